This design comes from an exercise in tuning for small area on the open sky130 flow, not from production work. At most, simulation tests tie the RTL to the original design; equivalence was not proved. The runs stand in the order in which they began. Some may have run side by side, so a run need not build on the results above it, and the first need not be the original design. Some runs may be left out. An edit can pass the tests and still lose a function that they never use. The RTL of run 14 was laid out without a check of its function. The clock cells of runs 9 and 11 to 17 come from the design's own scripts or RTL, not from TritonCTS. The clock port is modelled as an ideal driver, which makes a skipped or thinned clock tree look cheaper than it is; a real chip needs a root buffer or a tree. No activity file was given, so power comes from the tool's default toggle rates.

==> design/flow/design.v <==
`timescale 1 ns / 1 ps
module ame_sobel_filter #(
    parameter LINE_DATA_BITS = 7,
    parameter COMP_DATA_BITS = 8
) (
    input logic clk_i,
    input logic rst_n_i,
    input  logic comp_init_i,
    output logic comp_done_o,
    input logic [5:0] [LINE_DATA_BITS-1:0] line_data_i,
    output logic [3:0] [3:0] [COMP_DATA_BITS-1:0] comp_data_o
);
typedef enum logic [2:0] {
    IDLE   = 3'b000,
    COMP_1 = 3'b001,
    COMP_2 = 3'b010,
    COMP_3 = 3'b011,
    COMP_4 = 3'b100,
    COMP_5 = 3'b101,
    COMP_6 = 3'b110
} state_t;
state_t ctl_sta;
logic [5:0] [1:0] [COMP_DATA_BITS-1:0] line_data;
logic [3:0] [3:0] [COMP_DATA_BITS-1:0] comp_data;
typedef enum logic {
    DATA_1 = 1'b0,
    DATA_2 = 1'b1
} comp_data_t;
generate
    for (genvar i = 0; i < 6; i++) begin: comp_block
        assign line_data[i][DATA_1] = line_data_i[i];
        assign line_data[i][DATA_2] = line_data_i[i] << 1;
    end
endgenerate
logic comp_done;
assign comp_done_o = comp_done;
assign comp_data_o = comp_data;
always_ff @(posedge clk_i or negedge rst_n_i)
begin
    if (!rst_n_i) begin
        ctl_sta <= IDLE;
        comp_done <= 'b0;
        comp_data <= 'b0;
    end else begin
        case (ctl_sta)
            IDLE:
                ctl_sta <= comp_init_i ? COMP_1 : ctl_sta;
            COMP_1:
                ctl_sta <= COMP_2;
            COMP_2:
                ctl_sta <= COMP_3;
            COMP_3:
                ctl_sta <= COMP_4;
            COMP_4:
                ctl_sta <= COMP_5;
            COMP_5:
                ctl_sta <= COMP_6;
            COMP_6:
                ctl_sta <= comp_init_i ? COMP_1 : IDLE;
            default:
                ctl_sta <= IDLE;
        endcase
        comp_done <= (ctl_sta == COMP_6);
        case (ctl_sta)
            IDLE:
                comp_data <= 'b0;
            COMP_1: begin
                comp_data[0][0] <= - line_data[0][DATA_1] - line_data[1][DATA_2] - line_data[2][DATA_1];
                comp_data[1][0] <= - line_data[1][DATA_1] - line_data[2][DATA_2] - line_data[3][DATA_1];
                comp_data[2][0] <= - line_data[2][DATA_1] - line_data[3][DATA_2] - line_data[4][DATA_1];
                comp_data[3][0] <= - line_data[3][DATA_1] - line_data[4][DATA_2] - line_data[5][DATA_1];
            end
            COMP_2: begin
                comp_data[0][1] <= - line_data[0][DATA_1] - line_data[1][DATA_2] - line_data[2][DATA_1];
                comp_data[1][1] <= - line_data[1][DATA_1] - line_data[2][DATA_2] - line_data[3][DATA_1];
                comp_data[2][1] <= - line_data[2][DATA_1] - line_data[3][DATA_2] - line_data[4][DATA_1];
                comp_data[3][1] <= - line_data[3][DATA_1] - line_data[4][DATA_2] - line_data[5][DATA_1];
            end
            COMP_3: begin
                comp_data[0][0] <= comp_data[0][0] + line_data[0][DATA_1] + line_data[1][DATA_2] + line_data[2][DATA_1];
                comp_data[1][0] <= comp_data[1][0] + line_data[1][DATA_1] + line_data[2][DATA_2] + line_data[3][DATA_1];
                comp_data[2][0] <= comp_data[2][0] + line_data[2][DATA_1] + line_data[3][DATA_2] + line_data[4][DATA_1];
                comp_data[3][0] <= comp_data[3][0] + line_data[3][DATA_1] + line_data[4][DATA_2] + line_data[5][DATA_1];
                comp_data[0][2] <= - line_data[0][DATA_1] - line_data[1][DATA_2] - line_data[2][DATA_1];
                comp_data[1][2] <= - line_data[1][DATA_1] - line_data[2][DATA_2] - line_data[3][DATA_1];
                comp_data[2][2] <= - line_data[2][DATA_1] - line_data[3][DATA_2] - line_data[4][DATA_1];
                comp_data[3][2] <= - line_data[3][DATA_1] - line_data[4][DATA_2] - line_data[5][DATA_1];
            end
            COMP_4: begin
                comp_data[0][1] <= comp_data[0][1] + line_data[0][DATA_1] + line_data[1][DATA_2] + line_data[2][DATA_1];
                comp_data[1][1] <= comp_data[1][1] + line_data[1][DATA_1] + line_data[2][DATA_2] + line_data[3][DATA_1];
                comp_data[2][1] <= comp_data[2][1] + line_data[2][DATA_1] + line_data[3][DATA_2] + line_data[4][DATA_1];
                comp_data[3][1] <= comp_data[3][1] + line_data[3][DATA_1] + line_data[4][DATA_2] + line_data[5][DATA_1];
                comp_data[0][3] <= - line_data[0][DATA_1] - line_data[1][DATA_2] - line_data[2][DATA_1];
                comp_data[1][3] <= - line_data[1][DATA_1] - line_data[2][DATA_2] - line_data[3][DATA_1];
                comp_data[2][3] <= - line_data[2][DATA_1] - line_data[3][DATA_2] - line_data[4][DATA_1];
                comp_data[3][3] <= - line_data[3][DATA_1] - line_data[4][DATA_2] - line_data[5][DATA_1];
            end
            COMP_5: begin
                comp_data[0][2] <= comp_data[0][2] + line_data[0][DATA_1] + line_data[1][DATA_2] + line_data[2][DATA_1];
                comp_data[1][2] <= comp_data[1][2] + line_data[1][DATA_1] + line_data[2][DATA_2] + line_data[3][DATA_1];
                comp_data[2][2] <= comp_data[2][2] + line_data[2][DATA_1] + line_data[3][DATA_2] + line_data[4][DATA_1];
                comp_data[3][2] <= comp_data[3][2] + line_data[3][DATA_1] + line_data[4][DATA_2] + line_data[5][DATA_1];
            end
            COMP_6: begin
                comp_data[0][3] <= comp_data[0][3] + line_data[0][DATA_1] + line_data[1][DATA_2] + line_data[2][DATA_1];
                comp_data[1][3] <= comp_data[1][3] + line_data[1][DATA_1] + line_data[2][DATA_2] + line_data[3][DATA_1];
                comp_data[2][3] <= comp_data[2][3] + line_data[2][DATA_1] + line_data[3][DATA_2] + line_data[4][DATA_1];
                comp_data[3][3] <= comp_data[3][3] + line_data[3][DATA_1] + line_data[4][DATA_2] + line_data[5][DATA_1];
            end
            default:
                comp_data <= 'b0;
        endcase
    end
end
endmodule
==> design/flow/run.sh <==
#!/bin/bash
# synth_recipe.tcl (not shown) runs the flow's synth.tcl, then flattens the netlist and writes it again
# the make line also repeats each setting of config.mk as NAME=value (left out here)
make -C /OpenROAD-flow-scripts/flow DESIGN_CONFIG=/design/flow/config.mk WORK_HOME=/design/flow/orfs CLKGATE_MAP_FILE= SYNTH_SCRIPT=/design/flow/synth_recipe.tcl finish
==> design/flow/config.mk <==
export PLATFORM = sky130hd
export DESIGN_NAME = ame_sobel_filter
export DESIGN_NICKNAME = ame_sobel_filter
export VERILOG_FILES = /design/flow/design.v
export SDC_FILE = /design/flow/constraint.sdc
export NUM_CORES = 4
export LEC_CHECK = 0
export CAP_MARGIN = 20
export CORE_MARGIN = 2
export CORE_UTILIZATION = 40
export SLEW_MARGIN = 20
==> design/flow/constraint.sdc <==
create_clock -name core_clock -period 5.0 [get_ports {clk_i}]
set_input_delay 1.0000 -clock core_clock [delete_from_list [all_inputs] [get_ports {clk_i}]]
set_output_delay 1.0000 -clock core_clock [all_outputs]
set_load 0.01 [all_outputs]
==> impl_metrics.env, run 1 <==
export IMPL_status="complete, no violations"
export IMPL_diodes=0
export IMPL_rsz0062_at_grt="no"
export IMPL_start_util_pct=40.63
export IMPL_hold_path_class="flip-flop to flip-flop"
export IMPL_skew_ns=0.01482
export IMPL_r2r_end="comp_data[127]"
export IMPL_gp_congestion=0.8867
export IMPL_hold_violations=0
export IMPL_cap_viol_max_count=0
export IMPL_final_common_cell="inv_1"
export IMPL_cts_resized_gates=0
export IMPL_worst_slew_pin_slew_ns=1.022
export IMPL_critical_path_max_stage_delay_ns=0.59
export IMPL_synthFlopType="dfrtp_1"
export IMPL_num_rows=68
export IMPL_wl_per_cell_um=21.63
export IMPL_dieWidth_um=191.6
export IMPL_routed_via_density=5.399
export IMPL_wirelength_mm=45.06
export IMPL_synth_nets=1787
export IMPL_synth_edf_count=0
export IMPL_avgSynthCellArea_sq_um=9.718
export IMPL_crit_chain="clkdlybuf4s50_1, inv_1, fa_1, inv_1, fa_1, ha_1, fa_1, a21o_1, a21oi_1, xor2_1, nor2_1, a221o_1"
export IMPL_nets=1954
export IMPL_period_minus_slack_ns=4.267
export IMPL_post_route_util_pct=49.25
export IMPL_syn_inst=1448
export IMPL_crit_fanout=4
export IMPL_required_ns=5.33
export IMPL_crit_path_top_delay_cell="fa_1"
export IMPL_ir_worst_vdd_v=0.0002869
export IMPL_postLayoutCellArea_sq_um=17060
export IMPL_drtIter0Drc=946
export IMPL_min_to="comp_data[3]"
export IMPL_cts_buffers=17
export IMPL_synth_cell_types=44
export IMPL_cts_tree="done"
export IMPL_fp_dieH_um=191.6
export IMPL_areaGrowthSynthToFinish_pct=21.21
export IMPL_critPathLaunchType="primary input"
export IMPL_drive_gt1_share_pct=4.853
export IMPL_timing_hold_ws_ns=0.5105
export IMPL_dieArea_sq_um=36690
export IMPL_place_hpwl_mm=34.17
export IMPL_final_cell_mix="inv_1, clkdlybuf4s50_1, fa_1"
export IMPL_powerDensity_nw_per_um2=633.4
export IMPL_grt_max_degree=60
export IMPL_p_leak_nw=8.097
export IMPL_syn_area_sq_um=14070
export IMPL_vias=11246
export IMPL_slew_headroom_pct=31.62
export IMPL_fin_tns_setup_ns=0
export IMPL_clockBufferDepth=2
export IMPL_first_global_vias=11249
export IMPL_synth_seq_area_share_pct=23.48
export IMPL_endpoint_kind="flip-flop"
export IMPL_final_antenna_net_count=0
export IMPL_route_detailed_drc=0
export IMPL_ioPinCount=174
export IMPL_postPlaceCellArea_sq_um=16370
export IMPL_clkSlewWorstSetupHoldPaths_ns=0.07
export IMPL_io_buffers=173
export IMPL_fmax_mhz=234.4
export IMPL_dr_pass1_iters=5
export IMPL_clk_latency_ns=0.44
export IMPL_ys_seq_elements=132
export IMPL_crit_type="primary input to flip-flop"
export IMPL_r2r_start="ctl_sta[2]"
export IMPL_period_share_pct=85.34
export IMPL_ff2ff_path_depth=3
export IMPL_h_tree_depth=4
export IMPL_grt_overflow_total=0
export IMPL_holdBufCountCts=0
export IMPL_hold_start="comp_data[3]"
export IMPL_rrSetupSlack_ns=1.92
export IMPL_root_buffer="clkbuf_16"
export IMPL_arrival_ns=4.59
export IMPL_post_cts_buffers=0
export IMPL_grt_antenna_before_repair=0
export IMPL_async_reset_ff_share_pct=100.0
export IMPL_hold_depth=2
export IMPL_cpMostUsedCell="fa_1"
export IMPL_grt_pass1_wl_mm=69.05
export IMPL_finalSetupViolations=0
export IMPL_coreArea_sq_um=34630
export IMPL_maxSlewViolCount=0
export IMPL_track_usage_pct=25.55
export IMPL_yosysWarningCount=1
export IMPL_clock_sinks=132
-- layer usage --
metal | wire (um) | track usage, % | vias to the layer above
li1 | - | - | 5225
met5 | 0 | 0 | -
met3 | 3050 | 3.855 | 56
met2 | 19390 | 37.21 | 431
met1 | 21450 | 38.85 | 5534
met4 | 1166 | 7.751 | 0
-- state kept, by name (all words and copies together), names as in the netlist --
register / cells
comp_data: 128
ctl_sta: 3
comp_done: 1
-- worst max-delay path by stage --
stage,start,endpoint,slack [ns],depth (start not counted)
3_5_place_dp,line_data_i[28],comp_data[102],0.31,12
2_1_floorplan,line_data_i[21],comp_data[78],1.14,11
4_1_cts,line_data_i[28],comp_data[102],0.75,12
6_report,line_data_i[15],comp_data[70],0.73,12
5_1_grt,line_data_i[28],comp_data[102],0.57,12
3_3_place_gp,line_data_i[28],comp_data[102],0.33,12
-- cell families (layout without fill, tap and decap cells) --
logic type | after synthesis | after routing | synth area share (%)
simple gates | 144 | 144 | 4.348
flops | 132 | 132 | 23.48
fa+ha+maj | 294 | 294 | 34.57
xor+xnor | 103 | 103 | 6.865
buf+inv | 317 | 497 | 8.581
mux | 10 | 10 | 0.7203
compound gates | 448 | 448 | 21.44
-- power breakdown --
group	switching, W	internal, W	total, W
clock	0.000563	0.000991	0.00155
sequential	0.000490	0.00146	0.00195
combinational	0.00420	0.00310	0.00730
total	0.00525	0.00555	0.0108
-- Yosys cell counts (16+ instances only) --
cell type,n,share of area (%)
inv_1,272,7.3
a2111o_1,16,1.3
clkbuf_1,28,0.75
dfrtp_1,132,23
a211oi_1,28,1.5
fa_1,158,22
a21oi_1,110,3.9
a22oi_1,17,0.91
a22o_1,46,2.9
o21ai_0,106,3.8
xor2_1,36,2.2
ha_1,136,12
nor2_1,25,0.67
xnor2_1,63,3.9
o21bai_1,24,1.3
a21o_1,44,2.3
nand2_1,90,2.4
-- worst max-delay path, delay by kind of cell --
family	cells	cell delay, ns
AOI/OAI and AO/OA	3	0.76
xor gates and xnor gates	1	0.19
adders and majority gates	4	1.69
buffers and inverters	3	0.89
and+or+nand+nor	1	0.06
-- cell type report --
cell class / instances / area (sq um)
clock buffers: 20 / 436.7
inverters: 273 / 1025
clock inverters: 12 / 252.7
fillers: 3185 / 17570
repair buffers: 192 / 1876
flip-flops and latches: 132 / 3306
well taps: 455 / 569.3
multi-input cells: 999 / 9590
-- per-stage QoR --
step / cells / setup slack, ns / total power, W
finish: 2083 / 0.7329 / 0.01080
detailed placement: 2051 / 0.3055 / 0.009112
global placement: 2051 / 0.3255 / 0.008992
global route: 2083 / 0.5685 / 0.01171
CTS: 2083 / 0.7501 / 0.01074
floorplan: 1448 / 1.137 / 0.006613
==> run 2, diff against run 1 <==
==> design/flow/design.v (replaced) <==
`timescale 1 ns / 1 ps
module ame_sobel_filter #(
    parameter LINE_DATA_BITS = 7,
    parameter COMP_DATA_BITS = 8
) (
    input logic clk_i,
    input logic rst_n_i,
    input  logic comp_init_i,
    output logic comp_done_o,
    input logic [5:0] [LINE_DATA_BITS-1:0] line_data_i,
    output logic [3:0] [3:0] [COMP_DATA_BITS-1:0] comp_data_o
);
logic [2:0] ctl_sta;
logic       comp_done;
logic [3:0] [COMP_DATA_BITS-1:0] col_sum;
logic [3:0] [COMP_DATA_BITS-1:0] sum_d1;
logic [3:0] [COMP_DATA_BITS-1:0] sum_d2;
logic [3:0] [3:0] [COMP_DATA_BITS-1:0] comp_data;
logic [3:0] [COMP_DATA_BITS-1:0] comp_diff;
generate
    for (genvar r = 0; r < 4; r++) begin: row_block
        logic [6:0] a, b, c;
        logic [7:0] cs_s, cs_c, rp_c, sb_c, nd;
        assign a = line_data_i[r];
        assign b = line_data_i[r+1];
        assign c = line_data_i[r+2];
        assign cs_s[0] = a[0] ^ c[0];
        assign cs_c[0] = a[0] & c[0];
        for (genvar i = 1; i < 7; i++) begin: csa
            assign cs_s[i] = a[i] ^ c[i] ^ b[i-1];
            assign cs_c[i] = (a[i] & c[i]) | (a[i] & b[i-1]) | (c[i] & b[i-1]);
        end
        assign cs_s[7] = b[6];
        assign cs_c[7] = 1'b0;
        assign col_sum[r][0] = cs_s[0];
        assign col_sum[r][1] = cs_s[1] ^ cs_c[0];
        assign rp_c[1]       = cs_s[1] & cs_c[0];
        for (genvar i = 2; i < 7; i++) begin: rpa
            assign col_sum[r][i] = cs_s[i] ^ cs_c[i-1] ^ rp_c[i-1];
            assign rp_c[i]       = (cs_s[i] & cs_c[i-1]) | (cs_s[i] & rp_c[i-1]) | (cs_c[i-1] & rp_c[i-1]);
        end
        assign col_sum[r][7] = cs_s[7] ^ cs_c[6] ^ rp_c[6];
        assign nd = ~sum_d2[r];
        assign comp_diff[r][0] = col_sum[r][0] ^ nd[0] ^ 1'b1;
        assign sb_c[0]         = col_sum[r][0] | nd[0];
        for (genvar i = 1; i < 7; i++) begin: sub
            assign comp_diff[r][i] = col_sum[r][i] ^ nd[i] ^ sb_c[i-1];
            assign sb_c[i]         = (col_sum[r][i] & nd[i]) | (col_sum[r][i] & sb_c[i-1]) | (nd[i] & sb_c[i-1]);
        end
        assign comp_diff[r][7] = col_sum[r][7] ^ nd[7] ^ sb_c[6];
    end
endgenerate
assign comp_done_o = comp_done;
assign comp_data_o = comp_data;
always_ff @(posedge clk_i or negedge rst_n_i)
begin
    if (!rst_n_i) begin
        ctl_sta   <= 3'd0;
        comp_done <= 1'b0;
    end else begin
        if (ctl_sta == 3'd0)
            ctl_sta <= comp_init_i ? 3'd1 : 3'd0;
        else if (ctl_sta == 3'd6)
            ctl_sta <= comp_init_i ? 3'd1 : 3'd0;
        else
            ctl_sta <= ctl_sta + 3'd1;
        comp_done <= (ctl_sta == 3'd6);
    end
end
generate
    for (genvar r = 0; r < 4; r++) begin: shift_block
        always_ff @(posedge clk_i)
        begin
            sum_d1[r] <= col_sum[r];
            sum_d2[r] <= sum_d1[r];
            comp_data[r][3] <= comp_diff[r];
            comp_data[r][2] <= comp_data[r][3];
            comp_data[r][1] <= comp_data[r][2];
            comp_data[r][0] <= comp_data[r][1];
        end
    end
endgenerate
endmodule
==> impl_metrics.env, run 2 <==
export IMPL_grt_antenna_before_repair=0
export IMPL_track_usage_pct=13.87
export IMPL_setup_ws_ns=0.1718
export IMPL_final_cell_mix="dfxtp_1, clkdlybuf4s50_1, inv_1"
export IMPL_grt_pass1_wl_mm=17.40
export IMPL_endpoint_kind="flip-flop"
export IMPL_synthMuxAreaShare_pct=0.3431
export IMPL_syn_area_sq_um=6200
export IMPL_num_rows=45
export IMPL_period_minus_slack_ns=4.828
export IMPL_wl_per_cell_um=12.38
export IMPL_drtIter0Drc=96
export IMPL_clk_latency_ns=0.42
export IMPL_grt_overflow_total=0
export IMPL_clockBufferDepth=2
export IMPL_comb_power_share_pct=35.0
export IMPL_avgSynthCellArea_sq_um=14.35
export IMPL_ir_worst_vdd_v=0.0003992
export IMPL_hold_violations=0
export IMPL_wirelength_mm=10.43
export IMPL_synth_top_area_share_pct=62.00
export IMPL_rrSetupSlack_ns=2.12
export IMPL_vias=3377
export IMPL_final_antenna_net_count=0
export IMPL_routed_via_density=4.011
export IMPL_h_tree_depth=4
export IMPL_crit_fanout=3
export IMPL_nets=771
export IMPL_synth_top_family_by_area="adder cells"
export IMPL_crit_type="primary input to flip-flop"
export IMPL_final_cells=842
export IMPL_ys_top_cells_by_area="dfxtp_1, fa_1, inv_1"
export IMPL_yosysTopAreaCell="dfxtp_1"
export IMPL_swShare_pct=28.49
export IMPL_dp_slack_ns=-0.6712
export IMPL_route_detailed_drc=0
export IMPL_intPower_w=0.004253
export IMPL_worst_slew_pin_slew_ns=0.2947
export IMPL_largestRegisters="comp_data (128), sum_d1 (32), sum_d2 (32)"
export IMPL_gp_congestion=0.8011
export IMPL_dieWidth_um=128.5
export IMPL_drive_gt1_share_pct=12.39
export IMPL_root_buffer="clkbuf_16"
export IMPL_required_ns=5.31
export IMPL_io_buffers=173
export IMPL_largest_reg_flops=128
export IMPL_fp_dieH_um=128.5
export IMPL_cts_tree="done"
export IMPL_place_hpwl_mm=8.253
export IMPL_cts_buffers=17
export IMPL_p_sw_w=0.001694
export IMPL_dieArea_sq_um=16510
export IMPL_synth_compound_area_share_pct=0.9687
export IMPL_hold_path_class="flip-flop to flip-flop"
export IMPL_async_reset_ff_share_pct=2.041
export IMPL_synthXorXnorAreaFrac_pct=3.532
export IMPL_clkSlewWorstSetupHoldPaths_ns=0.07
export IMPL_synth_simple_gate_area_share_pct=1.029
export IMPL_synth_cell_types=15
export IMPL_first_global_vias=3697
export IMPL_pwr_share_seq_pct=42.9
export IMPL_slew_headroom_pct=80.21
export IMPL_synth_most_common_cell="dfxtp_1"
export IMPL_top_register="comp_data"
export IMPL_critPathLaunchType="primary input"
export IMPL_areaGrowthSynthToFinish_pct=44.52
export IMPL_fmax_mhz=207.1
export IMPL_diodes=0
export IMPL_finalSetupViolations=0
export IMPL_pwr_share_clk_pct=22.1
export IMPL_timing_hold_ws_ns=0.3261
export IMPL_postPlaceCellArea_sq_um=8302
export IMPL_skew_ns=0.009127
export IMPL_power_total_w=0.005947
export IMPL_post_cts_buffers=0
export IMPL_ys_seq_elements=196
export IMPL_synth_edf_count=0
export IMPL_final_common_cell="dfxtp_1"
export IMPL_start_util_pct=40.93
export IMPL_synthFlopType="dfxtp_1"
export IMPL_cap_viol_max_count=0
export IMPL_syn_inst=432
export IMPL_maxSlewViolCount=0
export IMPL_period_share_pct=96.56
export IMPL_coreArea_sq_um=15150
export IMPL_postLayoutCellArea_sq_um=8960
export IMPL_arrival_ns=5.14
export IMPL_synth_common_cells="dfxtp_1, inv_1, fa_1"
export IMPL_clock_sinks=196
export IMPL_powerDensity_nw_per_um2=663.7
export IMPL_place_inst=811
export IMPL_synthAdderAreaFrac_pct=24.22
export IMPL_synth_seq_area_share_pct=63.61
export IMPL_yosysWarningCount=1
export IMPL_grt_max_degree=18
export IMPL_synth_nets=561
export IMPL_ioPinCount=174
export IMPL_dr_pass1_iters=4
export IMPL_status="complete, no violations"
export IMPL_p_leak_nw=4.015
export IMPL_rsz0062_at_grt="no"
-- run 2: final timing paths --
kind	from	to	cells past startpoint
max in group asynchronous	rst_n_i	comp_done	1
max reg2reg	sum_d2[25]	comp_data[127]	10
min in group asynchronous	rst_n_i	ctl_sta[2]	1
min	sum_d1[8]	sum_d2[8]	0
min reg2reg	sum_d1[8]	sum_d2[8]	0
max	line_data_i[22]	comp_data[127]	16
-- run 2: cell type report --
| class | instances | area, sq um |
|---|---|---|
| Clock buffer | 20 | 466.7 |
| Clock inverter | 11 | 116.4 |
| Fill cell | 1198 | 6186 |
| Inverter | 104 | 390.4 |
| Multi-Input combinational cell | 132 | 1938 |
| Sequential cell | 196 | 3944 |
| Tap cell | 188 | 235.2 |
| Timing Repair Buffer | 191 | 1869 |
-- run 2: critical path, cell delays in order --
cell             delay (ns)
clkdlybuf4s50_1        0.47
inv_2                  0.07
fa_1                   0.49
inv_1                  0.09
ha_1                   0.14
inv_1                  0.06
fa_2                   0.57
inv_1                  0.06
ha_1                   0.17
a21o_1                 0.17
fa_2                   0.37
fa_2                   0.38
fa_1                   0.41
fa_1                   0.38
xor2_1                 0.18
xnor2_1                0.12
-- run 2: repair_timing --
item,4_1_cts,5_1_grt
resized for setup,20,12
hold buffers,0,0
endpoints found under the setup margin,4,4
endpoints found under the hold margin,0,0
pin swaps,1,7
-- run 2: power by group through the flow --
| stage | clock, W | sequential, W | combinational [W] |
|---|---|---|---|
| 2_1_floorplan | 0 | 0.00281 | 0.000558 |
| 3_3_place_gp | 0 | 0.00257 | 0.00206 |
| 3_5_place_dp | 0 | 0.00259 | 0.00206 |
| 4_1_cts | 0.00136 | 0.00257 | 0.00212 |
| 5_1_grt | 0.00143 | 0.00263 | 0.00229 |
| 6_report | 0.00132 | 0.00255 | 0.00208 |
-- run 2: cell families after synthesis --
kind of cell,after synthesis
flops,196
buf+inv,104
fa+ha+maj,84
xor+xnor,25
simple gates,13
compound gates,8
mux,2
-- run 2: routing by layer --
layer | track usage (%) | vias up | share of wire, %
met5 | 0 | - | 0
met4 | 6.138 | 0 | 1.5
met3 | 5.780 | 14 | 8.1
met2 | 21.96 | 107 | 47
met1 | 16.68 | 1589 | 43
li1 | - | 1667 | -
-- run 2: through the flow --
step	util (%)	setup TNS [ns]
global route	59.16	0
global placement	54.81	-4.393
detailed placement	54.81	-4.551
CTS	58.96	0
floorplan	-	0
finish	59.16	0
==> run 3, diff against run 2 <==
==> design/flow/flow/run.sh (new file) <==
#!/bin/bash
# Standard layout, with the smallest buffer on the ports and a clock tree of
# small buffers without dummy loads.
export BUFFER_PORTS_ARGS="-buffer_cell sky130_fd_sc_hd__buf_1"
export CTS_ARGS="-sink_clustering_enable -repair_clock_nets -dont_use_dummy_load -buf_list {sky130_fd_sc_hd__clkbuf_4 sky130_fd_sc_hd__clkbuf_8}"
bash standard.sh > standard.log 2>&1
==> design/flow/standard.sh (new file) <==
#!/bin/bash
# synth_recipe.tcl (not shown) runs the flow's synth.tcl, then flattens the netlist and writes it again
# the make line also repeats each setting of config.mk as NAME=value (left out here)
make -C /OpenROAD-flow-scripts/flow DESIGN_CONFIG=/design/flow/config.mk WORK_HOME=/design/flow/orfs CLKGATE_MAP_FILE= SYNTH_SCRIPT=/design/flow/synth_recipe.tcl "${@:-finish}"
--- a/design/flow/config.mk
+++ b/design/flow/config.mk
@@ -9,3 +9,3 @@
 export CORE_MARGIN = 2
-export CORE_UTILIZATION = 40
+export CORE_UTILIZATION = 70
 export SLEW_MARGIN = 20
removed: design/flow/run.sh
==> impl_metrics.env, run 3 <==
export IMPL_syn_inst=432
export IMPL_syn_area_sq_um=6200
export IMPL_grt_antenna_before_repair=0
export IMPL_clockBufferDepth=2
export IMPL_synthFlopType="dfxtp_1"
export IMPL_yosysWarningCount=1
export IMPL_clk_latency_ns=0.44
export IMPL_holdBufCountCts=0
export IMPL_synth_most_common_cell="dfxtp_1"
export IMPL_track_usage_pct=24.06
export IMPL_hold_path_class="flip-flop to flip-flop"
export IMPL_drive_gt1_share_pct=5.354
export IMPL_ys_seq_elements=196
export IMPL_timing_hold_ws_ns=0.3203
export IMPL_clkSlewWorstSetupHoldPaths_ns=0.10
export IMPL_endpoint_kind="flip-flop"
export IMPL_cpLargestDelayFamily="adder cells"
export IMPL_powerDensity_nw_per_um2=645.4
export IMPL_root_buffer="clkbuf_8"
export IMPL_finalSetupViolations=0
export IMPL_post_cts_buffers=0
export IMPL_status="complete, no violations"
export IMPL_grt_overflow_total=0
export IMPL_fin_tns_setup_ns=0
export IMPL_async_reset_ff_share_pct=2.041
export IMPL_cts_buffers=17
export IMPL_ioPinCount=174
export IMPL_place_inst=726
export IMPL_routed_via_density=4.606
export IMPL_final_antenna_net_count=0
export IMPL_multi_input_area_sq_um=1876
export IMPL_period_share_pct=96.78
export IMPL_critical_path_max_stage_delay_ns=0.57
export IMPL_num_rows=34
export IMPL_gp_congestion=0.7745
export IMPL_cap_viol_max_count=0
export IMPL_critPathLaunchType="primary input"
export IMPL_start_util_pct=71.79
export IMPL_largest_reg_flops=128
export IMPL_cp_num_buf_inv=5
export IMPL_avgSynthCellArea_sq_um=14.35
export IMPL_final_cell_mix="dfxtp_1, buf_1, inv_1"
export IMPL_post_route_util_pct=84.83
export IMPL_grt_max_degree=20
export IMPL_crit_type="primary input to flip-flop"
export IMPL_synth_top_area_share_pct=62.00
export IMPL_dieArea_sq_um=9626
export IMPL_period_minus_slack_ns=4.839
export IMPL_hold_violations=0
export IMPL_clock_sinks=196
export IMPL_place_hpwl_mm=8.340
export IMPL_areaGrowthSynthToFinish_pct=18.16
export IMPL_slew_headroom_pct=78.31
export IMPL_synth_nets=561
export IMPL_postPlaceCellArea_sq_um=7082
export IMPL_worst_slew_pin_slew_ns=0.3254
export IMPL_route_detailed_drc=0
export IMPL_synth_cell_types=15
export IMPL_fillers=458
export IMPL_synth_common_cells="dfxtp_1, inv_1, fa_1"
export IMPL_vias=3422
export IMPL_first_global_vias=3764
export IMPL_final_cells=743
export IMPL_crit_path_top_delay_cell="fa_2"
export IMPL_fp_dieH_um=98.11
export IMPL_fmax_mhz=206.7
export IMPL_p_leak_nw=3.372
export IMPL_arrival_ns=5.17
export IMPL_io_buffers=173
export IMPL_yosysTopAreaCell="dfxtp_1"
export IMPL_crit_fanout=2
export IMPL_final_common_cell="dfxtp_1"
export IMPL_ys_top_cells_by_area="dfxtp_1, fa_1, inv_1"
export IMPL_synth_seq_area_share_pct=63.61
export IMPL_cpMostUsedCell="fa_1"
export IMPL_synth_edf_count=0
export IMPL_coreArea_sq_um=8636
export IMPL_dr_pass1_iters=6
export IMPL_dieWidth_um=98.11
export IMPL_wl_per_cell_um=14.21
export IMPL_crit_chain="buf_1, inv_1, fa_1, inv_1, ha_1, inv_1, fa_1, fa_1, fa_2, inv_1, fa_1, fa_1, fa_1, xor2_2, xnor2_1"
export IMPL_seq_area_sq_um=3944
export IMPL_wirelength_mm=10.56
export IMPL_postLayoutCellArea_sq_um=7326
export IMPL_top_register="comp_data"
export IMPL_diodes=0
export IMPL_drtIter0Drc=57
export IMPL_h_tree_depth=4
export IMPL_cts_tree="done"
export IMPL_maxSlewViolCount=0
export IMPL_ir_worst_vdd_v=0.0004503
export IMPL_skew_ns=0.02800
export IMPL_grt_pass1_wl_mm=17.57
export IMPL_nets=766
export IMPL_largestRegisters="comp_data (128), sum_d1 (32), sum_d2 (32)"
export IMPL_required_ns=5.33
run 3: cell counts after synthesis:
Identical to the previous run, type by type.
run 3: final cells by class:
cell class,count,share of cell area [%]
sequential,196,53.83
multi-input combinational,132,25.60
timing repair buffer,186,10.20
inverter,104,5.329
clock buffer,17,3.194
tap,108,1.845
run 3: report_power, final:
group / switching [W] / leakage (nW) / internal, W
Combinational: 0.000870 / 1.58 / 0.000558
Sequential: 0.000272 / 1.67 / 0.00229
Clock: 0.000438 / 0.122 / 0.000302
run 3: logic make-up after synthesis:
kind of cell | share of synthesized area [%]
buffers and inverters | 6.297
muxes | 0.3431
DFF | 63.61
AOI/OAI and AO/OA | 0.9688
adders and majority gates | 24.22
xor gates and xnor gates | 3.532
and+or+nand+nor | 1.029
run 3: through the flow:
stage          total power, W  worst slack, ns
5_1_grt              0.005041        -0.005066
3_3_place_gp         0.003903          -0.1474
3_5_place_dp         0.004023          -0.2835
6_report             0.004728           0.1611
4_1_cts              0.004775          0.04275
2_1_floorplan        0.003368          0.04855
run 3: layer usage:
layer	up-vias	share of wire (%)	track usage [%]
li1	1637	-	-
met1	1645	37	26.52
met2	121	56	44.47
met3	19	5.7	7.731
met4	0	1.7	6.838
met5	-	0	0
run 3: final timing paths:
| path | startpoint | end | slack [ns] | cells after the start |
|---|---|---|---|---|
| hold / removal | sum_d1[24] | sum_d2[24] | 0.32 | 0 |
| min in group asynchronous | rst_n_i | comp_done | 0.36 | 1 |
| setup / recovery | line_data_i[8] | comp_data[63] | 0.16 | 15 |
| hold reg to reg | sum_d1[24] | sum_d2[24] | 0.32 | 0 |
| max in group asynchronous | rst_n_i | ctl_sta[1] | 4.46 | 1 |
| setup reg to reg | sum_d2[9] | comp_data[63] | 1.84 | 10 |
run 3: worst register-to-register path, stage by stage, from the launching register on:
cell and delay (ns):
dfxtp_1 0.32, inv_1 0.04, ha_1 0.17, o21bai_1 0.18, a21o_1 0.19, fa_1 0.41
fa_1 0.44, fa_1 0.44, fa_1 0.45, xor2_2 0.21, xnor2_1 0.21
run 3: what timing repair did:
| action | in CTS | in global routing |
|---|---|---|
| resized for setup | 0 | 3 |
| endpoints found under the hold margin | 0 | 0 |
| setup endpoints to repair | 0 | 2 |
==> run 4, diff against run 3 <==
==> design/flow/design.v (replaced) <==
`timescale 1 ns / 1 ps
module ame_sobel_filter #(
    parameter LINE_DATA_BITS = 7,
    parameter COMP_DATA_BITS = 8
) (
    input logic clk_i,
    input logic rst_n_i,
    input  logic comp_init_i,
    output logic comp_done_o,
    input logic [5:0] [LINE_DATA_BITS-1:0] line_data_i,
    output logic [3:0] [3:0] [COMP_DATA_BITS-1:0] comp_data_o
);
localparam logic [2:0] IDLE  = 3'b000;
localparam logic [2:0] COL_0 = 3'b001;
localparam logic [2:0] COL_1 = 3'b010;
localparam logic [2:0] COL_2 = 3'b100;
localparam logic [2:0] COL_3 = 3'b101;
localparam logic [2:0] COL_4 = 3'b110;
localparam logic [2:0] COL_5 = 3'b111;
logic [2:0] ctl_sta;
logic       comp_done;
logic sub_2;
logic sub_0;
logic [41:0] line_bits;
logic [3:0] [COMP_DATA_BITS-1:0] comp_new;
logic [3:0] [3:0] [COMP_DATA_BITS-1:0] comp_data;
assign line_bits = line_data_i;
assign sub_2 = ctl_sta[2];
assign sub_0 = ctl_sta[2] & ctl_sta[1];
assign comp_done_o = comp_done;
assign comp_data_o = comp_data;
always_ff @(posedge clk_i or negedge rst_n_i)
begin
    if (!rst_n_i) begin
        ctl_sta   <= IDLE;
        comp_done <= 1'b0;
    end else begin
        case (ctl_sta)
            IDLE:    ctl_sta <= comp_init_i ? COL_0 : IDLE;
            COL_0:   ctl_sta <= COL_1;
            COL_1:   ctl_sta <= COL_2;
            COL_2:   ctl_sta <= COL_3;
            COL_3:   ctl_sta <= COL_4;
            COL_4:   ctl_sta <= COL_5;
            COL_5:   ctl_sta <= comp_init_i ? COL_0 : IDLE;
            default: ctl_sta <= IDLE;
        endcase
        comp_done <= (ctl_sta == COL_5);
    end
end
generate
    if (1) begin: row_0
        logic [7:0] na, nb;
        logic s0, s1, s2, s3, s4, s5, s6, s7, s8, s9, s10, s11, s12, s13, s14, s15, s16, s17, s18, s19, s20, s21, s22, s23, s24, s25, s26, s27, s28;
        logic c0, c1, c2, c3, c4, c5, c6, c7, c8, c9, c10, c11, c12, c13, c14, c15, c16, c17, c18, c19, c20, c21, c22, c23, c24, c25, c26, c27, c28;
        assign na = ~({8{sub_2}} & comp_data[0][2]);
        assign nb = ~({8{sub_0}} & comp_data[0][0]);
        assign s0 = na[0] ^ nb[0] ^ line_bits[0];
        assign c0 = (na[0] & nb[0]) | (na[0] & line_bits[0]) | (nb[0] & line_bits[0]);
        assign s1 = line_bits[14] ^ s0;
        assign c1 = line_bits[14] & s0;
        assign s2 = na[1] ^ nb[1] ^ 1'b1;
        assign c2 = (na[1] & nb[1]) | (na[1] & 1'b1) | (nb[1] & 1'b1);
        assign s3 = line_bits[7] ^ line_bits[1] ^ line_bits[15];
        assign c3 = (line_bits[7] & line_bits[1]) | (line_bits[7] & line_bits[15]) | (line_bits[1] & line_bits[15]);
        assign s4 = s2 ^ c0 ^ s3;
        assign c4 = (s2 & c0) | (s2 & s3) | (c0 & s3);
        assign s5 = c1 ^ s4;
        assign c5 = c1 & s4;
        assign s6 = na[2] ^ nb[2] ^ line_bits[8];
        assign c6 = (na[2] & nb[2]) | (na[2] & line_bits[8]) | (nb[2] & line_bits[8]);
        assign s7 = line_bits[2] ^ line_bits[16] ^ c2;
        assign c7 = (line_bits[2] & line_bits[16]) | (line_bits[2] & c2) | (line_bits[16] & c2);
        assign s8 = c3 ^ s6 ^ s7;
        assign c8 = (c3 & s6) | (c3 & s7) | (s6 & s7);
        assign s9 = c4 ^ s8 ^ c5;
        assign c9 = (c4 & s8) | (c4 & c5) | (s8 & c5);
        assign s10 = na[3] ^ nb[3] ^ line_bits[9];
        assign c10 = (na[3] & nb[3]) | (na[3] & line_bits[9]) | (nb[3] & line_bits[9]);
        assign s11 = line_bits[3] ^ line_bits[17] ^ c6;
        assign c11 = (line_bits[3] & line_bits[17]) | (line_bits[3] & c6) | (line_bits[17] & c6);
        assign s12 = c7 ^ s10 ^ c8;
        assign c12 = (c7 & s10) | (c7 & c8) | (s10 & c8);
        assign s13 = s11 ^ s12 ^ c9;
        assign c13 = (s11 & s12) | (s11 & c9) | (s12 & c9);
        assign s14 = na[4] ^ nb[4] ^ line_bits[10];
        assign c14 = (na[4] & nb[4]) | (na[4] & line_bits[10]) | (nb[4] & line_bits[10]);
        assign s15 = line_bits[4] ^ line_bits[18] ^ c10;
        assign c15 = (line_bits[4] & line_bits[18]) | (line_bits[4] & c10) | (line_bits[18] & c10);
        assign s16 = s14 ^ c11 ^ s15;
        assign c16 = (s14 & c11) | (s14 & s15) | (c11 & s15);
        assign s17 = c12 ^ s16 ^ c13;
        assign c17 = (c12 & s16) | (c12 & c13) | (s16 & c13);
        assign s18 = na[5] ^ nb[5] ^ line_bits[11];
        assign c18 = (na[5] & nb[5]) | (na[5] & line_bits[11]) | (nb[5] & line_bits[11]);
        assign s19 = line_bits[5] ^ line_bits[19] ^ c14;
        assign c19 = (line_bits[5] & line_bits[19]) | (line_bits[5] & c14) | (line_bits[19] & c14);
        assign s20 = s18 ^ c15 ^ s19;
        assign c20 = (s18 & c15) | (s18 & s19) | (c15 & s19);
        assign s21 = c16 ^ s20 ^ c17;
        assign c21 = (c16 & s20) | (c16 & c17) | (s20 & c17);
        assign s22 = na[6] ^ nb[6] ^ line_bits[12];
        assign c22 = (na[6] & nb[6]) | (na[6] & line_bits[12]) | (nb[6] & line_bits[12]);
        assign s23 = line_bits[6] ^ line_bits[20] ^ c18;
        assign c23 = (line_bits[6] & line_bits[20]) | (line_bits[6] & c18) | (line_bits[20] & c18);
        assign s24 = s22 ^ c19 ^ s23;
        assign c24 = (s22 & c19) | (s22 & s23) | (c19 & s23);
        assign s25 = c20 ^ s24 ^ c21;
        assign c25 = (c20 & s24) | (c20 & c21) | (s24 & c21);
        assign s26 = na[7] ^ nb[7] ^ line_bits[13];
        assign s27 = c22 ^ s26 ^ c23;
        assign s28 = c24 ^ s27 ^ c25;
        assign comp_new[0][0] = s1;
        assign comp_new[0][1] = s5;
        assign comp_new[0][2] = s9;
        assign comp_new[0][3] = s13;
        assign comp_new[0][4] = s17;
        assign comp_new[0][5] = s21;
        assign comp_new[0][6] = s25;
        assign comp_new[0][7] = s28;
    end
    if (1) begin: row_1
        logic [7:0] na, nb;
        logic s0, s1, s2, s3, s4, s5, s6, s7, s8, s9, s10, s11, s12, s13, s14, s15, s16, s17, s18, s19, s20, s21, s22, s23, s24, s25, s26, s27, s28;
        logic c0, c1, c2, c3, c4, c5, c6, c7, c8, c9, c10, c11, c12, c13, c14, c15, c16, c17, c18, c19, c20, c21, c22, c23, c24, c25, c26, c27, c28;
        assign na = ~({8{sub_2}} & comp_data[1][2]);
        assign nb = ~({8{sub_0}} & comp_data[1][0]);
        assign s0 = na[0] ^ nb[0] ^ line_bits[7];
        assign c0 = (na[0] & nb[0]) | (na[0] & line_bits[7]) | (nb[0] & line_bits[7]);
        assign s1 = line_bits[21] ^ s0;
        assign c1 = line_bits[21] & s0;
        assign s2 = na[1] ^ nb[1] ^ 1'b1;
        assign c2 = (na[1] & nb[1]) | (na[1] & 1'b1) | (nb[1] & 1'b1);
        assign s3 = line_bits[14] ^ line_bits[8] ^ line_bits[22];
        assign c3 = (line_bits[14] & line_bits[8]) | (line_bits[14] & line_bits[22]) | (line_bits[8] & line_bits[22]);
        assign s4 = s2 ^ c0 ^ s3;
        assign c4 = (s2 & c0) | (s2 & s3) | (c0 & s3);
        assign s5 = c1 ^ s4;
        assign c5 = c1 & s4;
        assign s6 = na[2] ^ nb[2] ^ line_bits[15];
        assign c6 = (na[2] & nb[2]) | (na[2] & line_bits[15]) | (nb[2] & line_bits[15]);
        assign s7 = line_bits[9] ^ line_bits[23] ^ c2;
        assign c7 = (line_bits[9] & line_bits[23]) | (line_bits[9] & c2) | (line_bits[23] & c2);
        assign s8 = c3 ^ s6 ^ s7;
        assign c8 = (c3 & s6) | (c3 & s7) | (s6 & s7);
        assign s9 = c4 ^ s8 ^ c5;
        assign c9 = (c4 & s8) | (c4 & c5) | (s8 & c5);
        assign s10 = na[3] ^ nb[3] ^ line_bits[16];
        assign c10 = (na[3] & nb[3]) | (na[3] & line_bits[16]) | (nb[3] & line_bits[16]);
        assign s11 = line_bits[10] ^ line_bits[24] ^ c6;
        assign c11 = (line_bits[10] & line_bits[24]) | (line_bits[10] & c6) | (line_bits[24] & c6);
        assign s12 = c7 ^ s10 ^ c8;
        assign c12 = (c7 & s10) | (c7 & c8) | (s10 & c8);
        assign s13 = s11 ^ s12 ^ c9;
        assign c13 = (s11 & s12) | (s11 & c9) | (s12 & c9);
        assign s14 = na[4] ^ nb[4] ^ line_bits[17];
        assign c14 = (na[4] & nb[4]) | (na[4] & line_bits[17]) | (nb[4] & line_bits[17]);
        assign s15 = line_bits[11] ^ line_bits[25] ^ c10;
        assign c15 = (line_bits[11] & line_bits[25]) | (line_bits[11] & c10) | (line_bits[25] & c10);
        assign s16 = s14 ^ c11 ^ s15;
        assign c16 = (s14 & c11) | (s14 & s15) | (c11 & s15);
        assign s17 = c12 ^ s16 ^ c13;
        assign c17 = (c12 & s16) | (c12 & c13) | (s16 & c13);
        assign s18 = na[5] ^ nb[5] ^ line_bits[18];
        assign c18 = (na[5] & nb[5]) | (na[5] & line_bits[18]) | (nb[5] & line_bits[18]);
        assign s19 = line_bits[12] ^ line_bits[26] ^ c14;
        assign c19 = (line_bits[12] & line_bits[26]) | (line_bits[12] & c14) | (line_bits[26] & c14);
        assign s20 = s18 ^ c15 ^ s19;
        assign c20 = (s18 & c15) | (s18 & s19) | (c15 & s19);
        assign s21 = c16 ^ s20 ^ c17;
        assign c21 = (c16 & s20) | (c16 & c17) | (s20 & c17);
        assign s22 = na[6] ^ nb[6] ^ line_bits[19];
        assign c22 = (na[6] & nb[6]) | (na[6] & line_bits[19]) | (nb[6] & line_bits[19]);
        assign s23 = line_bits[13] ^ line_bits[27] ^ c18;
        assign c23 = (line_bits[13] & line_bits[27]) | (line_bits[13] & c18) | (line_bits[27] & c18);
        assign s24 = s22 ^ c19 ^ s23;
        assign c24 = (s22 & c19) | (s22 & s23) | (c19 & s23);
        assign s25 = c20 ^ s24 ^ c21;
        assign c25 = (c20 & s24) | (c20 & c21) | (s24 & c21);
        assign s26 = na[7] ^ nb[7] ^ line_bits[20];
        assign s27 = c22 ^ s26 ^ c23;
        assign s28 = c24 ^ s27 ^ c25;
        assign comp_new[1][0] = s1;
        assign comp_new[1][1] = s5;
        assign comp_new[1][2] = s9;
        assign comp_new[1][3] = s13;
        assign comp_new[1][4] = s17;
        assign comp_new[1][5] = s21;
        assign comp_new[1][6] = s25;
        assign comp_new[1][7] = s28;
    end
    if (1) begin: row_2
        logic [7:0] na, nb;
        logic s0, s1, s2, s3, s4, s5, s6, s7, s8, s9, s10, s11, s12, s13, s14, s15, s16, s17, s18, s19, s20, s21, s22, s23, s24, s25, s26, s27, s28;
        logic c0, c1, c2, c3, c4, c5, c6, c7, c8, c9, c10, c11, c12, c13, c14, c15, c16, c17, c18, c19, c20, c21, c22, c23, c24, c25, c26, c27, c28;
        assign na = ~({8{sub_2}} & comp_data[2][2]);
        assign nb = ~({8{sub_0}} & comp_data[2][0]);
        assign s0 = na[0] ^ nb[0] ^ line_bits[14];
        assign c0 = (na[0] & nb[0]) | (na[0] & line_bits[14]) | (nb[0] & line_bits[14]);
        assign s1 = line_bits[28] ^ s0;
        assign c1 = line_bits[28] & s0;
        assign s2 = na[1] ^ nb[1] ^ 1'b1;
        assign c2 = (na[1] & nb[1]) | (na[1] & 1'b1) | (nb[1] & 1'b1);
        assign s3 = line_bits[21] ^ line_bits[15] ^ line_bits[29];
        assign c3 = (line_bits[21] & line_bits[15]) | (line_bits[21] & line_bits[29]) | (line_bits[15] & line_bits[29]);
        assign s4 = s2 ^ c0 ^ s3;
        assign c4 = (s2 & c0) | (s2 & s3) | (c0 & s3);
        assign s5 = c1 ^ s4;
        assign c5 = c1 & s4;
        assign s6 = na[2] ^ nb[2] ^ line_bits[22];
        assign c6 = (na[2] & nb[2]) | (na[2] & line_bits[22]) | (nb[2] & line_bits[22]);
        assign s7 = line_bits[16] ^ line_bits[30] ^ c2;
        assign c7 = (line_bits[16] & line_bits[30]) | (line_bits[16] & c2) | (line_bits[30] & c2);
        assign s8 = c3 ^ s6 ^ s7;
        assign c8 = (c3 & s6) | (c3 & s7) | (s6 & s7);
        assign s9 = c4 ^ s8 ^ c5;
        assign c9 = (c4 & s8) | (c4 & c5) | (s8 & c5);
        assign s10 = na[3] ^ nb[3] ^ line_bits[23];
        assign c10 = (na[3] & nb[3]) | (na[3] & line_bits[23]) | (nb[3] & line_bits[23]);
        assign s11 = line_bits[17] ^ line_bits[31] ^ c6;
        assign c11 = (line_bits[17] & line_bits[31]) | (line_bits[17] & c6) | (line_bits[31] & c6);
        assign s12 = c7 ^ s10 ^ c8;
        assign c12 = (c7 & s10) | (c7 & c8) | (s10 & c8);
        assign s13 = s11 ^ s12 ^ c9;
        assign c13 = (s11 & s12) | (s11 & c9) | (s12 & c9);
        assign s14 = na[4] ^ nb[4] ^ line_bits[24];
        assign c14 = (na[4] & nb[4]) | (na[4] & line_bits[24]) | (nb[4] & line_bits[24]);
        assign s15 = line_bits[18] ^ line_bits[32] ^ c10;
        assign c15 = (line_bits[18] & line_bits[32]) | (line_bits[18] & c10) | (line_bits[32] & c10);
        assign s16 = s14 ^ c11 ^ s15;
        assign c16 = (s14 & c11) | (s14 & s15) | (c11 & s15);
        assign s17 = c12 ^ s16 ^ c13;
        assign c17 = (c12 & s16) | (c12 & c13) | (s16 & c13);
        assign s18 = na[5] ^ nb[5] ^ line_bits[25];
        assign c18 = (na[5] & nb[5]) | (na[5] & line_bits[25]) | (nb[5] & line_bits[25]);
        assign s19 = line_bits[19] ^ line_bits[33] ^ c14;
        assign c19 = (line_bits[19] & line_bits[33]) | (line_bits[19] & c14) | (line_bits[33] & c14);
        assign s20 = s18 ^ c15 ^ s19;
        assign c20 = (s18 & c15) | (s18 & s19) | (c15 & s19);
        assign s21 = c16 ^ s20 ^ c17;
        assign c21 = (c16 & s20) | (c16 & c17) | (s20 & c17);
        assign s22 = na[6] ^ nb[6] ^ line_bits[26];
        assign c22 = (na[6] & nb[6]) | (na[6] & line_bits[26]) | (nb[6] & line_bits[26]);
        assign s23 = line_bits[20] ^ line_bits[34] ^ c18;
        assign c23 = (line_bits[20] & line_bits[34]) | (line_bits[20] & c18) | (line_bits[34] & c18);
        assign s24 = s22 ^ c19 ^ s23;
        assign c24 = (s22 & c19) | (s22 & s23) | (c19 & s23);
        assign s25 = c20 ^ s24 ^ c21;
        assign c25 = (c20 & s24) | (c20 & c21) | (s24 & c21);
        assign s26 = na[7] ^ nb[7] ^ line_bits[27];
        assign s27 = c22 ^ s26 ^ c23;
        assign s28 = c24 ^ s27 ^ c25;
        assign comp_new[2][0] = s1;
        assign comp_new[2][1] = s5;
        assign comp_new[2][2] = s9;
        assign comp_new[2][3] = s13;
        assign comp_new[2][4] = s17;
        assign comp_new[2][5] = s21;
        assign comp_new[2][6] = s25;
        assign comp_new[2][7] = s28;
    end
    if (1) begin: row_3
        logic [7:0] na, nb;
        logic s0, s1, s2, s3, s4, s5, s6, s7, s8, s9, s10, s11, s12, s13, s14, s15, s16, s17, s18, s19, s20, s21, s22, s23, s24, s25, s26, s27, s28;
        logic c0, c1, c2, c3, c4, c5, c6, c7, c8, c9, c10, c11, c12, c13, c14, c15, c16, c17, c18, c19, c20, c21, c22, c23, c24, c25, c26, c27, c28;
        assign na = ~({8{sub_2}} & comp_data[3][2]);
        assign nb = ~({8{sub_0}} & comp_data[3][0]);
        assign s0 = na[0] ^ nb[0] ^ line_bits[21];
        assign c0 = (na[0] & nb[0]) | (na[0] & line_bits[21]) | (nb[0] & line_bits[21]);
        assign s1 = line_bits[35] ^ s0;
        assign c1 = line_bits[35] & s0;
        assign s2 = na[1] ^ nb[1] ^ 1'b1;
        assign c2 = (na[1] & nb[1]) | (na[1] & 1'b1) | (nb[1] & 1'b1);
        assign s3 = line_bits[28] ^ line_bits[22] ^ line_bits[36];
        assign c3 = (line_bits[28] & line_bits[22]) | (line_bits[28] & line_bits[36]) | (line_bits[22] & line_bits[36]);
        assign s4 = s2 ^ c0 ^ s3;
        assign c4 = (s2 & c0) | (s2 & s3) | (c0 & s3);
        assign s5 = c1 ^ s4;
        assign c5 = c1 & s4;
        assign s6 = na[2] ^ nb[2] ^ line_bits[29];
        assign c6 = (na[2] & nb[2]) | (na[2] & line_bits[29]) | (nb[2] & line_bits[29]);
        assign s7 = line_bits[23] ^ line_bits[37] ^ c2;
        assign c7 = (line_bits[23] & line_bits[37]) | (line_bits[23] & c2) | (line_bits[37] & c2);
        assign s8 = c3 ^ s6 ^ s7;
        assign c8 = (c3 & s6) | (c3 & s7) | (s6 & s7);
        assign s9 = c4 ^ s8 ^ c5;
        assign c9 = (c4 & s8) | (c4 & c5) | (s8 & c5);
        assign s10 = na[3] ^ nb[3] ^ line_bits[30];
        assign c10 = (na[3] & nb[3]) | (na[3] & line_bits[30]) | (nb[3] & line_bits[30]);
        assign s11 = line_bits[24] ^ line_bits[38] ^ c6;
        assign c11 = (line_bits[24] & line_bits[38]) | (line_bits[24] & c6) | (line_bits[38] & c6);
        assign s12 = c7 ^ s10 ^ c8;
        assign c12 = (c7 & s10) | (c7 & c8) | (s10 & c8);
        assign s13 = s11 ^ s12 ^ c9;
        assign c13 = (s11 & s12) | (s11 & c9) | (s12 & c9);
        assign s14 = na[4] ^ nb[4] ^ line_bits[31];
        assign c14 = (na[4] & nb[4]) | (na[4] & line_bits[31]) | (nb[4] & line_bits[31]);
        assign s15 = line_bits[25] ^ line_bits[39] ^ c10;
        assign c15 = (line_bits[25] & line_bits[39]) | (line_bits[25] & c10) | (line_bits[39] & c10);
        assign s16 = s14 ^ c11 ^ s15;
        assign c16 = (s14 & c11) | (s14 & s15) | (c11 & s15);
        assign s17 = c12 ^ s16 ^ c13;
        assign c17 = (c12 & s16) | (c12 & c13) | (s16 & c13);
        assign s18 = na[5] ^ nb[5] ^ line_bits[32];
        assign c18 = (na[5] & nb[5]) | (na[5] & line_bits[32]) | (nb[5] & line_bits[32]);
        assign s19 = line_bits[26] ^ line_bits[40] ^ c14;
        assign c19 = (line_bits[26] & line_bits[40]) | (line_bits[26] & c14) | (line_bits[40] & c14);
        assign s20 = s18 ^ c15 ^ s19;
        assign c20 = (s18 & c15) | (s18 & s19) | (c15 & s19);
        assign s21 = c16 ^ s20 ^ c17;
        assign c21 = (c16 & s20) | (c16 & c17) | (s20 & c17);
        assign s22 = na[6] ^ nb[6] ^ line_bits[33];
        assign c22 = (na[6] & nb[6]) | (na[6] & line_bits[33]) | (nb[6] & line_bits[33]);
        assign s23 = line_bits[27] ^ line_bits[41] ^ c18;
        assign c23 = (line_bits[27] & line_bits[41]) | (line_bits[27] & c18) | (line_bits[41] & c18);
        assign s24 = s22 ^ c19 ^ s23;
        assign c24 = (s22 & c19) | (s22 & s23) | (c19 & s23);
        assign s25 = c20 ^ s24 ^ c21;
        assign c25 = (c20 & s24) | (c20 & c21) | (s24 & c21);
        assign s26 = na[7] ^ nb[7] ^ line_bits[34];
        assign s27 = c22 ^ s26 ^ c23;
        assign s28 = c24 ^ s27 ^ c25;
        assign comp_new[3][0] = s1;
        assign comp_new[3][1] = s5;
        assign comp_new[3][2] = s9;
        assign comp_new[3][3] = s13;
        assign comp_new[3][4] = s17;
        assign comp_new[3][5] = s21;
        assign comp_new[3][6] = s25;
        assign comp_new[3][7] = s28;
    end
    for (genvar r = 0; r < 4; r++) begin: shift_block
        always_ff @(posedge clk_i)
        begin
            comp_data[r][3] <= comp_new[r];
            comp_data[r][2] <= comp_data[r][3];
            comp_data[r][1] <= comp_data[r][2];
            comp_data[r][0] <= comp_data[r][1];
        end
    end
endgenerate
endmodule
==> impl_metrics.env, run 4 <==
export IMPL_clockBufferDepth=2
export IMPL_skew_ns=0.02595
export IMPL_syn_area_sq_um=5816
export IMPL_grt_overflow_total=0
export IMPL_crit_fanout=5
export IMPL_synthFlopType="dfxtp_1"
export IMPL_drive_gt1_share_pct=6.042
export IMPL_period_minus_slack_ns=4.779
export IMPL_largest_reg_flops=128
export IMPL_first_global_vias=3913
export IMPL_syn_inst=467
export IMPL_period_share_pct=95.57
export IMPL_maxSlewViolCount=0
export IMPL_cap_viol_max_count=0
export IMPL_nets=813
export IMPL_arrival_ns=5.10
export IMPL_wl_per_cell_um=15.35
export IMPL_cts_tree="done"
export IMPL_gp_congestion=0.8409
export IMPL_cts_buffers=17
export IMPL_routed_via_density=4.857
export IMPL_dieArea_sq_um=9054
export IMPL_coreArea_sq_um=8134
export IMPL_hold_path_class="flip-flop to flip-flop"
export IMPL_ys_seq_elements=132
export IMPL_avgSynthCellArea_sq_um=12.45
export IMPL_status="complete, no violations"
export IMPL_synth_top_area_share_pct=44.06
export IMPL_clock_sinks=132
export IMPL_endpoint_kind="flip-flop"
export IMPL_synth_edf_count=0
export IMPL_final_antenna_net_count=0
export IMPL_final_common_cell="buf_1"
export IMPL_rsz0062_at_grt="no"
export IMPL_synth_cell_types=20
export IMPL_clk_latency_ns=0.43
export IMPL_place_hpwl_mm=9.202
export IMPL_dieWidth_um=95.15
export IMPL_route_detailed_drc=0
export IMPL_final_cell_mix="buf_1, dfxtp_1, inv_1"
export IMPL_synth_seq_area_share_pct=45.78
export IMPL_async_reset_ff_share_pct=3.030
export IMPL_finalSetupViolations=0
export IMPL_io_buffers=173
export IMPL_yosysWarningCount=1
export IMPL_synth_common_cells="dfxtp_1, inv_1, fa_1"
export IMPL_diodes=0
export IMPL_grt_max_degree=28
export IMPL_fin_tns_setup_ns=0
export IMPL_critPathLaunchType="flip-flop"
export IMPL_top_register="comp_data"
export IMPL_grt_antenna_before_repair=0
export IMPL_dr_pass1_iters=4
export IMPL_drtIter0Drc=82
export IMPL_h_tree_depth=4
export IMPL_worst_slew_pin_slew_ns=0.2818
export IMPL_start_util_pct=71.50
export IMPL_required_ns=5.32
export IMPL_areaGrowthSynthToFinish_pct=19.26
export IMPL_holdBufCountCts=0
export IMPL_synth_most_common_cell="dfxtp_1"
export IMPL_synth_nets=616
export IMPL_wirelength_mm=11.77
export IMPL_slew_headroom_pct=81.21
export IMPL_ys_top_cells_by_area="dfxtp_1, fa_1, inv_1"
export IMPL_clkSlewWorstSetupHoldPaths_ns=0.08
export IMPL_root_buffer="clkbuf_8"
export IMPL_track_usage_pct=28.27
export IMPL_largestRegisters="comp_data (128), ctl_sta (2), comp_done (1)"
export IMPL_yosysTopAreaCell="dfxtp_1"
export IMPL_vias=3725
export IMPL_fp_dieH_um=95.15
export IMPL_hold_violations=0
export IMPL_grt_pass1_wl_mm=18.58
export IMPL_ioPinCount=174
export IMPL_num_rows=33
export IMPL_fmax_mhz=209.3
export IMPL_crit_type="flip-flop to flip-flop"
==> run 4: stage by stage <==
| stage | instances | worst slack (ns) | hold slack (ns) | instance area, sq um | util (%) |
|---|---|---|---|---|---|
| floorplan | 467 | 0.1625 | 0.3817 | 5816 | - |
| global placement | 746 | -0.06455 | 0.3313 | 6648 | 81.73 |
| detailed placement | 746 | -0.1522 | 0.3354 | 6648 | 81.73 |
| CTS | 763 | 0.001081 | 0.3396 | 6883 | 84.62 |
| global route | 767 | 0.03827 | 0.3446 | 6935 | 85.26 |
| finish | 767 | 0.2215 | 0.3387 | 6935 | 85.26 |
==> run 4: critical path, cell delays in order, from the launching register on <==
cell,delay (ns)
dfrtp_2,0.41
buf_4,0.16
and3_1,0.16
ha_1,0.16
inv_1,0.06
fa_1,0.47
inv_1,0.06
fa_2,0.40
fa_1,0.54
inv_1,0.05
fa_1,0.38
inv_1,0.09
fa_1,0.20
inv_1,0.07
fa_1,0.38
fa_1,0.38
xnor3_1,0.41
xnor2_2,0.16
xnor2_1,0.13
==> run 4: timing repair <==
action / CTS / global route
gates resized for setup: 1 / 7
buffers inserted: 0 / 4
endpoints found under the setup margin: 1 / 4
pin swaps: 0 / 1
==> run 4: per-layer routing <==
metal  wire length [um]  vias to the layer above  global-route usage (%)
li1                   -                     1713                       -
met1               4656                     1833                   36.36
met2               6155                      156                   47.36
met3                777                       23                   5.929
met4                182                        0                   11.23
met5                  0                        -                       0
==> run 4: worst paths after layout <==
kind / start / to / slack (ns) / cells after the start
min in group asynchronous: rst_n_i / ctl_sta[0] / 0.38 / 1
min reg2reg: comp_data[12] / comp_data[4] / 0.34 / 0
max: flip-flop / comp_data[127] / 0.22 / 18
max in group asynchronous: rst_n_i / ctl_sta[1] / 4.43 / 1
max reg2reg: flip-flop / comp_data[127] / 0.22 / 18
min: comp_data[12] / comp_data[4] / 0.34 / 0
==> run 4: logic make-up (layout without fill, tap and decap cells) <==
| group | count (synthesis) | after routing | synth area share [%] |
|---|---|---|---|
| adders and majority gates | 104 | 104 | 34.25 |
| xor gates and xnor gates | 16 | 16 | 3.356 |
| and+or+nand+nor | 67 | 67 | 6.390 |
| AOI/OAI and AO/OA | 10 | 10 | 1.097 |
| muxes | 1 | 1 | 0.1721 |
| buffers and inverters | 137 | 332 | 8.950 |
| DFF | 132 | 132 | 45.78 |
==> run 4: area by class of cell <==
cell class / count / area, sq um
fill: 453 / 1199
inverter: 127 / 476.7
clock buffer: 17 / 234.0
multi-input combinational: 198 / 2656
timing repair buffer: 188 / 772.0
sequential: 132 / 2665
tap: 105 / 131.4
Power of run 4 is not shown: the default activity estimate is doubtful for this run.
==> run 5, diff against run 4 <==
==> design/flow/flow/run.sh (replaced) <==
#!/bin/bash
# The standard layout, with three changes:
#  - after the standard synthesis, flow/pol2.py re-picks the polarity of the
#    full adders and gates to drop inverters (registers untouched); Yosys
#    proves the new netlist equivalent to the standard one, and the standard
#    netlist is kept if that proof fails;
#  - the port buffers are the smallest buffer;
#  - the clock tree uses small buffers and no dummy loads.
set -u
export BUFFER_PORTS_ARGS="-buffer_cell sky130_fd_sc_hd__buf_1"
export CTS_ARGS="-sink_clustering_enable -repair_clock_nets -dont_use_dummy_load -buf_list {sky130_fd_sc_hd__clkbuf_4 sky130_fd_sc_hd__clkbuf_8}"
LIB=$FLOW_HOME/platforms/sky130hd/lib/sky130_fd_sc_hd__tt_025C_1v80.lib
R=orfs/results/sky130hd/ame_sobel_filter/base

bash standard.sh synth > synth.log 2>&1 || exit 1

cp $R/1_2_yosys.v std_netlist.v
if python3 flow/pol2.py $LIB std_netlist.v pol_netlist.v > pol.log 2>&1; then
    yosys -p "read_liberty -ignore_miss_func $LIB; read_verilog std_netlist.v; rename $FLOW_TOP gold; read_verilog pol_netlist.v; rename $FLOW_TOP gate; flatten; rename -hide gate/w:_* gate/w:*.*; async2sync; opt_clean; equiv_make gold gate eq; hierarchy -top eq; equiv_simple -undef; equiv_induct -undef; equiv_status -assert" > equiv.log 2>&1
    if [ $? -eq 0 ]; then
        echo "using the re-polarised netlist" >> pol.log
        cp pol_netlist.v $R/1_2_yosys.v
        touch $R/1_2_yosys.v
    else
        echo "equivalence failed: keeping the standard netlist" >> pol.log
    fi
fi

bash standard.sh > standard.log 2>&1
==> design/flow/flow/pol2.py (new file) <==
#!/usr/bin/env python3
"""Re-pick the polarity of cells in a flat, mapped netlist to drop inverters.

A full adder is self-dual: inverting all three inputs inverts both outputs.
A simple gate has a twin in the library with the inverted output (and2/nand2,
a21o/a21oi, xor2/xnor2, ...). Synthesis leaves inverters around fa cells and
between gates that flipping some of them removes. This script drops the
netlist's inverters, then picks for each fa cell whether to flip it and for
each gate which twin to use, so that the area of the gates plus the inverters
still needed is smallest (a local search), and writes the netlist back with
one inverter per net that still needs an inverted copy. xor3/xnor3 cells
become fa cells (smaller) with the carry left open. Registers are not touched.

usage: pol2.py LIB IN.v OUT.v
"""
import re, sys, random, itertools

LIBF, INF, OUTF = sys.argv[1:4]
P = 'sky130_fd_sc_hd__'

# ---- library: area, pins and functions of simple one-output cells
lib = open(LIBF).read()
area, func, inpins, outpin = {}, {}, {}, {}
for cm in re.finditer(r'\n\s*cell\s*\(\s*"?(\w+)"?\s*\)\s*\{', lib):
    name = cm.group(1)
    end = lib.find('\n    cell (', cm.end())
    end = len(lib) if end < 0 else end
    blk = lib[cm.end():end]
    am = re.search(r'\barea\s*:\s*([\d.]+)', blk)
    if am:
        area[name] = float(am.group(1))
    if 'ff (' in blk or 'latch (' in blk or 'statetable' in blk:
        continue
    ins, outs = [], []
    for pm in re.finditer(r'\n\s*pin\s*\(\s*"?(\w+)"?\s*\)\s*\{(.*?)\n\s{8}\}', blk, re.S):
        pb = pm.group(2)
        d = re.search(r'direction\s*:\s*"?(\w+)', pb)
        if not d:
            continue
        if d.group(1) == 'input':
            ins.append(pm.group(1))
        elif d.group(1) == 'output':
            f = re.search(r'function\s*:\s*"([^"]*)"', pb)
            outs.append((pm.group(1), f.group(1) if f else None))
    if len(outs) == 1 and outs[0][1] and 1 <= len(ins) <= 5:
        inpins[name] = sorted(ins)
        outpin[name] = outs[0][0]
        func[name] = outs[0][1]

def to_py(e):
    toks = re.findall(r"[A-Za-z_]\w*|[!&|+^()']|\S", e)
    out = []
    prev = None   # previous token kind: 'v' for a value end, 'o' for an operator
    for t in toks:
        if re.fullmatch(r"[A-Za-z_]\w*", t) or t == '(' or t == '!':
            if prev == 'v':
                out.append(' and ')
            out.append({'!': ' not ', '(': '('}.get(t, t))
            prev = 'o' if t in '!(' else 'v'
        elif t == ')':
            out.append(')'); prev = 'v'
        elif t == "'":
            out.insert(len(out) - 1, ' not ') if False else out.append('')
            raise ValueError('postfix not')
        else:
            out.append({'&': ' and ', '|': ' or ', '+': ' or ', '^': ' != '}[t]); prev = 'o'
    return ''.join(out)

def truth(name):
    e = to_py(func[name])
    ins = inpins[name]
    tt = 0
    for k, vals in enumerate(itertools.product([0, 1], repeat=len(ins))):
        env = dict(zip(ins, [bool(v) for v in vals]))
        if eval(e, {}, env):
            tt |= 1 << k
    return tt

def usable(n):
    return n.startswith(P) and 'lpflow' not in n and 'probe' not in n and re.search(r'_[01]$', n)

twin = {}
sig = {}
for n in func:
    if not usable(n):
        continue
    try:
        sig[n] = (tuple(inpins[n]), truth(n))
    except Exception:
        pass
bysig = {}
for n, s in sig.items():
    bysig.setdefault(s, []).append(n)
for n, (pins, tt) in sig.items():
    full = (1 << (1 << len(pins))) - 1
    cands = bysig.get((pins, tt ^ full), [])
    if cands:
        twin[n] = min(cands, key=lambda c: (area[c], c))

# ---- netlist
src = open(INF).read()
m = re.search(r'^\s*sky130_fd_sc_hd__\w+\s', src, re.M)
head, body_end = src[:m.start()], src.rindex('endmodule')
body = src[m.start():body_end]
cell_re = re.compile(r'\s*(sky130_fd_sc_hd__\w+)\s+(\S+)\s*\((.*?)\);', re.S)
pin_re = re.compile(r'\.(\w+)\(\s*((?:\\\S+\s)|[^()\s]*)\s*\)')
cells = []
pos = 0
for cm in cell_re.finditer(body):
    assert body[pos:cm.start()].strip() == '', body[pos:cm.start()]
    pos = cm.end()
    pins = [(p, n.strip()) for p, n in pin_re.findall(cm.group(3))]
    cells.append([cm.group(1), cm.group(2), pins])
assert body[pos:].strip() == ''
assert 'assign' not in head

OUTS = {'X', 'Y', 'Q', 'Q_N', 'SUM', 'COUT', 'HI', 'LO'}
ports = set()
for pm in re.finditer(r'^\s*output\s+(\[(\d+):(\d+)\]\s+)?(\S+);', head, re.M):
    if pm.group(1):
        hi, lo = int(pm.group(2)), int(pm.group(3))
        for i in range(min(hi, lo), max(hi, lo) + 1):
            ports.add(f'{pm.group(4)}[{i}]')
    else:
        ports.add(pm.group(4))

def short(t):
    return t[len(P):]
isinv = lambda t: re.fullmatch(r'inv_\d+', short(t)) is not None
isfa = lambda t: re.fullmatch(r'fa_\d+', short(t)) is not None

# xor3/xnor3 -> fa with open carry; xnor3 needs its output inverted
base_pol = {}
for i, c in enumerate(cells):
    s = short(c[0])
    if re.fullmatch(r'x(n?)or3_1', s) and not any(n in ports for p, n in c[2]):
        d = dict(c[2])
        neg = s.startswith('xnor')
        c[0] = P + 'fa_1'
        c[2] = [('A', d['A']), ('B', d['B']), ('CIN', d['C']), ('COUT', ''), ('SUM', d['X'])]
        base_pol[i] = 1 if neg else 0

inv_of = {}
for c in cells:
    if isinv(c[0]):
        d = dict(c[2])
        if d['Y'] not in ports:
            inv_of[d['Y']] = d['A']

def resolve(n):
    p = 0
    while n in inv_of:
        n = inv_of[n]; p ^= 1
    return n, p

driver = {}
for i, c in enumerate(cells):
    for p, n in c[2]:
        if p in OUTS and n:
            driver[n] = i

live = [i for i, c in enumerate(cells) if not (isinv(c[0]) and dict(c[2])['Y'] in inv_of)]
def drives_port(c):
    return any(p in OUTS and n in ports for p, n in c[2])
FA = [i for i in live if isfa(cells[i][0]) and not drives_port(cells[i])]
GATE = [i for i in live if cells[i][0] in twin and not drives_port(cells[i]) and not isinv(cells[i][0])]
FAset, GATEset = set(FA), set(GATE)

loads = []  # (cell, pin index, root, pol)
for i in live:
    for k, (p, n) in enumerate(cells[i][2]):
        if p in OUTS:
            continue
        r, pol = resolve(n)
        loads.append((i, k, r, pol))
byroot = {}
for L in loads:
    byroot.setdefault(L[2], []).append(L)

const = lambda r: re.fullmatch(r"1'h[01]", r) is not None
INV_A = area[P + 'inv_1']

def srcflip(f, r):
    s = driver.get(r)
    return f.get(s, 0) ^ base_pol.get(s, 0) if s is not None else 0

def need(f, L):
    i, k, r, pol = L
    return pol ^ srcflip(f, r) ^ (f[i] if i in FAset else 0)

def gate_area(f, i):
    return area[twin[cells[i][0]]] if f[i] else area[cells[i][0]]

def total(f):
    a = 0.0
    needs = set()
    for L in loads:
        if need(f, L) and not const(L[2]):
            needs.add(L[2])
    a += INV_A * len(needs)
    for i in GATE:
        a += gate_area(f, i)
    return a

f = {i: 0 for i in FA + GATE}
start = total(f)
best, bestf = start, dict(f)
rng = random.Random(1)
var = FA + GATE
for restart in range(12):
    if restart:
        f = dict(bestf)
        for i in var:
            if rng.random() < 0.3:
                f[i] ^= 1
    cur = total(f)
    improved = True
    while improved:
        improved = False
        for i in var:
            f[i] ^= 1
            c2 = total(f)
            if c2 < cur - 1e-9:
                cur = c2; improved = True
            else:
                f[i] ^= 1
    if cur < best - 1e-9:
        best, bestf = cur, dict(f)
f = bestf

# ---- rewrite
newinv = {}
def inverted(r):
    if const(r):
        return "1'h1" if r.endswith('0') else "1'h0"
    if r not in newinv:
        newinv[r] = f'_polinv_{len(newinv)}_'
    return newinv[r]

for L in loads:
    i, k, r, pol = L
    p = cells[i][2][k][0]
    cells[i][2][k] = (p, inverted(r) if need(f, L) else r)
for i in GATE:
    if f[i]:
        old, new = cells[i][0], twin[cells[i][0]]
        op, np_ = outpin[old], outpin[new]
        cells[i][0] = new
        cells[i][2] = [(np_ if p == op else p, n) for p, n in cells[i][2]]

ninv_before = sum(1 for c in cells if isinv(c[0]))
sys.stderr.write(f'pol2.py: area of gates and removable inverters {start:.1f} -> {best:.1f}; '
                 f'{len(FA)} fa, {len(GATE)} gates; {len(inv_of)} inverters -> {len(newinv)}\n')

def fmt(n):
    return n + ' ' if n.startswith('\\') else n
out = [head]
for w in newinv.values():
    out.append(f'  wire {w};\n')
for i in live:
    c = cells[i]
    pins = ',\n'.join(f'    .{p}({fmt(n)})' for p, n in c[2])
    out.append(f'  {c[0]} {c[1]} (\n{pins}\n  );\n')
for r, w in newinv.items():
    out.append(f'  {P}inv_1 _polinv_cell_{w[8:-1]}_ (\n    .A({fmt(r)}),\n    .Y({w})\n  );\n')
out.append(src[body_end:])
open(OUTF, 'w').write(''.join(out))
==> impl_metrics.env, run 5 <==
export IMPL_hold_path_class="flip-flop to flip-flop"
export IMPL_gp_congestion=0.8682
export IMPL_coreArea_sq_um=7292
export IMPL_slew_headroom_pct=75.28
export IMPL_fp_dieH_um=91.22
export IMPL_largestRegisters="comp_data (128), ctl_sta (2), comp_done (1)"
export IMPL_critical_path_max_stage_delay_ns=0.50
export IMPL_first_global_vias=3850
export IMPL_dieArea_sq_um=8321
export IMPL_timing_hold_ws_ns=0.3344
export IMPL_routed_via_density=5.358
export IMPL_areaGrowthSynthToFinish_pct=23.43
export IMPL_drtIter0Drc=139
export IMPL_crit_type="primary input to flip-flop"
export IMPL_route_detailed_drc=0
export IMPL_cap_viol_max_count=0
export IMPL_finalSetupViolations=0
export IMPL_period_minus_slack_ns=4.951
export IMPL_fmax_mhz=202.0
export IMPL_cpLargestDelayFamily="adder cells"
export IMPL_track_usage_pct=32.33
export IMPL_final_common_cell="buf_1"
export IMPL_final_cell_mix="buf_1, dfxtp_1, fa_1"
export IMPL_crit_fanout=3
export IMPL_drive_gt1_share_pct=11.83
export IMPL_hold_violations=0
export IMPL_cp_num_buf_inv=2
export IMPL_status="complete, no violations"
export IMPL_synth_nets=503
export IMPL_arrival_ns=5.28
export IMPL_num_rows=31
export IMPL_start_util_pct=73.03
export IMPL_crit_path_top_delay_cell="fa_1"
export IMPL_endpoint_kind="flip-flop"
export IMPL_place_hpwl_mm=9.596
export IMPL_wl_per_cell_um=20.44
export IMPL_largest_reg_flops=128
export IMPL_dieWidth_um=91.22
export IMPL_grt_overflow_total=0
export IMPL_period_share_pct=99.02
export IMPL_rrSetupSlack_ns=0.05
export IMPL_crit_chain="clkbuf_2, buf_4, fa_1, fa_1, ha_1, fa_2, fa_2, fa_1, fa_2, fa_1, xnor2_2, xnor2_2, xnor2_1"
export IMPL_clockBufferDepth=2
export IMPL_dr_pass1_iters=4
export IMPL_cts_buffers=17
export IMPL_fin_tns_setup_ns=0
export IMPL_wirelength_mm=13.43
export IMPL_cpMostUsedCell="fa_1"
export IMPL_avgSynthCellArea_sq_um=15.04
export IMPL_ioPinCount=174
export IMPL_io_buffers=173
export IMPL_clkSlewWorstSetupHoldPaths_ns=0.07
export IMPL_final_antenna_net_count=0
export IMPL_clk_latency_ns=0.42
export IMPL_yosysWarningCount=1
export IMPL_postPlaceCellArea_sq_um=6223
export IMPL_required_ns=5.33
export IMPL_root_buffer="clkbuf_8"
export IMPL_hold_depth=0
export IMPL_cts_tree="done"
export IMPL_syn_inst=354
export IMPL_grt_antenna_before_repair=0
export IMPL_h_tree_depth=4
export IMPL_ff2ff_path_depth=14
export IMPL_postLayoutCellArea_sq_um=6573
export IMPL_nets=709
export IMPL_timing_critical_path_depth=13
export IMPL_maxSlewViolCount=0
export IMPL_diodes=0
export IMPL_vias=3520
export IMPL_grt_max_degree=27
export IMPL_skew_ns=0.02447
export IMPL_worst_slew_pin_slew_ns=0.3708
export IMPL_critPathLaunchType="primary input"
export IMPL_top_register="comp_data"
export IMPL_clock_sinks=132
export IMPL_grt_pass1_wl_mm=19.64
export IMPL_syn_area_sq_um=5325
[run 5: final cells by class]
cell class	instances	area (sq um)
repair buffers	197	855.8
inverters	14	52.55
flip-flops and latches	132	2665
well taps	99	123.9
clock buffers	17	234.0
multi-input cells	198	2641
fillers	295	719.4
[run 5: what timing repair did]
item,4_1_cts,5_1_grt
setup endpoints to repair,4,4
buffers inserted,2,2
resized for setup,8,15
pin swaps,1,9
hold buffers,0,0
[run 5: per-layer routing]
| layer | share of wire (%) | track usage (%) |
|---|---|---|
| met1 | 34 | 38.74 |
| met2 | 55 | 55.68 |
| met3 | 7.8 | 7.801 |
| met4 | 2.7 | 14.77 |
| met5 | 0 | 0 |
[run 5: path summary, 6_finish.rpt]
check                                start       endpoint
max                        line_data_i[14]  comp_data[95]
min                          comp_data[79]  comp_data[71]
max reg2reg                     ctl_sta[1]  comp_data[95]
min reg2reg                  comp_data[79]  comp_data[71]
max in group asynchronous          rst_n_i      async pin
min in group asynchronous          rst_n_i     ctl_sta[0]
[run 5: through the flow]
| stage | utilization, % | std cells | setup slack (ns) |
|---|---|---|---|
| floorplan | - | 354 | 0.01131 |
| global placement | 85.35 | 636 | -0.2356 |
| detailed placement | 85.35 | 636 | -0.4530 |
| CTS | 89.28 | 655 | 0.01616 |
| global route | 90.13 | 657 | -0.07003 |
| finish | 90.13 | 657 | 0.04881 |
Power of run 5 is not shown: the default activity estimate is doubtful for this run.
==> run 6, diff against run 5 <==
--- a/design/flow/flow/run.sh
+++ b/design/flow/flow/run.sh
@@ -10,3 +10,3 @@
 export BUFFER_PORTS_ARGS="-buffer_cell sky130_fd_sc_hd__buf_1"
-export CTS_ARGS="-sink_clustering_enable -repair_clock_nets -dont_use_dummy_load -buf_list {sky130_fd_sc_hd__clkbuf_4 sky130_fd_sc_hd__clkbuf_8}"
+export CTS_ARGS="-sink_clustering_enable -repair_clock_nets -dont_use_dummy_load -buf_list {sky130_fd_sc_hd__clkbuf_4 sky130_fd_sc_hd__clkbuf_8} -sink_clustering_size 20 -sink_clustering_max_diameter 80"
 LIB=$FLOW_HOME/platforms/sky130hd/lib/sky130_fd_sc_hd__tt_025C_1v80.lib
--- a/design/flow/config.mk
+++ b/design/flow/config.mk
@@ -9,3 +9,3 @@
 export CORE_MARGIN = 2
-export CORE_UTILIZATION = 70
+export CORE_UTILIZATION = 60
 export SLEW_MARGIN = 20
==> impl_metrics.env, run 6 <==
export IMPL_largest_reg_flops=128
export IMPL_grt_pass1_wl_mm=17.32
export IMPL_track_usage_pct=23.87
export IMPL_fillers=636
export IMPL_syn_inst=354
export IMPL_start_util_pct=61.36
export IMPL_final_cell_mix="buf_1, dfxtp_1, fa_1"
export IMPL_grt_overflow_total=0
export IMPL_drive_gt1_share_pct=10.25
export IMPL_status="complete, no violations"
export IMPL_fmax_mhz=207.9
export IMPL_diodes=0
export IMPL_final_antenna_net_count=0
export IMPL_r2r_end="comp_data[31]"
export IMPL_fp_dieH_um=98.21
export IMPL_grt_max_degree=27
export IMPL_rrSetupSlack_ns=0.19
export IMPL_period_minus_slack_ns=4.809
export IMPL_clk_latency_ns=0.42
export IMPL_h_tree_depth=4
export IMPL_cts_tree="done"
export IMPL_route_detailed_drc=0
export IMPL_synth_nets=503
export IMPL_nets=707
export IMPL_wl_per_cell_um=15.96
export IMPL_crit_chain="clkbuf_2, fa_1, fa_1, ha_2, fa_2, fa_2, fa_1, fa_1, fa_1, inv_1, fa_1, xnor2_2, xnor2_1"
export IMPL_gp_congestion=0.7979
export IMPL_maxSlewViolCount=0
export IMPL_required_ns=5.31
export IMPL_dr_pass1_iters=5
export IMPL_skew_ns=0.02420
export IMPL_dieArea_sq_um=9645
export IMPL_avgSynthCellArea_sq_um=15.04
export IMPL_yosysWarningCount=1
export IMPL_hold_path_class="flip-flop to flip-flop"
export IMPL_hold_violations=0
export IMPL_crit_path_top_delay_cell="fa_1"
export IMPL_cap_viol_max_count=0
export IMPL_arrival_ns=5.12
export IMPL_cpMostUsedCell="fa_1"
export IMPL_top_register="comp_data"
export IMPL_finalSetupViolations=0
export IMPL_place_hpwl_mm=8.682
export IMPL_dieWidth_um=98.21
export IMPL_period_share_pct=96.19
export IMPL_min_to="comp_data[118]"
export IMPL_final_common_cell="buf_1"
export IMPL_routed_via_density=4.886
export IMPL_ff2ff_path_depth=14
export IMPL_cts_buffers=17
export IMPL_fin_tns_setup_ns=0
export IMPL_num_rows=34
export IMPL_drtIter0Drc=54
export IMPL_crit_type="primary input to flip-flop"
export IMPL_worst_slew_pin_slew_ns=0.3601
export IMPL_io_buffers=173
export IMPL_clkSlewWorstSetupHoldPaths_ns=0.07
export IMPL_hold_start="comp_data[126]"
export IMPL_hold_depth=0
export IMPL_clock_sinks=132
export IMPL_first_global_vias=3500
export IMPL_rsz0062_at_grt="yes"
export IMPL_coreArea_sq_um=8678
export IMPL_critical_path_max_stage_delay_ns=0.49
export IMPL_areaGrowthSynthToFinish_pct=22.56
export IMPL_critPathLaunchType="primary input"
export IMPL_syn_area_sq_um=5325
export IMPL_endpoint_kind="flip-flop"
export IMPL_largestRegisters="comp_data (128), ctl_sta (2), comp_done (1)"
export IMPL_wirelength_mm=10.60
export IMPL_slew_headroom_pct=75.99
export IMPL_holdBufCountCts=0
export IMPL_vias=3244
export IMPL_grt_antenna_before_repair=0
export IMPL_r2r_start="ctl_sta[1]"
export IMPL_root_buffer="clkbuf_8"
export IMPL_crit_fanout=3
export IMPL_ioPinCount=174
export IMPL_clockBufferDepth=2
-- run 6: cell count changes in the layout (fill, tap and decap cells not counted), sizes merged --
cell,delta
clkbuf,-1
buf,-1
-- run 6: worst max path at each step --
stage	slack (ns)	to	from
2_1_floorplan	0.01	comp_data[127]	line_data_i[22]
3_3_place_gp	-0.26	comp_data[95]	line_data_i[14]
3_5_place_dp	-0.40	comp_data[31]	line_data_i[15]
4_1_cts	0.04	comp_data[95]	line_data_i[14]
5_1_grt	-0.02	comp_data[127]	flip-flop
6_report	0.19	comp_data[127]	line_data_i[22]
-- run 6: final cells by class --
type / instances / area [sq um] / area share [%]
well taps: 108 / 135.1 / 2.071
repair buffers: 195 / 817.0 / 12.52
clock buffers: 17 / 234.0 / 3.585
inverters: 14 / 52.55 / 0.8052
multi-input cells: 198 / 2624 / 40.20
flip-flops and latches: 132 / 2664 / 40.82
-- run 6: per-stage QoR --
stage	cell area (sq um)	hold slack [ns]	instances	utilization (%)	setup WS (ns)
2_1_floorplan	5330	0.3817	354	-	0.01131
3_3_place_gp	6230	0.3309	646	71.78	-0.2595
3_5_place_dp	6230	0.3340	646	71.78	-0.3990
4_1_cts	6464	0.3369	663	74.48	0.03880
5_1_grt	6526	0.3445	664	75.20	-0.01621
6_report	6526	0.3406	664	75.20	0.1907
-- run 6: metal layers --
metal	GRT usage (%)	vias to the layer above	wire, um
li1	-	1500	-
met4	8.008	0	148
met5	0	-	0
met2	38.62	123	5355
met3	7.301	13	651
met1	31.27	1608	4443
-- run 6: repair_timing --
action,in CTS,in global routing
setup endpoints to repair,0,4
buffers inserted,0,1
resized for setup,0,15
-- run 6: critical path: cells and delay by family --
family / cells / cell delay, ns
xor gates and xnor gates: 2 / 0.29
adders and majority gates: 9 / 3.62
buffers and inverters: 2 / 0.20
Power of run 6 is not shown: the default activity estimate is doubtful for this run.
==> run 7, diff against run 6 <==
--- a/design/flow/flow/run.sh
+++ b/design/flow/flow/run.sh
@@ -10,3 +10,3 @@
 export BUFFER_PORTS_ARGS="-buffer_cell sky130_fd_sc_hd__buf_1"
-export CTS_ARGS="-sink_clustering_enable -repair_clock_nets -dont_use_dummy_load -buf_list {sky130_fd_sc_hd__clkbuf_4 sky130_fd_sc_hd__clkbuf_8} -sink_clustering_size 20 -sink_clustering_max_diameter 80"
+export CTS_ARGS="-sink_clustering_enable -repair_clock_nets -dont_use_dummy_load -buf_list {sky130_fd_sc_hd__clkbuf_8} -sink_clustering_size 30 -sink_clustering_max_diameter 100"
 LIB=$FLOW_HOME/platforms/sky130hd/lib/sky130_fd_sc_hd__tt_025C_1v80.lib
==> impl_metrics.env, run 7 <==
export IMPL_status="complete, no violations"
export IMPL_endpoint_kind="flip-flop"
export IMPL_vias=3244
export IMPL_coreArea_sq_um=8678
export IMPL_critPathLaunchType="primary input"
export IMPL_syn_inst=354
export IMPL_grt_antenna_before_repair=0
export IMPL_top_register="comp_data"
export IMPL_ioPinCount=174
export IMPL_largestRegisters="comp_data (128), ctl_sta (2), comp_done (1)"
export IMPL_clockBufferDepth=2
export IMPL_first_global_vias=3500
export IMPL_largest_reg_flops=128
export IMPL_num_rows=34
export IMPL_worst_slew_pin_slew_ns=0.3601
export IMPL_final_cell_mix="buf_1, dfxtp_1, fa_1"
export IMPL_synth_nets=503
export IMPL_place_hpwl_mm=8.682
export IMPL_areaGrowthSynthToFinish_pct=22.56
export IMPL_m1WireLength_mm=4.443
export IMPL_dieWidth_um=98.21
export IMPL_hold_violations=0
export IMPL_drive_gt1_share_pct=10.25
export IMPL_period_minus_slack_ns=4.809
export IMPL_h_tree_depth=4
export IMPL_clk_latency_ns=0.42
export IMPL_routed_wl_met3_um=651
export IMPL_route_detailed_drc=0
export IMPL_routed_via_density=4.886
export IMPL_fp_dieH_um=98.21
export IMPL_grt_pass1_wl_mm=17.32
export IMPL_diodes=0
export IMPL_required_ns=5.31
export IMPL_crit_type="primary input to flip-flop"
export IMPL_dr_pass1_iters=5
export IMPL_min_to="comp_data[118]"
export IMPL_clkSlewWorstSetupHoldPaths_ns=0.07
export IMPL_nets=707
export IMPL_avgSynthCellArea_sq_um=15.04
export IMPL_period_share_pct=96.19
export IMPL_seq_area_sq_um=2664
export IMPL_grt_max_degree=27
export IMPL_wl_per_cell_um=15.96
export IMPL_gp_congestion=0.7979
export IMPL_multi_input_area_sq_um=2624
export IMPL_finalSetupViolations=0
export IMPL_crit_fanout=3
export IMPL_hold_depth=0
export IMPL_start_util_pct=61.36
export IMPL_yosysWarningCount=1
export IMPL_arrival_ns=5.12
export IMPL_drtIter0Drc=54
export IMPL_rrSetupSlack_ns=0.19
export IMPL_cts_buffers=17
export IMPL_rsz0062_at_grt="yes"
export IMPL_ff2ff_path_depth=14
export IMPL_slew_headroom_pct=75.99
export IMPL_final_antenna_net_count=0
export IMPL_hold_path_class="flip-flop to flip-flop"
export IMPL_cap_viol_max_count=0
export IMPL_syn_area_sq_um=5325
export IMPL_hold_start="comp_data[126]"
export IMPL_skew_ns=0.02420
export IMPL_fillers=636
export IMPL_root_buffer="clkbuf_8"
export IMPL_holdBufCountCts=0
export IMPL_maxSlewViolCount=0
export IMPL_cts_tree="done"
export IMPL_io_buffers=173
export IMPL_fmax_mhz=207.9
export IMPL_top_layer_used="met4"
export IMPL_grt_overflow_total=0
export IMPL_r2r_end="comp_data[31]"
export IMPL_wirelength_mm=10.60
export IMPL_clock_sinks=132
export IMPL_final_common_cell="buf_1"
export IMPL_postPlaceCellArea_sq_um=6230
export IMPL_postLayoutCellArea_sq_um=6526
export IMPL_r2r_start="ctl_sta[1]"
export IMPL_dr_wl_met2_mm=5.355
export IMPL_track_usage_pct=23.87
export IMPL_dieArea_sq_um=9645
[run 7: layout make-up]
| type | instances | area share [%] |
|---|---|---|
| multi-input cells | 198 | 40.20 |
| repair buffers | 195 | 12.52 |
| well taps | 108 | 2.071 |
| inverters | 14 | 0.8052 |
| clock buffers | 17 | 3.585 |
| flip-flops and latches | 132 | 40.82 |
[run 7: worst max-delay path: stages]
cell      delay [ns]
clkbuf_2        0.13
fa_1            0.47
fa_1            0.49
ha_2            0.21
fa_2            0.42
fa_2            0.41
fa_1            0.42
fa_1            0.39
fa_1            0.37
inv_1           0.07
fa_1            0.44
xnor2_2         0.16
xnor2_1         0.13
[run 7: worst max path at each step]
stage                     end       startpoint
6_report       comp_data[127]  line_data_i[22]
5_1_grt        comp_data[127]        flip-flop
4_1_cts         comp_data[95]  line_data_i[14]
3_5_place_dp    comp_data[31]  line_data_i[15]
3_3_place_gp    comp_data[95]  line_data_i[14]
2_1_floorplan  comp_data[127]  line_data_i[22]
[run 7: timing repair]
| item | CTS | global route |
|---|---|---|
| endpoints found under the setup margin | 0 | 4 |
| buffers inserted | 0 | 1 |
| gates resized for setup | 0 | 15 |
[run 7: metrics by stage]
| stage | setup slack [ns] | std cells | utilization [%] | hold WS [ns] | setup TNS [ns] |
|---|---|---|---|---|---|
| global route | -0.01621 | 664 | 75.20 | 0.3445 | -0.01621 |
| CTS | 0.03880 | 663 | 74.48 | 0.3369 | 0 |
| finish | 0.1907 | 664 | 75.20 | 0.3406 | 0 |
| detailed placement | -0.3990 | 646 | 71.78 | 0.3340 | -1.515 |
| floorplan | 0.01131 | 354 | - | 0.3817 | 0 |
| global placement | -0.2595 | 646 | 71.78 | 0.3309 | -0.9794 |
[run 7: per-layer routing]
layer / track usage, % / vias up
li1: - / 1500
met1: 31.27 / 1608
met2: 38.62 / 123
met3: 7.301 / 13
met4: 8.008 / 0
met5: 0 / -
Power of run 7 is not shown: the default activity estimate is doubtful for this run.
==> run 8, diff against run 7 <==
--- a/design/flow/config.mk
+++ b/design/flow/config.mk
@@ -7,5 +7,5 @@
 export LEC_CHECK = 0
-export CAP_MARGIN = 20
+export CAP_MARGIN = 0
 export CORE_MARGIN = 2
 export CORE_UTILIZATION = 60
-export SLEW_MARGIN = 20
+export SLEW_MARGIN = 0
==> impl_metrics.env, run 8 <==
export IMPL_areaGrowthSynthToFinish_pct=22.56
export IMPL_grt_max_degree=27
export IMPL_postPlaceCellArea_sq_um=6230
export IMPL_cpLargestDelayFamily="adder cells"
export IMPL_cts_buffers=17
export IMPL_dieArea_sq_um=9645
export IMPL_holdBufCountCts=0
export IMPL_drtIter0Drc=54
export IMPL_final_antenna_net_count=0
export IMPL_ioPinCount=174
export IMPL_wl_per_cell_um=15.96
export IMPL_nets=707
export IMPL_cap_viol_max_count=0
export IMPL_syn_area_sq_um=5325
export IMPL_cp_num_buf_inv=2
export IMPL_worst_slew_pin_slew_ns=0.3601
export IMPL_grt_pass1_wl_mm=17.32
export IMPL_num_rows=34
export IMPL_r2r_end="comp_data[31]"
export IMPL_top_register="comp_data"
export IMPL_endpoint_kind="flip-flop"
export IMPL_clockBufferDepth=2
export IMPL_hold_depth=0
export IMPL_slew_headroom_pct=75.99
export IMPL_critPathLaunchType="primary input"
export IMPL_root_buffer="clkbuf_8"
export IMPL_period_minus_slack_ns=4.809
export IMPL_crit_chain="clkbuf_2, fa_1, fa_1, ha_2, fa_2, fa_2, fa_1, fa_1, fa_1, inv_1, fa_1, xnor2_2, xnor2_1"
export IMPL_crit_fanout=3
export IMPL_track_usage_pct=23.87
export IMPL_coreArea_sq_um=8678
export IMPL_routed_via_density=4.886
export IMPL_wirelength_mm=10.60
export IMPL_final_common_cell="buf_1"
export IMPL_grtUsageMet2_pct=38.62
export IMPL_place_inst=646
export IMPL_finalSetupViolations=0
export IMPL_grt_use_met3_pct=7.301
export IMPL_largest_reg_flops=128
export IMPL_diodes=0
export IMPL_required_ns=5.31
export IMPL_fmax_mhz=207.9
export IMPL_gr_max_usage_layer="met2"
export IMPL_rsz0062_at_grt="yes"
export IMPL_cts_tree="done"
export IMPL_hold_start="comp_data[126]"
export IMPL_grt_overflow_total=0
export IMPL_hold_path_class="flip-flop to flip-flop"
export IMPL_clkSlewWorstSetupHoldPaths_ns=0.07
export IMPL_fp_dieH_um=98.21
export IMPL_grt_met1_usage_pct=31.27
export IMPL_largestRegisters="comp_data (128), ctl_sta (2), comp_done (1)"
export IMPL_status="complete, no violations"
export IMPL_synth_nets=503
export IMPL_crit_type="primary input to flip-flop"
export IMPL_ff2ff_path_depth=14
export IMPL_postLayoutCellArea_sq_um=6526
export IMPL_skew_ns=0.02420
export IMPL_crit_path_top_delay_cell="fa_1"
export IMPL_maxSlewViolCount=0
export IMPL_syn_inst=354
export IMPL_min_to="comp_data[118]"
export IMPL_yosysWarningCount=1
export IMPL_rrSetupSlack_ns=0.19
export IMPL_route_detailed_drc=0
export IMPL_final_cell_mix="buf_1, dfxtp_1, fa_1"
export IMPL_final_cells=664
export IMPL_drive_gt1_share_pct=10.25
export IMPL_setup_ws_ns=0.1907
export IMPL_start_util_pct=61.36
export IMPL_clk_latency_ns=0.42
export IMPL_r2r_start="ctl_sta[1]"
export IMPL_grt_antenna_before_repair=0
export IMPL_dp_slack_ns=-0.3990
export IMPL_gp_congestion=0.7979
export IMPL_period_share_pct=96.19
export IMPL_io_buffers=173
export IMPL_dr_pass1_iters=5
export IMPL_h_tree_depth=4
export IMPL_hold_violations=0
export IMPL_dieWidth_um=98.21
export IMPL_place_hpwl_mm=8.682
export IMPL_avgSynthCellArea_sq_um=15.04
export IMPL_arrival_ns=5.12
export IMPL_cpMostUsedCell="fa_1"
export IMPL_critical_path_max_stage_delay_ns=0.49
export IMPL_first_global_vias=3500
export IMPL_clock_sinks=132
export IMPL_vias=3244
==> run 8: cell counts in the layout (fill, tap and decap cells not counted) <==
No cell type changed its count.
==> run 8: cell type report <==
type	instances	area, sq um
flip-flops and latches	132	2664
fillers	636	2152
repair buffers	195	817.0
clock buffers	17	234.0
inverters	14	52.55
multi-input cells	198	2624
well taps	108	135.1
==> run 8: how the worst max path moves through the flow <==
stage / startpoint / endpoint / cells after the start
6_report: line_data_i[22] / comp_data[127] / 13
3_3_place_gp: line_data_i[14] / comp_data[95] / 13
5_1_grt: flip-flop / comp_data[127] / 13
4_1_cts: line_data_i[14] / comp_data[95] / 13
3_5_place_dp: line_data_i[15] / comp_data[31] / 12
2_1_floorplan: line_data_i[22] / comp_data[127] / 12
==> run 8: metal layers <==
metal	vias up	routed length (um)
met5	-	0
met4	0	148
met3	13	651
met2	123	5355
met1	1608	4443
li1	1500	-
==> run 8: repair_timing <==
action / CTS / global route
endpoints found under the setup margin: 0 / 4
resized for setup: 0 / 15
buffers inserted: 0 / 1
==> run 8: per-stage QoR <==
stage                     setup TNS [ns]  hold slack, ns  util [%]
after detailed placement          -1.515          0.3340     71.78
after floorplan                        0          0.3817         -
after global placement           -0.9794          0.3309     71.78
final                                  0          0.3406     75.20
after global routing            -0.01621          0.3445     75.20
after CTS                              0          0.3369     74.48
Power of run 8 is not shown: the default activity estimate is doubtful for this run.
==> run 9, diff against run 8 <==
--- a/design/flow/flow/run.sh
+++ b/design/flow/flow/run.sh
@@ -7,6 +7,7 @@
 #  - the port buffers are the smallest buffer;
-#  - the clock tree uses small buffers and no dummy loads.
+#  - the clock tree is two levels of buffers built by flow/mycts.tcl: a root
+#    buffer on the clock port and one leaf buffer per cluster of registers.
 set -u
 export BUFFER_PORTS_ARGS="-buffer_cell sky130_fd_sc_hd__buf_1"
-export CTS_ARGS="-sink_clustering_enable -repair_clock_nets -dont_use_dummy_load -buf_list {sky130_fd_sc_hd__clkbuf_8} -sink_clustering_size 30 -sink_clustering_max_diameter 100"
+export PRE_CTS_TCL="$(pwd)/flow/mycts.tcl"
 LIB=$FLOW_HOME/platforms/sky130hd/lib/sky130_fd_sc_hd__tt_025C_1v80.lib
==> design/flow/flow/mycts.tcl (new file) <==
# Replaces clock_tree_synthesis with a two-level clock tree: one root buffer
# on the clock port driving one leaf buffer per cluster of registers, the
# clusters found by k-means on the register positions. Sourced as PRE_CTS_TCL.
rename clock_tree_synthesis orfs_clock_tree_synthesis
proc clock_tree_synthesis { args } {
  set leaf_cell [expr { [info exists ::env(MYCTS_LEAF)] ? $::env(MYCTS_LEAF) : "sky130_fd_sc_hd__clkbuf_8" }]
  set root_cell [expr { [info exists ::env(MYCTS_ROOT)] ? $::env(MYCTS_ROOT) : "sky130_fd_sc_hd__clkbuf_8" }]
  set per_leaf  [expr { [info exists ::env(MYCTS_PER_LEAF)] ? $::env(MYCTS_PER_LEAF) : 15 }]
  set db [ord::get_db]
  set block [ord::get_db_block]
  set clk_name [get_name [lindex [get_property [lindex [all_clocks] 0] sources] 0]]
  set clk_net [$block findNet $clk_name]
  # sinks: every instance pin on the clock net
  set sinks {}
  foreach it [$clk_net getITerms] {
    set bb [[$it getInst] getBBox]
    lappend sinks [list $it [expr { ([$bb xMin] + [$bb xMax]) / 2.0 }] [expr { ([$bb yMin] + [$bb yMax]) / 2.0 }]]
  }
  set n [llength $sinks]
  set k [expr { max(1, int(ceil(double($n) / $per_leaf))) }]
  # k-means, seeded along the sorted x positions
  set sorted [lsort -real -index 1 $sinks]
  set cx {}; set cy {}
  for { set i 0 } { $i < $k } { incr i } {
    set s [lindex $sorted [expr { int(($i + 0.5) * $n / $k) }]]
    lappend cx [lindex $s 1]; lappend cy [lindex $s 2]
  }
  for { set iter 0 } { $iter < 30 } { incr iter } {
    set sx [lrepeat $k 0.0]; set sy [lrepeat $k 0.0]; set sn [lrepeat $k 0]
    # balanced assignment: nearest free cluster, closest pairs first
    set cap [expr { int(ceil(double($n) / $k)) }]
    set pairs {}
    set j 0
    foreach s $sinks {
      for { set i 0 } { $i < $k } { incr i } {
        lappend pairs [list $j $i [expr { abs([lindex $s 1] - [lindex $cx $i]) + abs([lindex $s 2] - [lindex $cy $i]) }]]
      }
      incr j
    }
    set assign [lrepeat $n -1]
    foreach pr [lsort -real -index 2 $pairs] {
      lassign $pr j i d
      if { [lindex $assign $j] >= 0 || [lindex $sn $i] >= $cap } { continue }
      lset assign $j $i
      set s [lindex $sinks $j]
      lset sx $i [expr { [lindex $sx $i] + [lindex $s 1] }]
      lset sy $i [expr { [lindex $sy $i] + [lindex $s 2] }]
      lset sn $i [expr { [lindex $sn $i] + 1 }]
    }
    for { set i 0 } { $i < $k } { incr i } {
      if { [lindex $sn $i] > 0 } {
        lset cx $i [expr { [lindex $sx $i] / [lindex $sn $i] }]
        lset cy $i [expr { [lindex $sy $i] / [lindex $sn $i] }]
      }
    }
  }
  # root buffer at the centre of the leaves
  set rx 0.0; set ry 0.0
  for { set i 0 } { $i < $k } { incr i } { set rx [expr { $rx + [lindex $cx $i] / $k }]; set ry [expr { $ry + [lindex $cy $i] / $k }] }
  set root [odb::dbInst_create $block [$db findMaster $root_cell] clkbuf_root_$clk_name]
  $root setLocation [expr { int($rx) }] [expr { int($ry) }]
  $root setPlacementStatus PLACED
  set root_net [odb::dbNet_create $block clknet_root_$clk_name]
  $root_net setSigType CLOCK
  [$root findITerm A] connect $clk_net
  [$root findITerm X] connect $root_net
  set leaf_nets {}
  for { set i 0 } { $i < $k } { incr i } {
    set leaf [odb::dbInst_create $block [$db findMaster $leaf_cell] clkbuf_leaf_${i}_$clk_name]
    $leaf setLocation [expr { int([lindex $cx $i]) }] [expr { int([lindex $cy $i]) }]
    $leaf setPlacementStatus PLACED
    set net [odb::dbNet_create $block clknet_leaf_${i}_$clk_name]
    $net setSigType CLOCK
    [$leaf findITerm A] connect $root_net
    [$leaf findITerm X] connect $net
    lappend leaf_nets $net
  }
  foreach s $sinks a $assign {
    set it [lindex $s 0]
    $it disconnect
    $it connect [lindex $leaf_nets $a]
  }
  puts "mycts: $n sinks, $k leaf buffers ($leaf_cell), root $root_cell"
  set_propagated_clock [all_clocks]
}
--- a/design/flow/config.mk
+++ b/design/flow/config.mk
@@ -7,5 +7,5 @@
 export LEC_CHECK = 0
-export CAP_MARGIN = 0
+export CAP_MARGIN = 20
 export CORE_MARGIN = 2
 export CORE_UTILIZATION = 60
-export SLEW_MARGIN = 0
+export SLEW_MARGIN = 20
==> impl_metrics.env, run 9 <==
export IMPL_status="complete, no violations"
export IMPL_routed_via_density=4.879
export IMPL_yosysWarningCount=1
export IMPL_endpoint_kind="flip-flop"
export IMPL_dieWidth_um=98.21
export IMPL_slew_headroom_pct=76.53
export IMPL_top_register="comp_data"
export IMPL_first_global_vias=3448
export IMPL_avgSynthCellArea_sq_um=15.04
export IMPL_synth_nets=503
export IMPL_required_ns=5.28
export IMPL_maxSlewViolCount=0
export IMPL_start_util_pct=61.36
export IMPL_min_to="comp_data[71]"
export IMPL_syn_inst=354
export IMPL_skew_ns=0.01254
export IMPL_arrival_ns=5.13
export IMPL_rsz0062_at_grt="yes"
export IMPL_route_detailed_drc=0
export IMPL_period_minus_slack_ns=4.846
export IMPL_track_usage_pct=22.17
export IMPL_grt_max_degree=27
export IMPL_nets=702
export IMPL_coreArea_sq_um=8678
export IMPL_wirelength_mm=10.52
export IMPL_num_rows=34
export IMPL_crit_type="primary input to flip-flop"
export IMPL_cap_viol_max_count=0
export IMPL_setup_ws_ns=0.1542
export IMPL_place_inst=646
export IMPL_place_hpwl_mm=8.682
export IMPL_drtIter0Drc=56
export IMPL_areaGrowthSynthToFinish_pct=21.03
export IMPL_final_antenna_net_count=0
export IMPL_gp_congestion=0.7979
export IMPL_clkSlewWorstSetupHoldPaths_ns=0.08
export IMPL_ioPinCount=174
export IMPL_ff2ff_path_depth=15
export IMPL_largestRegisters="comp_data (128), ctl_sta (2), comp_done (1)"
export IMPL_final_common_cell="buf_1"
export IMPL_final_cell_mix="buf_1, dfxtp_1, fa_1"
export IMPL_dieArea_sq_um=9645
export IMPL_hold_depth=0
export IMPL_finalSetupViolations=0
export IMPL_grt_overflow_total=0
export IMPL_hold_start="comp_data[79]"
export IMPL_grt_antenna_before_repair=0
export IMPL_r2r_end="comp_data[127]"
export IMPL_io_buffers=173
export IMPL_dp_slack_ns=-0.3990
export IMPL_dr_pass1_iters=5
export IMPL_post_route_util_pct=74.26
export IMPL_critPathLaunchType="primary input"
export IMPL_grt_pass1_wl_mm=17.22
export IMPL_period_share_pct=96.92
export IMPL_vias=3215
export IMPL_clk_latency_ns=0.40
export IMPL_diodes=0
export IMPL_holdBufCountCts=0
export IMPL_fp_dieH_um=98.21
export IMPL_rrSetupSlack_ns=0.17
export IMPL_syn_area_sq_um=5325
export IMPL_wl_per_cell_um=15.96
export IMPL_hold_path_class="flip-flop to flip-flop"
export IMPL_largest_reg_flops=128
export IMPL_crit_fanout=1
export IMPL_drive_gt1_share_pct=9.437
export IMPL_hold_violations=0
export IMPL_worst_slew_pin_slew_ns=0.3521
export IMPL_final_cells=659
export IMPL_fmax_mhz=206.4
export IMPL_r2r_start="ctl_sta[1]"
==> run 9: worst max path at each step <==
stage / to / depth (start not counted) / from / slack, ns
CTS: comp_data[31] / 14 / ctl_sta[1] / 0.04
global placement: comp_data[95] / 13 / line_data_i[14] / -0.26
detailed placement: comp_data[31] / 12 / line_data_i[15] / -0.40
global route: comp_data[127] / 15 / ctl_sta[1] / -0.03
finish: comp_data[127] / 13 / line_data_i[36] / 0.15
floorplan: comp_data[127] / 12 / line_data_i[22] / 0.01
==> run 9: worst max-delay path: stages <==
cell     delay (ns)
buf_1          0.10
fa_1           0.51
fa_1           0.49
ha_2           0.21
fa_2           0.41
fa_2           0.41
fa_1           0.42
fa_1           0.39
fa_1           0.37
inv_1          0.07
fa_1           0.45
xnor2_2        0.16
xnor2_1        0.13
==> run 9: layer usage <==
layer / GRT usage [%] / wire [um] / vias to the layer above
met5: 0 / 0 / -
met4: 3.161 / 183 / 0
met3: 3.150 / 683 / 16
met2: 38.51 / 5286 / 123
met1: 31.09 / 4360 / 1590
li1: - / - / 1486
==> run 9: timing repair <==
item                                    in CTS  in global routing
resized for setup                            0                 15
buffers inserted                             0                  3
endpoints found under the setup margin       0                  4
==> run 9: layout make-up <==
| type | instances | area [sq um] |
|---|---|---|
| repair buffers | 197 | 832.0 |
| well taps | 108 | 135.1 |
| fillers | 639 | 2233 |
| flip-flops and latches | 132 | 2664 |
| plain buffers | 10 | 137.6 |
| multi-input cells | 198 | 2624 |
| inverters | 14 | 52.55 |
==> run 9: through the flow <==
step / area, sq um / hold slack, ns / TNS (ns)
2_1_floorplan: 5330 / 0.3817 / 0
3_5_place_dp: 6230 / 0.3340 / -1.515
5_1_grt: 6445 / 0.3565 / -0.04285
4_1_cts: 6367 / 0.3517 / 0
3_3_place_gp: 6230 / 0.3309 / -0.9794
6_report: 6445 / 0.3510 / 0
Power of run 9 is not shown: the default activity estimate is doubtful for this run.
==> run 10, diff against run 9 <==
--- a/design/flow/flow/run.sh
+++ b/design/flow/flow/run.sh
@@ -7,7 +7,6 @@
 #  - the port buffers are the smallest buffer;
-#  - the clock tree is two levels of buffers built by flow/mycts.tcl: a root
-#    buffer on the clock port and one leaf buffer per cluster of registers.
+#  - the clock tree uses small buffers and no dummy loads.
 set -u
 export BUFFER_PORTS_ARGS="-buffer_cell sky130_fd_sc_hd__buf_1"
-export PRE_CTS_TCL="$(pwd)/flow/mycts.tcl"
+export CTS_ARGS="-sink_clustering_enable -repair_clock_nets -dont_use_dummy_load -buf_list {sky130_fd_sc_hd__clkbuf_8} -sink_clustering_size 30 -sink_clustering_max_diameter 100"
 LIB=$FLOW_HOME/platforms/sky130hd/lib/sky130_fd_sc_hd__tt_025C_1v80.lib
--- a/design/flow/config.mk
+++ b/design/flow/config.mk
@@ -7,5 +7,6 @@
 export LEC_CHECK = 0
-export CAP_MARGIN = 20
+export CAP_MARGIN = 0
 export CORE_MARGIN = 2
 export CORE_UTILIZATION = 60
-export SLEW_MARGIN = 20
+export GPL_TIMING_DRIVEN = 0
+export SLEW_MARGIN = 0
removed: design/flow/flow/mycts.tcl
==> impl_metrics.env, run 10 <==
export IMPL_status="complete, no violations"
export IMPL_maxSlewViolCount=0
export IMPL_final_antenna_net_count=0
export IMPL_worst_slew_pin_slew_ns=0.3521
export IMPL_endpoint_kind="flip-flop"
export IMPL_timing_hold_ws_ns=0.3338
export IMPL_track_usage_pct=25.73
export IMPL_yosysWarningCount=1
export IMPL_cap_viol_max_count=0
export IMPL_routed_via_density=5.005
export IMPL_grt_overflow_total=0
export IMPL_start_util_pct=61.36
export IMPL_syn_inst=354
export IMPL_period_share_pct=96.56
export IMPL_syn_area_sq_um=5325
export IMPL_avgSynthCellArea_sq_um=15.04
export IMPL_final_cell_mix="buf_1, dfxtp_1, fa_1"
export IMPL_largestRegisters="comp_data (128), ctl_sta (2), comp_done (1)"
export IMPL_clockBufferDepth=2
export IMPL_io_buffers=173
export IMPL_rrSetupSlack_ns=0.17
export IMPL_dr_pass1_iters=5
export IMPL_rsz0062_at_grt="yes"
export IMPL_top_layer_used="met4"
export IMPL_synth_nets=503
export IMPL_fp_dieH_um=98.21
export IMPL_drive_gt1_share_pct=11.23
export IMPL_dr_wl_met2_mm=5.905
export IMPL_fillers=620
export IMPL_dieWidth_um=98.21
export IMPL_fmax_mhz=207.1
export IMPL_crit_fanout=4
export IMPL_first_global_vias=3598
export IMPL_clk_latency_ns=0.42
export IMPL_period_minus_slack_ns=4.828
export IMPL_ioPinCount=174
export IMPL_route_detailed_drc=0
export IMPL_arrival_ns=5.11
export IMPL_nets=703
export IMPL_clkSlewWorstSetupHoldPaths_ns=0.07
export IMPL_final_common_cell="buf_1"
export IMPL_slew_headroom_pct=76.53
export IMPL_routed_wl_met3_um=699
export IMPL_wirelength_mm=11.40
export IMPL_multi_input_area_sq_um=2654
export IMPL_required_ns=5.28
export IMPL_grt_antenna_before_repair=0
export IMPL_vias=3303
export IMPL_cts_tree="done"
export IMPL_critPathLaunchType="flip-flop"
export IMPL_m1WireLength_mm=4.631
export IMPL_root_buffer="clkbuf_8"
export IMPL_diodes=0
export IMPL_h_tree_depth=4
export IMPL_largest_reg_flops=128
export IMPL_fin_tns_setup_ns=0
export IMPL_ff2ff_path_depth=15
export IMPL_grt_max_degree=17
export IMPL_r2r_start="ctl_sta[1]"
export IMPL_hold_path_class="flip-flop to flip-flop"
export IMPL_top_register="comp_data"
export IMPL_gp_congestion=0.7866
export IMPL_min_to="comp_data[64]"
export IMPL_wl_per_cell_um=17.28
export IMPL_hold_violations=0
export IMPL_hold_depth=0
export IMPL_skew_ns=0.02870
export IMPL_finalSetupViolations=0
export IMPL_grt_pass1_wl_mm=18.26
export IMPL_num_rows=34
export IMPL_place_hpwl_mm=8.930
export IMPL_coreArea_sq_um=8678
export IMPL_areaGrowthSynthToFinish_pct=23.17
export IMPL_cts_buffers=17
export IMPL_crit_type="flip-flop to flip-flop"
export IMPL_r2r_end="comp_data[63]"
export IMPL_hold_start="comp_data[72]"
export IMPL_seq_area_sq_um=2664
export IMPL_clock_sinks=132
export IMPL_drtIter0Drc=56
export IMPL_dieArea_sq_um=9645
## run 10: worst max path at each step
stage	from	end	slack, ns	depth (start not counted)
floorplan	line_data_i[22]	comp_data[127]	0.01	12
global placement	flip-flop	comp_data[127]	-0.49	16
detailed placement	flip-flop	comp_data[127]	-0.54	16
CTS	ctl_sta[1]	comp_data[127]	0.03	16
global route	flip-flop	comp_data[127]	0.002	16
finish	ctl_sta[1]	comp_data[63]	0.17	15
## run 10: through the flow
step	std cells	setup slack (ns)	utilization (%)	cell area [sq um]
floorplan	354	0.01131	-	5330
global placement	635	-0.4909	70.46	6115
global route	660	0.001840	75.58	6559
CTS	657	0.03103	74.68	6481
detailed placement	635	-0.5421	70.46	6115
finish	660	0.1718	75.58	6559
## run 10: metal layers
layer  global-route usage (%)  up-vias
met5                        0        -
met4                    8.851        0
met3                    6.657       15
met2                    41.99      131
met1                    34.15     1667
li1                         -     1490
## run 10: repair_timing
item	CTS	global route
gates resized for setup	34	17
pin swaps	8	6
hold buffers	0	0
buffers inserted	5	3
setup endpoints to repair	6	4
## run 10: worst max-delay path, cell delays in order (launching register included)
cell and delay [ns]:
dfrtp_2 0.45, buf_8 0.15, buf_4 0.15, and3_1 0.18, ha_1 0.19, inv_1 0.07
fa_1 0.44, fa_2 0.41, fa_1 0.52, fa_2 0.38, fa_1 0.46, fa_2 0.40
fa_1 0.46, xnor2_2 0.15, xnor2_1 0.15, xnor2_1 0.12
## run 10: area by class of cell
class / instances / area share (%)
well taps: 108 / 2.060
clock buffers: 17 / 3.567
inverters: 14 / 0.8012
multi-input cells: 198 / 40.46
repair buffers: 181 / 10.82
flip-flops and latches: 132 / 40.61
plain buffers: 10 / 1.679
Power of run 10 is not shown: the default activity estimate is doubtful for this run.
==> run 11, diff against run 10 <==
--- a/design/flow/flow/run.sh
+++ b/design/flow/flow/run.sh
@@ -7,6 +7,7 @@
 #  - the port buffers are the smallest buffer;
-#  - the clock tree uses small buffers and no dummy loads.
+#  - the clock tree is two levels of buffers built by flow/mycts.tcl: a root
+#    buffer on the clock port and one leaf buffer per cluster of registers.
 set -u
 export BUFFER_PORTS_ARGS="-buffer_cell sky130_fd_sc_hd__buf_1"
-export CTS_ARGS="-sink_clustering_enable -repair_clock_nets -dont_use_dummy_load -buf_list {sky130_fd_sc_hd__clkbuf_8} -sink_clustering_size 30 -sink_clustering_max_diameter 100"
+export PRE_CTS_TCL="$(pwd)/flow/mycts.tcl"
 LIB=$FLOW_HOME/platforms/sky130hd/lib/sky130_fd_sc_hd__tt_025C_1v80.lib
==> design/flow/flow/mycts.tcl: back to that of run 9 <==
--- a/design/flow/config.mk
+++ b/design/flow/config.mk
@@ -7,6 +7,5 @@
 export LEC_CHECK = 0
-export CAP_MARGIN = 0
+export CAP_MARGIN = 20
 export CORE_MARGIN = 2
-export CORE_UTILIZATION = 60
-export GPL_TIMING_DRIVEN = 0
-export SLEW_MARGIN = 0
+export CORE_UTILIZATION = 50
+export SLEW_MARGIN = 20
==> impl_metrics.env, run 11 <==
export IMPL_syn_area_sq_um=5325
export IMPL_drtIter0Drc=70
export IMPL_vias=3206
export IMPL_critical_path_max_stage_delay_ns=0.52
export IMPL_avgSynthCellArea_sq_um=15.04
export IMPL_cpLargestDelayFamily="adder cells"
export IMPL_r2r_start="ctl_sta[1]"
export IMPL_largestRegisters="comp_data (128), ctl_sta (2), comp_done (1)"
export IMPL_clkSlewWorstSetupHoldPaths_ns=0.11
export IMPL_ioPinCount=174
export IMPL_wirelength_mm=10.92
export IMPL_endpoint_kind="flip-flop"
export IMPL_synth_nets=503
export IMPL_largest_reg_flops=128
export IMPL_nets=697
export IMPL_diodes=0
export IMPL_period_share_pct=97.06
export IMPL_syn_inst=354
export IMPL_status="complete, no violations"
export IMPL_timing_critical_path_depth=13
export IMPL_dieWidth_um=107.2
export IMPL_postPlaceCellArea_sq_um=6250
export IMPL_grt_overflow_total=0
export IMPL_place_inst=672
export IMPL_skew_ns=0.02679
export IMPL_hold_violations=0
export IMPL_cpMostUsedCell="fa_1"
export IMPL_yosysWarningCount=1
export IMPL_track_usage_pct=20.01
export IMPL_crit_chain="buf_1, fa_1, fa_1, ha_1, fa_2, fa_2, fa_1, fa_1, fa_1, inv_1, fa_1, xnor2_1, xnor2_1"
export IMPL_crit_path_top_delay_cell="fa_1"
export IMPL_dieArea_sq_um=11490
export IMPL_crit_type="primary input to flip-flop"
export IMPL_holdBufCountCts=0
export IMPL_gp_congestion=0.7875
export IMPL_cap_viol_max_count=0
export IMPL_coreArea_sq_um=10320
export IMPL_fp_dieH_um=107.2
export IMPL_ff2ff_path_depth=14
export IMPL_required_ns=5.34
export IMPL_dr_pass1_iters=4
export IMPL_hold_start="comp_data[11]"
export IMPL_wl_per_cell_um=16.00
export IMPL_period_minus_slack_ns=4.853
export IMPL_finalSetupViolations=0
export IMPL_grt_pass1_wl_mm=17.91
export IMPL_cp_num_buf_inv=2
export IMPL_maxSlewViolCount=0
export IMPL_areaGrowthSynthToFinish_pct=21.12
export IMPL_final_cell_mix="buf_1, dfxtp_1, fa_1"
export IMPL_num_rows=37
export IMPL_route_detailed_drc=0
export IMPL_cp_startpoint="line_data_i[22]"
export IMPL_io_buffers=173
export IMPL_crit_fanout=3
export IMPL_hold_path_class="flip-flop to flip-flop"
export IMPL_arrival_ns=5.19
export IMPL_worst_slew_pin_slew_ns=0.3408
export IMPL_post_cts_buffers=0
export IMPL_final_common_cell="buf_1"
export IMPL_slew_headroom_pct=77.28
export IMPL_fin_tns_setup_ns=0
export IMPL_top_register="comp_data"
export IMPL_clk_latency_ns=0.42
export IMPL_post_route_util_pct=62.48
export IMPL_postLayoutCellArea_sq_um=6450
export IMPL_grt_antenna_before_repair=0
export IMPL_drive_gt1_share_pct=8.608
export IMPL_final_antenna_net_count=0
export IMPL_grt_max_degree=27
export IMPL_routed_via_density=4.701
export IMPL_hold_depth=0
export IMPL_place_hpwl_mm=9.145
export IMPL_final_cells=682
export IMPL_fmax_mhz=206.1
export IMPL_start_util_pct=51.58
export IMPL_critPathLaunchType="primary input"
export IMPL_first_global_vias=3464
-- run 11: layout make-up --
class / count / area [sq um]
inverters: 14 / 52.55
repair buffers: 192 / 797.0
fillers: 862 / 3874
multi-input cells: 198 / 2628
flip-flops and latches: 132 / 2665
plain buffers: 10 / 137.6
well taps: 136 / 170.2
-- run 11: final timing paths --
check / slack [ns] / end
worst min-delay path: 0.34 / comp_data[3]
max in group asynchronous: 4.40 / async pin
worst max-delay path: 0.15 / comp_data[127]
worst min register to register: 0.34 / comp_data[3]
worst max register to register: 0.18 / comp_data[127]
min in group asynchronous: 0.41 / comp_done
-- run 11: per-layer routing --
metal,global-route usage (%),vias up,wire [um],part of all wire (%)
met1,27.48,1594,4411,40
li1,-,1476,-,-
met5,0,-,0,0
met2,34.45,116,5522,51
met3,3.040,20,760,7.0
met4,3.340,0,221,2.0
-- run 11: metrics by stage --
step | worst slack, ns | hold WS, ns
after floorplan | 0.01131 | 0.3817
after global placement | -0.2549 | 0.3330
after detailed placement | -0.3759 | 0.3364
after CTS | 0.01255 | 0.3316
after global routing | -0.01715 | 0.3470
final | 0.1471 | 0.3351
-- run 11: repair_timing --
action	CTS	global route
pin swaps	0	5
resized for setup	1	15
setup endpoints to repair	2	4
endpoints found under the hold margin	0	0
Power of run 11 is not shown: the default activity estimate is doubtful for this run.
==> run 12, diff against run 11 <==
--- a/design/flow/config.mk
+++ b/design/flow/config.mk
@@ -9,3 +9,3 @@
 export CORE_MARGIN = 2
-export CORE_UTILIZATION = 50
+export CORE_UTILIZATION = 65
 export SLEW_MARGIN = 20
==> impl_metrics.env, run 12 <==
export IMPL_status="complete, no violations"
export IMPL_num_rows=33
export IMPL_period_share_pct=96.71
export IMPL_vias=3272
export IMPL_maxSlewViolCount=0
export IMPL_timing_critical_path_depth=13
export IMPL_crit_chain="buf_1, fa_1, fa_1, ha_2, fa_2, fa_2, fa_1, fa_1, fa_1, inv_1, fa_1, xnor2_2, xnor2_1"
export IMPL_crit_path_top_delay_cell="fa_1"
export IMPL_grt_pass1_wl_mm=16.73
export IMPL_coreArea_sq_um=8093
export IMPL_final_common_cell="buf_1"
export IMPL_endpoint_kind="flip-flop"
export IMPL_nets=700
export IMPL_track_usage_pct=24.32
export IMPL_hold_start="comp_data[76]"
export IMPL_skew_ns=0.009783
export IMPL_top_register="comp_data"
export IMPL_areaGrowthSynthToFinish_pct=20.94
export IMPL_dieWidth_um=94.51
export IMPL_cap_viol_max_count=0
export IMPL_start_util_pct=65.80
export IMPL_clk_latency_ns=0.39
export IMPL_arrival_ns=5.11
export IMPL_post_route_util_pct=79.58
export IMPL_wirelength_mm=10.72
export IMPL_fmax_mhz=206.8
export IMPL_drtIter0Drc=72
export IMPL_yosysWarningCount=1
export IMPL_ioPinCount=174
export IMPL_required_ns=5.28
export IMPL_r2r_start="ctl_sta[1]"
export IMPL_final_antenna_net_count=0
export IMPL_grt_antenna_before_repair=0
export IMPL_worst_slew_pin_slew_ns=0.3456
export IMPL_route_detailed_drc=0
export IMPL_multi_input_area_sq_um=2633
export IMPL_grt_max_degree=30
export IMPL_fillers=529
export IMPL_largestRegisters="comp_data (128), ctl_sta (2), comp_done (1)"
export IMPL_drive_gt1_share_pct=9.654
export IMPL_critPathLaunchType="primary input"
export IMPL_crit_fanout=1
export IMPL_cpMostUsedCell="fa_1"
export IMPL_crit_type="primary input to flip-flop"
export IMPL_period_minus_slack_ns=4.835
export IMPL_routed_via_density=5.003
export IMPL_min_to="comp_data[68]"
export IMPL_rrSetupSlack_ns=0.19
export IMPL_hold_violations=0
export IMPL_slew_headroom_pct=76.96
export IMPL_io_buffers=173
export IMPL_wl_per_cell_um=16.39
export IMPL_critical_path_max_stage_delay_ns=0.51
export IMPL_dr_pass1_iters=4
export IMPL_cpLargestDelayFamily="adder cells"
export IMPL_cp_num_buf_inv=2
export IMPL_hold_path_class="flip-flop to flip-flop"
export IMPL_grt_overflow_total=0
export IMPL_diodes=0
export IMPL_holdBufCountCts=0
export IMPL_gp_congestion=0.8289
export IMPL_finalSetupViolations=0
export IMPL_ff2ff_path_depth=14
export IMPL_avgSynthCellArea_sq_um=15.04
export IMPL_dieArea_sq_um=8932
export IMPL_syn_area_sq_um=5325
export IMPL_first_global_vias=3401
export IMPL_place_hpwl_mm=8.905
export IMPL_fp_dieH_um=94.51
export IMPL_synth_nets=503
export IMPL_hold_depth=0
export IMPL_syn_inst=354
export IMPL_largest_reg_flops=128
export IMPL_r2r_end="comp_data[31]"
export IMPL_clkSlewWorstSetupHoldPaths_ns=0.09
export IMPL_seq_area_sq_um=2665
export IMPL_final_cell_mix="buf_1, dfxtp_1, fa_1"
run 12: metal layers:
layer  GRT usage (%)  share of wire, %
met2           41.90                50
met4           4.952               2.1
met1           34.08                41
met3           2.953               6.7
met5               0                 0
run 12: area by class of cell:
type | instances | share of cell area (%)
well taps | 105 | 2.040
repair buffers | 195 | 12.75
plain buffers | 10 | 2.137
inverters | 14 | 0.8160
multi-input cells | 198 | 40.88
flip-flops and latches | 132 | 41.38
run 12: what timing repair did:
| item | in CTS | in global routing |
|---|---|---|
| setup endpoints to repair | 1 | 4 |
| pin swaps | 0 | 6 |
| gates resized for setup | 1 | 18 |
| cloned | 0 | 0 |
| buffers inserted | 0 | 1 |
run 12: worst max path at each step:
stage / start / to / slack, ns
final: line_data_i[36] / comp_data[127] / 0.16
after CTS: ctl_sta[1] / comp_data[95] / 0.04
after global routing: flip-flop / comp_data[31] / -0.01
after detailed placement: line_data_i[21] / comp_data[95] / -0.37
after global placement: line_data_i[22] / comp_data[127] / -0.24
after floorplan: line_data_i[22] / comp_data[127] / 0.01
run 12: per-stage QoR:
| stage | std cells | TNS [ns] | setup slack (ns) | area (sq um) | hold WS, ns |
|---|---|---|---|---|---|
| floorplan | 354 | 0 | 0.01131 | 5330 | 0.3817 |
| global placement | 643 | -0.9241 | -0.2444 | 6226 | 0.3311 |
| CTS | 653 | 0 | 0.03596 | 6365 | 0.3448 |
| finish | 654 | 0 | 0.1647 | 6440 | 0.3487 |
| detailed placement | 643 | -1.312 | -0.3744 | 6226 | 0.3356 |
| global route | 654 | -0.01326 | -0.01326 | 6440 | 0.3518 |
Power of run 12 is not shown: the default activity estimate is doubtful for this run.
==> run 13, diff against run 12 <==
==> design/flow/flow/run.sh (replaced) <==
#!/bin/bash
# The standard layout, with four changes:
#  - after the standard synthesis, flow/dp.py rewrites the four adder trees
#    that feed the shift registers as explicit full/half adder cells, ordered
#    by arrival time, and flow/pol2.py re-picks the polarity of full adders
#    and gates to drop inverters (registers untouched). Yosys proves the new
#    netlist equivalent to the standard one; if the proof fails the standard
#    netlist is kept;
#  - the port buffers are the smallest buffer;
#  - the clock tree is two levels of buffers built by flow/mycts.tcl: a root
#    buffer on the clock port and one leaf buffer per cluster of registers.
set -u
export BUFFER_PORTS_ARGS="-buffer_cell sky130_fd_sc_hd__buf_1"
export PRE_CTS_TCL="$(pwd)/flow/mycts.tcl"
LIB=$FLOW_HOME/platforms/sky130hd/lib/sky130_fd_sc_hd__tt_025C_1v80.lib
R=orfs/results/sky130hd/ame_sobel_filter/base

bash standard.sh synth > synth.log 2>&1 || exit 1

cp $R/1_2_yosys.v std_netlist.v

equiv() {
    yosys -p "read_liberty -ignore_miss_func $LIB; read_verilog std_netlist.v; rename $FLOW_TOP gold; read_verilog $1; rename $FLOW_TOP gate; flatten; rename -hide gate/w:_* gate/w:*.*; async2sync; opt_clean; equiv_make gold gate eq; hierarchy -top eq; equiv_simple -undef; equiv_induct -undef; equiv_status -assert" > equiv_$1.log 2>&1
}

use=std_netlist.v
if python3 flow/dp.py std_netlist.v dp_netlist.v > dp.log 2>&1 && equiv dp_netlist.v; then
    use=dp_netlist.v
fi
if python3 flow/pol2.py $LIB $use pol_netlist.v > pol.log 2>&1 && equiv pol_netlist.v; then
    use=pol_netlist.v
fi
echo "using $use" >> pol.log
if [ $use != std_netlist.v ]; then
    cp $use $R/1_2_yosys.v
    touch $R/1_2_yosys.v
fi

bash standard.sh > standard.log 2>&1
==> design/flow/flow/dp.py (new file) <==
#!/usr/bin/env python3
"""Rebuild the adder trees of the Sobel filter in a mapped netlist.

The standard synthesis maps the four adder trees (one per row, feeding the D
pins of the newest stage of each row's shift register, comp_data[32r+24..31])
through ABC, which reorders the full adders without knowing when their inputs
arrive. This script removes the gates that only feed those D pins and writes
the same sums back as explicit sky130 cells: per row

    new = a + 2b + c + ~(sub_2 & q2) + ~(sub_0 & q0) + 2      (mod 256)

with a, b, c the row's three pixels, q2 = comp_data[r][2], q0 = comp_data[r][0],
sub_2 = ctl_sta[2] and sub_0 = ctl_sta[2] & ctl_sta[1] (see the RTL). The bits
of each column are reduced with full and half adders, the earliest-arriving
first and the latest on the fast carry-in pin; the top column is an xor chain.
Registers, their names and cell types are left as they are. The caller proves
the result equivalent to the input netlist.

usage: dp.py IN.v OUT.v
"""
import re, sys, collections

INF, OUTF = sys.argv[1:3]
P = 'sky130_fd_sc_hd__'
src = open(INF).read()
m = re.search(r'^\s*sky130_fd_sc_hd__\w+\s', src, re.M)
head, body_end = src[:m.start()], src.rindex('endmodule')
body = src[m.start():body_end]
cell_re = re.compile(r'\s*(sky130_fd_sc_hd__\w+)\s+(\\\S+\s|\S+)\s*\((.*?)\);', re.S)
pin_re = re.compile(r'\.(\w+)\(\s*((?:\\\S+\s)|[^()\s]*)\s*\)')
cells = []
pos = 0
for cm in cell_re.finditer(body):
    assert body[pos:cm.start()].strip() == '', body[pos:cm.start()]
    pos = cm.end()
    cells.append([cm.group(1), cm.group(2).strip(), [(p, n.strip()) for p, n in pin_re.findall(cm.group(3))]])
assert body[pos:].strip() == ''
assert 'assign' not in head

OUTS = {'X', 'Y', 'Q', 'Q_N', 'SUM', 'COUT', 'HI', 'LO'}
isff = lambda t: re.match(P + r'(df|sdf|edf)', t) is not None
byname = {c[1]: i for i, c in enumerate(cells)}
driver = {}
loads = collections.defaultdict(list)
for i, c in enumerate(cells):
    for p, n in c[2]:
        if p in OUTS:
            driver[n] = i
        else:
            loads[n].append(i)

def flop(name):
    return cells[byname[name]]
def pin(c, p):
    return dict(c[2])[p]

# state bits by their Q net names
qnet_state = {}
for c in cells:
    if isff(c[0]):
        q = pin(c, 'Q')
        mm = re.fullmatch(r'\\ctl_sta\[(\d)\]', q)
        if mm:
            qnet_state[int(mm.group(1))] = q
assert set(qnet_state) == {0, 1, 2}, qnet_state

def cd(n):
    return flop(f'\\comp_data[{n}]$_DFF_P_')

targets = {}   # flop index -> (row, bit)
for r in range(4):
    for b in range(8):
        targets[byname[f'\\comp_data[{32*r+24+b}]$_DFF_P_']] = (r, b)

# cone of the target D pins, stopping at flops and ports
cone = set()
stack = [pin(cells[i], 'D') for i in targets]
seen = set()
while stack:
    n = stack.pop()
    if n in seen:
        continue
    seen.add(n)
    d = driver.get(n)
    if d is None or isff(cells[d][0]):
        continue
    cone.add(d)
    for p, x in cells[d][2]:
        if p not in OUTS:
            stack.append(x)
# keep cone cells that also feed something outside the cone, with their fan-in
keep = set()
for i in cone:
    for p, n in cells[i][2]:
        if p in OUTS and any(l not in cone and l not in targets for l in loads[n]):
            keep.add(i)
stack = list(keep)
while stack:
    i = stack.pop()
    for p, n in cells[i][2]:
        if p in OUTS:
            continue
        d = driver.get(n)
        if d is not None and d in cone and d not in keep:
            keep.add(d); stack.append(d)
remove = cone - keep

# ---- new cells
new_cells = []
new_wires = []
cnt = [0]
def net():
    cnt[0] += 1
    w = f'_dpn_{cnt[0]}_'
    new_wires.append(w)
    return w
def add(t, pins):
    cnt[0] += 1
    new_cells.append([P + t, f'_dpc_{cnt[0]}_', pins])

FA_S_AB, FA_S_C, FA_C_AB, FA_C_C = 0.48, 0.40, 0.42, 0.36
HA_S, HA_C, XOR2, XNOR_OR = 0.22, 0.18, 0.15, 0.20
TIN, TG = 1.15, 0.9

s2, s1 = qnet_state[2], qnet_state[1]
sub0 = net()
add('and2_1', [('A', s2), ('B', s1), ('X', sub0)])

for r in range(4):
    cols = [[] for _ in range(8)]
    px = lambda k, i: f'line_data_i[{7*(r+k)+i}]'
    for i in range(7):
        cols[i].append((TIN, px(0, i)))
        cols[i + 1].append((TIN, px(1, i)))
        cols[i].append((TIN, px(2, i)))
    for i in range(8):
        q2 = pin(cd(32*r + 16 + i), 'Q')
        q0 = pin(cd(32*r + i), 'Q')
        na, nb = net(), net()
        add('nand2_1', [('A', s2), ('B', q2), ('Y', na)])
        add('nand2_1', [('A', sub0), ('B', q0), ('Y', nb)])
        cols[i].append((TG, na))
        cols[i].append((TG, nb))
    const_one = [False] * 8
    const_one[1] = True
    out = []
    for i in range(8):
        col = cols[i]
        if const_one[i]:
            # x + y + 1: sum = xnor(x, y), carry = x | y
            col.sort()
            (tx, x), (ty, y) = col[:2]
            del col[:2]
            s, c = net(), net()
            add('xnor2_1', [('A', x), ('B', y), ('Y', s)])
            add('or2_1', [('A', x), ('B', y), ('X', c)])
            t = max(tx, ty) + XNOR_OR
            col.append((t, s)); cols[i + 1].append((t, c))
        while len(col) > 1:
            col.sort()
            if i == 7:
                (tx, x), (ty, y) = col[:2]
                del col[:2]
                s = net()
                add('xor2_1', [('A', x), ('B', y), ('X', s)])
                col.append((max(tx, ty) + XOR2, s))
            elif len(col) >= 3:
                (tx, x), (ty, y), (tz, z) = col[:3]
                del col[:3]
                s, c = net(), net()
                add('fa_1', [('A', x), ('B', y), ('CIN', z), ('COUT', c), ('SUM', s)])
                col.append((max(tx + FA_S_AB, ty + FA_S_AB, tz + FA_S_C), s))
                cols[i + 1].append((max(tx + FA_C_AB, ty + FA_C_AB, tz + FA_C_C), c))
            else:
                (tx, x), (ty, y) = col[:2]
                del col[:2]
                s, c = net(), net()
                add('ha_1', [('A', x), ('B', y), ('COUT', c), ('SUM', s)])
                t = max(tx, ty)
                col.append((t + HA_S, s)); cols[i + 1].append((t + HA_C, c))
        out.append(col[0])
    sys.stderr.write(f'dp.py: row {r} bits ready at ' + ' '.join(f'{t:.2f}' for t, _ in out) + '\n')
    for i in range(8):
        fi = byname[f'\\comp_data[{32*r+24+i}]$_DFF_P_']
        cells[fi][2] = [(p, out[i][1] if p == 'D' else n) for p, n in cells[fi][2]]

def fmt(n):
    return n + ' ' if n.startswith('\\') else n
outl = [head]
for w in new_wires:
    outl.append(f'  wire {w};\n')
for i, c in enumerate(cells):
    if i in remove:
        continue
    pins = ',\n'.join(f'    .{p}({fmt(n)})' for p, n in c[2])
    outl.append(f'  {c[0]} {fmt(c[1])} (\n{pins}\n  );\n')
for c in new_cells:
    pins = ',\n'.join(f'    .{p}({fmt(n)})' for p, n in c[2])
    outl.append(f'  {c[0]} {c[1]} (\n{pins}\n  );\n')
outl.append(src[body_end:])
open(OUTF, 'w').write(''.join(outl))
sys.stderr.write(f'dp.py: removed {len(remove)} cells, kept {len(keep)} shared, added {len(new_cells)}\n')
--- a/design/flow/config.mk
+++ b/design/flow/config.mk
@@ -9,3 +9,3 @@
 export CORE_MARGIN = 2
-export CORE_UTILIZATION = 65
+export CORE_UTILIZATION = 60
 export SLEW_MARGIN = 20
==> impl_metrics.env, run 13 <==
export IMPL_status="complete, no violations"
export IMPL_syn_inst=343
export IMPL_yosysWarningCount=1
export IMPL_crit_type="flip-flop to flip-flop"
export IMPL_grt_overflow_total=0
export IMPL_critPathLaunchType="flip-flop"
export IMPL_maxSlewViolCount=0
export IMPL_first_global_vias=3276
export IMPL_grt_max_degree=26
export IMPL_cap_viol_max_count=0
export IMPL_wirelength_mm=9.802
export IMPL_dieWidth_um=97.04
export IMPL_multi_input_area_sq_um=2509
export IMPL_fmax_mhz=220.6
export IMPL_clk_latency_ns=0.40
export IMPL_areaGrowthSynthToFinish_pct=17.68
export IMPL_drtIter0Drc=31
export IMPL_drive_gt1_share_pct=2.672
export IMPL_r2r_start="ctl_sta[1]"
export IMPL_slew_headroom_pct=77.74
export IMPL_grt_antenna_before_repair=0
export IMPL_r2r_end="comp_data[31]"
export IMPL_final_antenna_net_count=0
export IMPL_required_ns=5.28
export IMPL_gp_congestion=0.8119
export IMPL_endpoint_kind="flip-flop"
export IMPL_finalSetupViolations=0
export IMPL_nets=671
export IMPL_period_share_pct=90.68
export IMPL_num_rows=33
export IMPL_worst_slew_pin_slew_ns=0.3338
export IMPL_dieArea_sq_um=9417
export IMPL_wl_per_cell_um=15.58
export IMPL_ioPinCount=174
export IMPL_crit_fanout=13
export IMPL_dr_pass1_iters=4
export IMPL_io_buffers=173
export IMPL_final_cell_mix="buf_1, dfxtp_1, fa_1"
export IMPL_seq_area_sq_um=2663
export IMPL_avgSynthCellArea_sq_um=15.14
export IMPL_ff2ff_path_depth=12
export IMPL_cp_startpoint="ctl_sta[1]"
export IMPL_synth_nets=488
export IMPL_arrival_ns=4.82
export IMPL_hold_violations=0
export IMPL_final_common_cell="buf_1"
export IMPL_cts_resized_gates=0
export IMPL_place_hpwl_mm=8.090
export IMPL_skew_ns=0.01484
export IMPL_routed_via_density=4.868
export IMPL_crit_end="comp_data[31]"
export IMPL_holdBufCountCts=0
export IMPL_hold_depth=0
export IMPL_timing_hold_ws_ns=0.3397
export IMPL_largest_reg_flops=128
export IMPL_grt_pass1_wl_mm=16.26
export IMPL_post_cts_buffers=0
export IMPL_clkSlewWorstSetupHoldPaths_ns=0.10
export IMPL_vias=3062
export IMPL_largestRegisters="comp_data (128), ctl_sta (2), comp_done (1)"
export IMPL_hold_path_class="flip-flop to flip-flop"
export IMPL_start_util_pct=62.58
export IMPL_fin_tns_setup_ns=0
export IMPL_period_minus_slack_ns=4.534
export IMPL_rsz0062_at_grt="no"
export IMPL_route_detailed_drc=0
export IMPL_top_register="comp_data"
export IMPL_fillers=623
export IMPL_track_usage_pct=21.43
export IMPL_syn_area_sq_um=5194
export IMPL_coreArea_sq_um=8299
export IMPL_fp_dieH_um=97.04
export IMPL_rrSetupSlack_ns=0.47
export IMPL_diodes=0
==> run 13: cell types whose count changed in the layout (fill, tap and decap cells not counted), sizes merged, moves of 8 or more <==
cell / before / now
xnor2: 12 / 4
nand3: 15 / 0
xor2: 0 / 24
inv: 14 / 0
buf: 193 / 176
nand2: 36 / 67
==> run 13: per-stage QoR <==
step                util, %  setup WS, ns  instances  instance area, sq um
global placement      71.99        0.4372        619                  5974
global route          73.65        0.2142        629                  6112
finish                73.65        0.4661        629                  6112
floorplan                 -        0.1151        343                  5195
CTS                   73.65        0.4339        629                  6112
detailed placement    71.99        0.3431        619                  5974
==> run 13: how the worst min path moves through the flow <==
stage,slack (ns),end,start
2_1_floorplan,0.38,comp_data[0],comp_data[8]
3_3_place_gp,0.33,comp_data[98],comp_data[106]
3_5_place_dp,0.33,comp_data[66],comp_data[74]
4_1_cts,0.34,comp_data[32],comp_data[40]
5_1_grt,0.35,comp_data[32],comp_data[40]
6_report,0.34,comp_data[32],comp_data[40]
==> run 13: cell type report <==
cell class	count	share of cell area [%]
well taps	105	2.149
repair buffers	176	10.99
plain buffers	10	2.252
flip-flops and latches	132	43.56
multi-input cells	206	41.04
==> run 13: metal layers <==
metal | wire length [um] | global-route usage (%)
met3 | 800 | 4.769
met2 | 4757 | 36.32
met1 | 4009 | 29.11
met5 | 0 | 0
met4 | 235 | 3.900
==> run 13: critical path, cell delays in order, from the launching register on <==
cell and delay (ns):
dfrtp_1 0.45, and2_2 0.39, nand2_1 0.13, xnor2_1 0.18
fa_1 0.56, fa_1 0.41, ha_1 0.20, fa_1 0.38
fa_1 0.39, fa_1 0.40, fa_1 0.40, fa_1 0.38
xor2_1 0.15
Power of run 13 is not shown: the default activity estimate is doubtful for this run.
==> run 14, diff against run 13 <==
--- a/design/flow/design.v
+++ b/design/flow/design.v
@@ -22,3 +22,3 @@
 logic sub_2;
-logic sub_0;
+logic sub_0;    
 logic [41:0] line_bits;
@@ -28,3 +28,2 @@
 assign sub_2 = ctl_sta[2];
-assign sub_0 = ctl_sta[2] & ctl_sta[1];
 assign comp_done_o = comp_done;
@@ -50,2 +49,6 @@
 end
+always_ff @(posedge clk_i)
+begin
+    sub_0 <= (ctl_sta == COL_3) || (ctl_sta == COL_4);
+end
 generate
--- a/design/flow/flow/dp.py
+++ b/design/flow/flow/dp.py
@@ -12,3 +12,4 @@
 with a, b, c the row's three pixels, q2 = comp_data[r][2], q0 = comp_data[r][0],
-sub_2 = ctl_sta[2] and sub_0 = ctl_sta[2] & ctl_sta[1] (see the RTL). The bits
+sub_2 = ctl_sta[2] and sub_0 = ctl_sta[2] & ctl_sta[1] or, if the RTL
+registers it, the register sub_0 (see the RTL). The bits
 of each column are reduced with full and half adders, the earliest-arriving
@@ -125,4 +126,8 @@
 s2, s1 = qnet_state[2], qnet_state[1]
-sub0 = net()
-add('and2_1', [('A', s2), ('B', s1), ('X', sub0)])
+sub0_reg = [pin(c, 'Q') for c in cells if isff(c[0]) and pin(c, 'Q') in ('sub_0', '\\sub_0')]
+if sub0_reg:
+    sub0 = sub0_reg[0]
+else:
+    sub0 = net()
+    add('and2_1', [('A', s2), ('B', s1), ('X', sub0)])
 
==> impl_metrics.env, run 14 <==
export IMPL_status="complete, no violations"
export IMPL_grt_max_degree=21
export IMPL_required_ns=5.27
export IMPL_final_antenna_net_count=0
export IMPL_cts_resized_gates=0
export IMPL_diodes=0
export IMPL_grt_overflow_total=0
export IMPL_fmax_mhz=227.7
export IMPL_worst_slew_pin_slew_ns=0.5158
export IMPL_drive_gt1_share_pct=3.025
export IMPL_timing_critical_path_depth=11
export IMPL_grt_pass1_wl_mm=16.08
export IMPL_period_share_pct=87.85
export IMPL_critical_path_max_stage_delay_ns=0.65
export IMPL_coreArea_sq_um=8299
export IMPL_holdBufCountCts=0
export IMPL_dieArea_sq_um=9447
export IMPL_track_usage_pct=21.07
export IMPL_crit_type="flip-flop to flip-flop"
export IMPL_crit_fanout=11
export IMPL_slew_headroom_pct=65.57
export IMPL_post_cts_buffers=0
export IMPL_min_to="comp_data[101]"
export IMPL_top_register="comp_data"
export IMPL_grt_antenna_before_repair=0
export IMPL_hold_start="comp_data[109]"
export IMPL_vias=3055
export IMPL_skew_ns=0.01324
export IMPL_rsz0062_at_grt="no"
export IMPL_clkSlewWorstSetupHoldPaths_ns=0.09
export IMPL_ff2ff_path_depth=11
export IMPL_rrSetupSlack_ns=0.61
export IMPL_syn_area_sq_um=5211
export IMPL_period_minus_slack_ns=4.392
export IMPL_largestRegisters="comp_data (128), ctl_sta (2)"
export IMPL_r2r_end="comp_data[31]"
export IMPL_synth_nets=488
export IMPL_yosysWarningCount=1
export IMPL_largest_reg_flops=128
export IMPL_clk_latency_ns=0.39
export IMPL_wirelength_mm=9.777
export IMPL_start_util_pct=62.79
export IMPL_first_global_vias=3184
export IMPL_areaGrowthSynthToFinish_pct=18.25
export IMPL_cpMostUsedCell="fa_1"
export IMPL_cpLargestDelayFamily="adder cells"
export IMPL_routed_via_density=4.819
export IMPL_hold_depth=0
export IMPL_maxSlewViolCount=0
export IMPL_critPathLaunchType="flip-flop"
export IMPL_avgSynthCellArea_sq_um=15.19
export IMPL_final_common_cell="buf_1"
export IMPL_num_rows=33
export IMPL_fin_tns_setup_ns=0
export IMPL_hold_violations=0
export IMPL_dr_pass1_iters=4
export IMPL_drtIter0Drc=57
export IMPL_crit_chain="nand2_1, xnor2_1, fa_1, fa_1, ha_1, fa_1, fa_1, fa_1, fa_1, fa_1, xor2_1"
export IMPL_ioPinCount=174
export IMPL_endpoint_kind="flip-flop"
export IMPL_io_buffers=173
export IMPL_crit_path_top_delay_cell="dfxtp_1"
export IMPL_finalSetupViolations=0
export IMPL_nets=676
export IMPL_r2r_start="sub_0"
export IMPL_dieWidth_um=97.20
export IMPL_final_cell_mix="buf_1, dfxtp_1, fa_1"
export IMPL_gp_congestion=0.8054
export IMPL_syn_inst=343
export IMPL_fp_dieH_um=97.20
export IMPL_arrival_ns=4.66
export IMPL_cap_viol_max_count=0
export IMPL_cp_num_buf_inv=0
export IMPL_route_detailed_drc=0
export IMPL_wl_per_cell_um=15.42
export IMPL_hold_path_class="flip-flop to flip-flop"
export IMPL_place_hpwl_mm=8.028
==> run 14: layer usage <==
| layer | routed length (um) | share of wire [%] | global-route usage [%] |
|---|---|---|---|
| met1 | 4158 | 43 | 30.35 |
| met2 | 4741 | 48 | 35.79 |
| met3 | 710 | 7.3 | 2.806 |
| met4 | 166 | 1.7 | 2.925 |
| met5 | 0 | 0 | 0 |
==> run 14: layout make-up <==
type	instances	area [sq um]
sequential	133	2683
tap	105	131.4
multi-input combinational	207	2516
fill	582	2137
buffer	10	137.6
timing repair buffer	179	694.4
==> run 14: worst max path at each step <==
stage	slack, ns	start	end
finish	0.61	sub_0	comp_data[31]
global route	0.40	sub_0	comp_data[31]
CTS	0.59	sub_0	comp_data[31]
detailed placement	0.35	line_data_i[15]	comp_data[31]
global placement	0.42	line_data_i[15]	comp_data[95]
floorplan	0.61	sub_0	comp_data[127]
==> run 14: stage by stage <==
step	utilization [%]	std cells	hold WS, ns	setup slack (ns)	area (sq um)
3_5_place_dp	72.59	624	0.3339	0.3536	6025
2_1_floorplan	-	343	0.3817	0.6063	5211
4_1_cts	74.25	634	0.3514	0.5899	6162
3_3_place_gp	72.59	624	0.3296	0.4222	6025
5_1_grt	74.25	634	0.3585	0.4012	6162
6_report	74.25	634	0.3530	0.6077	6162
Power of run 14 is not shown: the default activity estimate is doubtful for this run.
==> run 15, diff against run 14 <==
--- a/design/flow/design.v
+++ b/design/flow/design.v
@@ -22,3 +22,3 @@
 logic sub_2;
-logic sub_0;    
+logic sub_0;
 logic [41:0] line_bits;
@@ -28,2 +28,3 @@
 assign sub_2 = ctl_sta[2];
+assign sub_0 = ctl_sta[2] & ctl_sta[1];
 assign comp_done_o = comp_done;
@@ -49,6 +50,2 @@
 end
-always_ff @(posedge clk_i)
-begin
-    sub_0 <= (ctl_sta == COL_3) || (ctl_sta == COL_4);
-end
 generate
--- a/design/flow/flow/dp.py
+++ b/design/flow/flow/dp.py
@@ -12,4 +12,3 @@
 with a, b, c the row's three pixels, q2 = comp_data[r][2], q0 = comp_data[r][0],
-sub_2 = ctl_sta[2] and sub_0 = ctl_sta[2] & ctl_sta[1] or, if the RTL
-registers it, the register sub_0 (see the RTL). The bits
+sub_2 = ctl_sta[2] and sub_0 = ctl_sta[2] & ctl_sta[1] (see the RTL). The bits
 of each column are reduced with full and half adders, the earliest-arriving
@@ -126,8 +125,4 @@
 s2, s1 = qnet_state[2], qnet_state[1]
-sub0_reg = [pin(c, 'Q') for c in cells if isff(c[0]) and pin(c, 'Q') in ('sub_0', '\\sub_0')]
-if sub0_reg:
-    sub0 = sub0_reg[0]
-else:
-    sub0 = net()
-    add('and2_1', [('A', s2), ('B', s1), ('X', sub0)])
+sub0 = net()
+add('and2_1', [('A', s2), ('B', s1), ('X', sub0)])
 
--- a/design/flow/flow/mycts.tcl
+++ b/design/flow/flow/mycts.tcl
@@ -5,4 +5,4 @@
 proc clock_tree_synthesis { args } {
-  set leaf_cell [expr { [info exists ::env(MYCTS_LEAF)] ? $::env(MYCTS_LEAF) : "sky130_fd_sc_hd__clkbuf_8" }]
-  set root_cell [expr { [info exists ::env(MYCTS_ROOT)] ? $::env(MYCTS_ROOT) : "sky130_fd_sc_hd__clkbuf_8" }]
+  set leaf_cell [expr { [info exists ::env(MYCTS_LEAF)] ? $::env(MYCTS_LEAF) : "sky130_fd_sc_hd__buf_6" }]
+  set root_cell [expr { [info exists ::env(MYCTS_ROOT)] ? $::env(MYCTS_ROOT) : "sky130_fd_sc_hd__clkbuf_4" }]
   set per_leaf  [expr { [info exists ::env(MYCTS_PER_LEAF)] ? $::env(MYCTS_PER_LEAF) : 15 }]
==> impl_metrics.env, run 15 <==
export IMPL_skew_ns=0.01553
export IMPL_drive_gt1_share_pct=2.672
export IMPL_maxSlewViolCount=0
export IMPL_ff2ff_path_depth=12
export IMPL_required_ns=5.36
export IMPL_crit_path_top_delay_cell="fa_1"
export IMPL_fp_dieH_um=97.04
export IMPL_largestRegisters="comp_data (128), ctl_sta (2), comp_done (1)"
export IMPL_cts_resized_gates=0
export IMPL_dieArea_sq_um=9417
export IMPL_grt_pass1_wl_mm=16.26
export IMPL_hold_path_class="primary input to async pin"
export IMPL_nets=671
export IMPL_coreArea_sq_um=8299
export IMPL_cpLargestDelayFamily="adder cells"
export IMPL_largest_reg_flops=128
export IMPL_critical_path_max_stage_delay_ns=0.56
export IMPL_post_route_util_pct=73.30
export IMPL_syn_area_sq_um=5194
export IMPL_status="complete, no violations"
export IMPL_drtIter0Drc=32
export IMPL_clkSlewWorstSetupHoldPaths_ns=0.10
export IMPL_period_share_pct=90.72
export IMPL_diodes=0
export IMPL_routed_via_density=4.846
export IMPL_r2r_end="comp_data[31]"
export IMPL_dr_pass1_iters=4
export IMPL_ioPinCount=174
export IMPL_endpoint_kind="flip-flop"
export IMPL_clk_latency_ns=0.48
export IMPL_place_hpwl_mm=8.090
export IMPL_holdBufCountCts=0
export IMPL_io_buffers=173
export IMPL_first_global_vias=3276
export IMPL_wl_per_cell_um=15.59
export IMPL_fmax_mhz=220.5
export IMPL_finalSetupViolations=0
export IMPL_final_common_cell="buf_1"
export IMPL_cap_viol_max_count=0
export IMPL_period_minus_slack_ns=4.536
export IMPL_hold_violations=0
export IMPL_rrSetupSlack_ns=0.46
export IMPL_start_util_pct=62.58
export IMPL_syn_inst=343
export IMPL_cpMostUsedCell="fa_1"
export IMPL_final_antenna_net_count=0
export IMPL_wirelength_mm=9.803
export IMPL_fin_tns_setup_ns=0
export IMPL_avgSynthCellArea_sq_um=15.14
export IMPL_crit_type="flip-flop to flip-flop"
export IMPL_r2r_start="ctl_sta[1]"
export IMPL_yosysWarningCount=1
export IMPL_grt_overflow_total=0
export IMPL_crit_fanout=13
export IMPL_critPathLaunchType="flip-flop"
export IMPL_dieWidth_um=97.04
export IMPL_areaGrowthSynthToFinish_pct=17.13
export IMPL_worst_slew_pin_slew_ns=0.3357
export IMPL_slew_headroom_pct=77.62
export IMPL_top_register="comp_data"
export IMPL_num_rows=33
export IMPL_arrival_ns=4.90
export IMPL_route_detailed_drc=0
export IMPL_gp_congestion=0.8119
export IMPL_rsz0062_at_grt="no"
export IMPL_track_usage_pct=21.41
export IMPL_grt_max_degree=26
export IMPL_post_cts_buffers=0
export IMPL_synth_nets=488
export IMPL_grt_antenna_before_repair=0
export IMPL_final_cell_mix="buf_1, dfxtp_1, fa_1"
export IMPL_crit_chain="and2_2, nand2_1, xnor2_1, fa_1, fa_1, ha_1, fa_1, fa_1, fa_1, fa_1, fa_1, xor2_1"
export IMPL_cp_num_buf_inv=0
export IMPL_vias=3048
run 15: per-stage QoR:
step / instance area [sq um] / std cells / setup WS (ns) / hold WS [ns]
4_1_cts: 6083 / 629 / 0.4330 / 0.3225
6_report: 6083 / 629 / 0.4639 / 0.3373
5_1_grt: 6083 / 629 / 0.2136 / 0.3351
2_1_floorplan: 5195 / 343 / 0.1151 / 0.3817
3_3_place_gp: 5974 / 619 / 0.4372 / 0.3307
3_5_place_dp: 5974 / 619 / 0.3431 / 0.3346
run 15: final cells by class:
type | instances | area, sq um
buffer | 10 | 108.9
fill | 628 | 2216
multi-input combinational | 206 | 2509
sequential | 132 | 2663
tap | 105 | 131.4
timing repair buffer | 176 | 671.9
run 15: metal layers:
layer	wire, um	vias up	GRT usage, %
li1	-	1406	-
met1	4043	1502	29.06
met2	4726	121	36.27
met3	800	19	4.841
met4	233	0	3.900
met5	0	-	0
run 15: worst register-to-register path, delay by kind of cell, from the launching register on:
family,cells,cell delay [ns]
XOR/XNOR,2,0.33
adder cells (fa/ha/maj),8,3.12
flip-flops,1,0.46
AND/OR/NAND/NOR,2,0.53
run 15: worst max path at each step:
stage,start,end,cells after the start
2_1_floorplan,flip-flop,comp_data[127],12
3_3_place_gp,line_data_i[15],comp_data[31],10
3_5_place_dp,line_data_i[15],comp_data[31],10
4_1_cts,ctl_sta[1],comp_data[63],12
5_1_grt,ctl_sta[1],comp_data[127],12
6_report,ctl_sta[1],comp_data[31],12
Power of run 15 is not shown: the default activity estimate is doubtful for this run.
==> run 16, diff against run 15 <==
--- a/design/flow/config.mk
+++ b/design/flow/config.mk
@@ -9,3 +9,3 @@
 export CORE_MARGIN = 2
-export CORE_UTILIZATION = 60
+export CORE_UTILIZATION = 55
 export SLEW_MARGIN = 20
==> impl_metrics.env, run 16 <==
export IMPL_final_antenna_net_count=0
export IMPL_avgSynthCellArea_sq_um=15.14
export IMPL_syn_inst=343
export IMPL_wirelength_mm=10.00
export IMPL_routed_via_density=4.769
export IMPL_fin_tns_setup_ns=0
export IMPL_cp_num_buf_inv=1
export IMPL_drtIter0Drc=43
export IMPL_cpMostUsedCell="fa_1"
export IMPL_final_common_cell="buf_1"
export IMPL_ioPinCount=174
export IMPL_holdBufCountCts=0
export IMPL_coreArea_sq_um=9196
export IMPL_dr_pass1_iters=4
export IMPL_period_minus_slack_ns=4.581
export IMPL_arrival_ns=4.95
export IMPL_fmax_mhz=218.3
export IMPL_dieArea_sq_um=10240
export IMPL_gp_congestion=0.7858
export IMPL_cap_viol_max_count=0
export IMPL_synth_nets=488
export IMPL_largest_reg_flops=128
export IMPL_grt_max_degree=24
export IMPL_cts_resized_gates=0
export IMPL_maxSlewViolCount=0
export IMPL_place_inst=625
export IMPL_endpoint_kind="flip-flop"
export IMPL_place_hpwl_mm=8.251
export IMPL_critical_path_max_stage_delay_ns=0.51
export IMPL_diodes=0
export IMPL_crit_fanout=21
export IMPL_start_util_pct=56.48
export IMPL_final_cells=635
export IMPL_track_usage_pct=20.15
export IMPL_hold_path_class="primary input to async pin"
export IMPL_first_global_vias=3205
export IMPL_finalSetupViolations=0
export IMPL_skew_ns=0.01920
export IMPL_vias=3028
export IMPL_syn_area_sq_um=5194
export IMPL_rsz0062_at_grt="no"
export IMPL_clkSlewWorstSetupHoldPaths_ns=0.10
export IMPL_nets=671
export IMPL_grt_antenna_before_repair=0
export IMPL_io_buffers=173
export IMPL_areaGrowthSynthToFinish_pct=17.27
export IMPL_grt_pass1_wl_mm=15.99
export IMPL_route_detailed_drc=0
export IMPL_period_share_pct=91.62
export IMPL_crit_type="flip-flop to flip-flop"
export IMPL_num_rows=35
export IMPL_final_cell_mix="buf_1, dfxtp_1, fa_1"
export IMPL_grt_overflow_total=0
export IMPL_critPathLaunchType="flip-flop"
export IMPL_top_register="comp_data"
export IMPL_hold_violations=0
export IMPL_status="complete, no violations"
export IMPL_cpLargestDelayFamily="adder cells"
export IMPL_timing_hold_ws_ns=0.3247
export IMPL_post_route_util_pct=66.23
export IMPL_largestRegisters="comp_data (128), ctl_sta (2), comp_done (1)"
export IMPL_fp_dieH_um=101.2
export IMPL_clk_latency_ns=0.48
export IMPL_slew_headroom_pct=75.94
export IMPL_drive_gt1_share_pct=2.672
export IMPL_wl_per_cell_um=15.75
export IMPL_dieWidth_um=101.2
export IMPL_required_ns=5.37
export IMPL_post_cts_buffers=0
export IMPL_crit_chain="and2_2, buf_4, nand2_1, fa_1, fa_1, fa_1, fa_1, fa_1, fa_1, fa_1, xor2_1"
export IMPL_yosysWarningCount=1
export IMPL_worst_slew_pin_slew_ns=0.3609
export IMPL_crit_path_top_delay_cell="fa_1"
run 16: cell type report:
type,instances,area [sq um]
plain buffers,10,108.9
fillers,769,3105
well taps,111,138.9
flip-flops and latches,132,2663
repair buffers,176,671.9
multi-input cells,206,2509
run 16: layer usage:
metal	routed length, um	vias to the layer above	track usage (%)
met5	0	-	0
met4	174	0	2.807
met3	625	16	2.968
met2	4905	108	34.34
met1	4297	1494	28.63
li1	-	1410	-
run 16: through the flow:
stage / worst slack (ns) / area, sq um
CTS: 0.3675 / 6091
global placement: 0.4308 / 5982
detailed placement: 0.3092 / 5982
global route: 0.2024 / 6091
floorplan: 0.1151 / 5195
finish: 0.4192 / 6091
run 16: worst register-to-register path: stages (launching register included):
cell,delay [ns]
dfrtp_1,0.46
and2_2,0.38
buf_4,0.35
nand2_1,0.12
fa_1,0.50
fa_1,0.51
fa_1,0.42
fa_1,0.39
fa_1,0.39
fa_1,0.40
fa_1,0.40
xor2_1,0.15
run 16: path summary, 6_finish.rpt:
kind | startpoint | to | slack, ns | cells past startpoint
setup / recovery | ctl_sta[1] | comp_data[127] | 0.42 | 11
hold / removal | rst_n_i | async pin | 0.32 | 1
setup reg to reg | ctl_sta[1] | comp_data[127] | 0.42 | 11
hold reg to reg | comp_data[46] | comp_data[38] | 0.35 | 0
max in group asynchronous | rst_n_i | ctl_sta[1] | 4.50 | 1
min in group core_clock | comp_data[46] | comp_data[38] | 0.35 | 0
Power of run 16 is not shown: the default activity estimate is doubtful for this run.
==> run 17, diff against run 16 <==
--- a/design/flow/flow/dp.py
+++ b/design/flow/flow/dp.py
@@ -125,4 +125,11 @@
 s2, s1 = qnet_state[2], qnet_state[1]
-sub0 = net()
-add('and2_1', [('A', s2), ('B', s1), ('X', sub0)])
+# each half of the rows gets its own copies of the two gating signals, so
+# that no gate drives more than 16 gating nands
+sub0_of, sub2_of = {}, {}
+for half in (0, 1):
+    n0, n2 = net(), net()
+    add('and2_1', [('A', s2), ('B', s1), ('X', n0)])
+    add('buf_2', [('A', s2), ('X', n2)])
+    for r in (2 * half, 2 * half + 1):
+        sub0_of[r], sub2_of[r] = n0, n2
 
@@ -139,4 +146,4 @@
         na, nb = net(), net()
-        add('nand2_1', [('A', s2), ('B', q2), ('Y', na)])
-        add('nand2_1', [('A', sub0), ('B', q0), ('Y', nb)])
+        add('nand2_1', [('A', sub2_of[r]), ('B', q2), ('Y', na)])
+        add('nand2_1', [('A', sub0_of[r]), ('B', q0), ('Y', nb)])
         cols[i].append((TG, na))
--- a/design/flow/config.mk
+++ b/design/flow/config.mk
@@ -9,3 +9,3 @@
 export CORE_MARGIN = 2
-export CORE_UTILIZATION = 55
+export CORE_UTILIZATION = 60
 export SLEW_MARGIN = 20
==> impl_metrics.env, run 17 <==
export IMPL_syn_area_sq_um=5210
export IMPL_rrSetupSlack_ns=0.42
export IMPL_track_usage_pct=22.64
export IMPL_coreArea_sq_um=8299
export IMPL_yosysWarningCount=1
export IMPL_ff2ff_path_depth=12
export IMPL_nets=675
export IMPL_fp_dieH_um=97.19
export IMPL_cts_resized_gates=0
export IMPL_grt_pass1_wl_mm=17.02
export IMPL_status="complete, no violations"
export IMPL_dieWidth_um=97.19
export IMPL_crit_type="flip-flop to flip-flop"
export IMPL_dieArea_sq_um=9445
export IMPL_final_common_cell="buf_1"
export IMPL_first_global_vias=3357
export IMPL_avgSynthCellArea_sq_um=15.06
export IMPL_maxSlewViolCount=0
export IMPL_arrival_ns=4.94
export IMPL_route_detailed_drc=0
export IMPL_final_antenna_net_count=0
export IMPL_endpoint_kind="flip-flop"
export IMPL_period_share_pct=91.59
export IMPL_fin_tns_setup_ns=0
export IMPL_routed_via_density=4.893
export IMPL_io_buffers=173
export IMPL_holdBufCountCts=0
export IMPL_crit_fanout=9
export IMPL_hold_path_class="primary input to async pin"
export IMPL_worst_slew_pin_slew_ns=0.3534
export IMPL_diodes=0
export IMPL_syn_inst=346
export IMPL_timing_hold_ws_ns=0.3476
export IMPL_start_util_pct=62.78
export IMPL_clk_latency_ns=0.47
export IMPL_drtIter0Drc=43
export IMPL_post_cts_buffers=0
export IMPL_r2r_end="comp_data[31]"
export IMPL_rsz0062_at_grt="no"
export IMPL_vias=3097
export IMPL_final_cell_mix="buf_1, dfxtp_1, fa_1"
export IMPL_drive_gt1_share_pct=3.030
export IMPL_finalSetupViolations=0
export IMPL_synth_nets=491
export IMPL_dr_pass1_iters=4
export IMPL_dp_slack_ns=0.3219
export IMPL_slew_headroom_pct=76.44
export IMPL_r2r_start="ctl_sta[1]"
export IMPL_top_register="comp_data"
export IMPL_skew_ns=0.01322
export IMPL_place_hpwl_mm=8.733
export IMPL_cap_viol_max_count=0
export IMPL_clkSlewWorstSetupHoldPaths_ns=0.10
export IMPL_num_rows=33
export IMPL_fmax_mhz=218.4
export IMPL_areaGrowthSynthToFinish_pct=17.29
export IMPL_critPathLaunchType="flip-flop"
export IMPL_gp_congestion=0.7895
export IMPL_largest_reg_flops=128
export IMPL_grt_max_degree=18
export IMPL_ioPinCount=174
export IMPL_required_ns=5.36
export IMPL_setup_ws_ns=0.4203
export IMPL_grt_overflow_total=0
export IMPL_wl_per_cell_um=16.30
export IMPL_largestRegisters="comp_data (128), ctl_sta (2), comp_done (1)"
export IMPL_grt_antenna_before_repair=0
export IMPL_period_minus_slack_ns=4.580
export IMPL_hold_violations=0
export IMPL_wirelength_mm=10.32
[run 17: cell type report]
type,instances,area (sq um)
buffer,10,108.9
fill,623,2188
multi-input combinational,207,2514
sequential,132,2663
tap,105,131.4
timing repair buffer,179,694.4
[run 17: worst max path at each step]
stage	depth (start not counted)	startpoint	slack, ns	end
global route	12	ctl_sta[1]	0.16	comp_data[127]
CTS	12	ctl_sta[1]	0.39	comp_data[31]
detailed placement	10	line_data_i[15]	0.32	comp_data[95]
floorplan	12	flip-flop	0.71	comp_data[127]
finish	12	ctl_sta[1]	0.42	comp_data[31]
global placement	10	line_data_i[15]	0.42	comp_data[95]
[run 17: worst max-delay path, cell delays in order (launching register included)]
cell and delay, ns:
dfrtp_1 0.48, and2_1 0.38, nand2_1 0.14, xnor2_1 0.18, fa_1 0.57, fa_1 0.42
ha_1 0.20, fa_1 0.38, fa_1 0.39, fa_1 0.40, fa_1 0.40, fa_1 0.38
xor2_1 0.15
[run 17: layer usage]
| metal | wire length, um | GRT usage, % |
|---|---|---|
| met4 | 186 | 3.467 |
| met5 | 0 | 0 |
| met1 | 4208 | 31.00 |
| met2 | 5277 | 39.48 |
| met3 | 643 | 3.669 |
[run 17: through the flow]
| stage | instances | area, sq um | utilization, % |
|---|---|---|---|
| after floorplan | 346 | 5210 | - |
| after global placement | 623 | 6002 | 72.32 |
| after detailed placement | 623 | 6002 | 72.32 |
| after CTS | 633 | 6111 | 73.63 |
| after global routing | 633 | 6111 | 73.63 |
| final | 633 | 6111 | 73.63 |
Power of run 17 is not shown: the default activity estimate is doubtful for this run.

-- afterwards: timing with drivers on the ports --
How much do the figures lean on ideal ports? The routed layouts below were timed once more, with nothing changed but the port constraints.
Step 1 (the two cells are an assumption about what drives the block):
set clk [get_ports {clk_i}]
set_driving_cell -lib_cell sky130_fd_sc_hd__clkbuf_16 $clk
set_driving_cell -lib_cell sky130_fd_sc_hd__buf_2 [delete_from_list [all_inputs] $clk]
Step 2, shift: input delay + t, output delay - t, t = (earliest + latest rising clock arrival at the registers) / 2. This alone moves slack from input paths to output paths.
Three values: no drivers, after step 1, after step 2; two values: the first two.
| run | shift t [ns] | setup slack, ns | slew at the worst register clock pin (ns) |
|---|---|---|---|
| run 1 | 0.484 | 0.733 / 0.722 / 0.238 | 0.07 / 0.07 |
| run 2 | 0.459 | 0.172 / 0.165 / -0.293 | 0.07 / 0.07 |
| run 3 | 0.461 | 0.161 / 0.167 / -0.294 | 0.10 / 0.10 |
| run 4 | 0.451 | 0.221 / 0.221 / -0.199 | 0.08 / 0.08 |
| run 5 | 0.446 | 0.049 / 0.044 / -0.402 | 0.08 / 0.08 |
| run 6 | 0.444 | 0.191 / 0.193 / -0.247 | 0.08 / 0.08 |
| run 7 | 0.444 | 0.191 / 0.193 / -0.247 | 0.08 / 0.08 |
| run 8 | 0.444 | 0.191 / 0.193 / -0.247 | 0.08 / 0.08 |
| run 9 | 0.427 | 0.154 / 0.167 / -0.260 | 0.10 / 0.10 |
| run 10 | 0.445 | 0.172 / 0.172 / -0.233 | 0.08 / 0.08 |
| run 11 | 0.440 | 0.147 / 0.142 / -0.298 | 0.11 / 0.11 |
| run 12 | 0.419 | 0.165 / 0.175 / -0.244 | 0.10 / 0.10 |
| run 13 | 0.423 | 0.466 / 0.466 / 0.362 | 0.10 / 0.10 |
| run 14 | 0.414 | 0.608 / 0.608 / 0.377 | 0.10 / 0.10 |
| run 15 | 0.504 | 0.464 / 0.464 / 0.360 | 0.11 / 0.11 |
| run 16 | 0.507 | 0.419 / 0.419 / 0.345 | 0.11 / 0.11 |
| run 17 | 0.489 | 0.420 / 0.420 / 0.369 | 0.11 / 0.11 |
With both steps, setup timing fails in 11 of these runs, where it was met with ideal ports. For run 1, which loses most, drivers alone change the setup slack by -0.011 ns; drivers and shift together by -0.495 ns.
